Source: an optimization exercise on an open RTL-to-GDS flow (aim: small area, a short achievable clock period and few clock cycles per item). Production flows keep margins and buffers that such runs may drop.
At most, simulation tests tie the RTL to the original design; equivalence was not proved.
Order is by start time. A run may have started before the one above it ended, and the first run may already hold edits.
Some runs may be left out. An edit can pass the tests and still lose a function that they never use.
No functional check of the RTL was part of runs 1, 3 to 8, 12 to 14 and 17 to 21.
Power figures rest on the tool's default switching activity, not on a simulated workload.

--- flow/design.v ---
`timescale 1ns / 1ps
`default_nettype none
`timescale 1ns / 1ps
`default_nettype none
`timescale 1ns / 1ps
`default_nettype none
`timescale 1ns / 1ps
`default_nettype none
`timescale 1ns / 1ps
`default_nettype none
`timescale 1ns / 1ps
`default_nettype none
module lc4_processor(input wire         clk,
                     input wire         rst,
                     input wire         gwe,
                     output wire [15:0] o_cur_pc,
                     input wire [15:0]  i_cur_insn_A,
                     input wire [15:0]  i_cur_insn_B,
                     output wire [15:0] o_dmem_addr,
                     input wire [15:0]  i_cur_dmem_data,
                     output wire        o_dmem_we,
                     output wire [15:0] o_dmem_towrite,
                     output wire [ 1:0] test_stall_A,
                     output wire [ 1:0] test_stall_B,
                     output wire [15:0] test_cur_pc_A,
                     output wire [15:0] test_cur_pc_B,
                     output wire [15:0] test_cur_insn_A,
                     output wire [15:0] test_cur_insn_B,
                     output wire        test_regfile_we_A,
                     output wire        test_regfile_we_B,
                     output wire [ 2:0] test_regfile_wsel_A,
                     output wire [ 2:0] test_regfile_wsel_B,
                     output wire [15:0] test_regfile_data_A,
                     output wire [15:0] test_regfile_data_B,
                     output wire        test_nzp_we_A,
                     output wire        test_nzp_we_B,
                     output wire [ 2:0] test_nzp_new_bits_A,
                     output wire [ 2:0] test_nzp_new_bits_B,
                     output wire        test_dmem_we_A,
                     output wire        test_dmem_we_B,
                     output wire [15:0] test_dmem_addr_A,
                     output wire [15:0] test_dmem_addr_B,
                     output wire [15:0] test_dmem_data_A,
                     output wire [15:0] test_dmem_data_B,
                     input  wire [ 7:0] switch_data,
                     output wire [15:0] seven_segment_data,
                     output wire [ 7:0] led_data
                     );
   localparam DIV_STEPS = 8;                  
   localparam DIV_CYC   = 16 / DIV_STEPS;
   reg [15:0] pc;                             
   reg        d_valid;                        
   reg [15:0] d_pc, d_insn;
   reg        m_valid;                        
   reg [15:0] m_pc, m_insn, m_res, m_sdata;
   reg        m_rwe, m_nzp_we, m_load, m_store_we;
   reg [2:0]  m_wsel;
   reg        w_stall;                        
   reg [15:0] w_pc, w_insn, w_data, w_addr;
   reg        w_rwe, w_nzp_we, w_dwe, w_mem;
   reg [2:0]  w_wsel, w_nzp;
   reg [15:0] rf [0:7];
   reg [2:0]  nzp;
   reg [15:0] dv_r, dv_q;
   reg [1:0]  dv_cnt;
   wire [15:0] I  = d_insn;
   wire [3:0]  op = I[15:12];
   wire op_br   = op == 4'b0000;
   wire op_ar   = op == 4'b0001;
   wire op_cmp  = op == 4'b0010;
   wire op_jsr  = op == 4'b0100;
   wire op_log  = op == 4'b0101;
   wire op_ldr  = op == 4'b0110;
   wire op_str  = op == 4'b0111;
   wire op_rti  = op == 4'b1000;
   wire op_con  = op == 4'b1001;
   wire op_sh   = op == 4'b1010;
   wire op_jmp  = op == 4'b1100;
   wire op_hic  = op == 4'b1101;
   wire op_trap = op == 4'b1111;
   wire is_sub   = op_ar & ~I[5] & (I[4:3] == 2'b10);
   wire is_mul   = op_ar & ~I[5] & (I[4:3] == 2'b01);
   wire is_div   = op_ar & ~I[5] & (I[4:3] == 2'b11);
   wire is_mod   = op_sh & (I[5:4] == 2'b11);
   wire is_divmod = is_div | is_mod;
   wire [2:0] rs_sel = (op_cmp | op_hic) ? I[11:9] : op_rti ? 3'd7 : I[8:6];
   wire [2:0] rt_sel = op_str ? I[11:9] : I[2:0];
   wire rs_re = op_ar | op_cmp | (op_jsr & ~I[11]) | op_log | op_ldr | op_str |
                op_rti | op_sh | (op_jmp & ~I[11]) | op_hic;
   wire rt_re = (op_ar & ~I[5]) | (op_cmp & ~I[8]) |
                (op_log & ~I[5] & (I[4:3] != 2'b01)) | op_str | is_mod;
   wire x_rwe = op_ar | op_jsr | op_log | op_ldr | op_con | op_sh | op_hic | op_trap;
   wire [2:0] x_wsel = (op_jsr | op_trap) ? 3'd7 : I[11:9];
   wire x_nzp_we = x_rwe | op_cmp;
   wire m_fwd = m_valid & m_rwe & ~m_load;
   wire [15:0] rs_val = (m_fwd && m_wsel == rs_sel) ? m_res : rf[rs_sel];
   wire [15:0] rt_val = (m_fwd && m_wsel == rt_sel) ? m_res : rf[rt_sel];
   wire m_ld = m_valid & m_load;
   wire br_real = op_br & (I[11:9] != 3'b000);
   wire lu_stall = m_ld & (((m_wsel == rs_sel) & rs_re) | ((m_wsel == rt_sel) & rt_re) | br_real);
   wire div_stall = is_divmod & (dv_cnt != DIV_CYC - 1);
   wire x_stall = d_valid & (lu_stall | div_stall);
   wire [15:0] a = rs_val;
   wire [15:0] b = rt_val;
   wire [15:0] imm5 = {{11{I[4]}}, I[4:0]};
   wire [15:0] imm6 = {{10{I[5]}}, I[5:0]};
   wire [15:0] imm7 = {{9{I[6] & ~I[7]}}, I[6:0]};   
   wire [15:0] imm9 = {{7{I[8]}}, I[8:0]};
   wire addsub_neg = is_sub | op_cmp;
   wire [15:0] add_bsrc = (op_ldr | op_str) ? imm6 :
                          (op_ar & I[5])    ? imm5 :
                          (op_cmp & I[8])   ? imm7 : b;
   wire cmp_signed = ~I[7];
   wire a_x = op_cmp & cmp_signed & a[15];
   wire b_x = op_cmp & cmp_signed & add_bsrc[15];
   wire [16:0] sum = {a_x, a} + ({b_x, add_bsrc} ^ {17{addsub_neg}}) + {16'd0, addsub_neg};
   wire cmp_eq = (sum[15:0] == 16'd0);
   wire [15:0] cmp_res = cmp_eq ? 16'h0000 : sum[16] ? 16'hFFFF : 16'h0001;
   wire [15:0] mul_res = a * b;
   wire [15:0] logic_res = (I[5] | I[4:3] == 2'b00) ? (a & (I[5] ? imm5 : b)) :
                           (I[4:3] == 2'b01)        ? ~a :
                           (I[4:3] == 2'b10)        ? (a | b) : (a ^ b);
   wire [15:0] shl = a << I[3:0];
   wire [15:0] shr = $signed({I[4] & a[15], a}) >>> I[3:0];
   reg  [15:0] dvr [0:DIV_STEPS];
   reg  [16:0] dsh [0:DIV_STEPS-1];
   reg  [16:0] ddf [0:DIV_STEPS-1];
   reg  [DIV_STEPS-1:0] dvq;
   wire [15:0] dv_num = a << (dv_cnt * DIV_STEPS);
   integer k;
   always @(*) begin
      dvr[0] = (dv_cnt == 2'd0) ? 16'd0 : dv_r;
      for (k = 0; k < DIV_STEPS; k = k + 1) begin
         dsh[k] = {dvr[k], dv_num[15 - k]};
         ddf[k] = dsh[k] - {1'b0, b};
         dvq[DIV_STEPS - 1 - k] = ~ddf[k][16];
         dvr[k + 1] = ddf[k][16] ? dsh[k][15:0] : ddf[k][15:0];
      end
   end
   wire [15:0] dv_qn = {dv_q[15 - DIV_STEPS:0], dvq};
   wire b_zero = (b == 16'd0);
   wire [15:0] div_res = b_zero ? 16'd0 : dv_qn;
   wire [15:0] mod_res = b_zero ? 16'd0 : dvr[DIV_STEPS];
   wire [15:0] pc1 = d_pc + 16'd1;
   reg [15:0] x_res;
   always @(*) begin
      case (op)
        4'b0001: x_res = is_mul ? mul_res : is_div ? div_res : sum[15:0];
        4'b0010: x_res = cmp_res;
        4'b0101: x_res = logic_res;
        4'b0110, 4'b0111: x_res = sum[15:0];
        4'b1001: x_res = imm9;
        4'b1010: x_res = is_mod ? mod_res : (I[5:4] == 2'b00) ? shl : shr;
        4'b1101: x_res = {I[7:0], a[7:0]};
        default: x_res = pc1;    
      endcase
   end
   wire m_nzw = m_valid & m_nzp_we;
   wire [2:0] m_nzp_bits = {m_res[15], m_res == 16'd0, ~m_res[15] & (m_res != 16'd0)};
   wire [2:0] cur_nzp = m_nzw ? m_nzp_bits : (~w_stall & w_nzp_we) ? w_nzp : nzp;
   wire br_taken = op_br & ((I[11:9] & cur_nzp) != 3'b000) & (I[8:0] != 9'd0);
   wire jmp_rel  = op_jmp & I[11] & (I[10:0] != 11'd0);
   wire [15:0] rel_tgt = pc1 + (op_br ? imm9 : {{5{I[10]}}, I[10:0]});
   wire redirect = d_valid & (br_taken | jmp_rel | op_jsr | op_rti | (op_jmp & ~I[11]) | op_trap);
   wire [15:0] tgt = (op_br | op_jmp & I[11]) ? rel_tgt :
                     (op_jsr & I[11])          ? {d_pc[15], I[10:0], 4'b0000} :
                     op_trap                   ? {8'h80, I[7:0]} : a;
   wire [15:0] w_data_n = m_load ? i_cur_dmem_data : m_store_we ? m_sdata : m_res;
   wire m_mem = m_load | m_store_we;
   always @(posedge clk) begin
      if (gwe) begin
         if (rst) begin
            pc      <= 16'h8200;
            d_valid <= 1'b0;
            m_valid <= 1'b0;
            w_stall <= 1'b1;
            nzp     <= 3'b000;
            dv_cnt  <= 2'd0;
         end else begin
            if (!x_stall) begin
               pc      <= redirect ? tgt : pc + 16'd1;
               d_valid <= ~redirect;
               d_insn  <= i_cur_insn_A;
               d_pc    <= pc;
            end
            if (d_valid & is_divmod & ~lu_stall)
               dv_cnt <= (dv_cnt == DIV_CYC - 1) ? 2'd0 : dv_cnt + 2'd1;
            m_valid <= d_valid & ~x_stall;
            w_stall <= ~m_valid;
            if (~w_stall & w_nzp_we) nzp <= w_nzp;
         end
         dv_r <= dvr[DIV_STEPS];
         dv_q <= dv_qn;
         m_pc       <= d_pc;
         m_insn     <= d_insn;
         m_res      <= x_res;
         m_sdata    <= rt_val;
         m_rwe      <= x_rwe;
         m_nzp_we   <= x_nzp_we;
         m_wsel     <= x_wsel;
         m_load     <= op_ldr;
         m_store_we <= op_str & d_valid & ~x_stall & ~rst;
         w_pc     <= m_pc;
         w_insn   <= m_insn;
         w_data   <= w_data_n;
         w_addr   <= m_mem ? m_res : 16'd0;
         w_rwe    <= m_rwe;
         w_nzp_we <= m_nzp_we;
         w_wsel   <= m_wsel;
         w_dwe    <= m_store_we;
         w_mem    <= m_mem;
         w_nzp    <= {w_data_n[15], w_data_n == 16'd0, ~w_data_n[15] & (w_data_n != 16'd0)};
      end
   end
   genvar g;
   generate for (g = 0; g < 8; g = g + 1) begin : regs
      always @(posedge clk) begin
         if (gwe) begin
            if (rst) rf[g] <= 16'd0;
            else if (m_valid & m_rwe & (m_wsel == g)) rf[g] <= m_load ? i_cur_dmem_data : m_res;
         end
      end
   end endgenerate
   assign o_cur_pc       = pc;
   assign o_dmem_addr    = m_res;
   assign o_dmem_we      = m_store_we;
   assign o_dmem_towrite = m_sdata;
   assign test_stall_A        = {1'b0, w_stall};
   assign test_cur_pc_A       = w_pc;
   assign test_cur_insn_A     = w_insn;
   assign test_regfile_we_A   = w_rwe;
   assign test_regfile_wsel_A = w_wsel;
   assign test_regfile_data_A = w_data;
   assign test_nzp_we_A       = w_nzp_we;
   assign test_nzp_new_bits_A = w_nzp;
   assign test_dmem_we_A      = w_dwe;
   assign test_dmem_addr_A    = w_addr;
   assign test_dmem_data_A    = w_mem ? w_data : 16'd0;
   assign test_stall_B        = 2'd1;
   assign test_cur_pc_B       = 16'd0;
   assign test_cur_insn_B     = 16'd0;
   assign test_regfile_we_B   = 1'b0;
   assign test_regfile_wsel_B = 3'd0;
   assign test_regfile_data_B = 16'd0;
   assign test_nzp_we_B       = 1'b0;
   assign test_nzp_new_bits_B = 3'd0;
   assign test_dmem_we_B      = 1'b0;
   assign test_dmem_addr_B    = 16'd0;
   assign test_dmem_data_B    = 16'd0;
   assign seven_segment_data = 16'h0000;
   assign led_data = 8'h00;
endmodule
--- flow/run.sh ---
#!/bin/bash
# synth_recipe.tcl (not shown) runs the flow's synth.tcl, then flattens the netlist and writes it again
# the make line also repeats each setting of config.mk as NAME=value (left out here)
make -C /OpenROAD-flow-scripts/flow DESIGN_CONFIG=/design/flow/config.mk WORK_HOME=/design/flow/orfs CLKGATE_MAP_FILE= SYNTH_SCRIPT=/design/flow/synth_recipe.tcl finish
--- flow/config.mk ---
export PLATFORM = sky130hd
export DESIGN_NAME = lc4_processor
export DESIGN_NICKNAME = lc4_processor
export VERILOG_FILES = /design/flow/design.v
export SDC_FILE = /design/flow/constraint.sdc
export NUM_CORES = 4
export LEC_CHECK = 0
export CAP_MARGIN = 20
export CORE_MARGIN = 2
export CORE_UTILIZATION = 40
export SLEW_MARGIN = 20
--- flow/constraint.sdc ---
create_clock -name core_clock -period 38.0 [get_ports {clk}]
set_input_delay 7.6000 -clock core_clock [delete_from_list [all_inputs] [get_ports {clk}]]
set_output_delay 7.6000 -clock core_clock [all_outputs]
set_load 0.01 [all_outputs]
==> parameters.txt, run 1 <==
Parameter                              Value

Status
  Run status    finished clean

STA
  Total Neg Setup Slack    0 ns
  Portion of the clock cycle consumed by the worst path in the final layout    86.1%
  RSZ-0062 raised after global routing    no
  Pins Over Slew Limit    0
  FMAX    30.6 MHz
  Final Setup Violations    0
  Worst slew slack as a fraction of its limit    24.8%
  Least-Margin Pin Slew    1.13 ns
  Count of final hold-check violations    0
  Shortest period the worst path allows    32.72 ns
  Worst clock skew    0.0345 ns

GRT
  Largest net degree at the start of global routing    77
  GR Util All Layers    26.6%
  Initial antenna violation count    0
  Overflow after GRT    0
  First-pass GRT wire length    174000 um
  Vias in the first global route    27500

Placed design
  DP HPWL    84300 um
  Number of I/O port buffers    173
  Placer's final routability congestion estimate    1.00

Yosys
  Gate count after technology mapping    3744
  Flip-flop and latch count after synthesis    352
  Count of cell types in the netlist    101
  Number of synthesized flops with an enable pin    352
  Syn. warnings    5
  Most instantiated flip-flop cell in the synthesis netlist    sky130_fd_sc_hd__edfxtp_1
  Netlist Area Pre-Place    33500 um2
  Proportion of synthesized chip area in sequential cells    31.6%
  Fraction of registers with async set/reset    0%
  Average size of a mapped cell    8.94 um2

Die
  Horizontal die dimension    293 um
  Initial core utilization    40.2%
  Floorplan die area    86000 um2
  Chip Height    293 um
  Number of placed I/O pins    314
  Standard-cell rows    106
  Core area    83300 um2

Critical path
  Crit-path leading delay family    compound AO/OA/AOI/OAI gates
  Critical Setup Path Class    register to register
  Path depth of the worst reg2reg path    121
  Buffering stage count on the worst path with inverters included    13
  Max FO, Critical Path    31
  Nature of the critical path endpoint    register
  CP max stage delay    0.71 ns
  CP startpoint kind    register
  WP data arrival    33.02 ns
  Library cell contributing the largest single delay on the critical path    sky130_fd_sc_hd__nand4b_1
  Crit. path cell count    121
  Data required time of the worst path    38.30 ns
  Most prevalent standard cell on the critical path    sky130_fd_sc_hd__a21oi_1

Clock network
  Post-CTS Hold Fix Bufs    0
  Post CTS Setup Buffer Count    0
  Buffer levels on the longest clock path    3
  Sinks on the clock net    352
  Total of cells resized after clock tree synthesis    0
  Clock-pin slew on the worst setup and hold paths    0.06 ns
  Worst skew pair latency    0.58 ns
  Cts bufs inserted    38
  CTS H-Tree Depth    2
  Root buffer cell    sky130_fd_sc_hd__clkbuf_16
  Clock tree from TritonCTS    done

Drt
  Via-per-instance ratio    5.90
  DRT antenna net count    0
  Remaining design rule violation count    0
  Number of DRC markers in iteration 0    3378
  Wire per inst    23.6 um
  Overall via count from detail_route    29300
  Total wire length    117000 um
  Drt first pass iters    8

Final layout
  Total area of multi-input combinational cells    20900 um2
  Antenna cells    0
  Layout Utilization    45.0%
  Number of inserted filler cells in the final layout    8101
  Total area of sequential cells    10600 um2
  Total number of nets in the final design    4235
  Most used cells in the layout excluding fill and tap cells    sky130_fd_sc_hd__nand2_1, sky130_fd_sc_hd__edfxtp_1, sky130_fd_sc_hd__nor2_1
  Most common library cell in the layout ignoring fill and taps    sky130_fd_sc_hd__nand2_1
  Fraction of final layout cells sized beyond drive strength 1    7.68%
  Largest Register    rf
  Area growth from synthesis to layout    12.1%
  Flip-flop count of the largest register after layout    128

Hold path
  Hold depth    0
  Path class of the lowest-slack min-delay path    register to register

Job
  Number of max-capacitance violations reported    0
cell usage after synthesis, drive strengths merged (14+ instances only):
library cell	number	area share [%]
nand2	388	4.4
edfxtp	352	32
nor2	334	3.8
a21oi	262	3.9
inv	251	2.8
ha	235	8.8
o21ai	196	2.9
xnor2	165	4.3
clkbuf	157	1.8
buf	155	3.2
mux2i	96	2.9
fa	90	5.4
nand3	84	1.3
a211oi	77	1.8
nor3	66	1.0
mux2	65	2.2
nor2b	57	1.1
nand2b	53	0.99
xor2	53	1.4
o21a	45	1.0
o211ai	44	0.99
a21o	40	0.90
and2	37	0.70
and3	34	0.65
a221oi	27	0.76
o21bai	26	0.58
a22oi	25	0.56
a31oi	24	0.47
o31ai	24	0.57
a311oi	22	0.58
nor4	22	0.45
o22ai	22	0.41
a21boi	17	0.38
or3	17	0.32
mux4	14	0.94
nand4	14	0.26
final cells by class:
| cell class | instances | share of cell area, % |
|---|---|---|
| Clock buffer | 44 | 2.65 |
| Clock inverter | 26 | 0.904 |
| Inverter | 257 | 2.59 |
| Multi-Input combinational cell | 2937 | 55.6 |
| Sequential cell | 352 | 28.2 |
| Tap cell | 1080 | 3.60 |
| Timing Repair Buffer | 265 | 6.51 |
per-layer routing:
layer  vias up  global-route usage (%)  share of wire [%]
met5         -                       0                  0
met4         0                    10.6                4.4
met3       233                    4.02                8.8
met2      1386                    42.0                 45
met1     14200                    36.5                 42
li1      13500                       -                  -
logic make-up (layout without fill, tap and decap cells):
kind of cell	Yosys count	in the layout	share of synthesized area (%)
buffers and inverters	569	592	7.84
muxes	175	175	6.09
xor gates and xnor gates	219	219	5.79
DFF	352	352	31.6
other	2	116	0.0224
adders and majority gates	326	326	14.2
AOI/OAI and AO/OA	955	955	18.7
and+or+nand+nor	1146	1146	15.8
metrics by stage:
stage,hold slack [ns],cells,setup slack [ns],area [um2]
finish,0.417,4961,5.28,37500
global route,0.427,4961,3.23,37500
CTS,0.417,4961,5.82,37500
detailed placement,0.405,4891,5.95,36200
global placement,0.401,4890,6.15,36200
floorplan,0.400,3858,10.65,33900
worst paths after layout:
check                           startpoint        end  slack, ns
worst max register to register  d_insn[12]   m_res[4]       5.28
worst max-delay path            d_insn[12]   m_res[4]       5.28
worst min-delay path             m_insn[9]  w_insn[9]       0.42
worst min register to register   m_insn[9]  w_insn[9]       0.42
Power of run 1 is left out: the tool's default activity adds up to more than one toggle a clock period on the data nets, which glitch-free logic cannot reach.
==> run 2, diff against run 1 <==
--- a/flow/design.v
+++ b/flow/design.v
@@ -6,6 +6,35 @@
 `default_nettype none
 `timescale 1ns / 1ps
 `default_nettype none
+module lc4_fastadd #(parameter N = 16)
+   (input  wire [N-1:0] a,
+    input  wire [N-1:0] b,
+    input  wire         ci,
+    output wire [N-1:0] s,
+    output wire         co);
+   localparam L = 5;                          
+   wire [N:0] g [0:L];
+   wire [N:0] p [0:L];
+   assign g[0] = {a & b, ci};
+   assign p[0] = {a ^ b, 1'b0};
+   genvar l, i;
+   generate
+      for (l = 0; l < L; l = l + 1) begin : lev
+         for (i = 0; i <= N; i = i + 1) begin : bi
+            if ((i >> l) & 1) begin : comb
+               localparam integer J = ((i >> (l + 1)) << (l + 1)) + (1 << l) - 1;
+               assign g[l + 1][i] = g[l][i] | (p[l][i] & g[l][J]);
+               assign p[l + 1][i] = p[l][i] & p[l][J];
+            end else begin : pass
+               assign g[l + 1][i] = g[l][i];
+               assign p[l + 1][i] = p[l][i];
+            end
+         end
+      end
+   endgenerate
+   assign s  = p[0][N:1] ^ g[L][N-1:0];
+   assign co = g[L][N];
+endmodule
 `timescale 1ns / 1ps
 `default_nettype none
 `timescale 1ns / 1ps
@@ -46,11 +75,11 @@
                      output wire [15:0] seven_segment_data,
                      output wire [ 7:0] led_data
                      );
-   localparam DIV_STEPS = 8;                  
-   localparam DIV_CYC   = 16 / DIV_STEPS;
+   localparam S   = 2;                        
+   localparam NCH = 16 / S;                   
    reg [15:0] pc;                             
    reg        d_valid;                        
-   reg [15:0] d_pc, d_insn;
+   reg [15:0] d_insn;                         
    reg        m_valid;                        
    reg [15:0] m_pc, m_insn, m_res, m_sdata;
    reg        m_rwe, m_nzp_we, m_load, m_store_we;
@@ -61,8 +90,10 @@
    reg [2:0]  w_wsel, w_nzp;
    reg [15:0] rf [0:7];
    reg [2:0]  nzp;
-   reg [15:0] dv_r, dv_q;
-   reg [1:0]  dv_cnt;
+   reg [15:0] dv_r;                           
+   reg [15:0] dv_a;                           
+   reg [15-S:0] dv_q;                         
+   reg [2:0]  dv_cnt;                         
    wire [15:0] I  = d_insn;
    wire [3:0]  op = I[15:12];
    wire op_br   = op == 4'b0000;
@@ -98,7 +129,7 @@
    wire m_ld = m_valid & m_load;
    wire br_real = op_br & (I[11:9] != 3'b000);
    wire lu_stall = m_ld & (((m_wsel == rs_sel) & rs_re) | ((m_wsel == rt_sel) & rt_re) | br_real);
-   wire div_stall = is_divmod & (dv_cnt != DIV_CYC - 1);
+   wire div_stall;
    wire x_stall = d_valid & (lu_stall | div_stall);
    wire [15:0] a = rs_val;
    wire [15:0] b = rt_val;
@@ -113,7 +144,9 @@
    wire cmp_signed = ~I[7];
    wire a_x = op_cmp & cmp_signed & a[15];
    wire b_x = op_cmp & cmp_signed & add_bsrc[15];
-   wire [16:0] sum = {a_x, a} + ({b_x, add_bsrc} ^ {17{addsub_neg}}) + {16'd0, addsub_neg};
+   wire [16:0] sum;
+   lc4_fastadd #(17) u_add (.a({a_x, a}), .b({b_x, add_bsrc} ^ {17{addsub_neg}}), .ci(addsub_neg),
+                            .s(sum), .co());
    wire cmp_eq = (sum[15:0] == 16'd0);
    wire [15:0] cmp_res = cmp_eq ? 16'h0000 : sum[16] ? 16'hFFFF : 16'h0001;
    wire [15:0] mul_res = a * b;
@@ -121,27 +154,44 @@
                            (I[4:3] == 2'b01)        ? ~a :
                            (I[4:3] == 2'b10)        ? (a | b) : (a ^ b);
    wire [15:0] shl = a << I[3:0];
-   wire [15:0] shr = $signed({I[4] & a[15], a}) >>> I[3:0];
-   reg  [15:0] dvr [0:DIV_STEPS];
-   reg  [16:0] dsh [0:DIV_STEPS-1];
-   reg  [16:0] ddf [0:DIV_STEPS-1];
-   reg  [DIV_STEPS-1:0] dvq;
-   wire [15:0] dv_num = a << (dv_cnt * DIV_STEPS);
-   integer k;
+   wire [31:0] shr_w = {{16{I[4] & a[15]}}, a} >> I[3:0];
+   wire [15:0] shr = shr_w[15:0];
+   wire dv_first = (dv_cnt == 3'd0);
+   wire [15:0] dvr [0:S];
+   wire [S-1:0] dvq;
+   wire [15:0] dv_num = dv_first ? a : dv_a;
+   assign dvr[0] = dv_first ? 16'd0 : dv_r;
+   genvar k;
+   generate for (k = 0; k < S; k = k + 1) begin : dstep
+      wire [16:0] sh = {dvr[k], dv_num[15 - k]};
+      wire [16:0] df;
+      wire ge;
+      lc4_fastadd #(17) u_sub (.a(sh), .b(~{1'b0, b}), .ci(1'b1), .s(df), .co(ge));
+      assign dvq[S - 1 - k] = ge;
+      assign dvr[k + 1] = ge ? df[15:0] : sh[15:0];
+   end endgenerate
+   wire [NCH:1] lz;
+   generate for (k = 1; k <= NCH; k = k + 1) begin : dlz
+      assign lz[k] = ({{(16 - S * k){1'b0}}, a[15:16 - S * k]} < b);
+   end endgenerate
+   reg [3:0] dv_z;                            
+   integer kk;
    always @(*) begin
-      dvr[0] = (dv_cnt == 2'd0) ? 16'd0 : dv_r;
-      for (k = 0; k < DIV_STEPS; k = k + 1) begin
-         dsh[k] = {dvr[k], dv_num[15 - k]};
-         ddf[k] = dsh[k] - {1'b0, b};
-         dvq[DIV_STEPS - 1 - k] = ~ddf[k][16];
-         dvr[k + 1] = ddf[k][16] ? dsh[k][15:0] : ddf[k][15:0];
-      end
+      dv_z = 4'd0;
+      for (kk = 1; kk <= NCH; kk = kk + 1) if (lz[kk]) dv_z = kk;
    end
-   wire [15:0] dv_qn = {dv_q[15 - DIV_STEPS:0], dvq};
    wire b_zero = (b == 16'd0);
-   wire [15:0] div_res = b_zero ? 16'd0 : dv_qn;
-   wire [15:0] mod_res = b_zero ? 16'd0 : dvr[DIV_STEPS];
-   wire [15:0] pc1 = d_pc + 16'd1;
+   wire dv_now  = dv_first & (b_zero | lz[NCH]);    
+   wire dv_last = (dv_cnt == NCH - 1);
+   assign div_stall = is_divmod & ~dv_now & ~dv_last;
+   wire [15:0] div_res = dv_now ? 16'd0 : {dv_q, dvq};
+   wire [15:0] mod_res = dv_now ? (b_zero ? 16'd0 : a) : dvr[S];
+   wire [15:0] dv_r_n = (dv_first & dv_z != 4'd0) ? (a >> (16 - S * dv_z)) : dvr[S];
+   wire [15-S:0] dv_q_n = (dv_first & dv_z != 4'd0) ? {(16-S){1'b0}} : {dv_q[15-2*S:0], dvq};
+   wire [15:0] dv_a_n = (dv_first & dv_z != 4'd0) ? (a << (S * dv_z)) : (dv_num << S);
+   wire [2:0] dv_cnt_n = dv_first ? ((dv_z != 4'd0) ? dv_z[2:0] : 3'd1) : dv_cnt + 3'd1;
+   wire [15:0] pc1 = pc;                      
+   wire [15:0] d_pc = pc - 16'd1;
    reg [15:0] x_res;
    always @(*) begin
       case (op)
@@ -160,7 +210,9 @@
    wire [2:0] cur_nzp = m_nzw ? m_nzp_bits : (~w_stall & w_nzp_we) ? w_nzp : nzp;
    wire br_taken = op_br & ((I[11:9] & cur_nzp) != 3'b000) & (I[8:0] != 9'd0);
    wire jmp_rel  = op_jmp & I[11] & (I[10:0] != 11'd0);
-   wire [15:0] rel_tgt = pc1 + (op_br ? imm9 : {{5{I[10]}}, I[10:0]});
+   wire [15:0] rel_tgt;
+   lc4_fastadd #(16) u_tgt (.a(pc1), .b(op_br ? imm9 : {{5{I[10]}}, I[10:0]}), .ci(1'b0),
+                            .s(rel_tgt), .co());
    wire redirect = d_valid & (br_taken | jmp_rel | op_jsr | op_rti | (op_jmp & ~I[11]) | op_trap);
    wire [15:0] tgt = (op_br | op_jmp & I[11]) ? rel_tgt :
                      (op_jsr & I[11])          ? {d_pc[15], I[10:0], 4'b0000} :
@@ -175,22 +227,22 @@
             m_valid <= 1'b0;
             w_stall <= 1'b1;
             nzp     <= 3'b000;
-            dv_cnt  <= 2'd0;
+            dv_cnt  <= 3'd0;
          end else begin
             if (!x_stall) begin
                pc      <= redirect ? tgt : pc + 16'd1;
                d_valid <= ~redirect;
                d_insn  <= i_cur_insn_A;
-               d_pc    <= pc;
             end
             if (d_valid & is_divmod & ~lu_stall)
-               dv_cnt <= (dv_cnt == DIV_CYC - 1) ? 2'd0 : dv_cnt + 2'd1;
+               dv_cnt <= div_stall ? dv_cnt_n : 3'd0;
             m_valid <= d_valid & ~x_stall;
             w_stall <= ~m_valid;
             if (~w_stall & w_nzp_we) nzp <= w_nzp;
          end
-         dv_r <= dvr[DIV_STEPS];
-         dv_q <= dv_qn;
+         dv_r <= dv_r_n;
+         dv_q <= dv_q_n;
+         dv_a <= dv_a_n;
          m_pc       <= d_pc;
          m_insn     <= d_insn;
          m_res      <= x_res;
==> run 2 against run 1 <==
  * Still clean on timing, DRC and antenna
  * First-iteration DRC count up 5.5%
  * Fmax grew to 3.0 times the previous value
  * Synthesized cell count decreased by 11%
  * Via count decreased by 5.1%
  * Synthesized area fell by 4.9%
  * Critical path depth shrank 89
  * Sequential share of layout area rose by 1.9 points
  * Global-route usage up 2.3 points
  * Register-to-register slack gained 22 ns
  * Count of clock-buffer cells in the layout increased by 4
  * Setup slack better by 22 ns
  * Critical endpoint is now m_res[15]
==> parameters.txt, run 2 <==
Parameter                              Value

Status
  Run status    finished clean (unchanged)

Job
  Number of max-capacitance violations reported    0 (unchanged)

Clock network
  Worst skew pair latency    0.61 ns (was 0.58 ns)
  Total of cells resized after clock tree synthesis    0 (unchanged)
  Clock tree from TritonCTS    done (unchanged)
  Post CTS Setup Buffer Count    0 (unchanged)
  Post-CTS Hold Fix Bufs    0 (unchanged)
  Clock-pin slew on the worst setup and hold paths    0.06 ns (about the same)
  Buffer levels on the longest clock path    3 (unchanged)
  Cts bufs inserted    42 (was 38)
  Root buffer cell    sky130_fd_sc_hd__clkbuf_16 (unchanged)
  CTS H-Tree Depth    2 (unchanged)
  Sinks on the clock net    359 (was 352)

Placed design
  Cells after DPL    4457 (was 4891)
  Placer's final routability congestion estimate    0.988 (was 1.00)
  DP HPWL    84600 um (was 84300 um)
  Number of I/O port buffers    173 (unchanged)
  Worst setup timing slack at the placement stage    27.44 ns (was 5.95 ns)

Drt
  Drt first pass iters    9 (was 8)
  Number of DRC markers in iteration 0    3565 (was 3378)
  Via-per-instance ratio    6.12 (was 5.90)
  Total wire length    121000 um (was 117000 um)
  DRT antenna net count    0 (unchanged)
  Overall via count from detail_route    27800 (was 29300)
  Wire per inst    26.7 um (was 23.6 um)
  Remaining design rule violation count    0 (unchanged)

Yosys
  Fraction of registers with async set/reset    0% (unchanged)
  Parity-gate share of the synthesized area counting xor and xnor cells    3.58% (was 5.79%)
  Cell taking the most area after synthesis    sky130_fd_sc_hd__edfxtp_1 (unchanged)
  Proportion of synthesized chip area in sequential cells    33.8% (was 31.6%)
  Dominant cells by area after synthesis    sky130_fd_sc_hd__edfxtp_1, sky130_fd_sc_hd__ha_1, sky130_fd_sc_hd__fa_1 (unchanged)
  Most instantiated flip-flop cell in the synthesis netlist    sky130_fd_sc_hd__edfxtp_1 (unchanged)
  Combinational family with the most area after synthesis    compound AO/OA/AOI/OAI gates (unchanged)
  Netlist Area Pre-Place    31900 um2 (was 33500 um2)
  Gate count after technology mapping    3343 (was 3744)
  Flip-flop and latch count after synthesis    359 (was 352)
  Count of cell types in the netlist    110 (was 101)
  Simple-Gate Fraction of Synth Area    14.3% (was 15.8%)
  Number of synthesized flops with an enable pin    359 (was 352)
  Area share of fa/ha/maj cells after synthesis    14.7% (was 14.2%)
  Multiplexer share of the synthesized area    7.12% (was 6.09%)
  Average size of a mapped cell    9.53 um2 (was 8.94 um2)
  Share of the synthesized area in the top cell type    33.8% (was 31.6%)
  Synth cell count leaders    sky130_fd_sc_hd__edfxtp_1, sky130_fd_sc_hd__nor2_1, sky130_fd_sc_hd__nand2_1 (was sky130_fd_sc_hd__nand2_1, sky130_fd_sc_hd__edfxtp_1, sky130_fd_sc_hd__nor2_1)
  Most used standard cell by instance count after synthesis    sky130_fd_sc_hd__edfxtp_1 (was sky130_fd_sc_hd__nand2_1)
  Fraction of the mapped netlist area in compound gates    18.1% (was 18.7%)
  Syn. warnings    4 (was 5)

Critical path
  CP max stage delay    0.82 ns (was 0.71 ns)
  Library cell contributing the largest single delay on the critical path    sky130_fd_sc_hd__clkinv_1 (was sky130_fd_sc_hd__nand4b_1)
  CP startpoint kind    register (unchanged)
  Critical Setup Path Class    register to register (unchanged)
  Max FO, Critical Path    26 (was 31)
  Buffering stage count on the worst path with inverters included    9 (was 13)
  Setup slack of the worst register-to-register path    27.12 ns (was 5.28 ns)
  Nature of the critical path endpoint    register (unchanged)
  Crit-path leading delay family    adder cells (was compound AO/OA/AOI/OAI gates)
  Most prevalent standard cell on the critical path    sky130_fd_sc_hd__fa_1 (was sky130_fd_sc_hd__a21oi_1)
  WP data arrival    11.22 ns (was 33.02 ns)
  Data required time of the worst path    38.34 ns (was 38.30 ns)

Final layout
  Flip-flop count of the largest register after layout    128 (unchanged)
  Total number of nets in the final design    3830 (was 4235)
  Area growth from synthesis to layout    12.5% (was 12.1%)
  Largest Register    rf (unchanged)
  Most common library cell in the layout ignoring fill and taps    sky130_fd_sc_hd__edfxtp_1 (was sky130_fd_sc_hd__nand2_1)
  Count of placed standard cells in the final layout, fillers left out    4538 (was 4961)
  Most used cells in the layout excluding fill and tap cells    sky130_fd_sc_hd__edfxtp_1, sky130_fd_sc_hd__nor2_1, sky130_fd_sc_hd__nand2_1 (was sky130_fd_sc_hd__nand2_1, sky130_fd_sc_hd__edfxtp_1, sky130_fd_sc_hd__nor2_1)
  Fraction of final layout cells sized beyond drive strength 1    9.24% (was 7.68%)

STA
  Least-Margin Pin Slew    1.31 ns (was 1.13 ns)
  Portion of the clock cycle consumed by the worst path in the final layout    28.6% (was 86.1%)
  Worst slew slack as a fraction of its limit    12.3% (was 24.8%)
  Final hold slack    0.415 ns (was 0.417 ns)
  Count of final hold-check violations    0 (unchanged)
  FMAX    91.9 MHz (was 30.6 MHz)
  RSZ-0062 raised after global routing    no (unchanged)
  Final Setup Violations    0 (unchanged)
  Worst clock skew    0.0519 ns (was 0.0345 ns)
  Shortest period the worst path allows    10.88 ns (was 32.72 ns)
  Pins Over Slew Limit    0 (unchanged)
  Total Neg Setup Slack    0 ns (unchanged)
  Setup slack of the critical path after layout    27.12 ns (was 5.28 ns)

Die
  Chip Height    286 um (was 293 um)
  Core area    78900 um2 (was 83300 um2)
  Initial core utilization    40.4% (was 40.2%)
  Horizontal die dimension    286 um (was 293 um)
  Floorplan die area    81900 um2 (was 86000 um2)
  Standard-cell rows    103 (was 106)
  Number of placed I/O pins    314 (unchanged)

GRT
  Overflow after GRT    0 (unchanged)
  GR Util All Layers    28.9% (was 26.6%)
  Met1 track demand over resource in global routing    38.1% (was 36.5%)
  Met2 usage in global routing    44.3% (was 42.0%)
  GR Layer Usage met3    7.52% (was 4.02%)
  Layer carrying the most global-route usage    met2 (unchanged)
  Vias in the first global route    26100 (was 27500)
  First-pass GRT wire length    176000 um (was 174000 um)
  Initial antenna violation count    4 (was 0)
  Largest net degree at the start of global routing    86 (was 77)

Hold path
  Path class of the lowest-slack min-delay path    register to register (unchanged)

Pwr
  Max VDD drop    184 uV
  Power per Cell Area    74.4 nW/um2
  Total design power    0.00266 W
  Leak    14.1 nW
## run 2: logic make-up (layout without fill, tap and decap cells)
logic type / Yosys count / count (layout)
compound gates: 869 / 869
fa+ha+maj: 319 / 319
xor+xnor: 127 / 127
simple gates: 947 / 947
other cells: 2 / 119
mux: 173 / 173
flops: 359 / 359
buf+inv: 547 / 575
## run 2: where the power goes
group | internal, W | total (W) | switching (W)
logic | 0.000640 | 0.00174 | 0.00110
clock network | 0.000232 | 0.000408 | 0.000176
registers | 0.000492 | 0.000516 | 0.0000246
## run 2: layout make-up
type / instances / area, um2
well taps: 1050 / 1310
repair buffers: 291 / 2630
clock inverters: 29 / 290
flip-flops and latches: 359 / 10800
fillers: 7477 / 43000
diodes: 3 / 7.51
clock buffers: 48 / 1070
inverters: 207 / 777
multi-input cells: 2551 / 19000
## run 2: worst reg2reg max path: cells and delay by family (launching register included)
kind | cells | cell delay, ns
compound gates | 9 | 2.08
xor+xnor | 2 | 0.99
fa+ha+maj | 8 | 3.57
buf+inv | 9 | 2.46
flops | 1 | 0.32
mux | 2 | 0.86
simple gates | 2 | 0.34
## run 2: final timing paths
kind | startpoint | to | cells after the start
setup reg to reg | d_insn[15] | m_res[15] | 32
hold reg to reg | m_insn[4] | w_insn[4] | 0
setup / recovery | d_insn[15] | m_res[15] | 32
hold / removal | m_insn[4] | w_insn[4] | 0
## run 2: per-stage QoR
stage	utilization (%)	instance area [um2]
floorplan	-	32300
global placement	43.7	34400
detailed placement	43.7	34400
CTS	45.4	35800
global route	45.4	35800
finish	45.4	35800
## run 2: per-layer routing
layer	vias up	wire length [um]
li1	12200	-
met1	13500	47900
met2	1746	52800
met3	330	14100
met4	4	6270
met5	-	31
Testbench counts for the RTL of run 2, summed over its fixed seeds: cycles 73,275, instructions 64,000.
==> run 3, diff against run 2 <==
--- a/flow/design.v
+++ b/flow/design.v
@@ -82,6 +82,7 @@
    reg [15:0] d_insn;                         
    reg        m_valid;                        
    reg [15:0] m_pc, m_insn, m_res, m_sdata;
+   reg [15:0] m_addr;                         
    reg        m_rwe, m_nzp_we, m_load, m_store_we;
    reg [2:0]  m_wsel;
    reg        w_stall;                        
@@ -91,8 +92,7 @@
    reg [15:0] rf [0:7];
    reg [2:0]  nzp;
    reg [15:0] dv_r;                           
-   reg [15:0] dv_a;                           
-   reg [15-S:0] dv_q;                         
+   reg [15:0] dv_aq;                          
    reg [2:0]  dv_cnt;                         
    wire [15:0] I  = d_insn;
    wire [3:0]  op = I[15:12];
@@ -124,8 +124,12 @@
    wire [2:0] x_wsel = (op_jsr | op_trap) ? 3'd7 : I[11:9];
    wire x_nzp_we = x_rwe | op_cmp;
    wire m_fwd = m_valid & m_rwe & ~m_load;
-   wire [15:0] rs_val = (m_fwd && m_wsel == rs_sel) ? m_res : rf[rs_sel];
-   wire [15:0] rt_val = (m_fwd && m_wsel == rt_sel) ? m_res : rf[rt_sel];
+   wire [15:0] r_86  = (m_fwd && m_wsel == I[8:6])  ? m_res : rf[I[8:6]];
+   wire [15:0] r_119 = (m_fwd && m_wsel == I[11:9]) ? m_res : rf[I[11:9]];
+   wire [15:0] r_20  = (m_fwd && m_wsel == I[2:0])  ? m_res : rf[I[2:0]];
+   wire [15:0] r_7   = (m_fwd && m_wsel == 3'd7)    ? m_res : rf[7];
+   wire [15:0] rs_val = (op_cmp | op_hic) ? r_119 : op_rti ? r_7 : r_86;
+   wire [15:0] rt_val = op_str ? r_119 : r_20;
    wire m_ld = m_valid & m_load;
    wire br_real = op_br & (I[11:9] != 3'b000);
    wire lu_stall = m_ld & (((m_wsel == rs_sel) & rs_re) | ((m_wsel == rt_sel) & rt_re) | br_real);
@@ -137,7 +141,7 @@
    wire [15:0] imm6 = {{10{I[5]}}, I[5:0]};
    wire [15:0] imm7 = {{9{I[6] & ~I[7]}}, I[6:0]};   
    wire [15:0] imm9 = {{7{I[8]}}, I[8:0]};
-   wire addsub_neg = is_sub | op_cmp;
+   wire addsub_neg = is_sub | op_cmp | is_divmod;
    wire [15:0] add_bsrc = (op_ldr | op_str) ? imm6 :
                           (op_ar & I[5])    ? imm5 :
                           (op_cmp & I[8])   ? imm7 : b;
@@ -159,37 +163,32 @@
    wire dv_first = (dv_cnt == 3'd0);
    wire [15:0] dvr [0:S];
    wire [S-1:0] dvq;
-   wire [15:0] dv_num = dv_first ? a : dv_a;
+   wire [15:0] dv_aq_in = dv_first ? a : dv_aq;
    assign dvr[0] = dv_first ? 16'd0 : dv_r;
    genvar k;
    generate for (k = 0; k < S; k = k + 1) begin : dstep
-      wire [16:0] sh = {dvr[k], dv_num[15 - k]};
+      wire [16:0] sh = {dvr[k], dv_aq_in[15 - k]};
       wire [16:0] df;
       wire ge;
       lc4_fastadd #(17) u_sub (.a(sh), .b(~{1'b0, b}), .ci(1'b1), .s(df), .co(ge));
       assign dvq[S - 1 - k] = ge;
       assign dvr[k + 1] = ge ? df[15:0] : sh[15:0];
    end endgenerate
-   wire [NCH:1] lz;
-   generate for (k = 1; k <= NCH; k = k + 1) begin : dlz
-      assign lz[k] = ({{(16 - S * k){1'b0}}, a[15:16 - S * k]} < b);
-   end endgenerate
-   reg [3:0] dv_z;                            
-   integer kk;
-   always @(*) begin
-      dv_z = 4'd0;
-      for (kk = 1; kk <= NCH; kk = kk + 1) if (lz[kk]) dv_z = kk;
-   end
+   wire [15:0] dv_aq_step = {dv_aq_in[15-S:0], dvq};
    wire b_zero = (b == 16'd0);
-   wire dv_now  = dv_first & (b_zero | lz[NCH]);    
+   wire lz16 = sum[16];                       
+   wire lz8  = ({8'd0, a[15:8]} < b);         
+   wire lz4  = ({4'd0, a[15:4]} < b);         
+   wire dv_now  = dv_first & (b_zero | lz16);
    wire dv_last = (dv_cnt == NCH - 1);
    assign div_stall = is_divmod & ~dv_now & ~dv_last;
-   wire [15:0] div_res = dv_now ? 16'd0 : {dv_q, dvq};
+   wire [15:0] div_res = dv_now ? 16'd0 : dv_aq_step;
    wire [15:0] mod_res = dv_now ? (b_zero ? 16'd0 : a) : dvr[S];
-   wire [15:0] dv_r_n = (dv_first & dv_z != 4'd0) ? (a >> (16 - S * dv_z)) : dvr[S];
-   wire [15-S:0] dv_q_n = (dv_first & dv_z != 4'd0) ? {(16-S){1'b0}} : {dv_q[15-2*S:0], dvq};
-   wire [15:0] dv_a_n = (dv_first & dv_z != 4'd0) ? (a << (S * dv_z)) : (dv_num << S);
-   wire [2:0] dv_cnt_n = dv_first ? ((dv_z != 4'd0) ? dv_z[2:0] : 3'd1) : dv_cnt + 3'd1;
+   wire sk4 = dv_first & lz4;
+   wire sk8 = dv_first & lz8 & ~lz4;
+   wire [15:0] dv_r_n  = sk4 ? {4'd0, a[15:4]} : sk8 ? {8'd0, a[15:8]} : dvr[S];
+   wire [15:0] dv_aq_n = sk4 ? {a[3:0], 12'd0} : sk8 ? {a[7:0], 8'd0} : dv_aq_step;
+   wire [2:0] dv_cnt_n = sk4 ? 3'd6 : sk8 ? 3'd4 : dv_cnt + 3'd1;
    wire [15:0] pc1 = pc;                      
    wire [15:0] d_pc = pc - 16'd1;
    reg [15:0] x_res;
@@ -240,12 +239,12 @@
             w_stall <= ~m_valid;
             if (~w_stall & w_nzp_we) nzp <= w_nzp;
          end
-         dv_r <= dv_r_n;
-         dv_q <= dv_q_n;
-         dv_a <= dv_a_n;
+         dv_r  <= dv_r_n;
+         dv_aq <= dv_aq_n;
          m_pc       <= d_pc;
          m_insn     <= d_insn;
          m_res      <= x_res;
+         m_addr     <= sum[15:0];
          m_sdata    <= rt_val;
          m_rwe      <= x_rwe;
          m_nzp_we   <= x_nzp_we;
@@ -255,7 +254,7 @@
          w_pc     <= m_pc;
          w_insn   <= m_insn;
          w_data   <= w_data_n;
-         w_addr   <= m_mem ? m_res : 16'd0;
+         w_addr   <= m_mem ? m_addr : 16'd0;
          w_rwe    <= m_rwe;
          w_nzp_we <= m_nzp_we;
          w_wsel   <= m_wsel;
@@ -274,7 +273,7 @@
       end
    end endgenerate
    assign o_cur_pc       = pc;
-   assign o_dmem_addr    = m_res;
+   assign o_dmem_addr    = m_addr;
    assign o_dmem_we      = m_store_we;
    assign o_dmem_towrite = m_sdata;
    assign test_stall_A        = {1'b0, w_stall};
==> run 3 against run 2 <==
  * Count of clock-buffer cells in the layout unchanged
  * Die area decreased by 3.1%
  * Still clean on timing, DRC and antenna
  * Clock power decreased by 6.6%
  * Synthesized area decreased by 3.2%
  * Design area decreased by 3.7%
  * Wire length about the same
  * Critical path depth increased by 1
  * Combinational power decreased by 18%
  * Largest power group unchanged
  * Cell count decreased by 2.9%
  * Global-route usage increased by 1.0 points
==> parameters.txt, run 3 <==
Parameter                              Value

Status
  Run status    finished clean (unchanged)

Clock network
  Clock tree from TritonCTS    done (unchanged)
  Buffer levels on the longest clock path    3 (unchanged)
  Post CTS Setup Buffer Count    0 (unchanged)
  Cts bufs inserted    41 (was 42)
  Total of cells resized after clock tree synthesis    0 (unchanged)
  Clock-pin slew on the worst setup and hold paths    0.06 ns (about the same)
  Sinks on the clock net    361 (was 359)
  Worst skew pair latency    0.61 ns (about the same)
  CTS H-Tree Depth    2 (unchanged)
  Post-CTS Hold Fix Bufs    0 (unchanged)
  Root buffer cell    sky130_fd_sc_hd__clkbuf_16 (unchanged)

Pwr
  Internal Pwr Total    0.00126 W (was 0.00136 W)
  Total design power    0.00233 W (was 0.00266 W)
  Net switching fraction of the power    45.7% (was 48.8%)
  Net switching power    0.00106 W (was 0.00130 W)
  Logic gate share of total power    60.8% (was 65.3%)
  Power per Cell Area    67.4 nW/um2 (was 74.4 nW/um2)
  Sequential group share of total power    22.8% (was 19.4%)
  Max VDD drop    75.3 uV (was 184 uV)
  Clock Power Share    16.4% (was 15.3%)
  Leak    13.5 nW (was 14.1 nW)

Placed design
  DP HPWL    85600 um (was 84600 um)
  Placer's final routability congestion estimate    1.03 (was 0.988)
  Number of I/O port buffers    173 (unchanged)

Critical path
  Setup slack of the worst register-to-register path    27.38 ns (was 27.12 ns)
  Nature of the critical path endpoint    register (unchanged)
  CP max stage delay    0.74 ns (was 0.82 ns)
  Max FO, Critical Path    36 (was 26)
  Library cell contributing the largest single delay on the critical path    sky130_fd_sc_hd__nand2_1 (was sky130_fd_sc_hd__clkinv_1)
  Critical Setup Path Class    register to register (unchanged)
  WP data arrival    10.95 ns (was 11.22 ns)
  CP startpoint kind    register (unchanged)
  Data required time of the worst path    38.33 ns (was 38.34 ns)

STA
  Worst slew slack as a fraction of its limit    19.5% (was 12.3%)
  RSZ-0062 raised after global routing    no (unchanged)
  Final hold slack    0.416 ns (was 0.415 ns)
  FMAX    94.1 MHz (was 91.9 MHz)
  Shortest period the worst path allows    10.63 ns (was 10.88 ns)
  Least-Margin Pin Slew    1.19 ns (was 1.31 ns)
  Pins Over Slew Limit    0 (unchanged)
  Portion of the clock cycle consumed by the worst path in the final layout    28.0% (was 28.6%)
  Final Setup Violations    0 (unchanged)
  Worst clock skew    0.0476 ns (was 0.0519 ns)
  Total Neg Setup Slack    0 ns (unchanged)
  Count of final hold-check violations    0 (unchanged)

Die
  Number of placed I/O pins    314 (unchanged)
  Initial core utilization    40.5% (was 40.4%)
  Floorplan die area    79300 um2 (was 81900 um2)
  Horizontal die dimension    282 um (was 286 um)
  Standard-cell rows    101 (was 103)
  Core area    76100 um2 (was 78900 um2)
  Chip Height    282 um (was 286 um)

Yosys
  Fraction of the mapped netlist area in compound gates    18.3% (was 18.1%)
  Parity-gate share of the synthesized area counting xor and xnor cells    3.71% (was 3.58%)
  Multiplexer share of the synthesized area    7.53% (was 7.12%)
  Cell taking the most area after synthesis    sky130_fd_sc_hd__edfxtp_1 (unchanged)
  Most instantiated flip-flop cell in the synthesis netlist    sky130_fd_sc_hd__edfxtp_1 (unchanged)
  Share of the synthesized area in the top cell type    35.1% (was 33.8%)
  Combinational family with the most area after synthesis    compound AO/OA/AOI/OAI gates (unchanged)
  Gate count after technology mapping    3265 (was 3343)
  Fraction of registers with async set/reset    0% (unchanged)
  Area share of fa/ha/maj cells after synthesis    12.7% (was 14.7%)
  Count of cell types in the netlist    99 (was 110)
  Most used standard cell by instance count after synthesis    sky130_fd_sc_hd__edfxtp_1 (unchanged)
  Dominant cells by area after synthesis    sky130_fd_sc_hd__edfxtp_1, sky130_fd_sc_hd__ha_1, sky130_fd_sc_hd__fa_1 (unchanged)
  Netlist Area Pre-Place    30800 um2 (was 31900 um2)
  Syn. warnings    4 (unchanged)
  Simple-Gate Fraction of Synth Area    14.0% (was 14.3%)
  Average size of a mapped cell    9.45 um2 (was 9.53 um2)
  Number of synthesized flops with an enable pin    361 (was 359)
  Flip-flop and latch count after synthesis    361 (was 359)
  Proportion of synthesized chip area in sequential cells    35.1% (was 33.8%)
  Synth cell count leaders    sky130_fd_sc_hd__edfxtp_1, sky130_fd_sc_hd__nor2_1, sky130_fd_sc_hd__nand2_1 (unchanged)

Final layout
  Fraction of final layout cells sized beyond drive strength 1    7.43% (was 9.24%)
  Total number of nets in the final design    3667 (was 3830)
  Most used cells in the layout excluding fill and tap cells    sky130_fd_sc_hd__edfxtp_1, sky130_fd_sc_hd__nor2_1, sky130_fd_sc_hd__nand2_1 (unchanged)
  Layout Utilization    45.4% (about the same)
  Largest Register    rf (unchanged)
  Flip-flop count of the largest register after layout    128 (unchanged)
  Area growth from synthesis to layout    11.9% (was 12.5%)
  Most common library cell in the layout ignoring fill and taps    sky130_fd_sc_hd__edfxtp_1 (unchanged)

GRT
  Largest net degree at the start of global routing    82 (was 86)
  GR Util All Layers    29.9% (was 28.9%)
  Overflow after GRT    0 (unchanged)
  Initial antenna violation count    4 (unchanged)
  Vias in the first global route    25300 (was 26100)
  First-pass GRT wire length    174000 um (was 176000 um)

Drt
  Remaining design rule violation count    0 (unchanged)
  Via-per-instance ratio    6.12 (about the same)
  DRT antenna net count    0 (unchanged)
  Number of DRC markers in iteration 0    3466 (was 3565)
  Drt first pass iters    7 (was 9)
  Wire per inst    27.5 um (was 26.7 um)
  Overall via count from detail_route    27000 (was 27800)
  Total wire length    121000 um (about the same)

Hold path
  Path class of the lowest-slack min-delay path    register to register (unchanged)

Job
  Number of max-capacitance violations reported    0 (unchanged)
## run 3: path summary, 6_finish.rpt
path,start,to,cells after the start
max,d_insn[10],m_res[6],33
min,m_pc[5],w_pc[5],0
max reg2reg,d_insn[10],m_res[6],33
min reg2reg,m_pc[5],w_pc[5],0
## run 3: final cells by class
cell class / count / area, um2
repair buffers: 266 / 2430
diodes: 1 / 2.50
well taps: 1030 / 1290
clock inverters: 22 / 206
inverters: 223 / 837
flip-flops and latches: 361 / 10800
fillers: 7337 / 41600
clock buffers: 48 / 1050
multi-input cells: 2457 / 17900
## run 3: cell families after synthesis
family | after synthesis
AOI/OAI and AO/OA | 846
xor gates and xnor gates | 129
adders and majority gates | 258
buffers and inverters | 561
DFF | 361
muxes | 199
other | 2
and+or+nand+nor | 909
## run 3: power groups by stage
stage	clock network, W	logic (W)	registers [W]
2_1_floorplan	0	0.000926	0.000530
3_3_place_gp	0	0.00137	0.000537
3_5_place_dp	0	0.00138	0.000538
4_1_cts	0.000387	0.00140	0.000529
5_1_grt	0.000401	0.00156	0.000534
6_report	0.000381	0.00142	0.000530
## run 3: metal layers
metal	wire, um	GRT usage [%]	vias to the layer above
met2	52900	46.1	1716
met4	7060	15.2	4
met3	13200	6.90	386
met5	39	0	-
li1	-	-	11800
met1	47800	39.4	13100
## run 3: per-stage QoR
stage               setup WS [ns]  cells  instance area [um2]
global route                27.16   4407                34500
detailed placement          27.77   4337                33200
global placement            27.84   4337                33200
floorplan                   29.03   3379                31300
CTS                         27.67   4407                34500
finish                      27.38   4408                34500
## run 3: critical path: cells and delay by family, from the launching register on
family | cells | cell delay, ns
xor+xnor | 1 | 0.26
compound gates | 17 | 4.71
flops | 1 | 0.32
mux | 2 | 0.67
buf+inv | 5 | 1.67
fa+ha+maj | 2 | 0.62
simple gates | 6 | 1.99
==> run 4, diff against run 3 <==
--- a/flow/config.mk
+++ b/flow/config.mk
@@ -5,7 +5,7 @@
 export SDC_FILE = /design/flow/constraint.sdc
 export NUM_CORES = 4
 export LEC_CHECK = 0
-export CAP_MARGIN = 20
+export CAP_MARGIN = 50
 export CORE_MARGIN = 2
 export CORE_UTILIZATION = 40
-export SLEW_MARGIN = 20
+export SLEW_MARGIN = 70
==> run 4 against run 3 <==
  * Largest cell class unchanged
  * Global-route usage rose by 0.38 points
  * Critical path type unchanged
  * Non-clock buffer count is 52 higher
  * Worst hold slack barely moved
  * Critical path depth rose by 2
  * Core utilization up 1.7 points
  * Die area stayed put
  * Highest routed layer unchanged
  * Setup slack better by 1.1 ns
==> parameters.txt, run 4 <==
Parameter                              Value

Pwr
  Power per Cell Area    67.2 nW/um2 (was 67.4 nW/um2)
  Total design power    0.00241 W (was 0.00233 W)
  Max VDD drop    97.9 uV (was 75.3 uV)
  Leak    14.0 nW (was 13.5 nW)

Yosys
  Share of the synthesized area in the top cell type    35.1% (unchanged)
  Fraction of registers with async set/reset    0% (unchanged)
  Most used standard cell by instance count after synthesis    sky130_fd_sc_hd__edfxtp_1 (unchanged)
  Most instantiated flip-flop cell in the synthesis netlist    sky130_fd_sc_hd__edfxtp_1 (unchanged)
  Cell taking the most area after synthesis    sky130_fd_sc_hd__edfxtp_1 (unchanged)
  Gate count after technology mapping    3265 (unchanged)
  Syn. warnings    4 (unchanged)
  Count of cell types in the netlist    99 (unchanged)
  Synth cell count leaders    sky130_fd_sc_hd__edfxtp_1, sky130_fd_sc_hd__nor2_1, sky130_fd_sc_hd__nand2_1 (unchanged)
  Proportion of synthesized chip area in sequential cells    35.1% (unchanged)
  Dominant cells by area after synthesis    sky130_fd_sc_hd__edfxtp_1, sky130_fd_sc_hd__ha_1, sky130_fd_sc_hd__fa_1 (unchanged)
  Netlist Area Pre-Place    30800 um2 (unchanged)
  Average size of a mapped cell    9.45 um2 (unchanged)
  Flip-flop and latch count after synthesis    361 (unchanged)
  Number of synthesized flops with an enable pin    361 (unchanged)

GRT
  First-pass GRT wire length    176000 um (was 174000 um)
  Overflow after GRT    0 (unchanged)
  Largest net degree at the start of global routing    66 (was 82)
  Initial antenna violation count    5 (was 4)
  Vias in the first global route    25600 (was 25300)
  GR Util All Layers    30.3% (was 29.9%)

Clock network
  Clock tree from TritonCTS    done (unchanged)
  Sinks on the clock net    361 (unchanged)
  Total of cells resized after clock tree synthesis    0 (unchanged)
  Buffer levels on the longest clock path    3 (unchanged)
  CTS H-Tree Depth    2 (unchanged)
  Post-CTS Hold Fix Bufs    0 (unchanged)
  Post CTS Setup Buffer Count    0 (unchanged)
  Worst skew pair latency    0.60 ns (was 0.61 ns)
  Cts bufs inserted    41 (unchanged)
  Clock-pin slew on the worst setup and hold paths    0.06 ns (about the same)
  Root buffer cell    sky130_fd_sc_hd__clkbuf_16 (unchanged)

STA
  Least-Margin Pin Slew    0.500 ns (was 1.19 ns)
  Worst clock skew    0.0400 ns (was 0.0476 ns)
  RSZ-0062 raised after global routing    no (unchanged)
  Count of final hold-check violations    0 (unchanged)
  Final Setup Violations    0 (unchanged)
  Portion of the clock cycle consumed by the worst path in the final layout    25.0% (was 28.0%)
  FMAX    105 MHz (was 94.1 MHz)
  Total Neg Setup Slack    0 ns (unchanged)
  Worst slew slack as a fraction of its limit    66.6% (was 19.5%)
  Shortest period the worst path allows    9.50 ns (was 10.63 ns)
  Pins Over Slew Limit    0 (unchanged)

Final layout
  Count of placed standard cells in the final layout, fillers left out    4465 (was 4408)
  Flip-flop count of the largest register after layout    128 (unchanged)
  Number of inserted filler cells in the final layout    7172 (was 7337)
  Layout Utilization    47.1% (was 45.4%)
  Most used cells in the layout excluding fill and tap cells    sky130_fd_sc_hd__edfxtp_1, sky130_fd_sc_hd__nor2_1, sky130_fd_sc_hd__nand2_1 (unchanged)
  Largest Register    rf (unchanged)
  Area growth from synthesis to layout    16.1% (was 11.9%)
  Fraction of final layout cells sized beyond drive strength 1    12.8% (was 7.43%)
  Total number of nets in the final design    3719 (was 3667)
  Most common library cell in the layout ignoring fill and taps    sky130_fd_sc_hd__edfxtp_1 (unchanged)
  Area of all placed cells without fillers    35800 um2 (was 34500 um2)

Critical path
  Library cell contributing the largest single delay on the critical path    sky130_fd_sc_hd__or4b_2 (was sky130_fd_sc_hd__nand2_1)
  CP max stage delay    0.81 ns (was 0.74 ns)
  WP data arrival    9.85 ns (was 10.95 ns)
  Critical Setup Path Class    register to register (unchanged)
  Max FO, Critical Path    24 (was 36)
  CP startpoint kind    register (unchanged)
  Data required time of the worst path    38.36 ns (was 38.33 ns)
  Startpoint of the lowest-slack register-to-register path    d_insn[15] (was d_insn[10])
  Nature of the critical path endpoint    register (unchanged)
  Setup slack of the worst register-to-register path    28.50 ns (was 27.38 ns)
  FF-to-FF End    m_res[0] (was m_res[6])
  Path depth of the worst reg2reg path    35 (was 33)

Die
  Chip Height    282 um (unchanged)
  Standard-cell rows    101 (unchanged)
  Number of placed I/O pins    314 (unchanged)
  Core area    76100 um2 (unchanged)
  Floorplan die area    79300 um2 (unchanged)
  Initial core utilization    40.5% (unchanged)
  Horizontal die dimension    282 um (unchanged)

Placed design
  Placer's final routability congestion estimate    1.03 (unchanged)
  Total cell area at the placement stage    34300 um2 (was 33200 um2)
  Number of I/O port buffers    173 (unchanged)
  DP HPWL    87400 um (was 85600 um)
  Cells after DPL    4379 (was 4337)

Job
  Number of max-capacitance violations reported    0 (unchanged)

Hold path
  Path class of the lowest-slack min-delay path    register to register (unchanged)
  Worst Hold Endpoint    w_pc[5] (unchanged)
  Startpoint of the worst hold path    m_pc[5] (unchanged)
  Hold depth    0 (unchanged)

Status
  Run status    finished clean (unchanged)

Drt
  Drt first pass iters    8 (was 7)
  Remaining design rule violation count    0 (unchanged)
  Number of DRC markers in iteration 0    3794 (was 3466)
  Overall via count from detail_route    27200 (was 27000)
  Total wire length    122000 um (was 121000 um)
  Wire per inst    27.3 um (was 27.5 um)
  Via-per-instance ratio    6.10 (was 6.12)
  DRT antenna net count    0 (unchanged)
run 4: metal layers:
layer / track usage (%) / vias to the layer above / wire length, um
met5: 0 / - / 48
met2: 45.9 / 1824 / 53100
met1: 40.1 / 13100 / 47400
li1: - / 11900 / -
met3: 7.66 / 400 / 14400
met4: 15.4 / 8 / 7020
run 4: worst max path at each step:
stage | from | endpoint | slack, ns
finish | d_insn[15] | m_res[0] | 28.50
global route | d_insn[15] | m_res[0] | 28.05
global placement | d_insn[10] | m_res[6] | 27.84
floorplan | rst | d_valid | 29.03
CTS | w_mem | test_dmem_data_A[9] | 28.43
detailed placement | i_cur_dmem_data[4] | w_nzp[0] | 28.44
run 4: power breakdown:
| group | internal (W) | switching (W) |
|---|---|---|
| registers | 0.000500 | 0.0000259 |
| logic | 0.000600 | 0.000899 |
| clock network | 0.000210 | 0.000171 |
run 4: cell families (layout without fill, tap and decap cells):
logic type	after synthesis	count (layout)	synth area share, %
AND/OR/NAND/NOR	909	909	14.0
AO/OA/AOI/OAI	846	846	18.3
buffers and inverters	561	614	8.58
flip-flops	361	361	35.1
adder cells (fa/ha/maj)	258	258	12.7
multiplexers	199	199	7.53
XOR/XNOR	129	129	3.71
other	2	119	0.0244
run 4: metrics by stage:
| step | setup slack, ns | hold slack [ns] |
|---|---|---|
| 6_report | 28.50 | 0.416 |
| 3_3_place_gp | 27.84 | 0.401 |
| 4_1_cts | 28.43 | 0.416 |
| 2_1_floorplan | 29.03 | 0.400 |
| 5_1_grt | 28.05 | 0.418 |
| 3_5_place_dp | 28.44 | 0.405 |
run 4: worst max-delay path: cells and delay by family, from the launching register on:
kind                     cells  cell delay (ns)
AO/OA/AOI/OAI               17             4.19
AND/OR/NAND/NOR              8             2.03
buffers and inverters        6             1.35
multiplexers                 2             0.83
adder cells (fa/ha/maj)      2             0.46
flip-flops                   1             0.36
run 4: cell type report:
| class | instances | area (um2) | share of cell area, % |
|---|---|---|---|
| Clock inverter | 27 | 195 | 0.545 |
| Clock buffer | 46 | 1070 | 2.98 |
| Sequential cell | 361 | 10800 | 30.3 |
| Inverter | 223 | 847 | 2.37 |
| Antenna cell | 3 | 7.51 | 0.0210 |
| Timing Repair Buffer | 318 | 3020 | 8.43 |
| Tap cell | 1030 | 1290 | 3.60 |
| Multi-Input combinational cell | 2457 | 18500 | 51.8 |
==> run 5, diff against run 4 <==
--- a/flow/design.v
+++ b/flow/design.v
@@ -153,41 +153,43 @@
                             .s(sum), .co());
    wire cmp_eq = (sum[15:0] == 16'd0);
    wire [15:0] cmp_res = cmp_eq ? 16'h0000 : sum[16] ? 16'hFFFF : 16'h0001;
-   wire [15:0] mul_res = a * b;
+   wire [15:0] mul_res = r_86 * r_20;       
    wire [15:0] logic_res = (I[5] | I[4:3] == 2'b00) ? (a & (I[5] ? imm5 : b)) :
                            (I[4:3] == 2'b01)        ? ~a :
                            (I[4:3] == 2'b10)        ? (a | b) : (a ^ b);
    wire [15:0] shl = a << I[3:0];
    wire [31:0] shr_w = {{16{I[4] & a[15]}}, a} >> I[3:0];
    wire [15:0] shr = shr_w[15:0];
+   wire [15:0] da = r_86;                     
+   wire [15:0] db = r_20;
    wire dv_first = (dv_cnt == 3'd0);
    wire [15:0] dvr [0:S];
    wire [S-1:0] dvq;
-   wire [15:0] dv_aq_in = dv_first ? a : dv_aq;
+   wire [15:0] dv_aq_in = dv_first ? da : dv_aq;
    assign dvr[0] = dv_first ? 16'd0 : dv_r;
    genvar k;
    generate for (k = 0; k < S; k = k + 1) begin : dstep
       wire [16:0] sh = {dvr[k], dv_aq_in[15 - k]};
       wire [16:0] df;
       wire ge;
-      lc4_fastadd #(17) u_sub (.a(sh), .b(~{1'b0, b}), .ci(1'b1), .s(df), .co(ge));
+      lc4_fastadd #(17) u_sub (.a(sh), .b(~{1'b0, db}), .ci(1'b1), .s(df), .co(ge));
       assign dvq[S - 1 - k] = ge;
       assign dvr[k + 1] = ge ? df[15:0] : sh[15:0];
    end endgenerate
    wire [15:0] dv_aq_step = {dv_aq_in[15-S:0], dvq};
-   wire b_zero = (b == 16'd0);
+   wire b_zero = (db == 16'd0);
    wire lz16 = sum[16];                       
-   wire lz8  = ({8'd0, a[15:8]} < b);         
-   wire lz4  = ({4'd0, a[15:4]} < b);         
+   wire lz8  = ({8'd0, da[15:8]} < db);         
+   wire lz4  = ({4'd0, da[15:4]} < db);         
    wire dv_now  = dv_first & (b_zero | lz16);
    wire dv_last = (dv_cnt == NCH - 1);
    assign div_stall = is_divmod & ~dv_now & ~dv_last;
    wire [15:0] div_res = dv_now ? 16'd0 : dv_aq_step;
-   wire [15:0] mod_res = dv_now ? (b_zero ? 16'd0 : a) : dvr[S];
+   wire [15:0] mod_res = dv_now ? (b_zero ? 16'd0 : da) : dvr[S];
    wire sk4 = dv_first & lz4;
    wire sk8 = dv_first & lz8 & ~lz4;
-   wire [15:0] dv_r_n  = sk4 ? {4'd0, a[15:4]} : sk8 ? {8'd0, a[15:8]} : dvr[S];
-   wire [15:0] dv_aq_n = sk4 ? {a[3:0], 12'd0} : sk8 ? {a[7:0], 8'd0} : dv_aq_step;
+   wire [15:0] dv_r_n  = sk4 ? {4'd0, da[15:4]} : sk8 ? {8'd0, da[15:8]} : dvr[S];
+   wire [15:0] dv_aq_n = sk4 ? {da[3:0], 12'd0} : sk8 ? {da[7:0], 8'd0} : dv_aq_step;
    wire [2:0] dv_cnt_n = sk4 ? 3'd6 : sk8 ? 3'd4 : dv_cnt + 3'd1;
    wire [15:0] pc1 = pc;                      
    wire [15:0] d_pc = pc - 16'd1;
==> run 5 against run 4 <==
  * Still clean
  * Setup slack got worse by 0.044 ns
  * Highest routed layer unchanged
  * Critical path type is now register to primary output
  * Combinational power fell by 19%
  * Register-to-register slack improved by 0.09 ns
==> parameters.txt, run 5 <==
Parameter                              Value

Status
  Run status    finished clean (unchanged)

Hold path
  Path class of the lowest-slack min-delay path    register to register (unchanged)

Placed design
  Cells after DPL    4478 (was 4379)
  Number of I/O port buffers    173 (unchanged)
  Placer's final routability congestion estimate    1.04 (was 1.03)
  DP HPWL    91200 um (was 87400 um)

Pwr
  Power per Cell Area    58.5 nW/um2 (was 67.2 nW/um2)
  Max VDD drop    74.7 uV (was 97.9 uV)
  Leak    14.4 nW (was 14.0 nW)
  Sequential group share of total power    24.6% (was 21.8%)
  Net switching fraction of the power    44.1% (was 45.6%)
  Internal Pwr Total    0.00120 W (was 0.00131 W)
  Clock Power Share    18.7% (was 15.8%)
  Logic gate share of total power    56.7% (was 62.3%)
  Net switching power    0.000945 W (was 0.00110 W)

Clock network
  Sinks on the clock net    361 (unchanged)
  Clock tree from TritonCTS    done (unchanged)
  Total of cells resized after clock tree synthesis    0 (unchanged)
  Post CTS Setup Buffer Count    0 (unchanged)
  Clock-pin slew on the worst setup and hold paths    0.08 ns (was 0.06 ns)
  Root buffer cell    sky130_fd_sc_hd__clkbuf_16 (unchanged)
  Cts bufs inserted    40 (was 41)
  Worst skew pair latency    0.61 ns (was 0.60 ns)
  Buffer levels on the longest clock path    3 (unchanged)
  Post-CTS Hold Fix Bufs    0 (unchanged)
  CTS H-Tree Depth    2 (unchanged)

Critical path
  CP startpoint kind    register (unchanged)
  Max FO, Critical Path    19 (was 24)
  Library cell contributing the largest single delay on the critical path    sky130_fd_sc_hd__clkdlybuf4s50_1 (was sky130_fd_sc_hd__or4b_2)
  CP max stage delay    0.62 ns (was 0.81 ns)
  CP Cell Sequence    buf_4 > clkdlybuf4s50_1
  Nature of the critical path endpoint    primary output (was register)
  Data required time of the worst path    30.40 ns (was 38.36 ns)
  Critical Setup Path Class    register to primary output (was register to register)
  WP data arrival    1.94 ns (was 9.85 ns)

Drt
  Overall via count from detail_route    27600 (was 27200)
  DRT antenna net count    0 (unchanged)
  Total wire length    124000 um (was 122000 um)
  Wire per inst    27.2 um (was 27.3 um)
  Via-per-instance ratio    6.04 (was 6.10)
  Number of DRC markers in iteration 0    3918 (was 3794)
  Drt first pass iters    8 (unchanged)
  Remaining design rule violation count    0 (unchanged)

Yosys
  Number of synthesized flops with an enable pin    361 (unchanged)
  Dominant cells by area after synthesis    sky130_fd_sc_hd__edfxtp_1, sky130_fd_sc_hd__ha_1, sky130_fd_sc_hd__fa_1 (unchanged)
  Cell taking the most area after synthesis    sky130_fd_sc_hd__edfxtp_1 (unchanged)
  Count of cell types in the netlist    107 (was 99)
  Average size of a mapped cell    9.39 um2 (was 9.45 um2)
  Netlist Area Pre-Place    31300 um2 (was 30800 um2)
  Most instantiated flip-flop cell in the synthesis netlist    sky130_fd_sc_hd__edfxtp_1 (unchanged)
  Synth cell count leaders    sky130_fd_sc_hd__edfxtp_1, sky130_fd_sc_hd__nor2_1, sky130_fd_sc_hd__nand2_1 (unchanged)
  Syn. warnings    4 (unchanged)
  Flip-flop and latch count after synthesis    361 (unchanged)
  Most used standard cell by instance count after synthesis    sky130_fd_sc_hd__edfxtp_1 (unchanged)
  Share of the synthesized area in the top cell type    34.6% (was 35.1%)
  Proportion of synthesized chip area in sequential cells    34.6% (was 35.1%)
  Gate count after technology mapping    3333 (was 3265)
  Fraction of registers with async set/reset    0% (unchanged)

Die
  Standard-cell rows    102 (was 101)
  Chip Height    284 um (was 282 um)
  Horizontal die dimension    284 um (was 282 um)
  Core area    77500 um2 (was 76100 um2)
  Initial core utilization    40.4% (was 40.5%)
  Floorplan die area    80500 um2 (was 79300 um2)
  Number of placed I/O pins    314 (unchanged)

GRT
  First-pass GRT wire length    180000 um (was 176000 um)
  Overflow after GRT    0 (unchanged)
  Largest net degree at the start of global routing    53 (was 66)
  Vias in the first global route    26000 (was 25600)
  Initial antenna violation count    4 (was 5)
  GR Util All Layers    30.1% (was 30.3%)

STA
  Worst clock skew    0.0463 ns (was 0.0400 ns)
  Shortest period the worst path allows    9.54 ns (was 9.50 ns)
  Final Setup Violations    0 (unchanged)
  Pins Over Slew Limit    0 (unchanged)
  Total Neg Setup Slack    0 ns (unchanged)
  FMAX    105 MHz (about the same)
  Portion of the clock cycle consumed by the worst path in the final layout    25.1% (was 25.0%)
  Worst slew slack as a fraction of its limit    64.8% (was 66.6%)
  RSZ-0062 raised after global routing    no (unchanged)
  Count of final hold-check violations    0 (unchanged)
  Final hold slack    0.417 ns (was 0.416 ns)
  Least-Margin Pin Slew    0.522 ns (was 0.500 ns)

Final layout
  Flip-flop count of the largest register after layout    128 (unchanged)
  Most used cells in the layout excluding fill and tap cells    sky130_fd_sc_hd__edfxtp_1, sky130_fd_sc_hd__nor2_1, sky130_fd_sc_hd__nand2_1 (unchanged)
  Count of placed standard cells in the final layout, fillers left out    4568 (was 4465)
  Area growth from synthesis to layout    16.9% (was 16.1%)
  Largest Register    rf (unchanged)
  Total number of nets in the final design    3802 (was 3719)
  Most common library cell in the layout ignoring fill and taps    sky130_fd_sc_hd__edfxtp_1 (unchanged)
  Fraction of final layout cells sized beyond drive strength 1    13.8% (was 12.8%)
  Number of inserted filler cells in the final layout    7397 (was 7172)

Job
  Number of max-capacitance violations reported    0 (unchanged)
-- run 5: changes by cell type after synthesis, moves of 10 or more --
cell                       delta
sky130_fd_sc_hd__a221o_1     -10
sky130_fd_sc_hd__buf_4       +15
sky130_fd_sc_hd__mux2i_1     +16
sky130_fd_sc_hd__nand2_1     +30
sky130_fd_sc_hd__inv_1       +16
sky130_fd_sc_hd__clkbuf_1    -16
sky130_fd_sc_hd__buf_1       -14
-- run 5: critical path: cells and delay by family, from the launching register on --
family / cells / cell delay, ns
flops: 1 / 0.32
buf+inv: 2 / 0.99
-- run 5: worst paths after layout --
kind | start | endpoint | slack (ns) | cells past startpoint
worst max-delay path | m_store_we | o_dmem_we | 28.46 | 2
worst min-delay path | m_pc[15] | w_pc[15] | 0.42 | 0
worst max register to register | d_insn[1] | m_res[12] | 28.59 | 33
worst min register to register | m_pc[15] | w_pc[15] | 0.42 | 0
-- run 5: cell families after synthesis --
kind of cell	after synthesis	share of synthesized area [%]
other	2	0.0240
buffers and inverters	571	8.97
xor gates and xnor gates	128	3.69
adders and majority gates	250	12.2
AOI/OAI and AO/OA	863	18.5
muxes	208	7.69
and+or+nand+nor	950	14.3
DFF	361	34.6
-- run 5: power by group through the flow --
| stage | clock [W] | sequential, W | combinational (W) |
|---|---|---|---|
| 6_report | 0.000400 | 0.000526 | 0.00121 |
| 5_1_grt | 0.000420 | 0.000529 | 0.00133 |
| 4_1_cts | 0.000405 | 0.000526 | 0.00120 |
| 3_5_place_dp | 0 | 0.000534 | 0.00119 |
| 3_3_place_gp | 0 | 0.000537 | 0.00112 |
| 2_1_floorplan | 0 | 0.000530 | 0.000775 |
-- run 5: area by class of cell --
class / count / area [um2] / area share (%)
well taps: 1040 / 1300 / 3.56
inverters: 239 / 915 / 2.50
multi-input cells: 2515 / 19000 / 52.0
diodes: 3 / 7.51 / 0.0205
repair buffers: 336 / 3170 / 8.67
flip-flops and latches: 361 / 10800 / 29.6
clock inverters: 28 / 284 / 0.776
clock buffers: 46 / 1040 / 2.86
-- run 5: per-stage QoR --
stage	setup slack, ns	power (W)	cell area [um2]	utilization, %
6_report	28.46	0.00214	36600	47.2
5_1_grt	28.27	0.00228	36600	47.2
4_1_cts	28.44	0.00213	36300	46.9
3_5_place_dp	28.60	0.00172	35000	45.2
3_3_place_gp	27.38	0.00166	33700	43.5
2_1_floorplan	29.07	0.00130	31700	-
-- run 5: routing by layer --
layer  part of all wire [%]  vias to the layer above  wire [um]  track usage [%]
met2                     43                     1741      52800             44.3
li1                       -                    12200          -                -
met4                    5.7                        2       7060             15.8
met3                     11                      331      13700             6.66
met1                     41                    13300      50500             41.2
met5                 0.0056                        -          7                0
==> run 6, diff against run 5 <==
==> flow/flow/run.sh (new file) <==
#!/bin/bash
set -euo pipefail
cat >> config.mk <<'EOC'
export BUFFER_PORTS_ARGS = -buffer_cell sky130_fd_sc_hd__buf_4
EOC
bash standard.sh > flow.log 2>&1
==> flow/standard.sh (new file) <==
#!/bin/bash
# synth_recipe.tcl (not shown) runs the flow's synth.tcl, then flattens the netlist and writes it again
# the make line also repeats each setting of config.mk as NAME=value (left out here)
make -C /OpenROAD-flow-scripts/flow DESIGN_CONFIG=/design/flow/config.mk WORK_HOME=/design/flow/orfs CLKGATE_MAP_FILE= SYNTH_SCRIPT=/design/flow/synth_recipe.tcl "${@:-finish}"
--- a/flow/config.mk
+++ b/flow/config.mk
@@ -9,3 +9,4 @@
 export CORE_MARGIN = 2
 export CORE_UTILIZATION = 40
 export SLEW_MARGIN = 70
+export BUFFER_PORTS_ARGS = -buffer_cell sky130_fd_sc_hd__buf_4
removed: flow/run.sh
==> run 6 against run 5 <==
  * Worst hold slack worse by 0.0056 ns
  * Sequential power hardly changed
  * Combinational power hardly changed
  * Fmax is 0.95% lower
  * Global-route usage is 0.66 points lower
  * First-iteration DRC count is 5.7% lower
  * Power is 0.95% higher
  * Non-clock buffer count is 5 lower
  * Clock power is 1% lower
  * Die area stayed put
  * Count of clock-buffer cells in the layout is 4 lower
  * Register-to-register slack worse by 0.22 ns
  * Critical path type is now register to register
  * Highest routed layer unchanged
==> parameters.txt, run 6 <==
Parameter                              Value

Final layout
  Layout Utilization    46.5% (was 47.2%)
  Area growth from synthesis to layout    15.0% (was 16.9%)
  Number of inserted filler cells in the final layout    7412 (was 7397)
  Total number of nets in the final design    3796 (was 3802)
  Flip-flop count of the largest register after layout    128 (unchanged)
  Largest Register    rf (unchanged)
  Total area of multi-input combinational cells    19000 um2 (about the same)
  Total area of sequential cells    10800 um2 (unchanged)
  Most common library cell in the layout ignoring fill and taps    sky130_fd_sc_hd__edfxtp_1 (unchanged)
  Fraction of final layout cells sized beyond drive strength 1    18.2% (was 13.8%)
  Most used cells in the layout excluding fill and tap cells    sky130_fd_sc_hd__edfxtp_1, sky130_fd_sc_hd__nor2_1, sky130_fd_sc_hd__nand2_1, sky130_fd_sc_hd__buf_4, sky130_fd_sc_hd__inv_1 (was sky130_fd_sc_hd__edfxtp_1, sky130_fd_sc_hd__nor2_1, sky130_fd_sc_hd__nand2_1)

Clock network
  Total of cells resized after clock tree synthesis    0 (unchanged)
  CTS H-Tree Depth    2 (unchanged)
  Clock-pin slew on the worst setup and hold paths    0.06 ns (was 0.08 ns)
  Root buffer cell    sky130_fd_sc_hd__clkbuf_16 (unchanged)
  Post CTS Setup Buffer Count    0 (unchanged)
  Post-CTS Hold Fix Bufs    0 (unchanged)
  Cts bufs inserted    39 (was 40)
  Clock tree from TritonCTS    done (unchanged)
  Sinks on the clock net    361 (unchanged)
  Worst skew pair latency    0.60 ns (was 0.61 ns)
  Buffer levels on the longest clock path    3 (unchanged)

GRT
  Vias in the first global route    26100 (was 26000)
  Overflow after GRT    0 (unchanged)
  Largest net degree at the start of global routing    53 (unchanged)
  First-pass GRT wire length    178000 um (was 180000 um)
  Initial antenna violation count    3 (was 4)
  GR Util All Layers    29.4% (was 30.1%)

STA
  Least-Margin Pin Slew    0.520 ns (was 0.522 ns)
  RSZ-0062 raised after global routing    no (unchanged)
  Shortest period the worst path allows    9.63 ns (was 9.54 ns)
  FMAX    104 MHz (was 105 MHz)
  Count of final hold-check violations    0 (unchanged)
  Pins Over Slew Limit    0 (unchanged)
  Final Setup Violations    0 (unchanged)
  Worst slew slack as a fraction of its limit    64.9% (was 64.8%)
  Total Neg Setup Slack    0 ns (unchanged)
  Worst clock skew    0.0426 ns (was 0.0463 ns)
  Portion of the clock cycle consumed by the worst path in the final layout    25.3% (was 25.1%)

Critical path
  Critical Setup Path Class    register to register (was register to primary output)
  CP startpoint kind    register (unchanged)
  Max FO, Critical Path    38 (was 19)
  Nature of the critical path endpoint    register (was primary output)
  Library cell contributing the largest single delay on the critical path    sky130_fd_sc_hd__a41oi_1 (was sky130_fd_sc_hd__clkdlybuf4s50_1)
  CP max stage delay    0.50 ns (was 0.62 ns)
  WP data arrival    9.95 ns (was 1.94 ns)
  Data required time of the worst path    38.32 ns (was 30.40 ns)
  Most prevalent standard cell on the critical path    sky130_fd_sc_hd__a21oi_1

Drt
  DRT antenna net count    0 (unchanged)
  Via-per-instance ratio    6.07 (was 6.04)
  Overall via count from detail_route    27600 (about the same)
  Remaining design rule violation count    0 (unchanged)
  Number of DRC markers in iteration 0    3693 (was 3918)
  Drt first pass iters    6 (was 8)
  Wire per inst    26.7 um (was 27.2 um)
  Total wire length    122000 um (was 124000 um)

Yosys
  Number of synthesized flops with an enable pin    361 (unchanged)
  Fraction of registers with async set/reset    0% (unchanged)
  Synth cell count leaders    sky130_fd_sc_hd__edfxtp_1, sky130_fd_sc_hd__nor2_1, sky130_fd_sc_hd__nand2_1 (unchanged)
  Proportion of synthesized chip area in sequential cells    34.6% (unchanged)
  Most instantiated flip-flop cell in the synthesis netlist    sky130_fd_sc_hd__edfxtp_1 (unchanged)
  Share of the synthesized area in the top cell type    34.6% (unchanged)
  Syn. warnings    4 (unchanged)
  Average size of a mapped cell    9.39 um2 (unchanged)
  Dominant cells by area after synthesis    sky130_fd_sc_hd__edfxtp_1, sky130_fd_sc_hd__ha_1, sky130_fd_sc_hd__fa_1 (unchanged)
  Cell taking the most area after synthesis    sky130_fd_sc_hd__edfxtp_1 (unchanged)
  Count of cell types in the netlist    107 (unchanged)
  Netlist Area Pre-Place    31300 um2 (unchanged)
  Gate count after technology mapping    3333 (unchanged)
  Flip-flop and latch count after synthesis    361 (unchanged)
  Most used standard cell by instance count after synthesis    sky130_fd_sc_hd__edfxtp_1 (unchanged)

Die
  Core area    77500 um2 (unchanged)
  Chip Height    284 um (unchanged)
  Horizontal die dimension    284 um (unchanged)
  Initial core utilization    40.4% (unchanged)
  Floorplan die area    80500 um2 (unchanged)
  Standard-cell rows    102 (unchanged)
  Number of placed I/O pins    314 (unchanged)

Pwr
  Max VDD drop    88.7 uV (was 74.7 uV)
  Leak    14.5 nW (was 14.4 nW)
  Power per Cell Area    60.0 nW/um2 (was 58.5 nW/um2)

Hold path
  Path class of the lowest-slack min-delay path    register to register (unchanged)

Job
  Number of max-capacitance violations reported    0 (unchanged)

Placed design
  Number of I/O port buffers    173 (unchanged)
  DP HPWL    89500 um (was 91200 um)
  Placer's final routability congestion estimate    1.08 (was 1.04)

Status
  Run status    finished clean (unchanged)
run 6: cell count changes in the layout (fill, tap and decap cells not counted), moves of 4 or more:
cell                              change
sky130_fd_sc_hd__o21ai_1              -5
sky130_fd_sc_hd__buf_4              +171
sky130_fd_sc_hd__buf_12               -4
sky130_fd_sc_hd__buf_6                +4
sky130_fd_sc_hd__o21a_1               +5
sky130_fd_sc_hd__o21a_2               -5
sky130_fd_sc_hd__clkdlybuf4s50_1    -171
sky130_fd_sc_hd__clkinvlp_4           -5
run 6: final cells by class:
| cell class | instances | share of cell area [%] |
|---|---|---|
| diodes | 1 | 0.00695 |
| clock buffers | 42 | 2.74 |
| clock inverters | 25 | 0.831 |
| inverters | 239 | 2.53 |
| multi-input cells | 2515 | 52.8 |
| flip-flops and latches | 361 | 30.1 |
| well taps | 1040 | 3.61 |
| repair buffers | 331 | 7.38 |
run 6: critical path, delay by kind of cell, from the launching register on:
family | cells | cell delay (ns)
multiplexers | 2 | 0.63
AO/OA/AOI/OAI | 17 | 4.84
buffers and inverters | 5 | 1.28
adder cells (fa/ha/maj) | 2 | 0.56
AND/OR/NAND/NOR | 7 | 1.60
flip-flops | 1 | 0.35
run 6: report_power, final:
part | total [W] | switching [W] | internal (W)
clock network | 0.000395 | 0.000172 | 0.000224
registers | 0.000527 | 0.0000265 | 0.000500
logic | 0.00124 | 0.000763 | 0.000475
run 6: per-stage QoR:
stage                     setup slack, ns  instances  hold WS, ns  power (W)  cell area (um2)
after global placement              27.40       4432        0.401    0.00166            33200
after global routing                28.10       4553        0.425    0.00230            36000
after floorplan                     29.07       3447        0.400    0.00130            31700
after CTS                           28.64       4541        0.418    0.00215            35700
after detailed placement            28.71       4474        0.405    0.00175            34400
final                               28.37       4554        0.411    0.00216            36000
run 6: metal layers:
metal | wire [um] | part of all wire, % | global-route usage (%)
met5 | 7 | 0.0057 | 0
met4 | 7300 | 6.0 | 15.4
met3 | 13400 | 11 | 6.30
met2 | 51300 | 42 | 43.3
met1 | 49700 | 41 | 40.5
run 6: cell families after synthesis:
family                     share of synthesized area (%)
xor gates and xnor gates                            3.69
AOI/OAI and AO/OA                                   18.5
muxes                                               7.69
adders and majority gates                           12.2
other                                             0.0240
DFF                                                 34.6
and+or+nand+nor                                     14.3
buffers and inverters                               8.97
run 6: final timing paths:
check             depth (start not counted)  startpoint  endpoint  slack (ns)
setup / recovery                         33   d_insn[8]  m_res[4]       28.37
hold / removal                            0     m_pc[9]   w_pc[9]        0.41
setup reg to reg                         33   d_insn[8]  m_res[4]       28.37
hold reg to reg                           0     m_pc[9]   w_pc[9]        0.41
==> run 7, diff against run 6 <==
--- a/flow/design.v
+++ b/flow/design.v
@@ -78,6 +78,7 @@
    localparam S   = 2;                        
    localparam NCH = 16 / S;                   
    reg [15:0] pc;                             
+   reg [15:0] pc_o;                           
    reg        d_valid;                        
    reg [15:0] d_insn;                         
    reg        m_valid;                        
@@ -196,12 +197,12 @@
    reg [15:0] x_res;
    always @(*) begin
       case (op)
-        4'b0001: x_res = is_mul ? mul_res : is_div ? div_res : sum[15:0];
+        4'b0001: x_res = is_mul ? mul_res : sum[15:0];
         4'b0010: x_res = cmp_res;
         4'b0101: x_res = logic_res;
         4'b0110, 4'b0111: x_res = sum[15:0];
         4'b1001: x_res = imm9;
-        4'b1010: x_res = is_mod ? mod_res : (I[5:4] == 2'b00) ? shl : shr;
+        4'b1010: x_res = (I[5:4] == 2'b00) ? shl : shr;
         4'b1101: x_res = {I[7:0], a[7:0]};
         default: x_res = pc1;    
       endcase
@@ -224,6 +225,7 @@
       if (gwe) begin
          if (rst) begin
             pc      <= 16'h8200;
+            pc_o    <= 16'h8200;
             d_valid <= 1'b0;
             m_valid <= 1'b0;
             w_stall <= 1'b1;
@@ -232,6 +234,7 @@
          end else begin
             if (!x_stall) begin
                pc      <= redirect ? tgt : pc + 16'd1;
+               pc_o    <= redirect ? tgt : pc_o + 16'd1;
                d_valid <= ~redirect;
                d_insn  <= i_cur_insn_A;
             end
@@ -245,7 +248,7 @@
          dv_aq <= dv_aq_n;
          m_pc       <= d_pc;
          m_insn     <= d_insn;
-         m_res      <= x_res;
+         m_res      <= is_divmod ? (is_div ? div_res : mod_res) : x_res;    
          m_addr     <= sum[15:0];
          m_sdata    <= rt_val;
          m_rwe      <= x_rwe;
@@ -274,7 +277,7 @@
          end
       end
    end endgenerate
-   assign o_cur_pc       = pc;
+   assign o_cur_pc       = pc_o;
    assign o_dmem_addr    = m_addr;
    assign o_dmem_we      = m_store_we;
    assign o_dmem_towrite = m_sdata;
==> run 7 against run 6 <==
  * Still clean
  * Sequential power up 4.7%
  * Power up 8.2%
  * Via count up 1.2%
  * Worst hold slack better by 0.00060 ns
  * Synthesized cell count up 0.30%
  * Register-to-register slack better by 0.37 ns
  * Critical endpoint is now m_res[7]
  * Largest cell class unchanged
  * Highest routed layer is now met4
==> parameters.txt, run 7 <==
Parameter                              Value

Yosys
  Parity-gate share of the synthesized area counting xor and xnor cells    4.09% (was 3.69%)
  Share of the synthesized area in the top cell type    35.6% (was 34.6%)
  Most used standard cell by instance count after synthesis    sky130_fd_sc_hd__edfxtp_1 (unchanged)
  Netlist Area Pre-Place    31800 um2 (was 31300 um2)
  Fraction of the mapped netlist area in compound gates    18.2% (was 18.5%)
  Fraction of registers with async set/reset    0% (unchanged)
  Number of synthesized flops with an enable pin    377 (was 361)
  Simple-Gate Fraction of Synth Area    14.4% (was 14.3%)
  Most instantiated flip-flop cell in the synthesis netlist    sky130_fd_sc_hd__edfxtp_1 (unchanged)
  Gate count after technology mapping    3343 (was 3333)
  Multiplexer share of the synthesized area    7.41% (was 7.69%)
  Cell taking the most area after synthesis    sky130_fd_sc_hd__edfxtp_1 (unchanged)
  Proportion of synthesized chip area in sequential cells    35.6% (was 34.6%)
  Area share of fa/ha/maj cells after synthesis    12.1% (was 12.2%)
  Count of cell types in the netlist    99 (was 107)
  Flip-flop and latch count after synthesis    377 (was 361)
  Syn. warnings    4 (unchanged)
  Average size of a mapped cell    9.52 um2 (was 9.39 um2)
  Combinational family with the most area after synthesis    compound AO/OA/AOI/OAI gates (unchanged)
  Dominant cells by area after synthesis    sky130_fd_sc_hd__edfxtp_1, sky130_fd_sc_hd__ha_1, sky130_fd_sc_hd__fa_1 (unchanged)
  Synth cell count leaders    sky130_fd_sc_hd__edfxtp_1, sky130_fd_sc_hd__nor2_1, sky130_fd_sc_hd__nand2_1 (unchanged)

Clock network
  Cts bufs inserted    47 (was 39)
  Sinks on the clock net    377 (was 361)
  Total of cells resized after clock tree synthesis    0 (unchanged)
  Post CTS Setup Buffer Count    0 (unchanged)
  Clock tree from TritonCTS    done (unchanged)
  Clock-pin slew on the worst setup and hold paths    0.06 ns (about the same)
  Buffer levels on the longest clock path    3 (unchanged)
  Post-CTS Hold Fix Bufs    0 (unchanged)
  Root buffer cell    sky130_fd_sc_hd__clkbuf_16 (unchanged)
  Worst skew pair latency    0.60 ns (about the same)
  CTS H-Tree Depth    2 (unchanged)

STA
  Final Setup Violations    0 (unchanged)
  Pins Over Slew Limit    0 (unchanged)
  FMAX    108 MHz (was 104 MHz)
  Total Neg Setup Slack    0 ns (unchanged)
  Worst slew slack as a fraction of its limit    65.5% (was 64.9%)
  Count of final hold-check violations    0 (unchanged)
  Worst clock skew    0.0285 ns (was 0.0426 ns)
  Portion of the clock cycle consumed by the worst path in the final layout    24.4% (was 25.3%)
  RSZ-0062 raised after global routing    no (unchanged)
  Shortest period the worst path allows    9.26 ns (was 9.63 ns)
  Least-Margin Pin Slew    0.518 ns (was 0.520 ns)

Drt
  DRT antenna net count    0 (unchanged)
  Drt first pass iters    5 (was 6)
  Total wire length    123000 um (was 122000 um)
  Wire per inst    26.7 um (about the same)
  Remaining design rule violation count    0 (unchanged)
  Highest metal layer with signal wires    met4 (was met5)
  Met3 WL post-DR    13400 um (about the same)
  Via-per-instance ratio    6.06 (was 6.07)
  Met1 routed wirelength after detailed routing    48700 um (was 49700 um)
  Number of DRC markers in iteration 0    3473 (was 3693)
  Detailed-routed wire length on met2    54100 um (was 51300 um)
  Overall via count from detail_route    28000 (was 27600)

Final layout
  Total number of nets in the final design    3837 (was 3796)
  Most used cells in the layout excluding fill and tap cells    sky130_fd_sc_hd__edfxtp_1, sky130_fd_sc_hd__buf_4, sky130_fd_sc_hd__nor2_1 (was sky130_fd_sc_hd__edfxtp_1, sky130_fd_sc_hd__nor2_1, sky130_fd_sc_hd__nand2_1, sky130_fd_sc_hd__buf_4, sky130_fd_sc_hd__inv_1)
  Area growth from synthesis to layout    16.3% (was 15.0%)
  Count of placed standard cells in the final layout, fillers left out    4616 (was 4554)
  Fraction of final layout cells sized beyond drive strength 1    19.0% (was 18.2%)
  Number of inserted filler cells in the final layout    7461 (was 7412)
  Flip-flop count of the largest register after layout    128 (unchanged)
  Largest Register    rf (unchanged)
  Most common library cell in the layout ignoring fill and taps    sky130_fd_sc_hd__edfxtp_1 (unchanged)

Die
  Chip Height    286 um (was 284 um)
  Number of placed I/O pins    314 (unchanged)
  Core area    78900 um2 (was 77500 um2)
  Initial core utilization    40.4% (about the same)
  Horizontal die dimension    286 um (was 284 um)
  Floorplan die area    81900 um2 (was 80500 um2)
  Standard-cell rows    103 (was 102)

Pwr
  Power per Cell Area    63.1 nW/um2 (was 60.0 nW/um2)
  Leak    14.9 nW (was 14.5 nW)
  Sequential group share of total power    23.6% (was 24.4%)
  Net switching power    0.00102 W (was 0.000961 W)
  Logic gate share of total power    57.3% (about the same)
  Net switching fraction of the power    43.8% (was 44.5%)
  Clock Power Share    19.1% (was 18.3%)
  Max VDD drop    88.7 uV (about the same)
  Internal Pwr Total    0.00131 W (was 0.00120 W)

Placed design
  Number of I/O port buffers    173 (unchanged)
  DP HPWL    91300 um (was 89500 um)
  Cells after DPL    4522 (was 4474)
  Placer's final routability congestion estimate    1.02 (was 1.08)

Critical path
  WP data arrival    9.59 ns (was 9.95 ns)
  Library cell contributing the largest single delay on the critical path    sky130_fd_sc_hd__a2111oi_4 (was sky130_fd_sc_hd__a41oi_1)
  Startpoint of the lowest-slack register-to-register path    d_insn[0] (was d_insn[8])
  CP max stage delay    0.42 ns (was 0.50 ns)
  Setup slack of the worst register-to-register path    28.74 ns (was 28.37 ns)
  CP startpoint kind    register (unchanged)
  Startpoint of the most critical setup path    d_insn[0] (was d_insn[8])
  Max FO, Critical Path    36 (was 38)
  Nature of the critical path endpoint    register (unchanged)
  Critical Setup Path Class    register to register (unchanged)
  Data required time of the worst path    38.33 ns (was 38.32 ns)

GRT
  Initial antenna violation count    2 (was 3)
  Overflow after GRT    0 (unchanged)
  Vias in the first global route    26600 (was 26100)
  Largest net degree at the start of global routing    53 (unchanged)
  First-pass GRT wire length    179000 um (was 178000 um)
  GR Util All Layers    29.4% (about the same)

Hold path
  Path class of the lowest-slack min-delay path    register to register (unchanged)
  Startpoint of the worst hold path    m_pc[10] (was m_pc[9])

Job
  Number of max-capacitance violations reported    0 (unchanged)

Status
  Run status    finished clean (unchanged)
-- run 7: power groups by stage --
stage	registers [W]	clock network, W	logic [W]
finish	0.000552	0.000447	0.00134
global route	0.000556	0.000469	0.00146
CTS	0.000551	0.000452	0.00131
detailed placement	0.000560	0	0.00130
global placement	0.000563	0	0.00121
floorplan	0.000554	0	0.000834
-- run 7: through the flow --
stage	total power (W)	utilization (%)	hold WS (ns)	instance area, um2	setup WS, ns
global placement	0.00178	43.0	0.402	34000	26.61
global route	0.00248	47.0	0.422	37000	28.35
CTS	0.00231	46.6	0.412	36800	28.73
finish	0.00234	47.0	0.412	37000	28.74
floorplan	0.00139	-	0.400	32300	28.67
detailed placement	0.00185	44.7	0.405	35200	28.12
-- run 7: metal layers --
metal,up-vias,GRT usage (%)
met2,1665,44.7
met3,360,7.63
met1,13600,38.9
met4,0,14.7
li1,12300,-
met5,-,0
-- run 7: final timing paths --
| kind | endpoint | depth (start not counted) |
|---|---|---|
| max | m_res[7] | 33 |
| min | w_pc[10] | 0 |
| max reg2reg | m_res[7] | 33 |
| min reg2reg | w_pc[10] | 0 |
-- run 7: critical path, delay by kind of cell, from the launching register on --
| kind | cells | cell delay (ns) |
|---|---|---|
| xor+xnor | 1 | 0.18 |
| compound gates | 15 | 3.80 |
| buf+inv | 8 | 2.26 |
| fa+ha+maj | 2 | 0.67 |
| flops | 1 | 0.34 |
| mux | 2 | 0.73 |
| simple gates | 5 | 0.91 |
-- run 7: cell type report --
type	instances	area [um2]	share of cell area (%)
repair buffers	336	2660	7.18
clock inverters	32	280	0.757
diodes	2	5.00	0.0135
multi-input cells	2521	19300	52.1
well taps	1050	1310	3.55
clock buffers	54	1240	3.36
flip-flops and latches	377	11300	30.6
inverters	244	922	2.49
-- run 7: cells by family (layout without fill, tap and decap cells) --
logic type | count (synthesis) | count (layout)
buf+inv | 559 | 666
xor+xnor | 147 | 147
other cells | 2 | 118
fa+ha+maj | 251 | 251
flops | 377 | 377
simple gates | 948 | 948
mux | 199 | 199
compound gates | 860 | 860
==> run 8, diff against run 7 <==
==> flow/run.sh (new file) <==
#!/bin/bash
# synth_recipe.tcl (not shown) runs the flow's synth.tcl, then flattens the netlist and writes it again
# the make line also repeats each setting of config.mk as NAME=value (left out here)
make -C /OpenROAD-flow-scripts/flow DESIGN_CONFIG=/design/flow/config.mk WORK_HOME=/design/flow/orfs CLKGATE_MAP_FILE= SYNTH_SCRIPT=/design/flow/synth_recipe.tcl finish
--- a/flow/config.mk
+++ b/flow/config.mk
@@ -9,4 +9,3 @@
 export CORE_MARGIN = 2
 export CORE_UTILIZATION = 40
 export SLEW_MARGIN = 70
-export BUFFER_PORTS_ARGS = -buffer_cell sky130_fd_sc_hd__buf_4
removed: flow/flow/run.sh
removed: flow/standard.sh
==> run 8 against run 7 <==
  * Still clean on timing, DRC and antenna
  * Non-clock buffer count unchanged
  * Fmax shrank 2.7%
  * Synthesized area stayed put
  * First-iteration DRC count shrank 5.9%
  * Critical path depth shrank 31
  * Worst hold slack better by 0.0042 ns
  * Global-route usage is essentially flat
  * Cell count is 0.19% lower
  * Combinational power about the same
  * Via count barely moved
  * Wire length hardly changed
  * Die area stayed put
  * Highest routed layer is now met5
==> parameters.txt, run 8 <==
Parameter                              Value

Critical path
  FF-to-FF End    m_res[7] (unchanged)
  Startpoint of the lowest-slack register-to-register path    d_insn[2] (was d_insn[0])
  CP Cell Sequence    and2_1 > clkdlybuf4s50_1
  Startpoint of the most critical setup path    w_mem (was d_insn[0])
  Max FO, Critical Path    16 (was 36)
  Setup slack of the worst register-to-register path    29.10 ns (was 28.74 ns)
  WP data arrival    1.92 ns (was 9.59 ns)
  CP max stage delay    0.58 ns (was 0.42 ns)
  Path depth of the worst reg2reg path    32 (was 33)
  Worst setup path endpoint    test_dmem_data_A[0] (was m_res[7])
  Library cell contributing the largest single delay on the critical path    sky130_fd_sc_hd__edfxtp_1 (was sky130_fd_sc_hd__a2111oi_4)
  Critical Setup Path Class    register to primary output (was register to register)
  Nature of the critical path endpoint    primary output (was register)
  CP startpoint kind    register (unchanged)
  Data required time of the worst path    30.40 ns (was 38.33 ns)

GRT
  Initial antenna violation count    2 (unchanged)
  Vias in the first global route    26200 (was 26600)
  Overflow after GRT    0 (unchanged)
  First-pass GRT wire length    179000 um (about the same)
  GR Util All Layers    29.4% (about the same)
  Largest net degree at the start of global routing    56 (was 53)

Final layout
  Antenna cells    0 (was 2)
  Most common library cell in the layout ignoring fill and taps    sky130_fd_sc_hd__edfxtp_1 (unchanged)
  Area of all placed cells without fillers    37400 um2 (was 37000 um2)
  Flip-flop count of the largest register after layout    128 (unchanged)
  Most used cells in the layout excluding fill and tap cells    sky130_fd_sc_hd__edfxtp_1, sky130_fd_sc_hd__nor2_1, sky130_fd_sc_hd__nand2_1 (was sky130_fd_sc_hd__edfxtp_1, sky130_fd_sc_hd__buf_4, sky130_fd_sc_hd__nor2_1)
  Number of inserted filler cells in the final layout    7454 (was 7461)
  Fraction of final layout cells sized beyond drive strength 1    14.2% (was 19.0%)
  Total number of nets in the final design    3835 (was 3837)
  Largest Register    rf (unchanged)
  Layout Utilization    47.4% (was 47.0%)
  Count of placed standard cells in the final layout, fillers left out    4607 (was 4616)
  Area growth from synthesis to layout    17.5% (was 16.3%)

Placed design
  Total cell area at the placement stage    35600 um2 (was 35200 um2)
  Number of I/O port buffers    173 (unchanged)
  Cells after DPL    4520 (was 4522)
  DP HPWL    91100 um (was 91300 um)
  Worst setup timing slack at the placement stage    28.59 ns (was 28.12 ns)
  Placer's final routability congestion estimate    1.02 (about the same)

Drt
  Number of DRC markers in iteration 0    3268 (was 3473)
  Wire per inst    26.8 um (was 26.7 um)
  Overall via count from detail_route    28000 (about the same)
  Remaining design rule violation count    0 (unchanged)
  Via-per-instance ratio    6.07 (was 6.06)
  Drt first pass iters    8 (was 5)
  Total wire length    123000 um (about the same)
  DRT antenna net count    0 (unchanged)

Yosys
  Dominant cells by area after synthesis    sky130_fd_sc_hd__edfxtp_1, sky130_fd_sc_hd__ha_1, sky130_fd_sc_hd__fa_1 (unchanged)
  Proportion of synthesized chip area in sequential cells    35.6% (unchanged)
  Count of cell types in the netlist    99 (unchanged)
  Number of synthesized flops with an enable pin    377 (unchanged)
  Average size of a mapped cell    9.52 um2 (unchanged)
  Most instantiated flip-flop cell in the synthesis netlist    sky130_fd_sc_hd__edfxtp_1 (unchanged)
  Fraction of registers with async set/reset    0% (unchanged)
  Flip-flop and latch count after synthesis    377 (unchanged)
  Most used standard cell by instance count after synthesis    sky130_fd_sc_hd__edfxtp_1 (unchanged)
  Synth cell count leaders    sky130_fd_sc_hd__edfxtp_1, sky130_fd_sc_hd__nor2_1, sky130_fd_sc_hd__nand2_1 (unchanged)
  Share of the synthesized area in the top cell type    35.6% (unchanged)
  Syn. warnings    4 (unchanged)
  Cell taking the most area after synthesis    sky130_fd_sc_hd__edfxtp_1 (unchanged)
  Gate count after technology mapping    3343 (unchanged)
  Netlist Area Pre-Place    31800 um2 (unchanged)

Clock network
  CTS H-Tree Depth    2 (unchanged)
  Sinks on the clock net    377 (unchanged)
  Cts bufs inserted    45 (was 47)
  Post-CTS Hold Fix Bufs    0 (unchanged)
  Total of cells resized after clock tree synthesis    0 (unchanged)
  Clock-pin slew on the worst setup and hold paths    0.06 ns (about the same)
  Clock tree from TritonCTS    done (unchanged)
  Worst skew pair latency    0.60 ns (about the same)
  Post CTS Setup Buffer Count    0 (unchanged)
  Buffer levels on the longest clock path    3 (unchanged)
  Root buffer cell    sky130_fd_sc_hd__clkbuf_16 (unchanged)

Die
  Chip Height    286 um (unchanged)
  Floorplan die area    81900 um2 (unchanged)
  Number of placed I/O pins    314 (unchanged)
  Core area    78900 um2 (unchanged)
  Standard-cell rows    103 (unchanged)
  Horizontal die dimension    286 um (unchanged)
  Initial core utilization    40.4% (unchanged)

STA
  RSZ-0062 raised after global routing    no (unchanged)
  Count of final hold-check violations    0 (unchanged)
  Setup slack of the critical path after layout    28.48 ns (was 28.74 ns)
  Portion of the clock cycle consumed by the worst path in the final layout    25.1% (was 24.4%)
  Final Setup Violations    0 (unchanged)
  Pins Over Slew Limit    0 (unchanged)
  FMAX    105 MHz (was 108 MHz)
  Shortest period the worst path allows    9.52 ns (was 9.26 ns)
  Worst clock skew    0.0418 ns (was 0.0285 ns)
  Total Neg Setup Slack    0 ns (unchanged)

Pwr
  Leak    14.7 nW (was 14.9 nW)
  Max VDD drop    86.9 uV (was 88.7 uV)
  Power per Cell Area    63.2 nW/um2 (was 63.1 nW/um2)

Hold path
  Hold depth    0 (unchanged)
  Path class of the lowest-slack min-delay path    register to register (unchanged)

Job
  Number of max-capacitance violations reported    0 (unchanged)

Status
  Run status    finished clean (unchanged)
[run 8: kinds of logic after synthesis]
kind of cell,count (synthesis),synth area share [%]
simple gates,948,14.4
compound gates,860,18.2
buf+inv,559,8.31
flops,377,35.6
fa+ha+maj,251,12.1
mux,199,7.41
xor+xnor,147,4.09
other cells,2,0.0236
[run 8: worst max-delay path: cells and delay by family, from the launching register on]
kind | cells | cell delay, ns
simple gates | 1 | 0.20
flops | 1 | 0.58
buf+inv | 1 | 0.55
[run 8: routing by layer]
layer	track usage, %	vias up	wire length [um]
li1	-	12300	-
met1	39.3	13700	48900
met4	15.0	4	7230
met5	0	-	30
met3	6.24	339	12900
met2	45.0	1633	54500
[run 8: worst min-delay path by stage]
stage / slack (ns) / end / start
after floorplan: 0.40 / w_insn[0] / m_insn[0]
after global placement: 0.40 / w_insn[6] / m_insn[6]
after detailed placement: 0.40 / w_insn[7] / m_insn[7]
after CTS: 0.42 / w_insn[1] / m_insn[1]
after global routing: 0.42 / w_pc[15] / m_pc[15]
final: 0.42 / w_insn[7] / m_insn[7]
[run 8: power by group]
part | switching, W | internal, W | total [W]
Combinational | 0.000820 | 0.000537 | 0.00136
Sequential | 0.0000281 | 0.000523 | 0.000551
Clock | 0.000180 | 0.000275 | 0.000455
[run 8: cell type report]
cell class	instances	area, um2	area share [%]
inverters	244	927	2.48
multi-input cells	2521	19300	51.6
clock inverters	29	362	0.966
clock buffers	50	1170	3.12
repair buffers	336	3040	8.12
flip-flops and latches	377	11300	30.3
well taps	1050	1310	3.51
[run 8: stage by stage]
step                power (W)  hold WS (ns)
floorplan             0.00139         0.400
global placement      0.00179         0.402
detailed placement    0.00187         0.405
CTS                   0.00233         0.416
global route          0.00250         0.420
finish                0.00236         0.416
==> run 9, diff against run 8 <==
--- a/flow/design.v
+++ b/flow/design.v
@@ -80,6 +80,7 @@
    reg [15:0] pc;                             
    reg [15:0] pc_o;                           
    reg        d_valid;                        
+   reg [2:0]  d_rs, d_rt;                     
    reg [15:0] d_insn;                         
    reg        m_valid;                        
    reg [15:0] m_pc, m_insn, m_res, m_sdata;
@@ -95,6 +96,11 @@
    reg [15:0] dv_r;                           
    reg [15:0] dv_aq;                          
    reg [2:0]  dv_cnt;                         
+   wire [3:0] f_op = i_cur_insn_A[15:12];
+   wire [2:0] f_rs = (f_op == 4'b0010 || f_op == 4'b1101) ? i_cur_insn_A[11:9] :    
+                     (f_op == 4'b1000)                    ? 3'd7 :                  
+                                                            i_cur_insn_A[8:6];
+   wire [2:0] f_rt = (f_op == 4'b0111) ? i_cur_insn_A[11:9] : i_cur_insn_A[2:0];   
    wire [15:0] I  = d_insn;
    wire [3:0]  op = I[15:12];
    wire op_br   = op == 4'b0000;
@@ -115,8 +121,8 @@
    wire is_div   = op_ar & ~I[5] & (I[4:3] == 2'b11);
    wire is_mod   = op_sh & (I[5:4] == 2'b11);
    wire is_divmod = is_div | is_mod;
-   wire [2:0] rs_sel = (op_cmp | op_hic) ? I[11:9] : op_rti ? 3'd7 : I[8:6];
-   wire [2:0] rt_sel = op_str ? I[11:9] : I[2:0];
+   wire [2:0] rs_sel = d_rs;                  
+   wire [2:0] rt_sel = d_rt;
    wire rs_re = op_ar | op_cmp | (op_jsr & ~I[11]) | op_log | op_ldr | op_str |
                 op_rti | op_sh | (op_jmp & ~I[11]) | op_hic;
    wire rt_re = (op_ar & ~I[5]) | (op_cmp & ~I[8]) |
@@ -125,12 +131,8 @@
    wire [2:0] x_wsel = (op_jsr | op_trap) ? 3'd7 : I[11:9];
    wire x_nzp_we = x_rwe | op_cmp;
    wire m_fwd = m_valid & m_rwe & ~m_load;
-   wire [15:0] r_86  = (m_fwd && m_wsel == I[8:6])  ? m_res : rf[I[8:6]];
-   wire [15:0] r_119 = (m_fwd && m_wsel == I[11:9]) ? m_res : rf[I[11:9]];
-   wire [15:0] r_20  = (m_fwd && m_wsel == I[2:0])  ? m_res : rf[I[2:0]];
-   wire [15:0] r_7   = (m_fwd && m_wsel == 3'd7)    ? m_res : rf[7];
-   wire [15:0] rs_val = (op_cmp | op_hic) ? r_119 : op_rti ? r_7 : r_86;
-   wire [15:0] rt_val = op_str ? r_119 : r_20;
+   wire [15:0] rs_val = (m_fwd && m_wsel == rs_sel) ? m_res : rf[rs_sel];
+   wire [15:0] rt_val = (m_fwd && m_wsel == rt_sel) ? m_res : rf[rt_sel];
    wire m_ld = m_valid & m_load;
    wire br_real = op_br & (I[11:9] != 3'b000);
    wire lu_stall = m_ld & (((m_wsel == rs_sel) & rs_re) | ((m_wsel == rt_sel) & rt_re) | br_real);
@@ -154,15 +156,15 @@
                             .s(sum), .co());
    wire cmp_eq = (sum[15:0] == 16'd0);
    wire [15:0] cmp_res = cmp_eq ? 16'h0000 : sum[16] ? 16'hFFFF : 16'h0001;
-   wire [15:0] mul_res = r_86 * r_20;       
+   wire [15:0] mul_res = a * b;
    wire [15:0] logic_res = (I[5] | I[4:3] == 2'b00) ? (a & (I[5] ? imm5 : b)) :
                            (I[4:3] == 2'b01)        ? ~a :
                            (I[4:3] == 2'b10)        ? (a | b) : (a ^ b);
    wire [15:0] shl = a << I[3:0];
    wire [31:0] shr_w = {{16{I[4] & a[15]}}, a} >> I[3:0];
    wire [15:0] shr = shr_w[15:0];
-   wire [15:0] da = r_86;                     
-   wire [15:0] db = r_20;
+   wire [15:0] da = a;
+   wire [15:0] db = b;
    wire dv_first = (dv_cnt == 3'd0);
    wire [15:0] dvr [0:S];
    wire [S-1:0] dvq;
@@ -237,6 +239,8 @@
                pc_o    <= redirect ? tgt : pc_o + 16'd1;
                d_valid <= ~redirect;
                d_insn  <= i_cur_insn_A;
+               d_rs    <= f_rs;
+               d_rt    <= f_rt;
             end
             if (d_valid & is_divmod & ~lu_stall)
                dv_cnt <= div_stall ? dv_cnt_n : 3'd0;
==> flow/flow/run.sh (new file) <==
#!/bin/bash
set -euo pipefail
cat >> config.mk <<'EOC'
export BUFFER_PORTS_ARGS = -buffer_cell sky130_fd_sc_hd__buf_4
EOC
bash standard.sh > flow.log 2>&1
==> flow/standard.sh (new file) <==
#!/bin/bash
# synth_recipe.tcl (not shown) runs the flow's synth.tcl, then flattens the netlist and writes it again
# the make line also repeats each setting of config.mk as NAME=value (left out here)
make -C /OpenROAD-flow-scripts/flow DESIGN_CONFIG=/design/flow/config.mk WORK_HOME=/design/flow/orfs CLKGATE_MAP_FILE= SYNTH_SCRIPT=/design/flow/synth_recipe.tcl "${@:-finish}"
--- a/flow/config.mk
+++ b/flow/config.mk
@@ -9,3 +9,4 @@
 export CORE_MARGIN = 2
 export CORE_UTILIZATION = 40
 export SLEW_MARGIN = 70
+export BUFFER_PORTS_ARGS = -buffer_cell sky130_fd_sc_hd__buf_4
removed: flow/run.sh
==> run 9 against run 8 <==
  * Sequential power is 0.9% higher
  * Register-to-register slack better by 0.52 ns
  * Still clean
  * Critical path type unchanged
  * Global-route usage is 3.4 points lower
  * First-iteration DRC count is 22% lower
  * Power is 2.2% lower
  * Count of clock-buffer cells in the layout is 7 lower
  * Synthesized area is 5.0% lower
  * Critical path depth is 2 higher
  * Cell count is 8.0% lower
  * Highest routed layer unchanged
  * Design area is 8.0% lower
  * Combinational power hardly changed
==> parameters.txt, run 9 <==
Parameter                              Value

Final layout
  Largest Register    rf (unchanged)
  Total number of nets in the final design    3558 (was 3835)
  Count of placed standard cells in the final layout, fillers left out    4240 (was 4607)
  Number of inserted filler cells in the final layout    7021 (was 7454)
  Most used cells in the layout excluding fill and tap cells    sky130_fd_sc_hd__edfxtp_1, sky130_fd_sc_hd__nor2_1, sky130_fd_sc_hd__buf_4 (was sky130_fd_sc_hd__edfxtp_1, sky130_fd_sc_hd__nor2_1, sky130_fd_sc_hd__nand2_1)
  Fraction of final layout cells sized beyond drive strength 1    17.5% (was 14.2%)
  Flip-flop count of the largest register after layout    128 (unchanged)
  Area growth from synthesis to layout    13.8% (was 17.5%)
  Most common library cell in the layout ignoring fill and taps    sky130_fd_sc_hd__edfxtp_1 (unchanged)

Drt
  Drt first pass iters    6 (was 8)
  Number of DRC markers in iteration 0    2558 (was 3268)
  DRT antenna net count    0 (unchanged)
  Total wire length    103000 um (was 123000 um)
  Overall via count from detail_route    24800 (was 28000)
  Wire per inst    24.3 um (was 26.8 um)
  Via-per-instance ratio    5.85 (was 6.07)
  Remaining design rule violation count    0 (unchanged)

Clock network
  Clock-pin slew on the worst setup and hold paths    0.06 ns (about the same)
  Cts bufs inserted    39 (was 45)
  Post-CTS Hold Fix Bufs    0 (unchanged)
  CTS H-Tree Depth    2 (unchanged)
  Worst skew pair latency    0.60 ns (about the same)
  Buffer levels on the longest clock path    3 (unchanged)
  Clock tree from TritonCTS    done (unchanged)
  Sinks on the clock net    383 (was 377)
  Post CTS Setup Buffer Count    0 (unchanged)
  Total of cells resized after clock tree synthesis    0 (unchanged)
  Root buffer cell    sky130_fd_sc_hd__clkbuf_16 (unchanged)

Die
  Number of placed I/O pins    314 (unchanged)
  Floorplan die area    77800 um2 (was 81900 um2)
  Horizontal die dimension    279 um (was 286 um)
  Initial core utilization    40.5% (was 40.4%)
  Standard-cell rows    100 (was 103)
  Chip Height    279 um (was 286 um)
  Core area    74700 um2 (was 78900 um2)

Critical path
  Nature of the critical path endpoint    primary output (unchanged)
  Path depth of the worst reg2reg path    27 (was 32)
  Data required time of the worst path    30.40 ns (about the same)
  Critical Setup Path Class    register to primary output (unchanged)
  Startpoint of the lowest-slack register-to-register path    m_load (was d_insn[2])
  Max FO, Critical Path    8 (was 16)
  FF-to-FF End    m_res[13] (was m_res[7])
  WP data arrival    1.76 ns (was 1.92 ns)
  CP startpoint kind    register (unchanged)
  Setup slack of the worst register-to-register path    29.62 ns (was 29.10 ns)

Status
  Run status    finished clean (unchanged)

Yosys
  Synth cell count leaders    sky130_fd_sc_hd__edfxtp_1, sky130_fd_sc_hd__nor2_1, sky130_fd_sc_hd__nand2_1 (unchanged)
  Dominant cells by area after synthesis    sky130_fd_sc_hd__edfxtp_1, sky130_fd_sc_hd__ha_1, sky130_fd_sc_hd__fa_1 (unchanged)
  Count of cell types in the netlist    99 (unchanged)
  Share of the synthesized area in the top cell type    38.0% (was 35.6%)
  Cell taking the most area after synthesis    sky130_fd_sc_hd__edfxtp_1 (unchanged)
  Fraction of registers with async set/reset    0% (unchanged)
  Average size of a mapped cell    9.78 um2 (was 9.52 um2)
  Syn. warnings    4 (unchanged)
  Proportion of synthesized chip area in sequential cells    38.0% (was 35.6%)
  Netlist Area Pre-Place    30300 um2 (was 31800 um2)
  Gate count after technology mapping    3093 (was 3343)
  Most used standard cell by instance count after synthesis    sky130_fd_sc_hd__edfxtp_1 (unchanged)
  Most instantiated flip-flop cell in the synthesis netlist    sky130_fd_sc_hd__edfxtp_1 (unchanged)
  Number of synthesized flops with an enable pin    383 (was 377)
  Flip-flop and latch count after synthesis    383 (was 377)

STA
  Final Setup Violations    0 (unchanged)
  Shortest period the worst path allows    9.36 ns (was 9.52 ns)
  FMAX    107 MHz (was 105 MHz)
  Total Neg Setup Slack    0 ns (unchanged)
  Pins Over Slew Limit    0 (unchanged)
  Final hold slack    0.419 ns (was 0.416 ns)
  Count of final hold-check violations    0 (unchanged)
  RSZ-0062 raised after global routing    no (unchanged)
  Worst clock skew    0.0446 ns (was 0.0418 ns)
  Portion of the clock cycle consumed by the worst path in the final layout    24.6% (was 25.1%)

Pwr
  Sequential group share of total power    24.0% (was 23.3%)
  Leak    13.8 nW (was 14.7 nW)
  Net switching power    0.00102 W (was 0.00103 W)
  Max VDD drop    119 uV (was 86.9 uV)
  Clock Power Share    17.0% (was 19.3%)
  Power per Cell Area    67.1 nW/um2 (was 63.2 nW/um2)
  Logic gate share of total power    58.9% (was 57.4%)
  Total design power    0.00231 W (was 0.00236 W)
  Net switching fraction of the power    44.0% (was 43.5%)
  Internal Pwr Total    0.00129 W (was 0.00133 W)

GRT
  Initial antenna violation count    1 (was 2)
  Overflow after GRT    0 (unchanged)
  Largest net degree at the start of global routing    71 (was 56)
  Vias in the first global route    23600 (was 26200)
  GR Util All Layers    26.0% (was 29.4%)
  First-pass GRT wire length    152000 um (was 179000 um)

Placed design
  Cells after DPL    4157 (was 4520)
  DP HPWL    74700 um (was 91100 um)
  Number of I/O port buffers    173 (unchanged)
  Placer's final routability congestion estimate    0.994 (was 1.02)

Hold path
  Path class of the lowest-slack min-delay path    register to register (unchanged)
  Hold depth    0 (unchanged)
  Startpoint of the worst hold path    m_pc[12] (was m_insn[7])
  Worst Hold Endpoint    w_pc[12] (was w_insn[7])

Job
  Number of max-capacitance violations reported    0 (unchanged)
-- run 9: cell count changes in the layout (fill, tap and decap cells not counted), sizes merged, moves of 15 or more --
cell and change:
buf +136, mux2i -30, nand2 -39, o221a -15, nand2b -18, o22ai -18, clkdlybuf4s50 -171, a21oi -29
a221oi -21, xnor2 -23
-- run 9: routing by layer --
metal,global-route usage (%),vias up,wire length [um]
met4,11.5,2,4800
met1,35.3,12100,42300
met5,0,-,13
met2,40.1,1255,46100
li1,-,11200,-
met3,5.44,266,9840
-- run 9: critical path, cell delays in order, from the launching register on --
cell and delay [ns]:
sky130_fd_sc_hd__edfxtp_1 0.51, sky130_fd_sc_hd__buf_4 0.22, sky130_fd_sc_hd__buf_2 0.17, sky130_fd_sc_hd__and2_1 0.15
sky130_fd_sc_hd__buf_4 0.14
-- run 9: how the worst max path moves through the flow --
stage	from	slack, ns	endpoint	depth (start not counted)
after floorplan	gwe	27.23	d_valid	2
after global placement	gwe	27.63	rf[2][4]	3
after detailed placement	rst	28.32	pc[15]	7
after CTS	w_mem	28.62	test_dmem_data_A[4]	4
after global routing	w_mem	28.57	test_dmem_data_A[4]	4
final	w_mem	28.64	test_dmem_data_A[4]	4
-- run 9: final cells by class --
cell class	instances	area [um2]	share of cell area, %
multi-input combinational	2290	17200	50.0
clock inverter	27	284	0.825
timing repair buffer	299	2350	6.83
clock buffer	43	991	2.88
antenna	2	5.00	0.0145
sequential	383	11500	33.4
inverter	227	871	2.53
tap	969	1210	3.52
-- run 9: power by group through the flow --
stage	registers, W	clock network, W	logic [W]
finish	0.000556	0.000394	0.00136
global route	0.000561	0.000413	0.00149
CTS	0.000556	0.000398	0.00134
detailed placement	0.000565	0	0.00133
global placement	0.000567	0	0.00126
floorplan	0.000561	0	0.000874
-- run 9: cell families after synthesis --
| logic type | Yosys count | share of synthesized area (%) |
|---|---|---|
| and+or+nand+nor | 866 | 13.6 |
| AOI/OAI and AO/OA | 750 | 16.1 |
| buffers and inverters | 534 | 8.38 |
| DFF | 383 | 38.0 |
| adders and majority gates | 259 | 13.0 |
| muxes | 168 | 6.85 |
| xor gates and xnor gates | 131 | 3.98 |
| other | 2 | 0.0248 |
-- run 9: per-stage QoR --
stage          worst slack, ns  util [%]  cell area [um2]
2_1_floorplan            27.23         -            30700
3_3_place_gp             27.63      43.0            32100
3_5_place_dp             28.32      44.1            32900
4_1_cts                  28.62      45.8            34200
5_1_grt                  28.57      46.1            34400
6_report                 28.64      46.1            34400
Testbench counts for the RTL of run 9, summed over its fixed seeds: cycles 73,510, instructions 64,000.
==> run 10, diff against run 9 <==
--- a/flow/config.mk
+++ b/flow/config.mk
@@ -5,8 +5,8 @@
 export SDC_FILE = /design/flow/constraint.sdc
 export NUM_CORES = 4
 export LEC_CHECK = 0
-export CAP_MARGIN = 50
+export CAP_MARGIN = 30
 export CORE_MARGIN = 2
 export CORE_UTILIZATION = 40
-export SLEW_MARGIN = 70
+export SLEW_MARGIN = 50
 export BUFFER_PORTS_ARGS = -buffer_cell sky130_fd_sc_hd__buf_4
==> run 10 against run 9 <==
  * Still clean on timing, DRC and antenna
  * Worst hold slack worse by 0.0065 ns
  * First-iteration DRC count up 8.6%
  * Global-route usage down 0.21 points
  * Cell count down 1.2%
  * Critical endpoint is now pc[15]
  * Largest cell class unchanged
==> parameters.txt, run 10 <==
Parameter                              Value

Critical path
  CP Cell Sequence    buf_4 > inv_1 > nand2_1 > inv_1 > or3_1 > mux2i_1 > or3_1 (was buf_4 > buf_2 > and2_1 > buf_4)
  Critical Setup Path Class    input pin to register (was register to primary output)
  Library cell contributing the largest single delay on the critical path    sky130_fd_sc_hd__nand2_1 (was sky130_fd_sc_hd__edfxtp_1)
  WP data arrival    9.86 ns (was 1.76 ns)
  Max FO, Critical Path    32 (was 8)
  CP startpoint kind    input pin (was register)
  Nature of the critical path endpoint    register (was primary output)
  Data required time of the worst path    38.44 ns (was 30.40 ns)
  CP max stage delay    0.44 ns (was 0.51 ns)

STA
  Pins Over Slew Limit    0 (unchanged)
  Worst slew slack as a fraction of its limit    48.2%
  FMAX    106 MHz (was 107 MHz)
  Least-Margin Pin Slew    0.768 ns
  Total Neg Setup Slack    0 ns (unchanged)
  Count of final hold-check violations    0 (unchanged)
  Worst clock skew    0.0457 ns (was 0.0446 ns)
  Portion of the clock cycle consumed by the worst path in the final layout    24.8% (was 24.6%)
  RSZ-0062 raised after global routing    no (unchanged)
  Final Setup Violations    0 (unchanged)
  Shortest period the worst path allows    9.42 ns (was 9.36 ns)

Clock network
  Clock tree from TritonCTS    done (unchanged)
  Post-CTS Hold Fix Bufs    0 (unchanged)
  Cts bufs inserted    40 (was 39)
  Buffer levels on the longest clock path    3 (unchanged)
  CTS H-Tree Depth    2 (unchanged)
  Clock-pin slew on the worst setup and hold paths    0.06 ns (about the same)
  Sinks on the clock net    383 (unchanged)
  Worst skew pair latency    0.60 ns (about the same)
  Post CTS Setup Buffer Count    0 (unchanged)
  Total of cells resized after clock tree synthesis    0 (unchanged)
  Root buffer cell    sky130_fd_sc_hd__clkbuf_16 (unchanged)

Die
  Floorplan die area    77800 um2 (unchanged)
  Core area    74700 um2 (unchanged)
  Standard-cell rows    100 (unchanged)
  Number of placed I/O pins    314 (unchanged)
  Initial core utilization    40.5% (unchanged)
  Chip Height    279 um (unchanged)
  Horizontal die dimension    279 um (unchanged)

GRT
  Vias in the first global route    23400 (was 23600)
  First-pass GRT wire length    151000 um (was 152000 um)
  Initial antenna violation count    0 (was 1)
  Largest net degree at the start of global routing    93 (was 71)
  Overflow after GRT    0 (unchanged)
  GR Util All Layers    25.8% (was 26.0%)

Pwr
  Power per Cell Area    68.1 nW/um2 (was 67.1 nW/um2)
  Max VDD drop    112 uV (was 119 uV)
  Sequential group share of total power    24.4% (was 24.0%)
  Net switching power    0.00100 W (was 0.00102 W)
  Clock Power Share    18.7% (was 17.0%)
  Internal Pwr Total    0.00129 W (about the same)
  Logic gate share of total power    56.9% (was 58.9%)
  Net switching fraction of the power    43.7% (was 44.0%)
  Leak    13.5 nW (was 13.8 nW)

Yosys
  Average size of a mapped cell    9.78 um2 (unchanged)
  Most used standard cell by instance count after synthesis    sky130_fd_sc_hd__edfxtp_1 (unchanged)
  Gate count after technology mapping    3093 (unchanged)
  Most instantiated flip-flop cell in the synthesis netlist    sky130_fd_sc_hd__edfxtp_1 (unchanged)
  Count of cell types in the netlist    99 (unchanged)
  Syn. warnings    4 (unchanged)
  Area share of fa/ha/maj cells after synthesis    13.0% (unchanged)
  Simple-Gate Fraction of Synth Area    13.6% (unchanged)
  Netlist Area Pre-Place    30300 um2 (unchanged)
  Fraction of registers with async set/reset    0% (unchanged)
  Cell taking the most area after synthesis    sky130_fd_sc_hd__edfxtp_1 (unchanged)
  Dominant cells by area after synthesis    sky130_fd_sc_hd__edfxtp_1, sky130_fd_sc_hd__ha_1, sky130_fd_sc_hd__fa_1 (unchanged)
  Fraction of the mapped netlist area in compound gates    16.1% (unchanged)
  Multiplexer share of the synthesized area    6.85% (unchanged)
  Proportion of synthesized chip area in sequential cells    38.0% (unchanged)
  Number of synthesized flops with an enable pin    383 (unchanged)
  Share of the synthesized area in the top cell type    38.0% (unchanged)
  Combinational family with the most area after synthesis    compound AO/OA/AOI/OAI gates (unchanged)
  Flip-flop and latch count after synthesis    383 (unchanged)
  Parity-gate share of the synthesized area counting xor and xnor cells    3.98% (unchanged)
  Synth cell count leaders    sky130_fd_sc_hd__edfxtp_1, sky130_fd_sc_hd__nor2_1, sky130_fd_sc_hd__nand2_1 (unchanged)

Final layout
  Area growth from synthesis to layout    11.4% (was 13.8%)
  Antenna cells    0 (was 2)
  Total area of multi-input combinational cells    16800 um2 (was 17200 um2)
  Total area of sequential cells    11500 um2 (unchanged)
  Number of inserted filler cells in the final layout    7062 (was 7021)
  Most used cells in the layout excluding fill and tap cells    sky130_fd_sc_hd__edfxtp_1, sky130_fd_sc_hd__nor2_1, sky130_fd_sc_hd__buf_4 (unchanged)
  Most common library cell in the layout ignoring fill and taps    sky130_fd_sc_hd__edfxtp_1 (unchanged)
  Flip-flop count of the largest register after layout    128 (unchanged)
  Total number of nets in the final design    3508 (was 3558)
  Fraction of final layout cells sized beyond drive strength 1    13.7% (was 17.5%)
  Area of all placed cells without fillers    33700 um2 (was 34400 um2)
  Largest Register    rf (unchanged)

Status
  Run status    finished clean (unchanged)

Placed design
  DP HPWL    73700 um (was 74700 um)
  Placer's final routability congestion estimate    0.994 (unchanged)
  Number of I/O port buffers    173 (unchanged)
  Total cell area at the placement stage    32200 um2 (was 32900 um2)

Drt
  Drt first pass iters    6 (unchanged)
  DRT antenna net count    0 (unchanged)
  Overall via count from detail_route    24800 (about the same)
  Remaining design rule violation count    0 (unchanged)
  Wire per inst    24.6 um (was 24.3 um)
  Number of DRC markers in iteration 0    2777 (was 2558)
  Via-per-instance ratio    5.92 (was 5.85)
  Total wire length    103000 um (about the same)

Hold path
  Path class of the lowest-slack min-delay path    register to register (unchanged)

Job
  Number of max-capacitance violations reported    0 (unchanged)
[run 10: cell counts after synthesis]
Identical to the previous run, type by type.
[run 10: layer usage]
metal / wire (um) / global-route usage (%) / vias up
met1: 41800 / 34.9 / 12100
li1: - / - / 11100
met5: 0 / 0 / -
met4: 4800 / 10.8 / 0
met3: 10300 / 5.36 / 260
met2: 46200 / 40.4 / 1306
[run 10: power by group through the flow]
stage                     combinational (W)  clock [W]  sequential [W]
after global placement              0.00126          0        0.000567
final                               0.00131   0.000429        0.000560
after floorplan                    0.000874          0        0.000561
after CTS                           0.00128   0.000433        0.000559
after detailed placement            0.00127          0        0.000568
after global routing                0.00142   0.000446        0.000564
[run 10: cells by family (layout without fill, tap and decap cells)]
group,after synthesis,after routing
and+or+nand+nor,866,866
AOI/OAI and AO/OA,750,750
buffers and inverters,534,549
DFF,383,383
adders and majority gates,259,259
muxes,168,168
xor gates and xnor gates,131,131
other,2,116
[run 10: worst paths after layout]
path / from / end / slack, ns / cells after the start
min reg2reg: m_insn[5] / w_insn[5] / 0.41 / 0
min: m_insn[5] / w_insn[5] / 0.41 / 0
max reg2reg: d_rs[2] / m_res[15] / 28.98 / 25
max: rst / pc[15] / 28.58 / 7
[run 10: cell type report]
| cell class | instances | share of cell area, % |
|---|---|---|
| inverters | 227 | 2.54 |
| repair buffers | 248 | 5.71 |
| clock inverters | 29 | 1.15 |
| flip-flops and latches | 383 | 34.1 |
| well taps | 969 | 3.60 |
| clock buffers | 45 | 3.09 |
| multi-input cells | 2290 | 49.8 |
[run 10: per-stage QoR]
step | hold slack [ns] | instances | setup slack [ns] | util (%) | total power [W]
4_1_cts | 0.413 | 4189 | 28.60 | 45.0 | 0.00227
3_3_place_gp | 0.401 | 4113 | 27.63 | 43.0 | 0.00183
3_5_place_dp | 0.405 | 4115 | 28.02 | 43.1 | 0.00184
2_1_floorplan | 0.400 | 3207 | 27.23 | - | 0.00143
5_1_grt | 0.425 | 4191 | 28.45 | 45.1 | 0.00243
6_report | 0.413 | 4191 | 28.58 | 45.1 | 0.00230
[run 10: worst max-delay path: cells and delay by family]
kind          cells  cell delay [ns]
buf+inv           3             1.06
mux               1             0.20
simple gates      3             0.96
==> run 11, diff against run 10 <==
--- a/flow/config.mk
+++ b/flow/config.mk
@@ -5,8 +5,8 @@
 export SDC_FILE = /design/flow/constraint.sdc
 export NUM_CORES = 4
 export LEC_CHECK = 0
-export CAP_MARGIN = 30
+export CAP_MARGIN = 20
 export CORE_MARGIN = 2
 export CORE_UTILIZATION = 40
-export SLEW_MARGIN = 50
+export SLEW_MARGIN = 20
 export BUFFER_PORTS_ARGS = -buffer_cell sky130_fd_sc_hd__buf_4
==> run 11 against run 10 <==
  * Largest cell class unchanged
  * Fmax is 3.1% lower
  * Wire length is 0.49% lower
  * Still clean on timing, DRC and antenna
  * Register-to-register slack worse by 0.20 ns
==> parameters.txt, run 11 <==
Parameter                              Value

Pwr
  Total design power    0.00225 W (was 0.00230 W)
  Leak    13.4 nW (was 13.5 nW)
  Power per Cell Area    67.3 nW/um2 (was 68.1 nW/um2)
  Max VDD drop    110 uV (was 112 uV)

Clock network
  Clock tree from TritonCTS    done (unchanged)
  Clock-pin slew on the worst setup and hold paths    0.06 ns (about the same)
  Post CTS Setup Buffer Count    0 (unchanged)
  Worst skew pair latency    0.59 ns (was 0.60 ns)
  Buffer levels on the longest clock path    3 (unchanged)
  Sinks on the clock net    383 (unchanged)
  Total of cells resized after clock tree synthesis    0 (unchanged)
  Cts bufs inserted    40 (unchanged)
  Post-CTS Hold Fix Bufs    0 (unchanged)
  CTS H-Tree Depth    2 (unchanged)
  Root buffer cell    sky130_fd_sc_hd__clkbuf_16 (unchanged)

Critical path
  Setup slack of the worst register-to-register path    28.78 ns (was 28.98 ns)
  Buffering stage count on the worst path with inverters included    2 (was 3)
  WP data arrival    9.92 ns (was 9.86 ns)
  Critical Setup Path Class    input pin to register (unchanged)
  CP startpoint kind    input pin (unchanged)
  Path depth of the worst reg2reg path    26 (was 25)
  Startpoint of the lowest-slack register-to-register path    d_rs[0] (was d_rs[2])
  Nature of the critical path endpoint    register (unchanged)
  FF-to-FF End    m_res[15] (unchanged)
  Data required time of the worst path    38.20 ns (was 38.44 ns)
  CP Cell Sequence    buf_8 > buf_4 > and2_1 (was buf_4 > inv_1 > nand2_1 > inv_1 > or3_1 > mux2i_1 > or3_1)
  Crit-path leading delay family    buffers and inverters (unchanged)
  Crit. path cell count    3 (was 7)
  Max FO, Critical Path    92 (was 32)
  Library cell contributing the largest single delay on the critical path    sky130_fd_sc_hd__and2_1 (was sky130_fd_sc_hd__nand2_1)
  CP max stage delay    0.96 ns (was 0.44 ns)

Die
  Core area    74700 um2 (unchanged)
  Standard-cell rows    100 (unchanged)
  Number of placed I/O pins    314 (unchanged)
  Initial core utilization    40.5% (unchanged)
  Chip Height    279 um (unchanged)
  Floorplan die area    77800 um2 (unchanged)
  Horizontal die dimension    279 um (unchanged)

Hold path
  Worst Hold Endpoint    w_pc[8] (was w_insn[5])
  Path class of the lowest-slack min-delay path    register to register (unchanged)
  Startpoint of the worst hold path    m_pc[8] (was m_insn[5])
  Hold depth    0 (unchanged)

STA
  Total Neg Setup Slack    0 ns (unchanged)
  Final Setup Violations    0 (unchanged)
  Least-Margin Pin Slew    1.17 ns (was 0.768 ns)
  Worst slew slack as a fraction of its limit    21.1% (was 48.2%)
  Shortest period the worst path allows    9.72 ns (was 9.42 ns)
  Count of final hold-check violations    0 (unchanged)
  Worst clock skew    0.0389 ns (was 0.0457 ns)
  RSZ-0062 raised after global routing    no (unchanged)
  Portion of the clock cycle consumed by the worst path in the final layout    25.6% (was 24.8%)
  Pins Over Slew Limit    0 (unchanged)
  FMAX    103 MHz (was 106 MHz)

Drt
  Met1 routed wirelength after detailed routing    41900 um (was 41800 um)
  Detailed-routed wire length on met2    46100 um (was 46200 um)
  Number of DRC markers in iteration 0    2565 (was 2777)
  Via-per-instance ratio    5.89 (was 5.92)
  Overall via count from detail_route    24700 (was 24800)
  Highest metal layer with signal wires    met4 (unchanged)
  Wire per inst    24.5 um (was 24.6 um)
  Remaining design rule violation count    0 (unchanged)
  Drt first pass iters    6 (unchanged)
  Total wire length    103000 um (about the same)
  DRT antenna net count    0 (unchanged)
  Met3 WL post-DR    9920 um (was 10300 um)

Yosys
  Number of synthesized flops with an enable pin    383 (unchanged)
  Share of the synthesized area in the top cell type    38.0% (unchanged)
  Synth cell count leaders    sky130_fd_sc_hd__edfxtp_1, sky130_fd_sc_hd__nor2_1, sky130_fd_sc_hd__nand2_1 (unchanged)
  Fraction of registers with async set/reset    0% (unchanged)
  Most instantiated flip-flop cell in the synthesis netlist    sky130_fd_sc_hd__edfxtp_1 (unchanged)
  Most used standard cell by instance count after synthesis    sky130_fd_sc_hd__edfxtp_1 (unchanged)
  Count of cell types in the netlist    99 (unchanged)
  Syn. warnings    4 (unchanged)
  Netlist Area Pre-Place    30300 um2 (unchanged)
  Cell taking the most area after synthesis    sky130_fd_sc_hd__edfxtp_1 (unchanged)
  Average size of a mapped cell    9.78 um2 (unchanged)
  Dominant cells by area after synthesis    sky130_fd_sc_hd__edfxtp_1, sky130_fd_sc_hd__ha_1, sky130_fd_sc_hd__fa_1 (unchanged)
  Gate count after technology mapping    3093 (unchanged)
  Flip-flop and latch count after synthesis    383 (unchanged)
  Proportion of synthesized chip area in sequential cells    38.0% (unchanged)

Final layout
  Total number of nets in the final design    3506 (was 3508)
  Fraction of final layout cells sized beyond drive strength 1    12.9% (was 13.7%)
  Most common library cell in the layout ignoring fill and taps    sky130_fd_sc_hd__edfxtp_1 (unchanged)
  Layout Utilization    44.8% (was 45.1%)
  Flip-flop count of the largest register after layout    128 (unchanged)
  Count of placed standard cells in the final layout, fillers left out    4188 (was 4191)
  Most used cells in the layout excluding fill and tap cells    sky130_fd_sc_hd__edfxtp_1, sky130_fd_sc_hd__nor2_1, sky130_fd_sc_hd__buf_4 (unchanged)
  Area growth from synthesis to layout    10.5% (was 11.4%)
  Number of inserted filler cells in the final layout    7177 (was 7062)
  Largest Register    rf (unchanged)

GRT
  Largest net degree at the start of global routing    93 (unchanged)
  GR Util All Layers    25.9% (was 25.8%)
  Overflow after GRT    0 (unchanged)
  First-pass GRT wire length    152000 um (was 151000 um)
  Initial antenna violation count    0 (unchanged)
  Vias in the first global route    23500 (was 23400)

Placed design
  Number of I/O port buffers    173 (unchanged)
  DP HPWL    73700 um (about the same)
  Placer's final routability congestion estimate    0.994 (unchanged)
  Cells after DPL    4113 (was 4115)

Status
  Run status    finished clean (unchanged)

Job
  Number of max-capacitance violations reported    0 (unchanged)
## run 11: cell counts after synthesis
Identical to the previous run, type by type.
## run 11: area by class of cell
cell class | instances | area, um2 | share of cell area (%)
repair buffers | 246 | 1870 | 5.59
well taps | 969 | 1210 | 3.63
inverters | 227 | 855 | 2.56
clock buffers | 49 | 1060 | 3.16
flip-flops and latches | 383 | 11500 | 34.4
multi-input cells | 2290 | 16700 | 50.0
clock inverters | 23 | 225 | 0.674
diodes | 1 | 2.50 | 0.00748
## run 11: power breakdown
| group | internal [W] | switching (W) |
|---|---|---|
| clock network | 0.000220 | 0.000171 |
| registers | 0.000530 | 0.0000295 |
| logic | 0.000508 | 0.000793 |
## run 11: worst register-to-register path, delay by kind of cell, from the launching register on
kind | cells | cell delay (ns)
DFF | 1 | 0.32
and+or+nand+nor | 3 | 1.21
adders and majority gates | 6 | 2.79
AOI/OAI and AO/OA | 3 | 0.65
xor gates and xnor gates | 8 | 2.03
muxes | 1 | 0.58
buffers and inverters | 5 | 1.49
## run 11: per-layer routing
layer | up-vias | GRT usage [%]
li1 | 11100 | -
met1 | 12100 | 35.3
met2 | 1263 | 40.5
met3 | 245 | 4.59
met4 | 0 | 11.0
met5 | - | 0
## run 11: cells by family (layout without fill, tap and decap cells)
family	after synthesis	count (layout)	share of synthesized area, %
xor gates and xnor gates	131	131	3.98
muxes	168	168	6.85
and+or+nand+nor	866	866	13.6
DFF	383	383	38.0
buffers and inverters	534	545	8.38
other	2	117	0.0248
AOI/OAI and AO/OA	750	750	16.1
adders and majority gates	259	259	13.0
## run 11: stage by stage
step | setup WS [ns] | area [um2] | hold WS (ns)
4_1_cts | 28.22 | 33400 | 0.419
6_report | 28.28 | 33400 | 0.418
5_1_grt | 28.15 | 33400 | 0.421
2_1_floorplan | 27.23 | 30700 | 0.400
3_5_place_dp | 27.60 | 32100 | 0.405
3_3_place_gp | 27.63 | 32100 | 0.401
## run 11: how the worst max path moves through the flow
stage               slack (ns)        to  startpoint
floorplan                27.23   d_valid         gwe
global placement         27.63  rf[2][4]         gwe
detailed placement       27.60  rf[3][7]         gwe
CTS                      28.22  rf[2][6]         gwe
global route             28.15  rf[1][8]         gwe
finish                   28.28  rf[1][3]         gwe
==> run 12, diff against run 11 <==
--- a/flow/design.v
+++ b/flow/design.v
@@ -89,12 +89,12 @@
    reg [2:0]  m_wsel;
    reg        w_stall;                        
    reg [15:0] w_pc, w_insn, w_data, w_addr;
-   reg        w_rwe, w_nzp_we, w_dwe, w_mem;
+   reg        w_rwe, w_nzp_we, w_dwe, w_mem, w_mem_hi;    
    reg [2:0]  w_wsel, w_nzp;
    reg [15:0] rf [0:7];
    reg [2:0]  nzp;
-   reg [15:0] dv_r;                           
-   reg [15:0] dv_aq;                          
+   wire [15:0] dv_r  = m_addr;
+   wire [15:0] dv_aq = m_sdata;
    reg [2:0]  dv_cnt;                         
    wire [3:0] f_op = i_cur_insn_A[15:12];
    wire [2:0] f_rs = (f_op == 4'b0010 || f_op == 4'b1101) ? i_cur_insn_A[11:9] :    
@@ -187,6 +187,7 @@
    wire dv_now  = dv_first & (b_zero | lz16);
    wire dv_last = (dv_cnt == NCH - 1);
    assign div_stall = is_divmod & ~dv_now & ~dv_last;
+   wire dv_busy = d_valid & div_stall & ~lu_stall;    
    wire [15:0] div_res = dv_now ? 16'd0 : dv_aq_step;
    wire [15:0] mod_res = dv_now ? (b_zero ? 16'd0 : da) : dvr[S];
    wire sk4 = dv_first & lz4;
@@ -248,13 +249,11 @@
             w_stall <= ~m_valid;
             if (~w_stall & w_nzp_we) nzp <= w_nzp;
          end
-         dv_r  <= dv_r_n;
-         dv_aq <= dv_aq_n;
          m_pc       <= d_pc;
          m_insn     <= d_insn;
          m_res      <= is_divmod ? (is_div ? div_res : mod_res) : x_res;    
-         m_addr     <= sum[15:0];
-         m_sdata    <= rt_val;
+         m_addr     <= dv_busy ? dv_r_n  : sum[15:0];
+         m_sdata    <= dv_busy ? dv_aq_n : rt_val;
          m_rwe      <= x_rwe;
          m_nzp_we   <= x_nzp_we;
          m_wsel     <= x_wsel;
@@ -269,6 +268,7 @@
          w_wsel   <= m_wsel;
          w_dwe    <= m_store_we;
          w_mem    <= m_mem;
+         w_mem_hi <= m_insn[15:13] == 3'b011;        
          w_nzp    <= {w_data_n[15], w_data_n == 16'd0, ~w_data_n[15] & (w_data_n != 16'd0)};
       end
    end
@@ -295,7 +295,7 @@
    assign test_nzp_new_bits_A = w_nzp;
    assign test_dmem_we_A      = w_dwe;
    assign test_dmem_addr_A    = w_addr;
-   assign test_dmem_data_A    = w_mem ? w_data : 16'd0;
+   assign test_dmem_data_A    = {w_mem_hi ? w_data[15:8] : 8'd0, w_mem ? w_data[7:0] : 8'd0};
    assign test_stall_B        = 2'd1;
    assign test_cur_pc_B       = 16'd0;
    assign test_cur_insn_B     = 16'd0;
--- a/flow/config.mk
+++ b/flow/config.mk
@@ -5,8 +5,8 @@
 export SDC_FILE = /design/flow/constraint.sdc
 export NUM_CORES = 4
 export LEC_CHECK = 0
-export CAP_MARGIN = 20
+export CAP_MARGIN = 30
 export CORE_MARGIN = 2
 export CORE_UTILIZATION = 40
-export SLEW_MARGIN = 20
+export SLEW_MARGIN = 50
 export BUFFER_PORTS_ARGS = -buffer_cell sky130_fd_sc_hd__buf_4
==> run 12 against run 11 <==
  * Critical path depth up 30
  * Power down 12%
  * Still clean on timing, DRC and antenna
  * Cell count up 0.88%
  * Worst hold slack worse by 0.016 ns
  * Highest routed layer is now met5
  * Critical path type is now register to register
  * Non-clock buffer count up 12
  * Largest power group unchanged
  * Combinational power down 14%
  * Design area down 1.5%
  * Wire length up 3.9%
==> parameters.txt, run 12 <==
Parameter                              Value

Die
  Horizontal die dimension    276 um (was 279 um)
  Chip Height    276 um (was 279 um)
  Core area    73100 um2 (was 74700 um2)
  Number of placed I/O pins    314 (unchanged)
  Floorplan die area    76100 um2 (was 77800 um2)
  Standard-cell rows    99 (was 100)
  Initial core utilization    40.5% (about the same)

Pwr
  Sequential group share of total power    24.9% (about the same)
  Logic gate share of total power    56.2% (was 57.8%)
  Internal Pwr Total    0.00111 W (was 0.00126 W)
  Net switching fraction of the power    44.2% (was 44.1%)
  Leak    13.4 nW (about the same)
  Net switching power    0.000879 W (was 0.000994 W)
  Max VDD drop    109 uV (was 110 uV)
  Clock Power Share    18.9% (was 17.4%)
  Power per Cell Area    60.4 nW/um2 (was 67.3 nW/um2)

Job
  Number of max-capacitance violations reported    0 (unchanged)

Clock network
  Post-CTS Hold Fix Bufs    0 (unchanged)
  Worst skew pair latency    0.60 ns (was 0.59 ns)
  Buffer levels on the longest clock path    3 (unchanged)
  Sinks on the clock net    352 (was 383)
  Total of cells resized after clock tree synthesis    0 (unchanged)
  CTS H-Tree Depth    2 (unchanged)
  Clock-pin slew on the worst setup and hold paths    0.08 ns (was 0.06 ns)
  Post CTS Setup Buffer Count    0 (unchanged)
  Clock tree from TritonCTS    done (unchanged)
  Cts bufs inserted    42 (was 40)
  Root buffer cell    sky130_fd_sc_hd__clkbuf_16 (unchanged)

Final layout
  Most used cells in the layout excluding fill and tap cells    sky130_fd_sc_hd__edfxtp_1, sky130_fd_sc_hd__nor2_1, sky130_fd_sc_hd__nand2_1 (was sky130_fd_sc_hd__edfxtp_1, sky130_fd_sc_hd__nor2_1, sky130_fd_sc_hd__buf_4)
  Area growth from synthesis to layout    11.4% (was 10.5%)
  Total number of nets in the final design    3553 (was 3506)
  Flip-flop count of the largest register after layout    128 (unchanged)
  Layout Utilization    45.1% (was 44.8%)
  Largest Register    rf (unchanged)
  Area of all placed cells without fillers    32900 um2 (was 33400 um2)
  Fraction of final layout cells sized beyond drive strength 1    13.5% (was 12.9%)
  Most common library cell in the layout ignoring fill and taps    sky130_fd_sc_hd__edfxtp_1 (unchanged)

Yosys
  Synth cell count leaders    sky130_fd_sc_hd__edfxtp_1, sky130_fd_sc_hd__nor2_1, sky130_fd_sc_hd__nand2_1 (unchanged)
  Flip-flop and latch count after synthesis    352 (was 383)
  Proportion of synthesized chip area in sequential cells    35.7% (was 38.0%)
  Cell taking the most area after synthesis    sky130_fd_sc_hd__edfxtp_1 (unchanged)
  Number of synthesized flops with an enable pin    352 (was 383)
  Gate count after technology mapping    3124 (was 3093)
  Count of cell types in the netlist    93 (was 99)
  Netlist Area Pre-Place    29600 um2 (was 30300 um2)
  Syn. warnings    4 (unchanged)
  Most instantiated flip-flop cell in the synthesis netlist    sky130_fd_sc_hd__edfxtp_1 (unchanged)
  Most used standard cell by instance count after synthesis    sky130_fd_sc_hd__edfxtp_1 (unchanged)
  Average size of a mapped cell    9.46 um2 (was 9.78 um2)
  Share of the synthesized area in the top cell type    35.7% (was 38.0%)
  Dominant cells by area after synthesis    sky130_fd_sc_hd__edfxtp_1, sky130_fd_sc_hd__ha_1, sky130_fd_sc_hd__fa_1 (unchanged)
  Fraction of registers with async set/reset    0% (unchanged)

GRT
  Layer carrying the most global-route usage    met2 (unchanged)
  GR Layer Usage met3    5.05% (was 4.59%)
  Met1 track demand over resource in global routing    38.9% (was 35.3%)
  Overflow after GRT    0 (unchanged)
  Vias in the first global route    23800 (was 23500)
  Met2 usage in global routing    41.9% (was 40.5%)
  Initial antenna violation count    3 (was 0)
  First-pass GRT wire length    156000 um (was 152000 um)
  GR Util All Layers    27.6% (was 25.9%)
  Largest net degree at the start of global routing    69 (was 93)

STA
  Worst slew slack as a fraction of its limit    46.2% (was 21.1%)
  Total Neg Setup Slack    0 ns (unchanged)
  FMAX    102 MHz (was 103 MHz)
  Portion of the clock cycle consumed by the worst path in the final layout    25.7% (was 25.6%)
  Setup slack of the critical path after layout    28.23 ns (was 28.28 ns)
  Count of final hold-check violations    0 (unchanged)
  Shortest period the worst path allows    9.77 ns (was 9.72 ns)
  Final Setup Violations    0 (unchanged)
  RSZ-0062 raised after global routing    no (unchanged)
  Worst clock skew    0.0285 ns (was 0.0389 ns)
  Pins Over Slew Limit    0 (unchanged)
  Least-Margin Pin Slew    0.787 ns (was 1.17 ns)

Critical path
  Setup slack of the worst register-to-register path    28.23 ns (was 28.78 ns)
  Path depth of the worst reg2reg path    33 (was 26)
  Crit-path leading delay family    compound AO/OA/AOI/OAI gates (was buffers and inverters)
  Library cell contributing the largest single delay on the critical path    sky130_fd_sc_hd__a211oi_1 (was sky130_fd_sc_hd__and2_1)
  CP startpoint kind    register (was input pin)
  Max FO, Critical Path    42 (was 92)
  Startpoint of the most critical setup path    d_rs[1] (was gwe)
  Crit. path cell count    33 (was 3)
  Buffering stage count on the worst path with inverters included    6 (was 2)
  Most prevalent standard cell on the critical path    sky130_fd_sc_hd__a21oi_1
  FF-to-FF End    m_res[14] (was m_res[15])
  Critical Setup Path Class    register to register (was input pin to register)
  Nature of the critical path endpoint    register (unchanged)
  Worst setup path endpoint    m_res[14] (was rf[1][3])
  CP max stage delay    0.58 ns (was 0.96 ns)
  Data required time of the worst path    38.31 ns (was 38.20 ns)
  WP data arrival    10.07 ns (was 9.92 ns)
  Startpoint of the lowest-slack register-to-register path    d_rs[1] (was d_rs[0])

Placed design
  Worst setup timing slack at the placement stage    28.29 ns (was 27.60 ns)
  Placer's final routability congestion estimate    1.01 (was 0.994)
  DP HPWL    75600 um (was 73700 um)
  Number of I/O port buffers    173 (unchanged)
  Total cell area at the placement stage    31600 um2 (was 32100 um2)

Drt
  Via-per-instance ratio    5.99 (was 5.89)
  Drt first pass iters    17 (was 6)
  Number of DRC markers in iteration 0    3225 (was 2565)
  Overall via count from detail_route    25300 (was 24700)
  Wire per inst    25.2 um (was 24.5 um)
  Total wire length    106000 um (was 103000 um)
  DRT antenna net count    0 (unchanged)
  Remaining design rule violation count    0 (unchanged)

Hold path
  Path class of the lowest-slack min-delay path    register to register (unchanged)

Status
  Run status    finished clean (unchanged)
run 12: metal layers:
layer	up-vias	wire, um
li1	11200	-
met1	12300	44900
met2	1475	46700
met3	260	10500
met4	4	4370
met5	-	27
run 12: per-stage QoR:
stage	instances	hold slack, ns	total power, W
2_1_floorplan	3238	0.400	0.00124
3_3_place_gp	4148	0.402	0.00159
3_5_place_dp	4150	0.405	0.00160
4_1_cts	4224	0.408	0.00199
5_1_grt	4224	0.422	0.00212
6_report	4225	0.402	0.00199
run 12: worst min-delay path by stage:
stage | cells after the start | start | endpoint
floorplan | 0 | m_insn[0] | w_insn[0]
global placement | 0 | m_insn[0] | w_insn[0]
detailed placement | 0 | m_pc[10] | w_pc[10]
CTS | 0 | m_insn[5] | w_insn[5]
global route | 0 | m_insn[5] | w_insn[5]
finish | 0 | m_insn[5] | w_insn[5]
run 12: layout make-up:
type                    count  area, um2
multi-input cells        2358      17100
clock inverters            23        165
inverters                 223        837
diodes                      1       2.50
clock buffers              51       1080
well taps                 959       1200
fillers                  7075      40100
repair buffers            258       1960
flip-flops and latches    352      10600
run 12: logic make-up (layout without fill, tap and decap cells):
kind of cell    after synthesis  in the layout  synth area share, %
compound gates              803            803                 17.6
xor+xnor                    135            135                 4.09
fa+ha+maj                   259            259                 13.3
buf+inv                     528            555                 8.42
flops                       352            352                 35.7
mux                         156            156                 6.57
other cells                   2            117               0.0254
simple gates                889            889                 14.2
run 12: power groups by stage:
stage	Sequential (W)	Combinational (W)	Clock [W]
global route	0.000499	0.00123	0.000396
detailed placement	0.000503	0.00110	0
global placement	0.000503	0.00109	0
CTS	0.000495	0.00111	0.000384
floorplan	0.000498	0.000747	0
finish	0.000496	0.00112	0.000376
==> run 13, diff against run 12 <==
--- a/flow/design.v
+++ b/flow/design.v
@@ -78,7 +78,6 @@
    localparam S   = 2;                        
    localparam NCH = 16 / S;                   
    reg [15:0] pc;                             
-   reg [15:0] pc_o;                           
    reg        d_valid;                        
    reg [2:0]  d_rs, d_rt;                     
    reg [15:0] d_insn;                         
@@ -228,7 +227,6 @@
       if (gwe) begin
          if (rst) begin
             pc      <= 16'h8200;
-            pc_o    <= 16'h8200;
             d_valid <= 1'b0;
             m_valid <= 1'b0;
             w_stall <= 1'b1;
@@ -237,7 +235,6 @@
          end else begin
             if (!x_stall) begin
                pc      <= redirect ? tgt : pc + 16'd1;
-               pc_o    <= redirect ? tgt : pc_o + 16'd1;
                d_valid <= ~redirect;
                d_insn  <= i_cur_insn_A;
                d_rs    <= f_rs;
@@ -281,7 +278,7 @@
          end
       end
    end endgenerate
-   assign o_cur_pc       = pc_o;
+   assign o_cur_pc       = pc;
    assign o_dmem_addr    = m_addr;
    assign o_dmem_we      = m_store_we;
    assign o_dmem_towrite = m_sdata;
==> run 13 against run 12 <==
  * Sequential power shrank 4.0%
  * Critical path type unchanged
  * Design area fell by 2.6%
  * Flip-flop and latch count fell by 16
  * Setup slack lost 0.10 ns
  * Fmax down 1.1%
  * Cell count decreased by 2.8%
  * Highest routed layer unchanged
  * Largest cell class unchanged
  * Synthesized area is 2.8% lower
  * Global-route usage up 0.71 points
==> parameters.txt, run 13 <==
Parameter                              Value

Pwr
  Max VDD drop    123 uV (was 109 uV)
  Leak    13.0 nW (was 13.4 nW)
  Power per Cell Area    63.0 nW/um2 (was 60.4 nW/um2)

Clock network
  Sinks on the clock net    336 (was 352)
  Post-CTS Hold Fix Bufs    0 (unchanged)
  Buffer levels on the longest clock path    3 (unchanged)
  Clock-pin slew on the worst setup and hold paths    0.06 ns (was 0.08 ns)
  Worst skew pair latency    0.58 ns (was 0.60 ns)
  Clock tree from TritonCTS    done (unchanged)
  Cts bufs inserted    37 (was 42)
  Total of cells resized after clock tree synthesis    0 (unchanged)
  CTS H-Tree Depth    2 (unchanged)
  Post CTS Setup Buffer Count    0 (unchanged)
  Root buffer cell    sky130_fd_sc_hd__clkbuf_16 (unchanged)

STA
  FMAX    101 MHz (was 102 MHz)
  Total Neg Setup Slack    0 ns (unchanged)
  Worst clock skew    0.0308 ns (was 0.0285 ns)
  Final hold slack    0.412 ns (was 0.402 ns)
  Shortest period the worst path allows    9.87 ns (was 9.77 ns)
  Worst slew slack as a fraction of its limit    47.5% (was 46.2%)
  Final Setup Violations    0 (unchanged)
  RSZ-0062 raised after global routing    no (unchanged)
  Count of final hold-check violations    0 (unchanged)
  Pins Over Slew Limit    0 (unchanged)
  Portion of the clock cycle consumed by the worst path in the final layout    26.0% (was 25.7%)
  Least-Margin Pin Slew    0.777 ns (was 0.787 ns)

Yosys
  Syn. warnings    4 (unchanged)
  Flip-flop and latch count after synthesis    336 (was 352)
  Synth cell count leaders    sky130_fd_sc_hd__edfxtp_1, sky130_fd_sc_hd__nand2_1, sky130_fd_sc_hd__nor2_1 (was sky130_fd_sc_hd__edfxtp_1, sky130_fd_sc_hd__nor2_1, sky130_fd_sc_hd__nand2_1)
  Fraction of registers with async set/reset    0% (unchanged)
  Most used standard cell by instance count after synthesis    sky130_fd_sc_hd__edfxtp_1 (unchanged)
  Most instantiated flip-flop cell in the synthesis netlist    sky130_fd_sc_hd__edfxtp_1 (unchanged)
  Count of cell types in the netlist    94 (was 93)
  Dominant cells by area after synthesis    sky130_fd_sc_hd__edfxtp_1, sky130_fd_sc_hd__ha_1, sky130_fd_sc_hd__fa_1 (unchanged)
  Netlist Area Pre-Place    28700 um2 (was 29600 um2)
  Cell taking the most area after synthesis    sky130_fd_sc_hd__edfxtp_1 (unchanged)
  Gate count after technology mapping    3024 (was 3124)
  Proportion of synthesized chip area in sequential cells    35.1% (was 35.7%)
  Number of synthesized flops with an enable pin    336 (was 352)
  Average size of a mapped cell    9.51 um2 (was 9.46 um2)
  Share of the synthesized area in the top cell type    35.1% (was 35.7%)

Job
  Number of max-capacitance violations reported    0 (unchanged)

Final layout
  Layout Utilization    45.0% (was 45.1%)
  Flip-flop count of the largest register after layout    128 (unchanged)
  Area growth from synthesis to layout    11.6% (was 11.4%)
  Fraction of final layout cells sized beyond drive strength 1    14.2% (was 13.5%)
  Area of all placed cells without fillers    32100 um2 (was 32900 um2)
  Most common library cell in the layout ignoring fill and taps    sky130_fd_sc_hd__edfxtp_1 (unchanged)
  Largest Register    rf (unchanged)
  Most used cells in the layout excluding fill and tap cells    sky130_fd_sc_hd__edfxtp_1, sky130_fd_sc_hd__buf_4, sky130_fd_sc_hd__nand2_1 (was sky130_fd_sc_hd__edfxtp_1, sky130_fd_sc_hd__nor2_1, sky130_fd_sc_hd__nand2_1)
  Total number of nets in the final design    3447 (was 3553)

Die
  Number of placed I/O pins    314 (unchanged)
  Floorplan die area    74000 um2 (was 76100 um2)
  Chip Height    272 um (was 276 um)
  Initial core utilization    40.3% (was 40.5%)
  Horizontal die dimension    272 um (was 276 um)
  Core area    71400 um2 (was 73100 um2)
  Standard-cell rows    98 (was 99)

Critical path
  Data required time of the worst path    38.24 ns (was 38.31 ns)
  Max FO, Critical Path    46 (was 42)
  Library cell contributing the largest single delay on the critical path    sky130_fd_sc_hd__o21ba_2 (was sky130_fd_sc_hd__a211oi_1)
  CP max stage delay    0.54 ns (was 0.58 ns)
  CP startpoint kind    register (unchanged)
  Nature of the critical path endpoint    register (unchanged)
  Buffering stage count on the worst path with inverters included    6 (unchanged)
  Crit-path leading delay family    compound AO/OA/AOI/OAI gates (unchanged)
  WP data arrival    10.11 ns (was 10.07 ns)
  Critical Setup Path Class    register to register (unchanged)

Placed design
  Placer's final routability congestion estimate    1.02 (was 1.01)
  Total cell area at the placement stage    30800 um2 (was 31600 um2)
  DP HPWL    76400 um (was 75600 um)
  Number of I/O port buffers    173 (unchanged)

GRT
  First-pass GRT wire length    155000 um (was 156000 um)
  Overflow after GRT    0 (unchanged)
  Initial antenna violation count    5 (was 3)
  Vias in the first global route    23100 (was 23800)
  GR Util All Layers    28.3% (was 27.6%)
  Largest net degree at the start of global routing    69 (unchanged)

Drt
  Drt first pass iters    6 (was 17)
  Wire per inst    25.8 um (was 25.2 um)
  Number of DRC markers in iteration 0    2763 (was 3225)
  DRT antenna net count    0 (unchanged)
  Overall via count from detail_route    24400 (was 25300)
  Remaining design rule violation count    0 (unchanged)
  Via-per-instance ratio    5.95 (was 5.99)
  Total wire length    106000 um (about the same)

Hold path
  Path class of the lowest-slack min-delay path    register to register (unchanged)

Status
  Run status    finished clean (unchanged)
[run 13: cell types whose count changed after synthesis, moves of 12 or more]
cell                       change
sky130_fd_sc_hd__a21oi_1      -15
sky130_fd_sc_hd__edfxtp_1     -16
sky130_fd_sc_hd__inv_1        -15
sky130_fd_sc_hd__mux2_2       +12
sky130_fd_sc_hd__nor2_1       -27
[run 13: power by group]
part           internal (W)  switching [W]
sequential         0.000449      0.0000276
combinational      0.000447       0.000725
clock              0.000219       0.000156
total               0.00111       0.000908
[run 13: kinds of logic (layout without fill, tap and decap cells)]
logic type      Yosys count  in the layout  share of synthesized area [%]
compound gates          762            762                           17.4
xor+xnor                128            128                           4.14
fa+ha+maj               258            258                           13.7
buf+inv                 524            541                           8.68
flops                   336            336                           35.1
mux                     164            164                           6.90
other cells               2            118                         0.0261
simple gates            850            850                           14.1
[run 13: metrics by stage]
stage	total power, W	setup WS (ns)	instances
3_5_place_dp	0.00163	28.21	4037
3_3_place_gp	0.00162	27.99	4033
4_1_cts	0.00201	28.19	4101
2_1_floorplan	0.00124	28.99	3138
6_report	0.00202	28.13	4107
5_1_grt	0.00216	27.64	4105
[run 13: worst paths after layout]
path,startpoint,to,slack [ns],cells past startpoint
setup / recovery,d_rs[0],m_res[7],28.13,33
setup reg to reg,d_rs[0],m_res[7],28.13,33
hold / removal,m_pc[15],w_pc[15],0.41,0
hold reg to reg,m_pc[15],w_pc[15],0.41,0
[run 13: layer usage]
| metal | part of all wire [%] | up-vias | GRT usage [%] | wire (um) |
|---|---|---|---|---|
| met3 | 9.0 | 244 | 5.10 | 9510 |
| met2 | 44 | 1287 | 43.6 | 47200 |
| li1 | - | 10900 | - | - |
| met1 | 41 | 12000 | 38.7 | 43900 |
| met4 | 5.0 | 10 | 13.0 | 5350 |
| met5 | 0.099 | - | 0 | 105 |
[run 13: area by class of cell]
class	count	area (um2)
antenna	2	5.00
clock buffer	42	966
clock inverter	22	279
fill	6840	39300
inverter	213	800
multi-input combinational	2278	16700
sequential	336	10100
tap	950	1190
timing repair buffer	264	2020
==> run 14, diff against run 13 <==
--- a/flow/design.v
+++ b/flow/design.v
@@ -78,8 +78,10 @@
    localparam S   = 2;                        
    localparam NCH = 16 / S;                   
    reg [15:0] pc;                             
+   reg [15:0] pc_o;                           
    reg        d_valid;                        
    reg [2:0]  d_rs, d_rt;                     
+   reg        d_byp_s, d_byp_t;               
    reg [15:0] d_insn;                         
    reg        m_valid;                        
    reg [15:0] m_pc, m_insn, m_res, m_sdata;
@@ -129,9 +131,9 @@
    wire x_rwe = op_ar | op_jsr | op_log | op_ldr | op_con | op_sh | op_hic | op_trap;
    wire [2:0] x_wsel = (op_jsr | op_trap) ? 3'd7 : I[11:9];
    wire x_nzp_we = x_rwe | op_cmp;
-   wire m_fwd = m_valid & m_rwe & ~m_load;
-   wire [15:0] rs_val = (m_fwd && m_wsel == rs_sel) ? m_res : rf[rs_sel];
-   wire [15:0] rt_val = (m_fwd && m_wsel == rt_sel) ? m_res : rf[rt_sel];
+   wire [15:0] rs_val = d_byp_s ? m_res : rf[rs_sel];
+   wire [15:0] rt_val = d_byp_t ? m_res : rf[rt_sel];
+   wire x_fwd = d_valid & x_rwe & ~op_ldr;    
    wire m_ld = m_valid & m_load;
    wire br_real = op_br & (I[11:9] != 3'b000);
    wire lu_stall = m_ld & (((m_wsel == rs_sel) & rs_re) | ((m_wsel == rt_sel) & rt_re) | br_real);
@@ -227,7 +229,10 @@
       if (gwe) begin
          if (rst) begin
             pc      <= 16'h8200;
+            pc_o    <= 16'h8200;
             d_valid <= 1'b0;
+            d_byp_s <= 1'b0;
+            d_byp_t <= 1'b0;
             m_valid <= 1'b0;
             w_stall <= 1'b1;
             nzp     <= 3'b000;
@@ -235,11 +240,19 @@
          end else begin
             if (!x_stall) begin
                pc      <= redirect ? tgt : pc + 16'd1;
+               pc_o    <= redirect ? tgt : pc_o + 16'd1;
                d_valid <= ~redirect;
                d_insn  <= i_cur_insn_A;
                d_rs    <= f_rs;
                d_rt    <= f_rt;
             end
+            if (x_stall) begin                   
+               d_byp_s <= 1'b0;
+               d_byp_t <= 1'b0;
+            end else begin
+               d_byp_s <= x_fwd & (f_rs == x_wsel);
+               d_byp_t <= x_fwd & (f_rt == x_wsel);
+            end
             if (d_valid & is_divmod & ~lu_stall)
                dv_cnt <= div_stall ? dv_cnt_n : 3'd0;
             m_valid <= d_valid & ~x_stall;
@@ -278,7 +291,7 @@
          end
       end
    end endgenerate
-   assign o_cur_pc       = pc;
+   assign o_cur_pc       = pc_o;
    assign o_dmem_addr    = m_addr;
    assign o_dmem_we      = m_store_we;
    assign o_dmem_towrite = m_sdata;
==> run 14 against run 13 <==
  * Still clean
  * Sequential share of layout area rose by 0.46 points
  * Synthesized cell count rose by 4.5%
  * Power rose by 4.4%
  * Wire length rose by 4.5%
  * Setup slack improved by 0.42 ns
  * Core utilization fell by 0.062 points
  * Die area rose by 4.1%
  * Clock power rose by 9.6%
  * Register-to-register slack improved by 0.42 ns
  * Combinational power barely moved
  * Highest routed layer unchanged
==> parameters.txt, run 14 <==
Parameter                              Value

Status
  Run status    finished clean (unchanged)

Placed design
  Number of I/O port buffers    173 (unchanged)
  DP HPWL    78300 um (was 76400 um)
  Worst setup timing slack at the placement stage    28.06 ns (was 28.21 ns)
  Placer's final routability congestion estimate    1.02 (about the same)

Critical path
  Library cell contributing the largest single delay on the critical path    sky130_fd_sc_hd__or3_1 (was sky130_fd_sc_hd__o21ba_2)
  Startpoint of the most critical setup path    d_rt[1] (was d_rs[0])
  Nature of the critical path endpoint    register (unchanged)
  Startpoint of the lowest-slack register-to-register path    d_rt[1] (was d_rs[0])
  CP startpoint kind    register (unchanged)
  WP data arrival    9.78 ns (was 10.11 ns)
  Setup slack of the worst register-to-register path    28.55 ns (was 28.13 ns)
  CP max stage delay    0.70 ns (was 0.54 ns)
  Worst setup path endpoint    m_res[15] (was m_res[7])
  Max FO, Critical Path    42 (was 46)
  Path depth of the worst reg2reg path    26 (was 33)
  Crit. path cell count    26 (was 33)
  Crit-path leading delay family    adder cells (was compound AO/OA/AOI/OAI gates)
  Buffering stage count on the worst path with inverters included    7 (was 6)
  FF-to-FF End    m_res[15] (was m_res[7])
  Most prevalent standard cell on the critical path    sky130_fd_sc_hd__fa_1
  Critical Setup Path Class    register to register (unchanged)
  Data required time of the worst path    38.34 ns (was 38.24 ns)

STA
  Portion of the clock cycle consumed by the worst path in the final layout    24.9% (was 26.0%)
  Shortest period the worst path allows    9.45 ns (was 9.87 ns)
  Worst slew slack as a fraction of its limit    46.7% (was 47.5%)
  Pins Over Slew Limit    0 (unchanged)
  Total Neg Setup Slack    0 ns (unchanged)
  Setup slack of the critical path after layout    28.55 ns (was 28.13 ns)
  Count of final hold-check violations    0 (unchanged)
  FMAX    106 MHz (was 101 MHz)
  Worst clock skew    0.0236 ns (was 0.0308 ns)
  Least-Margin Pin Slew    0.800 ns (was 0.777 ns)
  Final Setup Violations    0 (unchanged)
  RSZ-0062 raised after global routing    no (unchanged)

Yosys
  Synth cell count leaders    sky130_fd_sc_hd__edfxtp_1, sky130_fd_sc_hd__nor2_1, sky130_fd_sc_hd__nand2_1 (was sky130_fd_sc_hd__edfxtp_1, sky130_fd_sc_hd__nand2_1, sky130_fd_sc_hd__nor2_1)
  Most instantiated flip-flop cell in the synthesis netlist    sky130_fd_sc_hd__edfxtp_1 (unchanged)
  Average size of a mapped cell    9.47 um2 (was 9.51 um2)
  Netlist Area Pre-Place    29900 um2 (was 28700 um2)
  Fraction of registers with async set/reset    0% (unchanged)
  Cell taking the most area after synthesis    sky130_fd_sc_hd__edfxtp_1 (unchanged)
  Number of synthesized flops with an enable pin    354 (was 336)
  Flip-flop and latch count after synthesis    354 (was 336)
  Proportion of synthesized chip area in sequential cells    35.5% (was 35.1%)
  Share of the synthesized area in the top cell type    35.5% (was 35.1%)
  Most used standard cell by instance count after synthesis    sky130_fd_sc_hd__edfxtp_1 (unchanged)
  Syn. warnings    4 (unchanged)
  Gate count after technology mapping    3161 (was 3024)
  Dominant cells by area after synthesis    sky130_fd_sc_hd__edfxtp_1, sky130_fd_sc_hd__ha_1, sky130_fd_sc_hd__fa_1 (unchanged)
  Count of cell types in the netlist    101 (was 94)

GRT
  Initial antenna violation count    3 (was 5)
  GR Util All Layers    27.9% (was 28.3%)
  Vias in the first global route    24500 (was 23100)
  First-pass GRT wire length    161000 um (was 155000 um)
  Largest net degree at the start of global routing    69 (unchanged)
  Overflow after GRT    0 (unchanged)

Clock network
  Total of cells resized after clock tree synthesis    0 (unchanged)
  Cts bufs inserted    41 (was 37)
  Sinks on the clock net    354 (was 336)
  Clock-pin slew on the worst setup and hold paths    0.06 ns (about the same)
  Buffer levels on the longest clock path    3 (unchanged)
  Post CTS Setup Buffer Count    0 (unchanged)
  Clock tree from TritonCTS    done (unchanged)
  Root buffer cell    sky130_fd_sc_hd__clkbuf_16 (unchanged)
  CTS H-Tree Depth    2 (unchanged)
  Post-CTS Hold Fix Bufs    0 (unchanged)
  Worst skew pair latency    0.59 ns (was 0.58 ns)

Drt
  Remaining design rule violation count    0 (unchanged)
  Number of DRC markers in iteration 0    3212 (was 2763)
  Wire per inst    26.0 um (was 25.8 um)
  Total wire length    111000 um (was 106000 um)
  Via-per-instance ratio    6.03 (was 5.95)
  DRT antenna net count    0 (unchanged)
  Overall via count from detail_route    25700 (was 24400)
  Drt first pass iters    9 (was 6)

Die
  Core area    74200 um2 (was 71400 um2)
  Horizontal die dimension    278 um (was 272 um)
  Initial core utilization    40.3% (about the same)
  Standard-cell rows    100 (was 98)
  Number of placed I/O pins    314 (unchanged)
  Chip Height    278 um (was 272 um)
  Floorplan die area    77000 um2 (was 74000 um2)

Final layout
  Total number of nets in the final design    3579 (was 3447)
  Most common library cell in the layout ignoring fill and taps    sky130_fd_sc_hd__edfxtp_1 (unchanged)
  Largest Register    rf (unchanged)
  Layout Utilization    44.9% (was 45.0%)
  Most used cells in the layout excluding fill and tap cells    sky130_fd_sc_hd__edfxtp_1, sky130_fd_sc_hd__nor2_1, sky130_fd_sc_hd__buf_4 (was sky130_fd_sc_hd__edfxtp_1, sky130_fd_sc_hd__buf_4, sky130_fd_sc_hd__nand2_1)
  Flip-flop count of the largest register after layout    128 (unchanged)
  Area growth from synthesis to layout    11.3% (was 11.6%)
  Fraction of final layout cells sized beyond drive strength 1    14.2% (about the same)

Pwr
  Max VDD drop    119 uV (was 123 uV)
  Leak    13.4 nW (was 13.0 nW)
  Power per Cell Area    63.4 nW/um2 (was 63.0 nW/um2)

Hold path
  Path class of the lowest-slack min-delay path    register to register (unchanged)

Job
  Number of max-capacitance violations reported    0 (unchanged)
[run 14: changes by cell type after synthesis, moves of 10 or more]
cell,change
sky130_fd_sc_hd__a21oi_1,+18
sky130_fd_sc_hd__a221oi_1,+12
sky130_fd_sc_hd__and2_1,-11
sky130_fd_sc_hd__edfxtp_1,+18
sky130_fd_sc_hd__inv_2,+10
sky130_fd_sc_hd__mux2i_1,-15
sky130_fd_sc_hd__nand2_1,-10
sky130_fd_sc_hd__nor2_1,+51
sky130_fd_sc_hd__o21a_1,+10
sky130_fd_sc_hd__xnor2_1,+11
[run 14: logic make-up after synthesis]
family | count (synthesis) | share of synthesized area (%)
AND/OR/NAND/NOR | 887 | 13.9
AO/OA/AOI/OAI | 827 | 18.4
buffers and inverters | 539 | 8.69
flip-flops | 354 | 35.5
adder cells (fa/ha/maj) | 259 | 13.2
multiplexers | 150 | 5.99
XOR/XNOR | 143 | 4.28
other | 2 | 0.0251
[run 14: metal layers]
| metal | share of wire, % | global-route usage [%] | wire length, um | up-vias |
|---|---|---|---|---|
| met5 | 0.027 | 0 | 30 | - |
| met4 | 4.8 | 12.2 | 5340 | 4 |
| met3 | 9.6 | 5.85 | 10700 | 310 |
| met2 | 44 | 43.2 | 49000 | 1479 |
| met1 | 41 | 37.8 | 45800 | 12500 |
| li1 | - | - | - | 11400 |
[run 14: worst min path at each step]
stage / startpoint / end / slack, ns / depth (start not counted)
final: m_pc[10] / w_pc[10] / 0.41 / 0
after CTS: m_pc[10] / w_pc[10] / 0.41 / 0
after global routing: m_insn[7] / w_insn[7] / 0.42 / 0
after detailed placement: m_pc[3] / w_pc[3] / 0.41 / 0
after floorplan: m_insn[0] / w_insn[0] / 0.40 / 0
after global placement: m_pc[12] / w_pc[12] / 0.40 / 0
[run 14: area by class of cell]
type                    count  area [um2]
fillers                  7240       40900
multi-input cells        2382       17300
well taps                 969        1210
clock inverters            27         303
inverters                 226         848
diodes                      3        7.51
clock buffers              47        1070
flip-flops and latches    354       10600
repair buffers            256        1940
[run 14: power breakdown]
group / switching, W / leakage, nW / internal [W]
combinational: 0.000749 / 9.28 / 0.000452
clock: 0.000173 / 0.677 / 0.000239
sequential: 0.0000272 / 3.46 / 0.000473
total: 0.000949 / 13.4 / 0.00116
[run 14: metrics by stage]
step | total power (W) | cell area, um2 | hold slack (ns) | cells
after floorplan | 0.00128 | 30400 | 0.400 | 3275
after global placement | 0.00167 | 31700 | 0.402 | 4181
after detailed placement | 0.00168 | 31800 | 0.405 | 4183
after CTS | 0.00211 | 33200 | 0.414 | 4257
after global routing | 0.00224 | 33300 | 0.422 | 4261
final | 0.00211 | 33300 | 0.414 | 4264
==> run 15, diff against run 14 <==
--- a/flow/design.v
+++ b/flow/design.v
@@ -78,7 +78,6 @@
    localparam S   = 2;                        
    localparam NCH = 16 / S;                   
    reg [15:0] pc;                             
-   reg [15:0] pc_o;                           
    reg        d_valid;                        
    reg [2:0]  d_rs, d_rt;                     
    reg        d_byp_s, d_byp_t;               
@@ -229,7 +228,6 @@
       if (gwe) begin
          if (rst) begin
             pc      <= 16'h8200;
-            pc_o    <= 16'h8200;
             d_valid <= 1'b0;
             d_byp_s <= 1'b0;
             d_byp_t <= 1'b0;
@@ -240,7 +238,6 @@
          end else begin
             if (!x_stall) begin
                pc      <= redirect ? tgt : pc + 16'd1;
-               pc_o    <= redirect ? tgt : pc_o + 16'd1;
                d_valid <= ~redirect;
                d_insn  <= i_cur_insn_A;
                d_rs    <= f_rs;
@@ -291,7 +288,7 @@
          end
       end
    end endgenerate
-   assign o_cur_pc       = pc_o;
+   assign o_cur_pc       = pc;
    assign o_dmem_addr    = m_addr;
    assign o_dmem_we      = m_store_we;
    assign o_dmem_towrite = m_sdata;
==> run 15 against run 14 <==
  * Still clean
  * Power increased by 1.8%
  * Critical path depth rose by 3
  * Synthesized cell count down 3.0%
  * Sequential power is 4% lower
  * Worst hold slack improved by 0.0017 ns
==> parameters.txt, run 15 <==
Parameter                              Value

Status
  Run status    finished clean (unchanged)

STA
  Portion of the clock cycle consumed by the worst path in the final layout    24.6% (was 24.9%)
  Worst clock skew    0.0452 ns (was 0.0236 ns)
  RSZ-0062 raised after global routing    no (unchanged)
  Shortest period the worst path allows    9.33 ns (was 9.45 ns)
  Worst slew slack as a fraction of its limit    45.4% (was 46.7%)
  Count of final hold-check violations    0 (unchanged)
  Least-Margin Pin Slew    0.814 ns (was 0.800 ns)
  Pins Over Slew Limit    0 (unchanged)
  FMAX    107 MHz (was 106 MHz)
  Total Neg Setup Slack    0 ns (unchanged)
  Final Setup Violations    0 (unchanged)

Critical path
  Max FO, Critical Path    64 (was 42)
  Library cell contributing the largest single delay on the critical path    sky130_fd_sc_hd__a221oi_1 (was sky130_fd_sc_hd__or3_1)
  Nature of the critical path endpoint    register (unchanged)
  Critical Setup Path Class    register to register (unchanged)
  CP startpoint kind    register (unchanged)
  Most prevalent standard cell on the critical path    sky130_fd_sc_hd__buf_4 (was sky130_fd_sc_hd__fa_1)
  CP max stage delay    0.66 ns (was 0.70 ns)
  Data required time of the worst path    38.28 ns (was 38.34 ns)
  WP data arrival    9.61 ns (was 9.78 ns)

Pwr
  Max VDD drop    168 uV (was 119 uV)
  Internal Pwr Total    0.00116 W (about the same)
  Sequential group share of total power    22.4% (was 23.7%)
  Power per Cell Area    66.2 nW/um2 (was 63.4 nW/um2)
  Total design power    0.00215 W (was 0.00211 W)
  Clock Power Share    17.2% (was 19.5%)
  Logic gate share of total power    60.4% (was 56.9%)
  Net switching fraction of the power    45.9% (was 44.9%)
  Net switching power    0.000987 W (was 0.000949 W)
  Leak    13.0 nW (was 13.4 nW)

Placed design
  Total cell area at the placement stage    31200 um2 (was 31800 um2)
  Cells after DPL    4090 (was 4183)
  Number of I/O port buffers    173 (unchanged)
  Placer's final routability congestion estimate    1.03 (was 1.02)
  DP HPWL    75900 um (was 78300 um)

Die
  Chip Height    274 um (was 278 um)
  Core area    72600 um2 (was 74200 um2)
  Standard-cell rows    99 (was 100)
  Floorplan die area    75200 um2 (was 77000 um2)
  Initial core utilization    40.2% (was 40.3%)
  Number of placed I/O pins    314 (unchanged)
  Horizontal die dimension    274 um (was 278 um)

Yosys
  Area share of fa/ha/maj cells after synthesis    13.5% (was 13.2%)
  Count of cell types in the netlist    98 (was 101)
  Parity-gate share of the synthesized area counting xor and xnor cells    4.12% (was 4.28%)
  Syn. warnings    4 (unchanged)
  Fraction of the mapped netlist area in compound gates    17.4% (was 18.4%)
  Flip-flop and latch count after synthesis    338 (was 354)
  Cell taking the most area after synthesis    sky130_fd_sc_hd__edfxtp_1 (unchanged)
  Average size of a mapped cell    9.52 um2 (was 9.47 um2)
  Combinational family with the most area after synthesis    compound AO/OA/AOI/OAI gates (unchanged)
  Fraction of registers with async set/reset    0% (unchanged)
  Proportion of synthesized chip area in sequential cells    34.8% (was 35.5%)
  Dominant cells by area after synthesis    sky130_fd_sc_hd__edfxtp_1, sky130_fd_sc_hd__ha_1, sky130_fd_sc_hd__fa_1 (unchanged)
  Number of synthesized flops with an enable pin    338 (was 354)
  Multiplexer share of the synthesized area    6.90% (was 5.99%)
  Most instantiated flip-flop cell in the synthesis netlist    sky130_fd_sc_hd__edfxtp_1 (unchanged)
  Netlist Area Pre-Place    29200 um2 (was 29900 um2)
  Gate count after technology mapping    3066 (was 3161)
  Share of the synthesized area in the top cell type    34.8% (was 35.5%)
  Simple-Gate Fraction of Synth Area    14.4% (was 13.9%)
  Synth cell count leaders    sky130_fd_sc_hd__edfxtp_1, sky130_fd_sc_hd__nand2_1, sky130_fd_sc_hd__nor2_1 (was sky130_fd_sc_hd__edfxtp_1, sky130_fd_sc_hd__nor2_1, sky130_fd_sc_hd__nand2_1)
  Most used standard cell by instance count after synthesis    sky130_fd_sc_hd__edfxtp_1 (unchanged)

Job
  Number of max-capacitance violations reported    0 (unchanged)

Drt
  Total wire length    108000 um (was 111000 um)
  Via-per-instance ratio    6.07 (was 6.03)
  Wire per inst    25.9 um (was 26.0 um)
  Remaining design rule violation count    0 (unchanged)
  Drt first pass iters    6 (was 9)
  DRT antenna net count    0 (unchanged)
  Overall via count from detail_route    25300 (was 25700)
  Number of DRC markers in iteration 0    3505 (was 3212)

Clock network
  Root buffer cell    sky130_fd_sc_hd__clkbuf_16 (unchanged)
  Clock tree from TritonCTS    done (unchanged)
  Total of cells resized after clock tree synthesis    0 (unchanged)
  Worst skew pair latency    0.60 ns (was 0.59 ns)
  Cts bufs inserted    40 (was 41)
  CTS H-Tree Depth    2 (unchanged)
  Post CTS Setup Buffer Count    0 (unchanged)
  Clock-pin slew on the worst setup and hold paths    0.06 ns (about the same)
  Post-CTS Hold Fix Bufs    0 (unchanged)
  Buffer levels on the longest clock path    3 (unchanged)
  Sinks on the clock net    338 (was 354)

Final layout
  Flip-flop count of the largest register after layout    128 (unchanged)
  Count of placed standard cells in the final layout, fillers left out    4164 (was 4264)
  Fraction of final layout cells sized beyond drive strength 1    14.9% (was 14.2%)
  Area of all placed cells without fillers    32500 um2 (was 33300 um2)
  Largest Register    rf (unchanged)
  Most used cells in the layout excluding fill and tap cells    sky130_fd_sc_hd__edfxtp_1, sky130_fd_sc_hd__nand2_1, sky130_fd_sc_hd__buf_4 (was sky130_fd_sc_hd__edfxtp_1, sky130_fd_sc_hd__nor2_1, sky130_fd_sc_hd__buf_4)
  Area growth from synthesis to layout    11.3% (about the same)
  Most common library cell in the layout ignoring fill and taps    sky130_fd_sc_hd__edfxtp_1 (unchanged)
  Total number of nets in the final design    3492 (was 3579)

GRT
  Initial antenna violation count    4 (was 3)
  Largest net degree at the start of global routing    73 (was 69)
  GR Util All Layers    28.3% (was 27.9%)
  First-pass GRT wire length    158000 um (was 161000 um)
  Vias in the first global route    23800 (was 24500)
  Overflow after GRT    0 (unchanged)

Hold path
  Path class of the lowest-slack min-delay path    register to register (unchanged)
## run 15: cell count changes after synthesis, sizes merged, moves of 10 or more
cell,change
a21o,-15
a21oi,-15
a221oi,-12
and2,+16
edfxtp,-16
mux2,-10
mux2i,-12
mux4,+20
nand2,+17
nand3b,+10
nor2,-45
o211ai,+10
o21bai,-10
## run 15: kinds of logic after synthesis
family	Yosys count
and+or+nand+nor	882
xor gates and xnor gates	131
AOI/OAI and AO/OA	778
DFF	338
other	2
adders and majority gates	258
muxes	148
buffers and inverters	529
## run 15: stage by stage
step           setup slack (ns)  util (%)  hold WS, ns
6_report                  28.67      44.8        0.416
5_1_grt                   28.36      44.8        0.421
2_1_floorplan             28.48         -        0.400
3_3_place_gp              28.13      42.8        0.402
4_1_cts                   28.68      44.7        0.419
3_5_place_dp              28.40      43.0        0.405
## run 15: final timing paths
check | startpoint | to | slack, ns | cells past startpoint
setup / recovery | d_rt[0] | m_res[13] | 28.67 | 29
hold / removal | m_insn[3] | w_insn[3] | 0.42 | 0
setup reg to reg | d_rt[0] | m_res[13] | 28.67 | 29
hold reg to reg | m_insn[3] | w_insn[3] | 0.42 | 0
## run 15: power by group through the flow
| stage | Combinational (W) | Clock, W | Sequential, W |
|---|---|---|---|
| 2_1_floorplan | 0.000854 | 0 | 0.000481 |
| 3_3_place_gp | 0.00126 | 0 | 0.000490 |
| 3_5_place_dp | 0.00127 | 0 | 0.000489 |
| 4_1_cts | 0.00128 | 0.000374 | 0.000482 |
| 5_1_grt | 0.00141 | 0.000388 | 0.000485 |
| 6_report | 0.00130 | 0.000370 | 0.000482 |
## run 15: area by class of cell
| class | count | area (um2) |
|---|---|---|
| tap | 959 | 1200 |
| sequential | 338 | 10100 |
| multi-input combinational | 2313 | 17100 |
| clock buffer | 44 | 1020 |
| inverter | 220 | 827 |
| clock inverter | 26 | 224 |
| timing repair buffer | 262 | 2000 |
| antenna | 2 | 5.00 |
| fill | 7048 | 40100 |
## run 15: layer usage
layer  wire length [um]  track usage (%)  vias up
met1              43200             39.1    12200
met5                 94            0.706        -
li1                   -                -    11100
met4               5670             13.1        6
met2              45800             41.8     1685
met3              13300             6.57      359
## run 15: worst max-delay path, delay by kind of cell (launching register included)
family	cells	cell delay, ns
flip-flops	1	0.34
AO/OA/AOI/OAI	19	5.16
buffers and inverters	7	2.30
multiplexers	1	0.40
adder cells (fa/ha/maj)	2	0.72
Testbench counts for the RTL of run 15, summed over its fixed seeds: cycles 73,510, instructions 64,000.
==> run 16, diff against run 15 <==
--- a/flow/config.mk
+++ b/flow/config.mk
@@ -7,6 +7,6 @@
 export LEC_CHECK = 0
 export CAP_MARGIN = 30
 export CORE_MARGIN = 2
-export CORE_UTILIZATION = 40
+export CORE_UTILIZATION = 55
 export SLEW_MARGIN = 50
 export BUFFER_PORTS_ARGS = -buffer_cell sky130_fd_sc_hd__buf_4
==> run 16 against run 15 <==
  * Global-route usage increased by 11 points
  * Count of clock-buffer cells in the layout increased by 4
  * Sequential share of layout area increased by 0.29 points
  * Fmax decreased by 4.2%
  * Synthesized area unchanged
  * Core utilization increased by 17 points
  * Via count increased by 1.8%
  * Combinational power about the same
  * Clock power increased by 5.9%
  * Critical path type unchanged
==> parameters.txt, run 16 <==
Parameter                              Value

Yosys
  Fraction of registers with async set/reset    0% (unchanged)
  Most instantiated flip-flop cell in the synthesis netlist    sky130_fd_sc_hd__edfxtp_1 (unchanged)
  Gate count after technology mapping    3066 (unchanged)
  Proportion of synthesized chip area in sequential cells    34.8% (unchanged)
  Average size of a mapped cell    9.52 um2 (unchanged)
  Flip-flop and latch count after synthesis    338 (unchanged)
  Most used standard cell by instance count after synthesis    sky130_fd_sc_hd__edfxtp_1 (unchanged)
  Synth cell count leaders    sky130_fd_sc_hd__edfxtp_1, sky130_fd_sc_hd__nand2_1, sky130_fd_sc_hd__nor2_1 (unchanged)
  Number of synthesized flops with an enable pin    338 (unchanged)
  Share of the synthesized area in the top cell type    34.8% (unchanged)
  Cell taking the most area after synthesis    sky130_fd_sc_hd__edfxtp_1 (unchanged)
  Dominant cells by area after synthesis    sky130_fd_sc_hd__edfxtp_1, sky130_fd_sc_hd__ha_1, sky130_fd_sc_hd__fa_1 (unchanged)
  Count of cell types in the netlist    98 (unchanged)
  Syn. warnings    4 (unchanged)
  Netlist Area Pre-Place    29200 um2 (unchanged)

Pwr
  Internal Pwr Total    0.00119 W (was 0.00116 W)
  Max VDD drop    351 uV (was 168 uV)
  Leak    13.0 nW (about the same)
  Net switching fraction of the power    45.8% (was 45.9%)
  Logic gate share of total power    60.1% (was 60.4%)
  Power per Cell Area    68.1 nW/um2 (was 66.2 nW/um2)
  Clock Power Share    17.9% (was 17.2%)
  Net switching power    0.00100 W (was 0.000987 W)
  Sequential group share of total power    22.0% (was 22.4%)
  Total design power    0.00219 W (was 0.00215 W)

Clock network
  Post CTS Setup Buffer Count    0 (unchanged)
  Sinks on the clock net    338 (unchanged)
  Clock tree from TritonCTS    done (unchanged)
  Post-CTS Hold Fix Bufs    0 (unchanged)
  Root buffer cell    sky130_fd_sc_hd__clkbuf_16 (unchanged)
  CTS H-Tree Depth    2 (unchanged)
  Worst skew pair latency    0.59 ns (was 0.60 ns)
  Cts bufs inserted    40 (unchanged)
  Buffer levels on the longest clock path    3 (unchanged)
  Clock-pin slew on the worst setup and hold paths    0.06 ns (about the same)
  Total of cells resized after clock tree synthesis    0 (unchanged)

GRT
  First-pass GRT wire length    156000 um (was 158000 um)
  Vias in the first global route    24100 (was 23800)
  Largest net degree at the start of global routing    73 (unchanged)
  GR Util All Layers    39.1% (was 28.3%)
  Initial antenna violation count    5 (was 4)
  Overflow after GRT    0 (unchanged)

Hold path
  Worst Hold Endpoint    w_pc[13] (was w_insn[3])
  Startpoint of the worst hold path    m_pc[13] (was m_insn[3])
  Path class of the lowest-slack min-delay path    register to register (unchanged)
  Hold depth    0 (unchanged)

Final layout
  Number of inserted filler cells in the final layout    4408 (was 7048)
  Area of all placed cells without fillers    32200 um2 (was 32500 um2)
  Most common library cell in the layout ignoring fill and taps    sky130_fd_sc_hd__edfxtp_1 (unchanged)
  Flip-flop count of the largest register after layout    128 (unchanged)
  Fraction of final layout cells sized beyond drive strength 1    14.8% (was 14.9%)
  Largest Register    rf (unchanged)
  Area growth from synthesis to layout    10.3% (was 11.3%)
  Count of placed standard cells in the final layout, fillers left out    3892 (was 4164)
  Most used cells in the layout excluding fill and tap cells    sky130_fd_sc_hd__edfxtp_1, sky130_fd_sc_hd__nand2_1, sky130_fd_sc_hd__buf_4 (unchanged)
  Antenna cells    0 (was 2)
  Layout Utilization    61.3% (was 44.8%)
  Total number of nets in the final design    3490 (was 3492)

Die
  Number of placed I/O pins    314 (unchanged)
  Core area    52600 um2 (was 72600 um2)
  Chip Height    234 um (was 274 um)
  Standard-cell rows    84 (was 99)
  Initial core utilization    55.5% (was 40.2%)
  Horizontal die dimension    234 um (was 274 um)
  Floorplan die area    54900 um2 (was 75200 um2)

Critical path
  Crit-path leading delay family    adder cells (was compound AO/OA/AOI/OAI gates)
  CP startpoint kind    register (unchanged)
  Setup slack of the worst register-to-register path    28.26 ns (was 28.67 ns)
  Library cell contributing the largest single delay on the critical path    sky130_fd_sc_hd__a2111oi_1 (was sky130_fd_sc_hd__a221oi_1)
  Data required time of the worst path    38.32 ns (was 38.28 ns)
  Critical Setup Path Class    register to register (unchanged)
  FF-to-FF End    m_res[15] (was m_res[13])
  Startpoint of the lowest-slack register-to-register path    d_rt[1] (was d_rt[0])
  WP data arrival    10.06 ns (was 9.61 ns)
  Path depth of the worst reg2reg path    27 (was 29)
  Most prevalent standard cell on the critical path    sky130_fd_sc_hd__fa_1 (was sky130_fd_sc_hd__buf_4)
  Max FO, Critical Path    60 (was 64)
  Nature of the critical path endpoint    register (unchanged)
  CP max stage delay    0.77 ns (was 0.66 ns)
  Buffering stage count on the worst path with inverters included    7 (unchanged)

STA
  Least-Margin Pin Slew    0.794 ns (was 0.814 ns)
  Worst slew slack as a fraction of its limit    47.0% (was 45.4%)
  FMAX    103 MHz (was 107 MHz)
  Shortest period the worst path allows    9.74 ns (was 9.33 ns)
  Pins Over Slew Limit    0 (unchanged)
  Count of final hold-check violations    0 (unchanged)
  Total Neg Setup Slack    0 ns (unchanged)
  RSZ-0062 raised after global routing    no (unchanged)
  Final Setup Violations    0 (unchanged)
  Worst clock skew    0.0252 ns (was 0.0452 ns)
  Portion of the clock cycle consumed by the worst path in the final layout    25.6% (was 24.6%)

Job
  Number of max-capacitance violations reported    0 (unchanged)

Drt
  DRT antenna net count    0 (unchanged)
  Number of DRC markers in iteration 0    3349 (was 3505)
  Wire per inst    28.1 um (was 25.9 um)
  Via-per-instance ratio    6.61 (was 6.07)
  Total wire length    109000 um (was 108000 um)
  Drt first pass iters    9 (was 6)
  Remaining design rule violation count    0 (unchanged)
  Overall via count from detail_route    25700 (was 25300)

Placed design
  DP HPWL    77400 um (was 75900 um)
  Total cell area at the placement stage    30800 um2 (was 31200 um2)
  Placer's final routability congestion estimate    1.04 (was 1.03)
  Cells after DPL    3816 (was 4090)
  Number of I/O port buffers    173 (unchanged)

Status
  Run status    finished clean (unchanged)
==> run 16: cell families after synthesis <==
family          after synthesis  share of synthesized area [%]
fa+ha+maj                   258                           13.5
xor+xnor                    131                           4.12
buf+inv                     529                           8.93
other cells                   2                         0.0257
flops                       338                           34.8
simple gates                882                           14.4
mux                         148                           6.90
compound gates              778                           17.4
==> run 16: how the worst max path moves through the flow <==
stage | startpoint | end | slack (ns) | cells after the start
2_1_floorplan | rst | d_valid | 28.48 | 3
3_3_place_gp | gwe | dv_cnt[0] | 27.78 | 4
3_5_place_dp | gwe | dv_cnt[1] | 27.99 | 4
4_1_cts | d_rt[1] | m_res[15] | 28.20 | 27
5_1_grt | d_rs[0] | m_res[15] | 28.06 | 28
6_report | d_rt[1] | m_res[15] | 28.26 | 27
==> run 16: final cells by class <==
type / count / area (um2) / area share [%]
Clock inverter: 25 / 288 / 0.894
Multi-Input combinational cell: 2313 / 17100 / 53.0
Timing Repair Buffer: 260 / 1970 / 6.11
Sequential cell: 338 / 10100 / 31.5
Clock buffer: 48 / 1030 / 3.20
Tap cell: 688 / 861 / 2.67
Inverter: 220 / 827 / 2.57
==> run 16: per-stage QoR <==
step	hold slack, ns	setup WS (ns)
4_1_cts	0.418	28.20
2_1_floorplan	0.400	28.48
3_5_place_dp	0.405	27.99
3_3_place_gp	0.401	27.78
5_1_grt	0.424	28.06
6_report	0.417	28.26
==> run 16: metal layers <==
metal,track usage (%),up-vias,wire [um]
met2,58.2,1808,47000
met5,0,-,23
met3,10.7,428,14200
met4,21.5,4,6760
li1,-,11100,-
met1,51.8,12400,41400
==> run 16: power by group through the flow <==
stage | clock network (W) | registers, W | logic, W
after floorplan | 0 | 0.000481 | 0.000854
after global placement | 0 | 0.000488 | 0.00126
after detailed placement | 0 | 0.000489 | 0.00129
after CTS | 0.000393 | 0.000482 | 0.00130
after global routing | 0.000407 | 0.000485 | 0.00143
final | 0.000392 | 0.000483 | 0.00132
==> run 17, diff against run 16 <==
--- a/flow/design.v
+++ b/flow/design.v
@@ -156,7 +156,13 @@
                             .s(sum), .co());
    wire cmp_eq = (sum[15:0] == 16'd0);
    wire [15:0] cmp_res = cmp_eq ? 16'h0000 : sum[16] ? 16'hFFFF : 16'h0001;
-   wire [15:0] mul_res = a * b;
+   wire [15:0] mpp [0:15];
+   genvar mi;
+   generate for (mi = 0; mi < 16; mi = mi + 1) begin : mpart
+      assign mpp[mi] = b[mi] ? (a << mi) : 16'd0;
+   end endgenerate
+   wire [15:0] mul_res = mpp[0] + mpp[1] + mpp[2] + mpp[3] + mpp[4] + mpp[5] + mpp[6] + mpp[7] +
+                         mpp[8] + mpp[9] + mpp[10] + mpp[11] + mpp[12] + mpp[13] + mpp[14] + mpp[15];
    wire [15:0] logic_res = (I[5] | I[4:3] == 2'b00) ? (a & (I[5] ? imm5 : b)) :
                            (I[4:3] == 2'b01)        ? ~a :
                            (I[4:3] == 2'b10)        ? (a | b) : (a ^ b);
--- a/flow/config.mk
+++ b/flow/config.mk
@@ -7,6 +7,6 @@
 export LEC_CHECK = 0
 export CAP_MARGIN = 30
 export CORE_MARGIN = 2
-export CORE_UTILIZATION = 55
+export CORE_UTILIZATION = 40
 export SLEW_MARGIN = 50
 export BUFFER_PORTS_ARGS = -buffer_cell sky130_fd_sc_hd__buf_4
==> run 17 against run 16 <==
  * Still clean
  * Non-clock buffer count up 3
  * Clock skew rose by 0.0090 ns
  * Fmax decreased by 2.4%
  * Largest power group unchanged
  * Highest routed layer is now met4
==> parameters.txt, run 17 <==
Parameter                              Value

Status
  Run status    finished clean (unchanged)

Clock network
  Post CTS Setup Buffer Count    0 (unchanged)
  Clock tree from TritonCTS    done (unchanged)
  Cts bufs inserted    36 (was 40)
  Buffer levels on the longest clock path    3 (unchanged)
  Clock-pin slew on the worst setup and hold paths    0.06 ns (about the same)
  Sinks on the clock net    338 (unchanged)
  Worst skew pair latency    0.58 ns (was 0.59 ns)
  Root buffer cell    sky130_fd_sc_hd__clkbuf_16 (unchanged)
  Post-CTS Hold Fix Bufs    0 (unchanged)
  Total of cells resized after clock tree synthesis    0 (unchanged)
  CTS H-Tree Depth    2 (unchanged)

Final layout
  Antenna cells    0 (unchanged)
  Flip-flop count of the largest register after layout    128 (unchanged)
  Most used cells in the layout excluding fill and tap cells    sky130_fd_sc_hd__edfxtp_1, sky130_fd_sc_hd__buf_4, sky130_fd_sc_hd__nor2_1 (was sky130_fd_sc_hd__edfxtp_1, sky130_fd_sc_hd__nand2_1, sky130_fd_sc_hd__buf_4)
  Total number of nets in the final design    3425 (was 3490)
  Number of inserted filler cells in the final layout    6863 (was 4408)
  Layout Utilization    44.8% (was 61.3%)
  Most common library cell in the layout ignoring fill and taps    sky130_fd_sc_hd__edfxtp_1 (unchanged)
  Largest Register    rf (unchanged)
  Total area of sequential cells    10100 um2 (unchanged)
  Fraction of final layout cells sized beyond drive strength 1    14.5% (was 14.8%)
  Total area of multi-input combinational cells    16700 um2 (was 17100 um2)
  Area growth from synthesis to layout    11.2% (was 10.3%)

Yosys
  Count of cell types in the netlist    92 (was 98)
  Combinational family with the most area after synthesis    compound AO/OA/AOI/OAI gates (unchanged)
  Netlist Area Pre-Place    28700 um2 (was 29200 um2)
  Simple-Gate Fraction of Synth Area    14.2% (was 14.4%)
  Proportion of synthesized chip area in sequential cells    35.3% (was 34.8%)
  Share of the synthesized area in the top cell type    35.3% (was 34.8%)
  Most used standard cell by instance count after synthesis    sky130_fd_sc_hd__edfxtp_1 (unchanged)
  Synth cell count leaders    sky130_fd_sc_hd__edfxtp_1, sky130_fd_sc_hd__nor2_1, sky130_fd_sc_hd__nand2_1 (was sky130_fd_sc_hd__edfxtp_1, sky130_fd_sc_hd__nand2_1, sky130_fd_sc_hd__nor2_1)
  Area share of fa/ha/maj cells after synthesis    13.6% (was 13.5%)
  Parity-gate share of the synthesized area counting xor and xnor cells    4.30% (was 4.12%)
  Gate count after technology mapping    3012 (was 3066)
  Fraction of the mapped netlist area in compound gates    18.3% (was 17.4%)
  Fraction of registers with async set/reset    0% (unchanged)
  Flip-flop and latch count after synthesis    338 (unchanged)
  Dominant cells by area after synthesis    sky130_fd_sc_hd__edfxtp_1, sky130_fd_sc_hd__ha_1, sky130_fd_sc_hd__fa_1 (unchanged)
  Multiplexer share of the synthesized area    5.93% (was 6.90%)
  Syn. warnings    4 (unchanged)
  Average size of a mapped cell    9.53 um2 (was 9.52 um2)
  Cell taking the most area after synthesis    sky130_fd_sc_hd__edfxtp_1 (unchanged)
  Most instantiated flip-flop cell in the synthesis netlist    sky130_fd_sc_hd__edfxtp_1 (unchanged)
  Number of synthesized flops with an enable pin    338 (unchanged)

Critical path
  Buffering stage count on the worst path with inverters included    6 (was 7)
  Max FO, Critical Path    34 (was 60)
  Path depth of the worst reg2reg path    30 (was 27)
  FF-to-FF End    m_res[15] (unchanged)
  WP data arrival    10.28 ns (was 10.06 ns)
  Critical Setup Path Class    register to register (unchanged)
  Setup slack of the worst register-to-register path    28.02 ns (was 28.26 ns)
  Crit-path leading delay family    adder cells (unchanged)
  CP startpoint kind    register (unchanged)
  CP max stage delay    0.71 ns (was 0.77 ns)
  Data required time of the worst path    38.30 ns (was 38.32 ns)
  Nature of the critical path endpoint    register (unchanged)
  Library cell contributing the largest single delay on the critical path    sky130_fd_sc_hd__and2_0 (was sky130_fd_sc_hd__a2111oi_1)
  Startpoint of the lowest-slack register-to-register path    d_rt[2] (was d_rt[1])

Drt
  DRT antenna net count    0 (unchanged)
  Number of DRC markers in iteration 0    3160 (was 3349)
  Total wire length    115000 um (was 109000 um)
  Via-per-instance ratio    6.14 (was 6.61)
  Drt first pass iters    6 (was 9)
  Overall via count from detail_route    25100 (was 25700)
  Remaining design rule violation count    0 (unchanged)
  Wire per inst    28.2 um (was 28.1 um)

Die
  Initial core utilization    40.3% (was 55.5%)
  Standard-cell rows    98 (was 84)
  Core area    71200 um2 (was 52600 um2)
  Chip Height    272 um (was 234 um)
  Floorplan die area    73900 um2 (was 54900 um2)
  Number of placed I/O pins    314 (unchanged)
  Horizontal die dimension    272 um (was 234 um)

Pwr
  Power per Cell Area    68.0 nW/um2 (was 68.1 nW/um2)
  Max VDD drop    103 uV (was 351 uV)
  Clock Power Share    16.2% (was 17.9%)
  Sequential group share of total power    22.1% (was 22.0%)
  Logic gate share of total power    61.7% (was 60.1%)
  Internal Pwr Total    0.00118 W (was 0.00119 W)
  Total design power    0.00217 W (was 0.00219 W)
  Net switching fraction of the power    45.7% (was 45.8%)
  Leak    12.8 nW (was 13.0 nW)
  Net switching power    0.000992 W (was 0.00100 W)

Placed design
  Placer's final routability congestion estimate    1.03 (was 1.04)
  Worst setup timing slack at the placement stage    28.08 ns (was 27.99 ns)
  Number of I/O port buffers    173 (unchanged)
  DP HPWL    83100 um (was 77400 um)

STA
  Final hold slack    0.418 ns (was 0.417 ns)
  Final Setup Violations    0 (unchanged)
  FMAX    100 MHz (was 103 MHz)
  RSZ-0062 raised after global routing    no (unchanged)
  Count of final hold-check violations    0 (unchanged)
  Least-Margin Pin Slew    0.789 ns (was 0.794 ns)
  Worst slew slack as a fraction of its limit    47.4% (was 47.0%)
  Portion of the clock cycle consumed by the worst path in the final layout    26.3% (was 25.6%)
  Shortest period the worst path allows    9.98 ns (was 9.74 ns)
  Total Neg Setup Slack    0 ns (unchanged)
  Pins Over Slew Limit    0 (unchanged)
  Setup slack of the critical path after layout    28.02 ns (was 28.26 ns)
  Worst clock skew    0.0343 ns (was 0.0252 ns)

Hold path
  Startpoint of the worst hold path    m_pc[0] (was m_pc[13])
  Worst Hold Endpoint    w_pc[0] (was w_pc[13])
  Hold depth    0 (unchanged)
  Path class of the lowest-slack min-delay path    register to register (unchanged)

Job
  Number of max-capacitance violations reported    0 (unchanged)

GRT
  Overflow after GRT    0 (unchanged)
  GR Util All Layers    30.4% (was 39.1%)
  Largest net degree at the start of global routing    81 (was 73)
  Vias in the first global route    23600 (was 24100)
  First-pass GRT wire length    165000 um (was 156000 um)
  Initial antenna violation count    2 (was 5)
-- run 17: cell count changes after synthesis, moves of 14 or more --
cell and delta:
sky130_fd_sc_hd__a21o_1 +14, sky130_fd_sc_hd__nor3_1 +17, sky130_fd_sc_hd__inv_1 -28, sky130_fd_sc_hd__mux4_2 -17
sky130_fd_sc_hd__nand2_1 -23, sky130_fd_sc_hd__a21oi_1 -29, sky130_fd_sc_hd__clkbuf_1 +24
-- run 17: layout make-up --
| cell class | count | area share (%) |
|---|---|---|
| multi-input combinational | 2284 | 52.4 |
| inverter | 190 | 2.23 |
| sequential | 338 | 31.8 |
| tap | 950 | 3.72 |
| clock buffer | 42 | 2.89 |
| clock inverter | 24 | 0.697 |
| timing repair buffer | 263 | 6.23 |
-- run 17: how the worst max path moves through the flow --
stage	depth (start not counted)	slack, ns	to	from
2_1_floorplan	2	29.16	d_insn[0]	rst
3_3_place_gp	4	27.92	dv_cnt[0]	gwe
3_5_place_dp	4	28.08	dv_cnt[0]	gwe
4_1_cts	30	28.05	m_res[15]	d_rt[2]
5_1_grt	30	27.77	m_res[15]	d_rt[2]
6_report	30	28.02	m_res[15]	d_rt[2]
-- run 17: cells by family (layout without fill, tap and decap cells) --
family | after synthesis | count (layout)
AO/OA/AOI/OAI | 785 | 785
XOR/XNOR | 133 | 133
adder cells (fa/ha/maj) | 253 | 253
buffers and inverters | 504 | 519
flip-flops | 338 | 338
multiplexers | 139 | 139
other | 2 | 116
AND/OR/NAND/NOR | 858 | 858
-- run 17: power groups by stage --
stage / clock (W) / combinational (W) / sequential (W)
after floorplan: 0 / 0.000869 / 0.000480
after global placement: 0 / 0.00130 / 0.000487
after detailed placement: 0 / 0.00131 / 0.000488
after CTS: 0.000355 / 0.00132 / 0.000480
after global routing: 0.000369 / 0.00145 / 0.000483
final: 0.000352 / 0.00134 / 0.000481
-- run 17: worst reg2reg max path: cells and delay by family, from the launching register on --
kind            cells  cell delay (ns)
fa+ha+maj           9             3.28
buf+inv             6             1.33
simple gates        5             2.16
compound gates      8             1.63
flops               1             0.53
xor+xnor            2             0.79
-- run 17: through the flow --
step           cells  instance area [um2]
2_1_floorplan   3126                29100
3_3_place_gp    4024                30700
3_5_place_dp    4024                30700
4_1_cts         4090                31900
5_1_grt         4091                31900
6_report        4091                31900
-- run 17: routing by layer --
metal | track usage [%] | share of wire [%] | up-vias
li1 | - | - | 10900
met1 | 41.4 | 40 | 12300
met2 | 45.9 | 43 | 1562
met3 | 5.55 | 10 | 340
met4 | 16.0 | 6.2 | 0
met5 | 0 | 0 | -
==> run 18, diff against run 17 <==
--- a/flow/config.mk
+++ b/flow/config.mk
@@ -7,6 +7,6 @@
 export LEC_CHECK = 0
 export CAP_MARGIN = 30
 export CORE_MARGIN = 2
-export CORE_UTILIZATION = 40
+export CORE_UTILIZATION = 35
 export SLEW_MARGIN = 50
 export BUFFER_PORTS_ARGS = -buffer_cell sky130_fd_sc_hd__buf_4
==> run 18 against run 17 <==
  * Still clean on timing, DRC and antenna
  * Largest power group unchanged
  * Highest routed layer is now met5
  * Design area up 0.49%
  * Die area up 14%
  * Setup slack better by 0.34 ns
==> parameters.txt, run 18 <==
Parameter                              Value

Yosys
  Gate count after technology mapping    3012 (unchanged)
  Dominant cells by area after synthesis    sky130_fd_sc_hd__edfxtp_1, sky130_fd_sc_hd__ha_1, sky130_fd_sc_hd__fa_1 (unchanged)
  Share of the synthesized area in the top cell type    35.3% (unchanged)
  Proportion of synthesized chip area in sequential cells    35.3% (unchanged)
  Netlist Area Pre-Place    28700 um2 (unchanged)
  Number of synthesized flops with an enable pin    338 (unchanged)
  Synth cell count leaders    sky130_fd_sc_hd__edfxtp_1, sky130_fd_sc_hd__nor2_1, sky130_fd_sc_hd__nand2_1 (unchanged)
  Syn. warnings    4 (unchanged)
  Count of cell types in the netlist    92 (unchanged)
  Average size of a mapped cell    9.53 um2 (unchanged)
  Most used standard cell by instance count after synthesis    sky130_fd_sc_hd__edfxtp_1 (unchanged)
  Fraction of registers with async set/reset    0% (unchanged)
  Flip-flop and latch count after synthesis    338 (unchanged)
  Cell taking the most area after synthesis    sky130_fd_sc_hd__edfxtp_1 (unchanged)
  Most instantiated flip-flop cell in the synthesis netlist    sky130_fd_sc_hd__edfxtp_1 (unchanged)

Drt
  Met1 routed wirelength after detailed routing    44700 um (was 46500 um)
  Overall via count from detail_route    25100 (about the same)
  Remaining design rule violation count    0 (unchanged)
  Drt first pass iters    6 (unchanged)
  Total wire length    113000 um (was 115000 um)
  Detailed-routed wire length on met2    50100 um (was 49900 um)
  Number of DRC markers in iteration 0    2973 (was 3160)
  Wire per inst    26.9 um (was 28.2 um)
  Highest metal layer with signal wires    met5 (was met4)
  DRT antenna net count    0 (unchanged)
  Via-per-instance ratio    5.95 (was 6.14)
  Met3 WL post-DR    11400 um (was 11900 um)

Critical path
  Nature of the critical path endpoint    register (unchanged)
  Most prevalent standard cell on the critical path    sky130_fd_sc_hd__fa_1
  Library cell contributing the largest single delay on the critical path    sky130_fd_sc_hd__nor2b_1 (was sky130_fd_sc_hd__and2_0)
  Startpoint of the lowest-slack register-to-register path    d_rs[2] (was d_rt[2])
  Buffering stage count on the worst path with inverters included    5 (was 6)
  Critical Setup Path Class    register to register (unchanged)
  Startpoint of the most critical setup path    d_rs[2] (was d_rt[2])
  CP max stage delay    0.75 ns (was 0.71 ns)
  Max FO, Critical Path    39 (was 34)
  Setup slack of the worst register-to-register path    28.35 ns (was 28.02 ns)
  Crit-path leading delay family    adder cells (unchanged)
  Data required time of the worst path    38.29 ns (was 38.30 ns)
  CP startpoint kind    register (unchanged)
  WP data arrival    9.93 ns (was 10.28 ns)

Die
  Floorplan die area    84300 um2 (was 73900 um2)
  Initial core utilization    35.1% (was 40.3%)
  Standard-cell rows    105 (was 98)
  Chip Height    290 um (was 272 um)
  Horizontal die dimension    290 um (was 272 um)
  Core area    81700 um2 (was 71200 um2)
  Number of placed I/O pins    314 (unchanged)

GRT
  Overflow after GRT    0 (unchanged)
  Initial antenna violation count    2 (unchanged)
  Vias in the first global route    23800 (was 23600)
  GR Util All Layers    26.0% (was 30.4%)
  First-pass GRT wire length    164000 um (was 165000 um)
  Largest net degree at the start of global routing    71 (was 81)

Placed design
  DP HPWL    81900 um (was 83100 um)
  Number of I/O port buffers    173 (unchanged)
  Cells after DPL    4147 (was 4024)
  Placer's final routability congestion estimate    1.04 (was 1.03)

Pwr
  Leak    12.9 nW (was 12.8 nW)
  Max VDD drop    73.4 uV (was 103 uV)
  Power per Cell Area    67.5 nW/um2 (was 68.0 nW/um2)

Clock network
  Clock-pin slew on the worst setup and hold paths    0.07 ns (was 0.06 ns)
  CTS H-Tree Depth    2 (unchanged)
  Post-CTS Hold Fix Bufs    0 (unchanged)
  Worst skew pair latency    0.57 ns (was 0.58 ns)
  Sinks on the clock net    338 (unchanged)
  Post CTS Setup Buffer Count    0 (unchanged)
  Clock tree from TritonCTS    done (unchanged)
  Root buffer cell    sky130_fd_sc_hd__clkbuf_16 (unchanged)
  Cts bufs inserted    35 (was 36)
  Total of cells resized after clock tree synthesis    0 (unchanged)
  Buffer levels on the longest clock path    3 (unchanged)

STA
  Shortest period the worst path allows    9.65 ns (was 9.98 ns)
  Least-Margin Pin Slew    0.845 ns (was 0.789 ns)
  Final hold slack    0.411 ns (was 0.418 ns)
  Worst clock skew    0.0332 ns (was 0.0343 ns)
  Worst slew slack as a fraction of its limit    43.5% (was 47.4%)
  FMAX    104 MHz (was 100 MHz)
  Pins Over Slew Limit    0 (unchanged)
  Final Setup Violations    0 (unchanged)
  RSZ-0062 raised after global routing    no (unchanged)
  Portion of the clock cycle consumed by the worst path in the final layout    25.4% (was 26.3%)
  Count of final hold-check violations    0 (unchanged)
  Total Neg Setup Slack    0 ns (unchanged)

Hold path
  Path class of the lowest-slack min-delay path    register to register (unchanged)
  Startpoint of the worst hold path    m_pc[1] (was m_pc[0])

Final layout
  Number of inserted filler cells in the final layout    8128 (was 6863)
  Most common library cell in the layout ignoring fill and taps    sky130_fd_sc_hd__edfxtp_1 (unchanged)
  Flip-flop count of the largest register after layout    128 (unchanged)
  Total number of nets in the final design    3428 (was 3425)
  Most used cells in the layout excluding fill and tap cells    sky130_fd_sc_hd__edfxtp_1, sky130_fd_sc_hd__buf_4, sky130_fd_sc_hd__nor2_1 (unchanged)
  Area growth from synthesis to layout    11.7% (was 11.2%)
  Count of placed standard cells in the final layout, fillers left out    4213 (was 4091)
  Largest Register    rf (unchanged)
  Fraction of final layout cells sized beyond drive strength 1    14.6% (was 14.5%)

Job
  Number of max-capacitance violations reported    0 (unchanged)

Status
  Run status    finished clean (unchanged)
==> run 18: cell type report <==
class | count | area (um2) | area share (%)
tap | 1070 | 1340 | 4.17
clock buffer | 37 | 883 | 2.75
clock inverter | 25 | 224 | 0.698
inverter | 190 | 714 | 2.23
timing repair buffer | 267 | 2020 | 6.31
sequential | 338 | 10100 | 31.6
antenna | 2 | 5.00 | 0.0156
multi-input combinational | 2284 | 16700 | 52.2
==> run 18: final timing paths <==
kind / to / depth (start not counted)
max: m_res[15] / 29
min: w_pc[1] / 0
max reg2reg: m_res[15] / 29
min reg2reg: w_pc[1] / 0
==> run 18: where the power goes <==
| part | internal (W) | switching (W) | total, W |
|---|---|---|---|
| logic | 0.000532 | 0.000811 | 0.00134 |
| clock network | 0.000185 | 0.000157 | 0.000342 |
| registers | 0.000452 | 0.0000284 | 0.000480 |
==> run 18: metrics by stage <==
step	total power [W]	instance area, um2	worst slack (ns)	util (%)
floorplan	0.00135	29100	29.16	-
global placement	0.00179	30900	27.69	37.8
detailed placement	0.00180	30900	28.01	37.8
CTS	0.00215	32000	28.30	39.2
global route	0.00229	32100	28.16	39.3
finish	0.00216	32100	28.35	39.3
==> run 18: per-layer routing <==
layer / track usage [%] / vias up
met5: 0 / -
met4: 14.3 / 2
met3: 5.19 / 349
met2: 41.0 / 1544
met1: 33.6 / 12300
li1: - / 10900
==> run 18: cells by family (layout without fill, tap and decap cells) <==
family	Yosys count	count (layout)	synth area share (%)
buffers and inverters	504	519	8.28
other	2	118	0.0262
DFF	338	338	35.3
muxes	139	139	5.93
adders and majority gates	253	253	13.6
xor gates and xnor gates	133	133	4.30
and+or+nand+nor	858	858	14.2
AOI/OAI and AO/OA	785	785	18.3
==> run 19, diff against run 18 <==
--- a/flow/config.mk
+++ b/flow/config.mk
@@ -5,8 +5,8 @@
 export SDC_FILE = /design/flow/constraint.sdc
 export NUM_CORES = 4
 export LEC_CHECK = 0
-export CAP_MARGIN = 30
+export CAP_MARGIN = 40
 export CORE_MARGIN = 2
-export CORE_UTILIZATION = 35
-export SLEW_MARGIN = 50
+export CORE_UTILIZATION = 40
+export SLEW_MARGIN = 60
 export BUFFER_PORTS_ARGS = -buffer_cell sky130_fd_sc_hd__buf_4
==> run 19 against run 18 <==
  * Still clean
  * Wire length is 2.1% higher
  * Clock skew rose by 0.0011 ns
  * Design area up 0.65%
  * Power is 2.4% higher
  * Sequential share of layout area fell by 0.20 points
  * Global-route usage is 4.5 points higher
  * Worst hold slack improved by 0.0063 ns
  * Synthesized area unchanged
  * Via count rose by 0.39%
  * Critical path type unchanged
  * Critical endpoint unchanged
  * Highest routed layer is now met4
==> parameters.txt, run 19 <==
Parameter                              Value

STA
  FMAX    101 MHz (was 104 MHz)
  Worst slew slack as a fraction of its limit    56.6% (was 43.5%)
  Shortest period the worst path allows    9.91 ns (was 9.65 ns)
  Final Setup Violations    0 (unchanged)
  Pins Over Slew Limit    0 (unchanged)
  Count of final hold-check violations    0 (unchanged)
  Portion of the clock cycle consumed by the worst path in the final layout    26.1% (was 25.4%)
  Total Neg Setup Slack    0 ns (unchanged)
  Worst clock skew    0.0343 ns (was 0.0332 ns)
  Final hold slack    0.417 ns (was 0.411 ns)
  RSZ-0062 raised after global routing    no (unchanged)
  Setup slack of the critical path after layout    28.09 ns (was 28.35 ns)
  Least-Margin Pin Slew    0.647 ns (was 0.845 ns)

Final layout
  Flip-flop count of the largest register after layout    128 (unchanged)
  Fraction of final layout cells sized beyond drive strength 1    15.9% (was 14.6%)
  Antenna cells    0 (was 2)
  Total number of nets in the final design    3429 (was 3428)
  Largest Register    rf (unchanged)
  Most used cells in the layout excluding fill and tap cells    sky130_fd_sc_hd__edfxtp_1, sky130_fd_sc_hd__buf_4, sky130_fd_sc_hd__nor2_1 (unchanged)
  Area growth from synthesis to layout    12.5% (was 11.7%)
  Most common library cell in the layout ignoring fill and taps    sky130_fd_sc_hd__edfxtp_1 (unchanged)

Drt
  DRT antenna net count    0 (unchanged)
  Total wire length    116000 um (was 113000 um)
  Overall via count from detail_route    25200 (was 25100)
  Remaining design rule violation count    0 (unchanged)
  Met1 routed wirelength after detailed routing    45500 um (was 44700 um)
  Via-per-instance ratio    6.15 (was 5.95)
  Drt first pass iters    6 (unchanged)
  Highest metal layer with signal wires    met4 (was met5)
  Detailed-routed wire length on met2    50800 um (was 50100 um)
  Wire per inst    28.3 um (was 26.9 um)
  Number of DRC markers in iteration 0    3090 (was 2973)
  Met3 WL post-DR    13000 um (was 11400 um)

Die
  Standard-cell rows    98 (was 105)
  Horizontal die dimension    272 um (was 290 um)
  Chip Height    272 um (was 290 um)
  Core area    71200 um2 (was 81700 um2)
  Floorplan die area    73900 um2 (was 84300 um2)
  Initial core utilization    40.3% (was 35.1%)
  Number of placed I/O pins    314 (unchanged)

Pwr
  Net switching power    0.00101 W (was 0.000996 W)
  Logic gate share of total power    61.8% (was 62.0%)
  Net switching fraction of the power    45.5% (was 46.0%)
  Power per Cell Area    68.6 nW/um2 (was 67.5 nW/um2)
  Clock Power Share    16.5% (was 15.8%)
  Max VDD drop    106 uV (was 73.4 uV)
  Total design power    0.00222 W (was 0.00216 W)
  Internal Pwr Total    0.00121 W (was 0.00117 W)
  Leak    12.9 nW (about the same)
  Sequential group share of total power    21.7% (was 22.2%)

Hold path
  Hold depth    0 (unchanged)
  Path class of the lowest-slack min-delay path    register to register (unchanged)
  Startpoint of the worst hold path    m_pc[0] (was m_pc[1])
  Worst Hold Endpoint    w_pc[0] (was w_pc[1])

Yosys
  Flip-flop and latch count after synthesis    338 (unchanged)
  Most used standard cell by instance count after synthesis    sky130_fd_sc_hd__edfxtp_1 (unchanged)
  Most instantiated flip-flop cell in the synthesis netlist    sky130_fd_sc_hd__edfxtp_1 (unchanged)
  Syn. warnings    4 (unchanged)
  Count of cell types in the netlist    92 (unchanged)
  Dominant cells by area after synthesis    sky130_fd_sc_hd__edfxtp_1, sky130_fd_sc_hd__ha_1, sky130_fd_sc_hd__fa_1 (unchanged)
  Netlist Area Pre-Place    28700 um2 (unchanged)
  Synth cell count leaders    sky130_fd_sc_hd__edfxtp_1, sky130_fd_sc_hd__nor2_1, sky130_fd_sc_hd__nand2_1 (unchanged)
  Share of the synthesized area in the top cell type    35.3% (unchanged)
  Average size of a mapped cell    9.53 um2 (unchanged)
  Gate count after technology mapping    3012 (unchanged)
  Cell taking the most area after synthesis    sky130_fd_sc_hd__edfxtp_1 (unchanged)
  Fraction of registers with async set/reset    0% (unchanged)
  Proportion of synthesized chip area in sequential cells    35.3% (unchanged)
  Number of synthesized flops with an enable pin    338 (unchanged)

GRT
  Initial antenna violation count    1 (was 2)
  Vias in the first global route    23700 (was 23800)
  Overflow after GRT    0 (unchanged)
  First-pass GRT wire length    166000 um (was 164000 um)
  Largest net degree at the start of global routing    81 (was 71)
  GR Util All Layers    30.6% (was 26.0%)

Clock network
  Total of cells resized after clock tree synthesis    0 (unchanged)
  Clock-pin slew on the worst setup and hold paths    0.06 ns (was 0.07 ns)
  Cts bufs inserted    37 (was 35)
  Buffer levels on the longest clock path    3 (unchanged)
  Sinks on the clock net    338 (unchanged)
  Post CTS Setup Buffer Count    0 (unchanged)
  Clock tree from TritonCTS    done (unchanged)
  Root buffer cell    sky130_fd_sc_hd__clkbuf_16 (unchanged)
  Post-CTS Hold Fix Bufs    0 (unchanged)
  CTS H-Tree Depth    2 (unchanged)
  Worst skew pair latency    0.59 ns (was 0.57 ns)

Critical path
  Nature of the critical path endpoint    register (unchanged)
  WP data arrival    10.22 ns (was 9.93 ns)
  CP startpoint kind    register (unchanged)
  Max FO, Critical Path    34 (was 39)
  CP max stage delay    0.76 ns (was 0.75 ns)
  Most prevalent standard cell on the critical path    sky130_fd_sc_hd__fa_1 (unchanged)
  FF-to-FF End    m_res[15] (unchanged)
  Data required time of the worst path    38.31 ns (was 38.29 ns)
  Library cell contributing the largest single delay on the critical path    sky130_fd_sc_hd__or3_2 (was sky130_fd_sc_hd__nor2b_1)
  Startpoint of the lowest-slack register-to-register path    d_rt[2] (was d_rs[2])
  Critical Setup Path Class    register to register (unchanged)
  Path depth of the worst reg2reg path    29 (unchanged)
  Setup slack of the worst register-to-register path    28.09 ns (was 28.35 ns)

Placed design
  Placer's final routability congestion estimate    1.03 (was 1.04)
  Worst setup timing slack at the placement stage    28.29 ns (was 28.01 ns)
  DP HPWL    83300 um (was 81900 um)
  Number of I/O port buffers    173 (unchanged)

Job
  Number of max-capacitance violations reported    0 (unchanged)

Status
  Run status    finished clean (unchanged)
## run 19: cell counts after synthesis
Identical to the previous run, type by type.
## run 19: worst max-delay path: cells and delay by family (launching register included)
kind            cells  cell delay [ns]
fa+ha+maj           8             3.12
xor+xnor            2             0.79
simple gates        5             2.30
buf+inv             6             1.08
compound gates      8             1.77
flops               1             0.53
## run 19: layout make-up
class                   instances  area (um2)
clock buffers                  44         952
well taps                     950        1190
multi-input cells            2284       17000
inverters                     190         713
fillers                      6828       38900
flip-flops and latches        338       10100
clock inverters                22         254
repair buffers                266        2070
## run 19: per-layer routing
metal	vias up	GRT usage [%]
met4	0	15.1
met2	1586	46.7
met3	312	6.17
met1	12300	41.4
li1	11000	-
met5	-	0
## run 19: worst max-delay path by stage
stage	endpoint	startpoint	slack (ns)
after CTS	m_res[15]	d_rt[2]	28.21
after floorplan	d_insn[0]	rst	29.16
after detailed placement	dv_cnt[0]	gwe	28.29
after global routing	m_res[15]	d_rt[2]	27.94
after global placement	dv_cnt[0]	gwe	27.92
final	m_res[15]	d_rt[2]	28.09
## run 19: cell families after synthesis
| kind of cell | share of synthesized area (%) |
|---|---|
| buffers and inverters | 8.28 |
| AO/OA/AOI/OAI | 18.3 |
| XOR/XNOR | 4.30 |
| AND/OR/NAND/NOR | 14.2 |
| adder cells (fa/ha/maj) | 13.6 |
| multiplexers | 5.93 |
| flip-flops | 35.3 |
| other | 0.0262 |
## run 19: metrics by stage
stage	cells	utilization, %	cell area, um2
final	4094	45.3	32300
after global routing	4094	45.3	32300
after CTS	4091	45.1	32200
after detailed placement	4025	43.4	30900
after global placement	4024	43.1	30700
after floorplan	3126	-	29100
## run 19: power groups by stage
stage / registers [W] / clock network (W) / logic (W)
finish: 0.000480 / 0.000367 / 0.00137
global route: 0.000483 / 0.000383 / 0.00148
CTS: 0.000480 / 0.000370 / 0.00135
detailed placement: 0.000487 / 0 / 0.00133
global placement: 0.000487 / 0 / 0.00130
floorplan: 0.000480 / 0 / 0.000869
==> run 20, diff against run 19 <==
--- a/flow/config.mk
+++ b/flow/config.mk
@@ -5,8 +5,8 @@
 export SDC_FILE = /design/flow/constraint.sdc
 export NUM_CORES = 4
 export LEC_CHECK = 0
-export CAP_MARGIN = 40
+export CAP_MARGIN = 30
 export CORE_MARGIN = 2
-export CORE_UTILIZATION = 40
-export SLEW_MARGIN = 60
+export CORE_UTILIZATION = 45
+export SLEW_MARGIN = 50
 export BUFFER_PORTS_ARGS = -buffer_cell sky130_fd_sc_hd__buf_4
==> run 20 against run 19 <==
  * Register-to-register slack gained 0.23 ns
  * Sequential power barely moved
  * Critical path depth shrank 2
  * Die area shrank 11%
  * Wire length up 1.8%
  * Clock skew is 0.013 ns higher
==> parameters.txt, run 20 <==
Parameter                              Value

Yosys
  Most used standard cell by instance count after synthesis    sky130_fd_sc_hd__edfxtp_1 (unchanged)
  Dominant cells by area after synthesis    sky130_fd_sc_hd__edfxtp_1, sky130_fd_sc_hd__ha_1, sky130_fd_sc_hd__fa_1 (unchanged)
  Netlist Area Pre-Place    28700 um2 (unchanged)
  Cell taking the most area after synthesis    sky130_fd_sc_hd__edfxtp_1 (unchanged)
  Syn. warnings    4 (unchanged)
  Fraction of registers with async set/reset    0% (unchanged)
  Count of cell types in the netlist    92 (unchanged)
  Most instantiated flip-flop cell in the synthesis netlist    sky130_fd_sc_hd__edfxtp_1 (unchanged)
  Gate count after technology mapping    3012 (unchanged)
  Flip-flop and latch count after synthesis    338 (unchanged)
  Average size of a mapped cell    9.53 um2 (unchanged)
  Proportion of synthesized chip area in sequential cells    35.3% (unchanged)
  Synth cell count leaders    sky130_fd_sc_hd__edfxtp_1, sky130_fd_sc_hd__nor2_1, sky130_fd_sc_hd__nand2_1 (unchanged)
  Share of the synthesized area in the top cell type    35.3% (unchanged)
  Number of synthesized flops with an enable pin    338 (unchanged)

Critical path
  Path depth of the worst reg2reg path    27 (was 29)
  WP data arrival    9.95 ns (was 10.22 ns)
  Crit-path leading delay family    compound AO/OA/AOI/OAI gates (was adder cells)
  CP max stage delay    0.76 ns (about the same)
  Crit. path cell count    27 (was 29)
  Library cell contributing the largest single delay on the critical path    sky130_fd_sc_hd__inv_1 (was sky130_fd_sc_hd__or3_2)
  Nature of the critical path endpoint    register (unchanged)
  Buffering stage count on the worst path with inverters included    6 (unchanged)
  Data required time of the worst path    38.27 ns (was 38.31 ns)
  Max FO, Critical Path    40 (was 34)
  CP startpoint kind    register (unchanged)
  Critical Setup Path Class    register to register (unchanged)

STA
  Least-Margin Pin Slew    0.811 ns (was 0.647 ns)
  Final Setup Violations    0 (unchanged)
  Pins Over Slew Limit    0 (unchanged)
  Portion of the clock cycle consumed by the worst path in the final layout    25.5% (was 26.1%)
  FMAX    103 MHz (was 101 MHz)
  Shortest period the worst path allows    9.68 ns (was 9.91 ns)
  Count of final hold-check violations    0 (unchanged)
  Worst clock skew    0.0478 ns (was 0.0343 ns)
  RSZ-0062 raised after global routing    no (unchanged)
  Worst slew slack as a fraction of its limit    45.8% (was 56.6%)
  Total Neg Setup Slack    0 ns (unchanged)

Hold path
  Hold depth    0 (unchanged)
  Path class of the lowest-slack min-delay path    register to register (unchanged)

GRT
  Vias in the first global route    24500 (was 23700)
  Initial antenna violation count    6 (was 1)
  GR Util All Layers    34.9% (was 30.6%)
  Largest net degree at the start of global routing    75 (was 81)
  Overflow after GRT    0 (unchanged)
  First-pass GRT wire length    169000 um (was 166000 um)

Drt
  Total wire length    118000 um (was 116000 um)
  DRT antenna net count    0 (unchanged)
  Drt first pass iters    8 (was 6)
  Number of DRC markers in iteration 0    2928 (was 3090)
  Remaining design rule violation count    0 (unchanged)
  Via-per-instance ratio    6.36 (was 6.15)
  Overall via count from detail_route    25400 (was 25200)
  Wire per inst    29.5 um (was 28.3 um)

Clock network
  Root buffer cell    sky130_fd_sc_hd__clkbuf_16 (unchanged)
  Post-CTS Hold Fix Bufs    0 (unchanged)
  Post CTS Setup Buffer Count    0 (unchanged)
  Sinks on the clock net    338 (unchanged)
  Cts bufs inserted    40 (was 37)
  CTS H-Tree Depth    2 (unchanged)
  Clock-pin slew on the worst setup and hold paths    0.06 ns (about the same)
  Buffer levels on the longest clock path    3 (unchanged)
  Total of cells resized after clock tree synthesis    0 (unchanged)
  Worst skew pair latency    0.61 ns (was 0.59 ns)
  Clock tree from TritonCTS    done (unchanged)

Job
  Number of max-capacitance violations reported    0 (unchanged)

Final layout
  Most common library cell in the layout ignoring fill and taps    sky130_fd_sc_hd__edfxtp_1 (unchanged)
  Fraction of final layout cells sized beyond drive strength 1    14.8% (was 15.9%)
  Flip-flop count of the largest register after layout    128 (unchanged)
  Most used cells in the layout excluding fill and tap cells    sky130_fd_sc_hd__edfxtp_1, sky130_fd_sc_hd__buf_4, sky130_fd_sc_hd__nor2_1 (unchanged)
  Total number of nets in the final design    3431 (was 3429)
  Layout Utilization    50.7% (was 45.3%)
  Count of placed standard cells in the final layout, fillers left out    3991 (was 4094)
  Area growth from synthesis to layout    11.4% (was 12.5%)
  Antenna cells    0 (unchanged)
  Largest Register    rf (unchanged)

Die
  Floorplan die area    65800 um2 (was 73900 um2)
  Number of placed I/O pins    314 (unchanged)
  Standard-cell rows    92 (was 98)
  Chip Height    257 um (was 272 um)
  Initial core utilization    45.5% (was 40.3%)
  Core area    63100 um2 (was 71200 um2)
  Horizontal die dimension    257 um (was 272 um)

Placed design
  Placer's final routability congestion estimate    0.992 (was 1.03)
  Number of I/O port buffers    173 (unchanged)
  Cells after DPL    3923 (was 4025)
  DP HPWL    84800 um (was 83300 um)

Pwr
  Leak    12.9 nW (about the same)
  Total design power    0.00218 W (was 0.00222 W)
  Power per Cell Area    68.2 nW/um2 (was 68.6 nW/um2)
  Max VDD drop    117 uV (was 106 uV)

Status
  Run status    finished clean (unchanged)
## run 20: cell counts after synthesis
No cell type changed its count.
## run 20: layer usage
| metal | routed length (um) | part of all wire [%] | track usage (%) | vias to the layer above |
|---|---|---|---|---|
| li1 | - | - | - | 10900 |
| met1 | 46900 | 40 | 46.8 | 12500 |
| met2 | 50900 | 43 | 52.1 | 1601 |
| met3 | 12900 | 11 | 8.55 | 358 |
| met4 | 7130 | 6.0 | 18.1 | 4 |
| met5 | 24 | 0.020 | 0 | - |
## run 20: cell type report
class,instances,area [um2]
multi-input combinational,2284,16800
clock inverter,23,238
timing repair buffer,265,2000
clock buffer,45,1020
fill,5899,31100
sequential,338,10100
inverter,190,714
tap,846,1060
## run 20: logic make-up after synthesis
family | count (synthesis) | share of synthesized area [%]
XOR/XNOR | 133 | 4.30
flip-flops | 338 | 35.3
adder cells (fa/ha/maj) | 253 | 13.6
multiplexers | 139 | 5.93
buffers and inverters | 504 | 8.28
AND/OR/NAND/NOR | 858 | 14.2
other | 2 | 0.0262
AO/OA/AOI/OAI | 785 | 18.3
## run 20: final timing paths
| check | start | endpoint | slack [ns] |
|---|---|---|---|
| worst max register to register | d_rt[2] | m_res[10] | 28.32 |
| worst min-delay path | m_pc[2] | w_pc[2] | 0.42 |
| worst max-delay path | d_rt[2] | m_res[10] | 28.32 |
| worst min register to register | m_pc[2] | w_pc[2] | 0.42 |
## run 20: per-stage QoR
step | worst slack (ns) | hold WS [ns] | cell area [um2]
floorplan | 29.16 | 0.400 | 29100
global placement | 28.41 | 0.400 | 30500
global route | 28.07 | 0.423 | 32000
detailed placement | 28.60 | 0.405 | 30700
CTS | 28.53 | 0.417 | 31900
finish | 28.32 | 0.417 | 32000
## run 20: worst register-to-register path, delay by kind of cell (launching register included)
kind,cells,cell delay [ns]
AND/OR/NAND/NOR,2,0.61
multiplexers,2,0.67
AO/OA/AOI/OAI,15,4.98
buffers and inverters,6,2.28
flip-flops,1,0.34
adder cells (fa/ha/maj),2,0.51
## run 20: power by group
group	internal (W)	switching, W
clock network	0.000210	0.000167
logic	0.000533	0.000789
registers	0.000452	0.0000304
total	0.00119	0.000986
==> run 21, diff against run 20 <==
--- a/flow/config.mk
+++ b/flow/config.mk
@@ -7,6 +7,6 @@
 export LEC_CHECK = 0
 export CAP_MARGIN = 30
 export CORE_MARGIN = 2
-export CORE_UTILIZATION = 45
+export CORE_UTILIZATION = 30
 export SLEW_MARGIN = 50
 export BUFFER_PORTS_ARGS = -buffer_cell sky130_fd_sc_hd__buf_4
==> run 21 against run 20 <==
  * Largest cell class unchanged
  * First-iteration DRC count increased by 16%
  * Register-to-register slack got worse by 0.18 ns
  * Non-clock buffer count up 5
  * Cell count is 11% higher
  * Still clean on timing, DRC and antenna
  * Power increased by 2.6%
  * Critical endpoint is now m_res[15]
==> parameters.txt, run 21 <==
Parameter                              Value

Clock network
  Root buffer cell    sky130_fd_sc_hd__clkbuf_16 (unchanged)
  Clock tree from TritonCTS    done (unchanged)
  Buffer levels on the longest clock path    3 (unchanged)
  Cts bufs inserted    36 (was 40)
  Clock-pin slew on the worst setup and hold paths    0.07 ns (was 0.06 ns)
  CTS H-Tree Depth    2 (unchanged)
  Sinks on the clock net    338 (unchanged)
  Total of cells resized after clock tree synthesis    0 (unchanged)
  Worst skew pair latency    0.58 ns (was 0.61 ns)
  Post-CTS Hold Fix Bufs    0 (unchanged)
  Post CTS Setup Buffer Count    0 (unchanged)

Critical path
  WP data arrival    10.15 ns (was 9.95 ns)
  Library cell contributing the largest single delay on the critical path    sky130_fd_sc_hd__clkinv_1 (was sky130_fd_sc_hd__inv_1)
  Startpoint of the most critical setup path    d_rs[1] (was d_rt[2])
  Critical Setup Path Class    register to register (unchanged)
  Data required time of the worst path    38.29 ns (was 38.27 ns)
  Most prevalent standard cell on the critical path    sky130_fd_sc_hd__fa_1
  Startpoint of the lowest-slack register-to-register path    d_rs[1] (was d_rt[2])
  Max FO, Critical Path    48 (was 40)
  CP max stage delay    0.73 ns (was 0.76 ns)
  CP startpoint kind    register (unchanged)
  Nature of the critical path endpoint    register (unchanged)

Die
  Floorplan die area    98200 um2 (was 65800 um2)
  Number of placed I/O pins    314 (unchanged)
  Chip Height    313 um (was 257 um)
  Initial core utilization    30.3% (was 45.5%)
  Standard-cell rows    113 (was 92)
  Horizontal die dimension    313 um (was 257 um)
  Core area    94900 um2 (was 63100 um2)

Drt
  Total wire length    116000 um (was 118000 um)
  Wire per inst    26.4 um (was 29.5 um)
  Number of DRC markers in iteration 0    3396 (was 2928)
  Drt first pass iters    6 (was 8)
  Via-per-instance ratio    5.73 (was 6.36)
  DRT antenna net count    0 (unchanged)
  Remaining design rule violation count    0 (unchanged)
  Overall via count from detail_route    25300 (was 25400)

GRT
  GR Util All Layers    22.9% (was 34.9%)
  Vias in the first global route    23600 (was 24500)
  Largest net degree at the start of global routing    72 (was 75)
  First-pass GRT wire length    166000 um (was 169000 um)
  Overflow after GRT    0 (unchanged)
  Initial antenna violation count    1 (was 6)

STA
  Final hold slack    0.398 ns (was 0.417 ns)
  Portion of the clock cycle consumed by the worst path in the final layout    25.9% (was 25.5%)
  Shortest period the worst path allows    9.86 ns (was 9.68 ns)
  Total Neg Setup Slack    0 ns (unchanged)
  FMAX    101 MHz (was 103 MHz)
  RSZ-0062 raised after global routing    no (unchanged)
  Least-Margin Pin Slew    0.790 ns (was 0.811 ns)
  Worst slew slack as a fraction of its limit    47.3% (was 45.8%)
  Worst clock skew    0.0401 ns (was 0.0478 ns)
  Final Setup Violations    0 (unchanged)
  Count of final hold-check violations    0 (unchanged)
  Pins Over Slew Limit    0 (unchanged)

Final layout
  Largest Register    rf (unchanged)
  Area growth from synthesis to layout    13.4% (was 11.4%)
  Fraction of final layout cells sized beyond drive strength 1    14.8% (about the same)
  Flip-flop count of the largest register after layout    128 (unchanged)
  Most common library cell in the layout ignoring fill and taps    sky130_fd_sc_hd__edfxtp_1 (unchanged)
  Most used cells in the layout excluding fill and tap cells    sky130_fd_sc_hd__edfxtp_1, sky130_fd_sc_hd__buf_4, sky130_fd_sc_hd__nor2_1 (unchanged)
  Area of all placed cells without fillers    32600 um2 (was 32000 um2)
  Total area of sequential cells    10100 um2 (unchanged)
  Total number of nets in the final design    3432 (was 3431)
  Total area of multi-input combinational cells    16700 um2 (was 16800 um2)
  Number of inserted filler cells in the final layout    9630 (was 5899)

Yosys
  Number of synthesized flops with an enable pin    338 (unchanged)
  Most instantiated flip-flop cell in the synthesis netlist    sky130_fd_sc_hd__edfxtp_1 (unchanged)
  Fraction of registers with async set/reset    0% (unchanged)
  Cell taking the most area after synthesis    sky130_fd_sc_hd__edfxtp_1 (unchanged)
  Flip-flop and latch count after synthesis    338 (unchanged)
  Netlist Area Pre-Place    28700 um2 (unchanged)
  Synth cell count leaders    sky130_fd_sc_hd__edfxtp_1, sky130_fd_sc_hd__nor2_1, sky130_fd_sc_hd__nand2_1 (unchanged)
  Share of the synthesized area in the top cell type    35.3% (unchanged)
  Dominant cells by area after synthesis    sky130_fd_sc_hd__edfxtp_1, sky130_fd_sc_hd__ha_1, sky130_fd_sc_hd__fa_1 (unchanged)
  Most used standard cell by instance count after synthesis    sky130_fd_sc_hd__edfxtp_1 (unchanged)
  Average size of a mapped cell    9.53 um2 (unchanged)
  Proportion of synthesized chip area in sequential cells    35.3% (unchanged)
  Count of cell types in the netlist    92 (unchanged)
  Syn. warnings    4 (unchanged)
  Gate count after technology mapping    3012 (unchanged)

Placed design
  Total cell area at the placement stage    31200 um2 (was 30700 um2)
  DP HPWL    83500 um (was 84800 um)
  Placer's final routability congestion estimate    1.02 (was 0.992)
  Number of I/O port buffers    173 (unchanged)

Status
  Run status    finished clean (unchanged)

Hold path
  Path class of the lowest-slack min-delay path    register to register (unchanged)
  Startpoint of the worst hold path    m_insn[7] (was m_pc[2])

Pwr
  Max VDD drop    104 uV (was 117 uV)
  Power per Cell Area    68.7 nW/um2 (was 68.2 nW/um2)
  Leak    13.0 nW (was 12.9 nW)

Job
  Number of max-capacitance violations reported    0 (unchanged)
## run 21: cell types whose count changed in the layout (fill, tap and decap cells not counted), moves of 3 or more
cell	previous run	this run
sky130_fd_sc_hd__bufinv_16	2	8
sky130_fd_sc_hd__clkinv_2	7	1
sky130_fd_sc_hd__clkinv_1	14	10
sky130_fd_sc_hd__buf_6	1	4
sky130_fd_sc_hd__clkbuf_16	40	37
sky130_fd_sc_hd__diode_2	0	3
## run 21: logic make-up (layout without fill, tap and decap cells)
group	Yosys count	after routing	synth area share, %
other	2	119	0.0262
adder cells (fa/ha/maj)	253	253	13.6
XOR/XNOR	133	133	4.30
flip-flops	338	338	35.3
AO/OA/AOI/OAI	785	785	18.3
buffers and inverters	504	524	8.28
multiplexers	139	139	5.93
AND/OR/NAND/NOR	858	858	14.2
## run 21: final timing paths
| check | endpoint | slack, ns | cells after the start |
|---|---|---|---|
| worst max-delay path | m_res[15] | 28.14 | 28 |
| worst min-delay path | w_insn[7] | 0.40 | 0 |
| worst max register to register | m_res[15] | 28.14 | 28 |
| worst min register to register | w_insn[7] | 0.40 | 0 |
## run 21: metrics by stage
stage               total power, W  std cells  setup slack (ns)  utilization (%)
global placement           0.00180       4341             28.43             32.8
floorplan                  0.00135       3126             29.16                -
detailed placement         0.00181       4346             28.43             32.9
finish                     0.00224       4414             28.14             34.3
global route               0.00236       4411             27.80             34.3
CTS                        0.00222       4410             28.36             34.3
## run 21: layout make-up
type                       instances  area share [%]
inverter                         190            2.19
multi-input combinational       2284            51.4
clock buffer                      41            2.89
tap                             1265            4.86
timing repair buffer             270            6.29
clock inverter                    23            1.15
antenna                            3          0.0231
sequential                       338            31.2
## run 21: critical path: cells and delay by family (launching register included)
kind,cells,cell delay (ns)
flops,1,0.33
xor+xnor,2,0.87
compound gates,8,1.69
buf+inv,5,1.84
simple gates,5,1.64
fa+ha+maj,8,3.13
## run 21: metal layers
metal  wire length, um  GRT usage (%)  vias to the layer above  part of all wire (%)
li1                  -              -                    10900                     -
met1             45800           30.1                    12300                    39
met2             51500           35.5                     1728                    44
met3             12100           4.43                      338                    10
met4              7110           12.7                        2                   6.1
met5                13              0                        -                 0.011
## run 21: power by group
part | internal (W) | switching [W] | total [W]
Clock | 0.000236 | 0.000165 | 0.000401
Combinational | 0.000532 | 0.000823 | 0.00135
Sequential | 0.000452 | 0.0000300 | 0.000482
==> run 22, diff against run 21 <==
--- a/flow/design.v
+++ b/flow/design.v
@@ -156,13 +156,7 @@
                             .s(sum), .co());
    wire cmp_eq = (sum[15:0] == 16'd0);
    wire [15:0] cmp_res = cmp_eq ? 16'h0000 : sum[16] ? 16'hFFFF : 16'h0001;
-   wire [15:0] mpp [0:15];
-   genvar mi;
-   generate for (mi = 0; mi < 16; mi = mi + 1) begin : mpart
-      assign mpp[mi] = b[mi] ? (a << mi) : 16'd0;
-   end endgenerate
-   wire [15:0] mul_res = mpp[0] + mpp[1] + mpp[2] + mpp[3] + mpp[4] + mpp[5] + mpp[6] + mpp[7] +
-                         mpp[8] + mpp[9] + mpp[10] + mpp[11] + mpp[12] + mpp[13] + mpp[14] + mpp[15];
+   wire [15:0] mul_res = a * b;
    wire [15:0] logic_res = (I[5] | I[4:3] == 2'b00) ? (a & (I[5] ? imm5 : b)) :
                            (I[4:3] == 2'b01)        ? ~a :
                            (I[4:3] == 2'b10)        ? (a | b) : (a ^ b);
--- a/flow/config.mk
+++ b/flow/config.mk
@@ -7,6 +7,6 @@
 export LEC_CHECK = 0
 export CAP_MARGIN = 30
 export CORE_MARGIN = 2
-export CORE_UTILIZATION = 30
+export CORE_UTILIZATION = 35
 export SLEW_MARGIN = 50
 export BUFFER_PORTS_ARGS = -buffer_cell sky130_fd_sc_hd__buf_4
==> run 22 against run 21 <==
  * Clock skew is 0.015 ns lower
  * Die area is 13% lower
  * Still clean
  * Sequential share of layout area is 0.20 points lower
  * Global-route usage is 2.4 points higher
  * Fmax is 1.7% higher
  * Synthesized area is 1.7% higher
  * Setup slack better by 0.17 ns
  * Critical path depth stayed put
  * Cell count is 2.9% lower
  * Clock power hardly changed
==> parameters.txt, run 22 <==
Parameter                              Value

GRT
  First-pass GRT wire length    161000 um (was 166000 um)
  Largest net degree at the start of global routing    77 (was 72)
  GR Util All Layers    25.3% (was 22.9%)
  Vias in the first global route    23400 (was 23600)
  Initial antenna violation count    3 (was 1)
  Overflow after GRT    0 (unchanged)

Critical path
  Nature of the critical path endpoint    register (unchanged)
  CP startpoint kind    register (unchanged)
  WP data arrival    9.96 ns (was 10.15 ns)
  Critical Setup Path Class    register to register (unchanged)
  Library cell contributing the largest single delay on the critical path    sky130_fd_sc_hd__o311ai_0 (was sky130_fd_sc_hd__clkinv_1)
  CP max stage delay    0.60 ns (was 0.73 ns)
  Data required time of the worst path    38.26 ns (was 38.29 ns)
  Max FO, Critical Path    49 (was 48)

STA
  Count of final hold-check violations    0 (unchanged)
  Least-Margin Pin Slew    0.750 ns (was 0.790 ns)
  Pins Over Slew Limit    0 (unchanged)
  Total Neg Setup Slack    0 ns (unchanged)
  FMAX    103 MHz (was 101 MHz)
  Worst slew slack as a fraction of its limit    49.6% (was 47.3%)
  Portion of the clock cycle consumed by the worst path in the final layout    25.5% (was 25.9%)
  Final Setup Violations    0 (unchanged)
  Shortest period the worst path allows    9.69 ns (was 9.86 ns)
  RSZ-0062 raised after global routing    no (unchanged)
  Worst clock skew    0.0253 ns (was 0.0401 ns)

Drt
  Met1 routed wirelength after detailed routing    45100 um (was 45800 um)
  Overall via count from detail_route    25200 (was 25300)
  Total wire length    112000 um (was 116000 um)
  Number of DRC markers in iteration 0    3677 (was 3396)
  Via-per-instance ratio    5.89 (was 5.73)
  Met3 WL post-DR    12100 um (about the same)
  Wire per inst    26.1 um (was 26.4 um)
  Highest metal layer with signal wires    met4 (was met5)
  DRT antenna net count    0 (unchanged)
  Remaining design rule violation count    0 (unchanged)
  Detailed-routed wire length on met2    48900 um (was 51500 um)
  Drt first pass iters    6 (unchanged)

Placed design
  Cells after DPL    4204 (was 4346)
  Number of I/O port buffers    173 (unchanged)
  DP HPWL    78600 um (was 83500 um)
  Placer's final routability congestion estimate    1.02 (about the same)
  Total cell area at the placement stage    31300 um2 (was 31200 um2)

Die
  Horizontal die dimension    293 um (was 313 um)
  Floorplan die area    85700 um2 (was 98200 um2)
  Chip Height    293 um (was 313 um)
  Number of placed I/O pins    314 (unchanged)
  Initial core utilization    35.4% (was 30.3%)
  Core area    82400 um2 (was 94900 um2)
  Standard-cell rows    105 (was 113)

Clock network
  Clock-pin slew on the worst setup and hold paths    0.06 ns (was 0.07 ns)
  Root buffer cell    sky130_fd_sc_hd__clkbuf_16 (unchanged)
  Cts bufs inserted    41 (was 36)
  Worst skew pair latency    0.60 ns (was 0.58 ns)
  Post CTS Setup Buffer Count    0 (unchanged)
  Clock tree from TritonCTS    done (unchanged)
  CTS H-Tree Depth    2 (unchanged)
  Total of cells resized after clock tree synthesis    0 (unchanged)
  Post-CTS Hold Fix Bufs    0 (unchanged)
  Sinks on the clock net    338 (unchanged)
  Buffer levels on the longest clock path    3 (unchanged)

Yosys
  Average size of a mapped cell    9.52 um2 (was 9.53 um2)
  Count of cell types in the netlist    98 (was 92)
  Flip-flop and latch count after synthesis    338 (unchanged)
  Syn. warnings    4 (unchanged)
  Netlist Area Pre-Place    29200 um2 (was 28700 um2)
  Most instantiated flip-flop cell in the synthesis netlist    sky130_fd_sc_hd__edfxtp_1 (unchanged)
  Cell taking the most area after synthesis    sky130_fd_sc_hd__edfxtp_1 (unchanged)
  Most used standard cell by instance count after synthesis    sky130_fd_sc_hd__edfxtp_1 (unchanged)
  Number of synthesized flops with an enable pin    338 (unchanged)
  Share of the synthesized area in the top cell type    34.8% (was 35.3%)
  Dominant cells by area after synthesis    sky130_fd_sc_hd__edfxtp_1, sky130_fd_sc_hd__ha_1, sky130_fd_sc_hd__fa_1 (unchanged)
  Gate count after technology mapping    3066 (was 3012)
  Synth cell count leaders    sky130_fd_sc_hd__edfxtp_1, sky130_fd_sc_hd__nand2_1, sky130_fd_sc_hd__nor2_1 (was sky130_fd_sc_hd__edfxtp_1, sky130_fd_sc_hd__nor2_1, sky130_fd_sc_hd__nand2_1)
  Proportion of synthesized chip area in sequential cells    34.8% (was 35.3%)
  Fraction of registers with async set/reset    0% (unchanged)

Hold path
  Path class of the lowest-slack min-delay path    register to register (unchanged)

Final layout
  Largest Register    rf (unchanged)
  Most common library cell in the layout ignoring fill and taps    sky130_fd_sc_hd__edfxtp_1 (unchanged)
  Count of placed standard cells in the final layout, fillers left out    4286 (was 4414)
  Total number of nets in the final design    3501 (was 3432)
  Number of inserted filler cells in the final layout    8128 (was 9630)
  Total area of sequential cells    10100 um2 (unchanged)
  Antenna cells    0 (was 3)
  Total area of multi-input combinational cells    17000 um2 (was 16700 um2)
  Fraction of final layout cells sized beyond drive strength 1    14.9% (was 14.8%)
  Area growth from synthesis to layout    12.3% (was 13.4%)
  Most used cells in the layout excluding fill and tap cells    sky130_fd_sc_hd__edfxtp_1, sky130_fd_sc_hd__buf_4, sky130_fd_sc_hd__nand2_1 (was sky130_fd_sc_hd__edfxtp_1, sky130_fd_sc_hd__buf_4, sky130_fd_sc_hd__nor2_1)
  Area of all placed cells without fillers    32800 um2 (was 32600 um2)
  Flip-flop count of the largest register after layout    128 (unchanged)

Pwr
  Power per Cell Area    66.6 nW/um2 (was 68.7 nW/um2)
  Leak    13.0 nW (about the same)
  Max VDD drop    67.4 uV (was 104 uV)

Job
  Number of max-capacitance violations reported    0 (unchanged)

Status
  Run status    finished clean (unchanged)
run 22: cell count changes in the layout (fill, tap and decap cells not counted), moves of 13 or more:
| cell | delta |
|---|---|
| sky130_fd_sc_hd__a211oi_1 | -13 |
| sky130_fd_sc_hd__a21o_1 | -14 |
| sky130_fd_sc_hd__a21oi_1 | +31 |
| sky130_fd_sc_hd__and3_1 | +13 |
| sky130_fd_sc_hd__inv_1 | +29 |
| sky130_fd_sc_hd__mux4_2 | +17 |
| sky130_fd_sc_hd__nand2_1 | +22 |
| sky130_fd_sc_hd__nand3b_1 | +13 |
| sky130_fd_sc_hd__nor3_1 | -18 |
| sky130_fd_sc_hd__o21a_1 | +13 |
run 22: power breakdown:
part	internal, W	switching [W]
Clock	0.000228	0.000170
Sequential	0.000452	0.0000291
Combinational	0.000506	0.000797
Total	0.00119	0.000996
run 22: layout make-up:
class	instances	share of cell area, %
Multi-Input combinational cell	2313	52.0
Sequential cell	338	31.0
Timing Repair Buffer	270	6.32
Tap cell	1070	4.09
Clock buffer	47	3.20
Inverter	220	2.52
Clock inverter	28	0.878
run 22: routing by layer:
layer / track usage (%) / up-vias
met5: 0 / -
met4: 11.4 / 0
met2: 38.7 / 1535
met1: 34.1 / 12300
li1: - / 11100
met3: 5.66 / 286
run 22: worst max-delay path: cells and delay by family, from the launching register on:
family | cells | cell delay (ns)
buf+inv | 7 | 2.42
fa+ha+maj | 2 | 0.67
simple gates | 2 | 0.70
flops | 1 | 0.32
mux | 1 | 0.43
compound gates | 16 | 4.76
run 22: worst paths after layout:
check,startpoint,end,slack (ns),depth (start not counted)
max,d_rt[0],m_res[9],28.31,28
min,m_insn[6],w_insn[6],0.41,0
max reg2reg,d_rt[0],m_res[9],28.31,28
min reg2reg,m_insn[6],w_insn[6],0.41,0
run 22: logic make-up after synthesis:
kind of cell / count (synthesis) / synth area share (%)
AO/OA/AOI/OAI: 778 / 17.4
buffers and inverters: 529 / 8.93
flip-flops: 338 / 34.8
AND/OR/NAND/NOR: 882 / 14.4
other: 2 / 0.0257
adder cells (fa/ha/maj): 258 / 13.5
multiplexers: 148 / 6.90
XOR/XNOR: 131 / 4.12
run 22: stage by stage:
step / hold slack (ns) / worst slack, ns / utilization [%] / power (W)
after floorplan: 0.400 / 28.48 / - / 0.00133
after global placement: 0.401 / 27.79 / 37.9 / 0.00173
after detailed placement: 0.406 / 28.01 / 38.0 / 0.00175
after CTS: 0.414 / 28.16 / 39.7 / 0.00215
after global routing: 0.424 / 28.05 / 39.8 / 0.00231
final: 0.411 / 28.31 / 39.8 / 0.00218
Testbench counts for the RTL of run 22, summed over its fixed seeds: cycles 73,510, instructions 64,000.
==> run 23, diff against run 22 <==
--- a/flow/config.mk
+++ b/flow/config.mk
@@ -5,8 +5,8 @@
 export SDC_FILE = /design/flow/constraint.sdc
 export NUM_CORES = 4
 export LEC_CHECK = 0
-export CAP_MARGIN = 30
+export CAP_MARGIN = 40
 export CORE_MARGIN = 2
-export CORE_UTILIZATION = 35
-export SLEW_MARGIN = 50
+export CORE_UTILIZATION = 40
+export SLEW_MARGIN = 60
 export BUFFER_PORTS_ARGS = -buffer_cell sky130_fd_sc_hd__buf_4
==> run 23 against run 22 <==
  * Clock power decreased by 3%
  * Critical endpoint is now test_dmem_data_A[14]
  * First-iteration DRC count grew 0.71%
  * Largest cell class unchanged
  * Register-to-register slack improved by 0.49 ns
  * Still clean on timing, DRC and antenna
  * Global-route usage grew 3.0 points
==> parameters.txt, run 23 <==
Parameter                              Value

Final layout
  Largest Register    rf (unchanged)
  Fraction of final layout cells sized beyond drive strength 1    15.8% (was 14.9%)
  Most used cells in the layout excluding fill and tap cells    sky130_fd_sc_hd__edfxtp_1, sky130_fd_sc_hd__nand2_1, sky130_fd_sc_hd__buf_4 (was sky130_fd_sc_hd__edfxtp_1, sky130_fd_sc_hd__buf_4, sky130_fd_sc_hd__nand2_1)
  Flip-flop count of the largest register after layout    128 (unchanged)
  Layout Utilization    45.2% (was 39.8%)
  Area growth from synthesis to layout    12.5% (was 12.3%)
  Most common library cell in the layout ignoring fill and taps    sky130_fd_sc_hd__edfxtp_1 (unchanged)
  Total number of nets in the final design    3503 (was 3501)

Die
  Horizontal die dimension    274 um (was 293 um)
  Floorplan die area    75200 um2 (was 85700 um2)
  Standard-cell rows    99 (was 105)
  Chip Height    274 um (was 293 um)
  Number of placed I/O pins    314 (unchanged)
  Core area    72600 um2 (was 82400 um2)
  Initial core utilization    40.2% (was 35.4%)

Yosys
  Cell taking the most area after synthesis    sky130_fd_sc_hd__edfxtp_1 (unchanged)
  Share of the synthesized area in the top cell type    34.8% (unchanged)
  Dominant cells by area after synthesis    sky130_fd_sc_hd__edfxtp_1, sky130_fd_sc_hd__ha_1, sky130_fd_sc_hd__fa_1 (unchanged)
  Synth cell count leaders    sky130_fd_sc_hd__edfxtp_1, sky130_fd_sc_hd__nand2_1, sky130_fd_sc_hd__nor2_1 (unchanged)
  Most used standard cell by instance count after synthesis    sky130_fd_sc_hd__edfxtp_1 (unchanged)
  Flip-flop and latch count after synthesis    338 (unchanged)
  Netlist Area Pre-Place    29200 um2 (unchanged)
  Number of synthesized flops with an enable pin    338 (unchanged)
  Average size of a mapped cell    9.52 um2 (unchanged)
  Count of cell types in the netlist    98 (unchanged)
  Gate count after technology mapping    3066 (unchanged)
  Most instantiated flip-flop cell in the synthesis netlist    sky130_fd_sc_hd__edfxtp_1 (unchanged)
  Fraction of registers with async set/reset    0% (unchanged)
  Syn. warnings    4 (unchanged)
  Proportion of synthesized chip area in sequential cells    34.8% (unchanged)

Pwr
  Leak    13.1 nW (was 13.0 nW)
  Max VDD drop    141 uV (was 67.4 uV)
  Power per Cell Area    66.2 nW/um2 (was 66.6 nW/um2)

STA
  Least-Margin Pin Slew    0.805 ns (was 0.750 ns)
  Setup slack of the critical path after layout    28.76 ns (was 28.31 ns)
  Shortest period the worst path allows    9.24 ns (was 9.69 ns)
  Total Neg Setup Slack    0 ns (unchanged)
  Pins Over Slew Limit    0 (unchanged)
  FMAX    108 MHz (was 103 MHz)
  Count of final hold-check violations    0 (unchanged)
  Final Setup Violations    0 (unchanged)
  RSZ-0062 raised after global routing    no (unchanged)
  Worst clock skew    0.0413 ns (was 0.0253 ns)
  Portion of the clock cycle consumed by the worst path in the final layout    24.3% (was 25.5%)
  Worst slew slack as a fraction of its limit    45.5% (was 49.6%)

Clock network
  Root buffer cell    sky130_fd_sc_hd__clkbuf_16 (unchanged)
  Cts bufs inserted    40 (was 41)
  Clock-pin slew on the worst setup and hold paths    0.06 ns (about the same)
  Total of cells resized after clock tree synthesis    0 (unchanged)
  Sinks on the clock net    338 (unchanged)
  Worst skew pair latency    0.60 ns (about the same)
  Clock tree from TritonCTS    done (unchanged)
  CTS H-Tree Depth    2 (unchanged)
  Post CTS Setup Buffer Count    0 (unchanged)
  Post-CTS Hold Fix Bufs    0 (unchanged)
  Buffer levels on the longest clock path    3 (unchanged)

Critical path
  Path depth of the worst reg2reg path    30 (was 28)
  Crit-path leading delay family    flip-flops (was compound AO/OA/AOI/OAI gates)
  Max FO, Critical Path    8 (was 49)
  Buffering stage count on the worst path with inverters included    1 (was 7)
  CP startpoint kind    register (unchanged)
  Data required time of the worst path    30.40 ns (was 38.26 ns)
  Library cell contributing the largest single delay on the critical path    sky130_fd_sc_hd__edfxtp_1 (was sky130_fd_sc_hd__o311ai_0)
  Crit. path cell count    2 (was 28)
  WP data arrival    1.64 ns (was 9.96 ns)
  CP Cell Sequence    and2_1 > buf_4
  CP max stage delay    0.68 ns (was 0.60 ns)
  Critical Setup Path Class    register to primary output (was register to register)
  Nature of the critical path endpoint    primary output (was register)

Drt
  Detailed-routed wire length on met2    46700 um (was 48900 um)
  Overall via count from detail_route    25400 (was 25200)
  Met1 routed wirelength after detailed routing    44200 um (was 45100 um)
  Total wire length    108000 um (was 112000 um)
  Met3 WL post-DR    12800 um (was 12100 um)
  Number of DRC markers in iteration 0    3703 (was 3677)
  Wire per inst    26.0 um (was 26.1 um)
  Drt first pass iters    8 (was 6)
  Via-per-instance ratio    6.08 (was 5.89)
  Remaining design rule violation count    0 (unchanged)
  DRT antenna net count    0 (unchanged)
  Highest metal layer with signal wires    met5 (was met4)

Hold path
  Hold depth    0 (unchanged)
  Path class of the lowest-slack min-delay path    register to register (unchanged)

GRT
  Initial antenna violation count    5 (was 3)
  First-pass GRT wire length    158000 um (was 161000 um)
  Largest net degree at the start of global routing    73 (was 77)
  Vias in the first global route    23700 (was 23400)
  Overflow after GRT    0 (unchanged)
  GR Util All Layers    28.3% (was 25.3%)

Placed design
  DP HPWL    76100 um (was 78600 um)
  Placer's final routability congestion estimate    1.03 (was 1.02)
  Worst setup timing slack at the placement stage    28.62 ns (was 28.01 ns)
  Number of I/O port buffers    173 (unchanged)

Status
  Run status    finished clean (unchanged)

Job
  Number of max-capacitance violations reported    0 (unchanged)
-- run 23: cell counts after synthesis --
No cell type changed its count.
-- run 23: final cells by class --
| class | instances | area [um2] |
|---|---|---|
| Antenna cell | 2 | 5.00 |
| Timing Repair Buffer | 273 | 2110 |
| Inverter | 220 | 827 |
| Clock inverter | 26 | 280 |
| Sequential cell | 338 | 10100 |
| Tap cell | 959 | 1200 |
| Clock buffer | 44 | 1020 |
| Fill cell | 7003 | 39800 |
| Multi-Input combinational cell | 2313 | 17200 |
-- run 23: cell families (layout without fill, tap and decap cells) --
family                   Yosys count  in the layout  share of synthesized area [%]
multiplexers                     148            148                           6.90
flip-flops                       338            338                           34.8
AND/OR/NAND/NOR                  882            882                           14.4
buffers and inverters            529            563                           8.93
XOR/XNOR                         131            131                           4.12
other                              2            118                         0.0257
adder cells (fa/ha/maj)          258            258                           13.5
AO/OA/AOI/OAI                    778            778                           17.4
-- run 23: final timing paths --
kind             from  slack (ns)              endpoint
min           m_pc[2]        0.42               w_pc[2]
max          w_mem_hi       28.76  test_dmem_data_A[14]
max reg2reg   d_rt[0]       28.80              m_res[9]
min reg2reg   m_pc[2]        0.42               w_pc[2]
-- run 23: power breakdown --
part           total (W)  internal (W)  switching, W
clock network   0.000388      0.000222      0.000166
registers       0.000481      0.000452     0.0000293
logic            0.00130      0.000513      0.000790
-- run 23: layer usage --
layer,vias to the layer above,global-route usage [%]
li1,11100,-
met1,12300,39.2
met2,1632,42.8
met3,320,6.80
met4,4,10.8
met5,-,0.706
-- run 23: per-stage QoR --
stage | cell area, um2 | hold slack [ns] | power (W) | std cells
CTS | 32700 | 0.419 | 0.00216 | 4166
floorplan | 29600 | 0.400 | 0.00133 | 3180
global route | 32800 | 0.420 | 0.00230 | 4173
finish | 32800 | 0.418 | 0.00217 | 4175
global placement | 31000 | 0.402 | 0.00175 | 4084
detailed placement | 31400 | 0.405 | 0.00176 | 4096
-- run 23: worst register-to-register path, delay by kind of cell (launching register included) --
| family | cells | cell delay (ns) |
|---|---|---|
| buffers and inverters | 7 | 2.33 |
| AOI/OAI and AO/OA | 20 | 5.07 |
| DFF | 1 | 0.35 |
| adders and majority gates | 2 | 0.74 |
| muxes | 1 | 0.41 |

## port drivers added, routing unchanged
In the flow no input, the clock included, has a driving cell. The finished layouts below were timed again as built, in two steps.
Step 1: set_driving_cell puts a clkbuf_16 on clk and a buf_2 on each other input, an assumption about the parent block.
Step 2 also shifts input and output timing later by t, the mid clock arrival at the registers, as if the neighbouring blocks saw the same clock.
Slacks: ideal / step 1 / step 2; pairs: ideal / step 1.
| run | t, ns | slack for setup (ns) | clock arrival spread, ns | worst slew at a driven data input, ns |
|---|---|---|---|---|
| run 1 | 0.627 | 5.279 / 5.279 / 5.279 | 0.038 / 0.039 | 0.08 |
| run 2 | 0.653 | 27.119 / 27.119 / 27.119 | 0.052 / 0.052 | 0.07 |
| run 3 | 0.651 | 27.375 / 27.375 / 27.375 | 0.047 / 0.048 | 0.06 |
| run 4 | 0.645 | 28.504 / 28.469 / 28.448 | 0.040 / 0.040 | 0.05 |
| run 5 | 0.657 | 28.460 / 28.393 / 28.588 | 0.047 / 0.046 | 0.05 |
| run 6 | 0.647 | 28.368 / 28.368 / 28.368 | 0.043 / 0.043 | 0.06 |
| run 7 | 0.646 | 28.740 / 28.740 / 28.208 | 0.031 / 0.032 | 0.07 |
| run 8 | 0.637 | 28.479 / 28.417 / 28.533 | 0.042 / 0.042 | 0.06 |
| run 9 | 0.640 | 28.644 / 28.582 / 28.298 | 0.048 / 0.048 | 0.06 |
| run 10 | 0.643 | 28.580 / 28.620 / 27.978 | 0.046 / 0.047 | 0.06 |
| run 11 | 0.629 | 28.279 / 28.292 / 27.663 | 0.040 / 0.039 | 0.05 |
| run 12 | 0.641 | 28.234 / 28.234 / 28.234 | 0.029 / 0.029 | 0.05 |
| run 13 | 0.627 | 28.130 / 28.130 / 28.130 | 0.031 / 0.031 | 0.05 |
| run 14 | 0.642 | 28.554 / 28.554 / 28.094 | 0.026 / 0.026 | 0.05 |
| run 15 | 0.642 | 28.668 / 28.668 / 28.320 | 0.046 / 0.046 | 0.05 |
| run 16 | 0.639 | 28.257 / 28.257 / 28.099 | 0.026 / 0.026 | 0.08 |
| run 17 | 0.631 | 28.018 / 28.018 / 28.018 | 0.035 / 0.035 | 0.05 |
| run 18 | 0.612 | 28.355 / 28.355 / 28.249 | 0.034 / 0.034 | 0.06 |
| run 19 | 0.637 | 28.090 / 28.090 / 28.090 | 0.034 / 0.034 | 0.05 |
| run 20 | 0.647 | 28.324 / 28.324 / 28.324 | 0.048 / 0.049 | 0.08 |
| run 21 | 0.631 | 28.141 / 28.141 / 28.141 | 0.041 / 0.041 | 0.05 |
| run 22 | 0.655 | 28.306 / 28.306 / 28.306 | 0.025 / 0.025 | 0.05 |
| run 23 | 0.643 | 28.756 / 28.695 / 28.541 | 0.042 / 0.042 | 0.06 |
After both steps every run listed still meets setup and hold. For run 11, which loses most, drivers alone change the setup slack by +0.013 ns; drivers and shift together by -0.616 ns.
